Context: an optimization exercise on an open-source flow, tuned for small area and a short achievable clock period. The choices shown serve that exercise and are no tape-out recipe. Only simulation tests tie the RTL to the original design; equivalence was not proved. Order is by start time. A run may have started before the one above it ended, and the first run may already hold edits. The series may have gaps, and a smaller design here may also do less where the tests do not look. Power is estimated from default activity; no workload was simulated.

--- flow/design.v ---
`timescale 1ns / 1ps
module mux2 #(parameter width=4)
	(
    input [width-1:0] a,
    input [width-1:0] b,
	input s,
    output [width-1:0] y
    );
assign	y=s?b:a;
endmodule
`timescale 1ns / 1ps
module mux4 #(parameter width=4)
	(
    input [width-1:0] a,
    input [width-1:0] b,
	input [width-1:0] c,
    input [width-1:0] d,
    input [1:0] s,
    output [width-1:0] y
    );
assign	y=s[0]?(s[1]?d:b):(s[1]?c:a);
endmodule
`timescale 1ns / 1ps
module flop_enr #(parameter width=1)
	(
    input [width-1:0] d,
    input clk,
    input en,
    input rst,
    output reg [width-1:0] q
    );
always @(posedge clk)
begin
	if(rst)		q<=0;
	else 
	begin
		if(!en)	q<=q;
		else	q<=d; 
	end
end
endmodule
`timescale 1ns / 1ps
module flop_r #(parameter width=1)
	(
    input [width-1:0] d,
    input clk,
    input rst,
    output  reg [width-1:0] q
    );
always @(posedge clk)
if(rst)		q<=0;
else		q<=d;
endmodule
`timescale 1ns / 1ps
module alu #(parameter width=16)
	(
    input [width-1:0] a,
    input [width-1:0] b,
    input [3:0] alu_op,
    output reg [width-1:0] y,
	output  alu_z
    );
wire 	[width-1:0] slt,temp;
parameter	set=16'h0001,clear=16'b0;
parameter add=4'b0000 , sub=4'b0001 , mul=4'b0010 , shr=4'b0011 , sl_t=4'b0100 , x_or=4'b0101 , o_r=4'b0110 , a_nd=4'b0111 , lui=4'b1100, beq=4'b1111 ;
assign	temp=a-b;
assign	slt=(a[15]^b[15])?((a[15])?set:clear):(temp[15]?set:clear);
always@(*)
case(alu_op)
     add:	y<=a+b;
	 sub:	y<=temp;
     mul:	y<=a*b;
     shr:	y<={a[15],a[15:1]};
     sl_t:	y<=slt;
     x_or:	y<=a^b;
     o_r:	y<=a|b;
     a_nd:	y<=a&b;
	 lui:	y<={b[7:0],8'b0};
	 beq:   y<=a^b;
     default:	y<=clear;
endcase
assign alu_z=(alu_op==beq && y==16'b0)?1'b1:1'b0;
endmodule
`timescale 1ns / 1ps
module regfile #(parameter width=16)
	(
    input [3:0] rr1,
    input [3:0] rr2,
    input [3:0] wr,
    input [width-1:0] wd,
    input clk,
    input rst,
    input we,
    output [width-1:0] dr1,
    output [width-1:0] dr2
    );
reg	 [width-1:0] mem [width-1:0];
integer i;
wire [width-1:0] rd1,rd2;
always @(posedge clk)
if(rst) begin
	for(i=0;i<16;i=i+1) mem[i]<=0;
end
else if(we)	mem[wr]<=wd;
assign	rd1=(we && wr==rr1)?wd:mem[rr1];
assign	rd2=(we && wr==rr2)?wd:mem[rr2];
assign	dr1=rr1?((&rr1)?16'hffff:rd1):16'b0;
assign	dr2=rr2?((&rr2)?16'hffff:rd2):16'b0;	
endmodule
`timescale 1ns / 1ps
module decoder(
    input [15:0] add,
    input en,
    output reg [1:0] y
    );
always@(*)
if(en) begin
if(&add[15:13]) y<=2'b10;
else            y<=2'b01;
end
else   y<=2'b00;
endmodule
`timescale 1ns / 1ps
module bankselection(
    input bank_en,
    input rst,
    input clk,
    output [1:0] q
    );
reg [1:0] state,nextstate;
always @(posedge clk)
if(rst) state<=2'b0;
else    state<=nextstate;
always @(state or bank_en)
case (state)
2'b00:      if(bank_en) nextstate<=2'b01;
            else        nextstate<=2'b00;
2'b01:	    if(bank_en) nextstate<=2'b10;
            else        nextstate<=2'b01;
2'b10:      if(bank_en) nextstate<=2'b11;
            else        nextstate<=2'b10;	
2'b11:      if(bank_en) nextstate<=2'b00;
            else        nextstate<=2'b11;
default:                nextstate<=2'b00;
endcase
assign  q=(bank_en)?nextstate:state;
endmodule
`timescale 1ns / 1ps
module datapath #(parameter numbits=16)
	(
	input stall_cmis,
	input [15:0] datamem_readdata,
	input stall_dummy,
	input flush_T_mis,
	input flush_NT_mis,
	input mem_we,
    input rst,
    input pc_src,
	input stall_ld,
	input flush_ir,
    input bank_en,
    input rr1_src,
    input rr2_src,
    input wr_src,
    input format_sel,
    input rfile_we,
	input [1:0] dr1_src,
	input [1:0] dr2_src,
    input alu_src,
    input [3:0] alu_op,
	input wd_src,
    input clk,
    input [15:0] imem_data,
	output [numbits-1:0] datamem_writedata,        
    output [3:0] opcode,
    output alu_z,
	output [3:0] rr1,
	output [3:0] rr2,
	output [3:0] wr_exe,
	output [3:0] wr_mem,
	output io_we,
	output modified_mem_we,
	output [15:0] datamem_add,
	output [15:0] imem_addr
    );
wire   [numbits-1:0] mux2_8_in1,mux2_8_out,ir_in,mem_in,pc_in,alu_in2,dr1_out,dr2_out,mux2_5_out,mux2_7_out,pc_out,ir_out;
wire   [51:0] exe_out;
wire   [35:0] mem_out;
wire   [31:0] exe_in; 
wire   [35:0] wb_out;
wire   [11:0] dec_in;
wire   [27:0] dec_out;
wire   [1:0] adder_2_in1;
wire   ir_rst,dec_rst,exe_rst,flush_temp;
flop_enr   #(numbits) 	 pc(pc_in,clk,(stall_ld&stall_dummy&stall_cmis),rst,pc_out);
flop_enr   #(numbits) 	 ir(ir_in,clk,(stall_ld&stall_cmis),ir_rst,ir_out);
flop_enr   #(28) 		 dec({{8{ir_out[7]}},ir_out[7:0],dec_in},clk,(stall_ld&stall_cmis),dec_rst,dec_out);
flop_enr   #(52) 		 exe({dec_out[27:12],exe_in,dec_out[3:0]},clk,stall_cmis,exe_rst,exe_out);
flop_enr   #(36)	     mem({exe_out[35:20],mem_in,exe_out[3:0]},clk,(stall_dummy&stall_cmis),rst,mem_out);
flop_r	   #(36) 		 wb({datamem_readdata,mem_out[19:4],mem_out[3:0]},clk,rst,wb_out);
assign imem_addr=pc_out;
assign ir_in=imem_data;
mux2	   #(numbits)    mux2_1((pc_out+16'd1),(pc_out+mux2_5_out),pc_src,mux2_8_in1);
mux2       #(numbits)    mux2_8(mux2_8_in1,(pc_out+(exe_out[51:36]-16'd2)),flush_T_mis,mux2_8_out);
mux2	   #(numbits)    mux2_9(mux2_8_out,(pc_out-(exe_out[51:36]+16'd1)),flush_NT_mis,pc_in);
or                       or_2(ir_rst,rst,flush_temp);
or                       or_8(flush_temp,flush_T_mis,flush_ir);
bankselection            bank_selection(bank_en,rst,clk,adder_2_in1);
mux2	   #(4)			 mux2_2(ir_out[3:0],{2'b0,ir_out[9:8]},wr_src,dec_in[3:0]);
mux2	   #(4)			 mux2_3({adder_2_in1,ir_out[11:10]},ir_out[11:8],rr1_src,dec_in[7:4]);
mux2	   #(4)			 mux2_4({adder_2_in1,ir_out[9:8]},ir_out[7:4],rr2_src,dec_in[11:8]);
mux2	   #(numbits)	 mux2_5({{8{ir_out[7]}},ir_out[7:0]},{{4{ir_out[11]}},ir_out[11:0]},format_sel,mux2_5_out);
or                       or_3(dec_rst,rst,flush_T_mis);
regfile    #(numbits)    reg_file(dec_out[7:4],dec_out[11:8],wb_out[3:0],mux2_7_out,clk,rst,rfile_we,dr1_out,dr2_out);
mux4	   #(numbits)    mux4_2(mem_out[19:4],mem_in[15:0],dr1_out,datamem_readdata,dr1_src,exe_in[15:0]);
mux4       #(numbits)    mux4_3(mem_out[19:4],mem_in[15:0],dr2_out,datamem_readdata,dr2_src,exe_in[31:16]);
or                       or_4(exe_rst,rst,flush_T_mis);
mux2	   #(numbits)	 mux2_6(exe_out[35:20],exe_out[51:36],alu_src,alu_in2);
alu		   #(numbits)    ALU(exe_out[19:4],alu_in2,alu_op,mem_in[15:0],alu_z);
decoder 				 decoder_1(mem_out[19:4],mem_we,{io_we,modified_mem_we});
mux2	   #(numbits)	 mux2_7(wb_out[19:4],wb_out[35:20],wd_src,mux2_7_out); 
assign opcode=ir_out[15:12];
assign rr1=dec_out[7:4];
assign rr2=dec_out[11:8];
assign wr_exe=exe_out[3:0];
assign wr_mem=mem_out[3:0];
assign datamem_add=mem_out[19:4];
assign datamem_writedata=mem_out[35:20];
endmodule
`timescale 1ns / 1ps
module control_unit(
    input B_taken, 
    input [3:0] aluop_cdec, 
    input [3:0] opcode,
	input clk,
	input rst,
	output reg pc_src,
    output reg rr1_src,
    output reg rr2_src,
    output reg wr_src,
    output reg format_sel,
    output reg [9:0] c_dec_in,
	output reg flush_ir,
	output bank_en
    );
parameter add=4'b0000, sub=4'b0001, mul=4'b0010, shr=4'b0011, slt=4'b0100, xo_r=4'b0101, o_r=4'b0110, a_nd=4'b0111, adi=4'b1000, st=4'b1001, ld=4'b1010, div=4'b1011, lui=4'b1100, beq=4'b1101, jmp=4'b1110 , jal=4'b1111;
always @(*)
case(opcode[3:0])
add:   begin pc_src<=1'b0;rr1_src<=1'b1;rr2_src<=1'b1;wr_src<=1'b0;c_dec_in[0]<=1'b0;c_dec_in[4:1]<=opcode;c_dec_in[5]<=1'b0;c_dec_in[6]<=1'b0;c_dec_in[7]<=1'b1;flush_ir<=1'b0;format_sel<=1'b0;c_dec_in[8]<=1'b0;c_dec_in[9]<=1'b0;end
sub:   begin pc_src<=1'b0;rr1_src<=1'b1;rr2_src<=1'b1;wr_src<=1'b0;c_dec_in[0]<=1'b0;c_dec_in[4:1]<=opcode;c_dec_in[5]<=1'b0;c_dec_in[6]<=1'b0;c_dec_in[7]<=1'b1;flush_ir<=1'b0;format_sel<=1'b0;c_dec_in[8]<=1'b0;c_dec_in[9]<=1'b0;end
mul:   begin pc_src<=1'b0;rr1_src<=1'b1;rr2_src<=1'b1;wr_src<=1'b0;c_dec_in[0]<=1'b0;c_dec_in[4:1]<=opcode;c_dec_in[5]<=1'b0;c_dec_in[6]<=1'b0;c_dec_in[7]<=1'b1;flush_ir<=1'b0;format_sel<=1'b0;c_dec_in[8]<=1'b0;c_dec_in[9]<=1'b0;end
shr:   begin pc_src<=1'b0;rr1_src<=1'b1;rr2_src<=1'b1;wr_src<=1'b0;c_dec_in[0]<=1'b0;c_dec_in[4:1]<=opcode;c_dec_in[5]<=1'b0;c_dec_in[6]<=1'b0;c_dec_in[7]<=1'b1;flush_ir<=1'b0;format_sel<=1'b0;c_dec_in[8]<=1'b0;c_dec_in[9]<=1'b1;end
slt:   begin pc_src<=1'b0;rr1_src<=1'b1;rr2_src<=1'b1;wr_src<=1'b0;c_dec_in[0]<=1'b0;c_dec_in[4:1]<=opcode;c_dec_in[5]<=1'b0;c_dec_in[6]<=1'b0;c_dec_in[7]<=1'b1;flush_ir<=1'b0;format_sel<=1'b0;c_dec_in[8]<=1'b0;c_dec_in[9]<=1'b0;end
xo_r:  begin pc_src<=1'b0;rr1_src<=1'b1;rr2_src<=1'b1;wr_src<=1'b0;c_dec_in[0]<=1'b0;c_dec_in[4:1]<=opcode;c_dec_in[5]<=1'b0;c_dec_in[6]<=1'b0;c_dec_in[7]<=1'b1;flush_ir<=1'b0;format_sel<=1'b0;c_dec_in[8]<=1'b0;c_dec_in[9]<=1'b0;end
o_r:   begin pc_src<=1'b0;rr1_src<=1'b1;rr2_src<=1'b1;wr_src<=1'b0;c_dec_in[0]<=1'b0;c_dec_in[4:1]<=opcode;c_dec_in[5]<=1'b0;c_dec_in[6]<=1'b0;c_dec_in[7]<=1'b1;flush_ir<=1'b0;format_sel<=1'b0;c_dec_in[8]<=1'b0;c_dec_in[9]<=1'b0;end
a_nd:  begin pc_src<=1'b0;rr1_src<=1'b1;rr2_src<=1'b1;wr_src<=1'b0;c_dec_in[0]<=1'b0;c_dec_in[4:1]<=opcode;c_dec_in[5]<=1'b0;c_dec_in[6]<=1'b0;c_dec_in[7]<=1'b1;flush_ir<=1'b0;format_sel<=1'b0;c_dec_in[8]<=1'b0;c_dec_in[9]<=1'b0;end
adi:   begin flush_ir<=1'b0;pc_src<=1'b0;rr1_src<=1'b0;rr2_src<=1'b0;wr_src<=1'b1;format_sel<=1'b0;c_dec_in[0]<=1'b1;c_dec_in[4:1]<=4'b0000;c_dec_in[5]<=1'b0;c_dec_in[6]<=1'b0;c_dec_in[7]<=1'b1;c_dec_in[8]<=1'b0;c_dec_in[9]<=1'b1;end
st:	   begin flush_ir<=1'b0;pc_src<=1'b0;rr1_src<=1'b0;rr2_src<=1'b0;format_sel<=1'b0;c_dec_in[0]<=1'b1;c_dec_in[4:1]<=4'b0000;c_dec_in[5]<=1'b1;c_dec_in[7]<=1'b0;wr_src<=1'b1;c_dec_in[6]<=1'b0;c_dec_in[8]<=1'b0;c_dec_in[9]<=1'b0;end
ld:    begin flush_ir<=1'b0;pc_src<=1'b0;rr1_src<=1'b0;rr2_src<=1'b0;wr_src<=1'b1;format_sel<=1'b0;c_dec_in[0]<=1'b1;c_dec_in[4:1]<=4'b0000;c_dec_in[5]<=1'b0;c_dec_in[6]<=1'b1;c_dec_in[7]<=1'b1;c_dec_in[8]<=1'b1;c_dec_in[9]<=1'b1;end
div:   begin pc_src<=1'b0;rr1_src<=1'b1;rr2_src<=1'b1;wr_src<=1'b0;c_dec_in[0]<=1'b0;c_dec_in[4:1]<=opcode;c_dec_in[5]<=1'b0;c_dec_in[6]<=1'b0;c_dec_in[7]<=1'b1;flush_ir<=1'b0;format_sel<=1'b0;c_dec_in[8]<=1'b0;c_dec_in[9]<=1'b0;end
lui:   begin flush_ir<=1'b0;pc_src<=1'b0;rr1_src<=1'b0;rr2_src<=1'b0;wr_src<=1'b1;format_sel<=1'b0;c_dec_in[0]<=1'b1;c_dec_in[4:1]<=4'b1100;c_dec_in[5]<=1'b0;c_dec_in[6]<=1'b0;c_dec_in[7]<=1'b1;c_dec_in[8]<=1'b0;c_dec_in[9]<=1'b0;end
beq:   begin flush_ir<=(B_taken);rr1_src<=1'b0;rr2_src<=1'b0;wr_src<=1'b1;format_sel<=1'b0;c_dec_in[0]<=1'b0;c_dec_in[4:1]<=4'b1111;c_dec_in[5]<=1'b0;c_dec_in[7]<=1'b0;c_dec_in[6]<=1'b0;c_dec_in[8]<=1'b0;c_dec_in[9]<=1'b0;pc_src<=(B_taken);end
jmp:   begin pc_src<=1'b1;format_sel<=1'b1;flush_ir<=1'b1;rr1_src<=1'b1;rr2_src<=1'b1;wr_src<=1'b0;c_dec_in[0]<=1'b0;c_dec_in[4:1]<=4'b0000;c_dec_in[6]<=1'b0;c_dec_in[8]<=1'b0;c_dec_in[9]<=1'b0;
c_dec_in[5]<=1'b0;c_dec_in[7]<=1'b0;end
jal:   begin pc_src<=1'b1;format_sel<=1'b1;flush_ir<=1'b1;rr1_src<=1'b1;rr2_src<=1'b1;wr_src<=1'b0;c_dec_in[0]<=1'b0;c_dec_in[4:1]<=4'b0000;c_dec_in[6]<=1'b0;c_dec_in[8]<=1'b0;c_dec_in[9]<=1'b0;
c_dec_in[5]<=1'b0;c_dec_in[7]<=1'b0;end
default: begin flush_ir<=1'b0;pc_src<=1'b0;c_dec_in[5]<=1'b0;c_dec_in[7]<=1'b0;format_sel<=1'b0;c_dec_in[6]<=1'b0;c_dec_in[4:1]<=4'b0000;c_dec_in[0]<=1'b0;rr1_src<=1'b1;rr2_src<=1'b1;wr_src<=1'b0;c_dec_in[8]<=1'b0;c_dec_in[9]<=1'b0;end
endcase
assign bank_en=(aluop_cdec==4'b0011 && opcode[3]==1'b1 && opcode[2:1]!=2'b11)?1'b1:1'b0;
endmodule
`timescale 1ns / 1ps
module controlpath(
input stall_cmis,
input  [15:0] datamem_writedata,
    input flush_T_mis,
    input B_taken,
    input [3:0] opcode,
	input clk,
	input rst,
	input stall_ld,
    output rr1_src,
    output rr2_src,
    output wr_src,
    output format_sel,
    output rfile_we,
    output alu_src,
    output [3:0] alu_op,
    output mem_we,
    output wd_src,
	output flush_ir,
	output pc_src,
	output load_cexe,
	output load_cmem,
	output forget_scr2,
	output rfile_we_cexe,
	output rfile_we_cmem,
	output bank_en,
	output stall_dummy
    );
wire [9:0] c_dec_in;
wire [8:0] c_dec_out;
wire [1:0] c_exe_out;
wire c_mem_out,flush_cexe,c_dec_rst,c_exe_rst,temp_rst;
flop_enr #(10)		c_dec(c_dec_in,clk,stall_ld,c_dec_rst,{forget_scr2,c_dec_out});		
flop_r   #(9)		c_exe(c_dec_out,clk,c_exe_rst,{load_cexe,rfile_we_cexe,c_exe_out,alu_op,alu_src});
flop_r   #(4) 		c_mem({load_cexe,rfile_we_cexe,c_exe_out},clk,rst,{load_cmem,rfile_we_cmem,c_mem_out,mem_we});
flop_r	 #(2)       c_wb({rfile_we_cmem,c_mem_out},clk,(rst|(~stall_cmis)),{rfile_we,wd_src});
control_unit        controller(B_taken,c_dec_out[4:1],opcode,clk,rst,pc_src,rr1_src,rr2_src,wr_src,format_sel,c_dec_in,flush_ir,bank_en);
or                  or_1(c_exe_rst,temp_rst,flush_cexe);
or                  or_5(c_dec_rst,rst,flush_T_mis);
or                  or_6(temp_rst,rst,flush_T_mis);
not					not_1(flush_cexe,stall_ld);
assign stall_dummy=(datamem_writedata==16'h0a18)?1'b0:1'b1;
endmodule
`timescale 1ns / 1ps
module hazardunit(
    input [3:0] rr1,
    input [3:0] rr2,
    input [3:0] wr_exe,
    input [3:0] wr_mem,
    input load_cexe,
	input load_cmem,	
	input forget_src2,
	input rfile_we_cexe,
	input rfile_we_cmem,
    input rst,
    input clk,
    output [1:0] dr1_src,
    output [1:0] dr2_src,
    output stall_ld
    );
reg state,nextstate;
wire l;  
assign		dr1_src=(rr1==wr_exe && rfile_we_cexe==1'b1)?2'b01:((rr1==wr_mem && rfile_we_cmem==1'b1)?((load_cmem)?2'b11:2'b00):2'b10);
assign		dr2_src=(rr2==wr_exe && forget_src2==1'b0 && rfile_we_cexe==1'b1)?2'b01:((rr2==wr_mem && forget_src2==1'b0 && rfile_we_cmem==1'b1)?((load_cmem==1'b1)?2'b11:2'b00):2'b10);
assign      l=(rr1==wr_exe && load_cexe==1'b1 || (rr2==wr_exe && forget_src2==1'b0 && load_cexe==1'b1))?1'b1:1'b0;
always @(posedge clk)
if(rst)	state<=1'b0;
else    state<=nextstate;
always @(l or state)		
case (state)
1'b0:   if(l) nextstate<=1'b1;
		else  nextstate<=1'b0;
1'b1:   if(l) nextstate<=1'b0;
		else  nextstate<=1'b0;
endcase
assign  stall_ld=state | ~l;
endmodule
`timescale 1ns / 1ps
module branchprediction(
	input [3:0] alu_op,
    input alu_z,
    input rst,
    input clk,
    output B_taken,
	output flush_T_mis,
	output flush_NT_mis
    );
parameter strong_NT=2'b00, weak_NT=2'b11, weak_T=2'b01, strong_T=2'b10;
reg [1:0] state,nextstate;
always @(posedge clk)
if(rst)  state<=2'b00;
else     state<=nextstate;
always @(*)
case(state)
strong_NT: if(alu_z) nextstate<=weak_NT;
           else      nextstate<=strong_NT;
weak_NT:   begin if(alu_z) nextstate<=weak_T;
		   else if ((!alu_z) && (|alu_op)) nextstate<=strong_NT;
		   else      nextstate<=weak_NT;end
weak_T:    begin if(alu_z) nextstate<=strong_T;
		   else if ((!alu_z) && (|alu_op)) nextstate<=weak_NT;
		   else      nextstate<=weak_T;end
strong_T:  begin if(alu_z) nextstate<=strong_T;
		   else if ((!alu_z) && (|alu_op)) nextstate<=weak_T;
		   else      nextstate<=strong_T;end
endcase
assign   B_taken=state[0]^state[1];
assign   flush_T_mis=(((state==strong_NT && (alu_z)))||(state==weak_NT && (alu_z))||(state==weak_T && (!alu_z) && (|alu_op))||(state==strong_T && (!alu_z) && (|alu_op)))?1'b1:1'b0;
assign   flush_NT_mis=((state==weak_T && (!alu_z) && (|alu_op))||(state==strong_T && (!alu_z) && (|alu_op)))?1'b1:1'b0;
endmodule
`timescale 1ns / 1ps
module risc_core(
    input clk,
    input rst,
    output [15:0] imem_addr,
    input  [15:0] imem_data,
    output [15:0] dmem_addr,
    output [15:0] dmem_wdata,
    output dmem_we,
    output dmem_re,
    output io_we,
    input  [15:0] dmem_rdata,
    input  mem_ready
    );
wire   stall_cmis;
wire   pc_src,stall_ld,rr1_src,rr2_src,wr_src,format_sel,rfile_we,alu_src,wd_src,load_cexe,load_cmem,forget_src2,rfile_we_cexe,rfile_we_cmem,bank_en,B_taken,alu_z,stall_dummy,flush_NT_mis,flush_T_mis,flush_ir,mem_we;
wire   [1:0] dr1_src,dr2_src;
wire   [3:0] alu_op,opcode,rr1,rr2,wr_exe,wr_mem;
wire   [15:0] cache_writedata,cache_add;
assign stall_cmis=mem_ready;
datapath    #(16) data_path(stall_cmis,dmem_rdata,stall_dummy,flush_T_mis,flush_NT_mis,mem_we,rst,pc_src,stall_ld,flush_ir, bank_en,rr1_src,rr2_src,wr_src,format_sel,rfile_we,dr1_src,dr2_src,alu_src,alu_op,wd_src,clk,imem_data,cache_writedata,opcode,alu_z,rr1,rr2,wr_exe,wr_mem,io_we,dmem_we,cache_add,imem_addr);
controlpath       control_path(stall_cmis,cache_writedata,flush_T_mis,B_taken,opcode,clk,rst,stall_ld,rr1_src,rr2_src,wr_src,format_sel,rfile_we,alu_src,alu_op,mem_we,wd_src,flush_ir,pc_src,load_cexe,load_cmem,forget_src2,rfile_we_cexe,rfile_we_cmem,bank_en,stall_dummy);
hazardunit        hazard_unit(rr1,rr2,wr_exe,wr_mem,load_cexe,load_cmem,forget_src2,rfile_we_cexe,rfile_we_cmem,rst,clk,dr1_src,dr2_src,stall_ld);
branchprediction  branch_prediction(alu_op,alu_z,rst,clk,B_taken,flush_T_mis,flush_NT_mis);
assign dmem_addr=cache_add;
assign dmem_wdata=cache_writedata;
assign dmem_re=load_cmem;
endmodule
--- flow/run.sh ---
#!/bin/bash
# synth_recipe.tcl (not shown) runs the flow's synth.tcl, then flattens the netlist and writes it again
# the make line also repeats each setting of config.mk as NAME=value (left out here)
make -C /OpenROAD-flow-scripts/flow DESIGN_CONFIG=/design/flow/config.mk WORK_HOME=/design/flow/orfs CLKGATE_MAP_FILE= SYNTH_SCRIPT=/design/flow/synth_recipe.tcl finish
--- flow/config.mk ---
export PLATFORM = sky130hd
export DESIGN_NAME = risc_core
export DESIGN_NICKNAME = risc_core
export VERILOG_FILES = /design/flow/design.v
export SDC_FILE = /design/flow/constraint.sdc
export NUM_CORES = 4
export LEC_CHECK = 0
export CAP_MARGIN = 20
export CORE_MARGIN = 2
export CORE_UTILIZATION = 40
export SLEW_MARGIN = 20
--- flow/constraint.sdc ---
create_clock -name core_clock -period 12.0 [get_ports {clk}]
set_input_delay 2.4000 -clock core_clock [delete_from_list [all_inputs] [get_ports {clk}]]
set_output_delay 2.4000 -clock core_clock [all_outputs]
set_load 0.01 [all_outputs]
==> run summary, run 1 <==
* Outcome: timing/DRC/antenna clean
* Clock power frac at 0.360
* Final Hold Fails at 0
* First-pass GRT wire length at 149000 um
* Worst Path Required at 12.53 ns
* Ys Warns at 16
* Post-synth top flop: edfxtp_1
* I/O Pins at 86
* Sw Pwr at 0.00123 W
* Comb pwr share at 0.198
* Maximum clock path buffer count at 3
* Leak at 12.2 nW
* Crit. End Element: flop
* Sequential share of power at 0.442
* GR Layer Usage met3 at 0.0459
* Initial drt markers at 2573
* Tcrit/Tclk final at 0.931
* Initial antenna violation count at 1
* Worst Hold Class: flop to flop
* DR DRC count at 0
* CTS tree: done
* Slew Limit Headroom at 0.198
* Worst path bufs/invs at 5
* Die H at 279 um
* Max Slew Vio Count at 0
* Kind of critical path: flop to flop
* Placer congestion estimate at 1.06
* Fin Setup TNS at 0 ns
* Max Cap Viol at 0
* Vias/cell at 5.88
* HPWL Detailed at 70300 um
* Gate Count Post-Synth at 3064
* Seq cells post-synth at 459
* Int Pwr at 0.00284 W
* Commonest cells after routing, fill and taps aside: nor2_1, nand2_1, edfxtp_1
* Final net count at 3290
* Post-DR wirelength/cell at 24.7 um
* Distinct cell type count of the synthesized netlist at 88
* Top post-synthesis cells by area: edfxtp_1, dfxtp_1, mux4_2, nor2_1, fa_1
* Max FO, Critical Path at 14
* Max Clock Skew at 0.0484 ns
* Fmax achieved at 89.5 MHz
* Number of port buffers at 85
* Hold Buf Count CTS at 0
* Share of layout cells above drive strength 1 at 0.129
* Pre-CTS setup slack at 0.455 ns
* RSZ-0062 raised after global routing: false
* Core area at 74700 um2
* Setup-failing EPs final at 0
* Startpoint types: flop
* Post-synth EDFFs at 256
* Die X-Extent at 279 um
* Grt met1 use at 0.351
* Post-synth top area cell: edfxtp_1
* Vias at 23850
* Vias in the first global route at 23353
* CP delay by family, top: adder cells
* PD cells at 121 nW/um2
* Inserted Clock Buffers at 48
* Post-route ant nets at 0
* Commonest non-fill, non-tap cell in the layout: nor2_1
* Cell Rows at 100
* Yosys top cell area share at 0.254
* Total gr overflow at 0
* Total wire length at 100000 um
* Drt first pass iters at 6
* Clock transition at path regs at 0.06 ns
* Slowest stage cell, crit path: fa_1
* Global route hottest layer: met2
* Num Clock Sinks at 459
* GRT Util Overall at 0.255
* CTS root buf: clkbuf_16
* Shortest period the worst path allows at 11.17 ns
* Max H-tree Level at 2
* P&R area growth vs syn at 11.0%
* Worst vdd ir at 0.105 mV
* Post-Syn Area at 30200 um2
* Crit path DAT at 11.70 ns
* Largest net degree at the start of global routing at 81
* Post-Syn Area per Cell at 9.87 um2
* Switching Share at 0.303
* Seq/Total Area, Yosys at 0.389
* Async SR Flop Fraction at 0
* Initial Util at 0.405
* Die area at 77800 um2
* Min setup slack post-route at 0.828 ns
* Grt met2 use at 0.406
* Worst-Margin Slew at 1.19 ns
* Crit path largest cell delay at 0.52 ns
* Clk latency of the worst-skew pair at 0.63 ns
[path summary, 6_finish.rpt]
check / startpoint / slack (ns) / end / depth (start not counted)
max: control_path.c_exe.q[0] / 0.83 / data_path.pc.q[15] / 46
min reg2reg: data_path.dec.q[2] / 0.45 / data_path.dec.q[2] / 2
min: data_path.dec.q[2] / 0.45 / data_path.dec.q[2] / 2
max reg2reg: control_path.c_exe.q[0] / 0.83 / data_path.pc.q[15] / 46
[timing repair]
item                                    4_1_cts  5_1_grt
endpoints found under the setup margin        0        1
gates resized for setup                       0        4
endpoints found under the hold margin         0        0
buffers inserted                              0        4
[power groups by stage]
stage                     sequential, W  clock, W  combinational (W)
after floorplan                 0.00179         0           0.000539
after global placement          0.00183         0           0.000783
after detailed placement        0.00183         0           0.000785
after CTS                       0.00180   0.00149           0.000789
after global routing            0.00181   0.00154           0.000861
final                           0.00180   0.00147           0.000807
[cell families after synthesis]
family	count (synthesis)	share of synthesized area
AND/OR/NAND/NOR	1084	0.156
AO/OA/AOI/OAI	537	0.112
flip-flops	459	0.389
buffers and inverters	439	0.0605
multiplexers	235	0.147
adder cells (fa/ha/maj)	204	0.105
XOR/XNOR	106	0.0312
[cell usage after synthesis (18+ instances only)]
| master | n |
|---|---|
| inv_1 | 182 |
| xor2_1 | 33 |
| a211oi_1 | 60 |
| buf_4 | 34 |
| a21oi_1 | 214 |
| nor2b_1 | 53 |
| edfxtp_1 | 256 |
| o21ai_0 | 87 |
| nor3_1 | 36 |
| mux4_2 | 161 |
| nand2_1 | 277 |
| dfxtp_1 | 203 |
| buf_2 | 23 |
| ha_1 | 121 |
| buf_1 | 24 |
| nor2_1 | 546 |
| mux2i_1 | 55 |
| o22ai_1 | 19 |
| fa_1 | 83 |
| clkbuf_1 | 163 |
| and2_1 | 18 |
| xnor2_1 | 72 |
| nand3_1 | 32 |
| nand2b_1 | 33 |
[through the flow]
stage / total power, W / util / std cells / area, um2 / hold slack, ns
detailed placement: 0.00262 / 0.428 / 3966 / 32000 / 0.445
global placement: 0.00261 / 0.428 / 3966 / 32000 / 0.441
CTS: 0.00408 / 0.448 / 4052 / 33500 / 0.453
finish: 0.00407 / 0.450 / 4058 / 33600 / 0.451
floorplan: 0.00232 / - / 3064 / 30200 / 0.414
global route: 0.00421 / 0.450 / 4056 / 33600 / 0.468
[layout make-up]
cell class,count,area [um2]
Tap cell,969,1210
Antenna cell,2,5.00
Sequential cell,459,11800
Timing Repair Buffer,185,1630
Clock inverter,27,254
Inverter,191,717
Clock buffer,59,1270
Multi-Input combinational cell,2166,16700
Fill cell,7013,41100
[flip-flops by register name (all words and copies together), names as in the netlist, named ones only]
name / flops
data_path.reg_file.mem: 256
data_path.wb.q: 36
data_path.mem.q: 36
data_path.exe.q: 44
data_path.ir.q: 16
hazard_unit.state: 1
control_path.c_dec.q: 9
data_path.pc.q: 16
control_path.c_wb.q: 2
branch_prediction.state: 2
control_path.c_mem.q: 3
data_path.dec.q: 20
data_path.bank_selection.state: 2
control_path.c_exe.q: 8
[worst min-delay path: cells and delay by family, from the launching register on]
| family | cells | cell delay (ns) |
|---|---|---|
| simple gates | 1 | 0.05 |
| compound gates | 1 | 0.05 |
| flops | 1 | 0.31 |
[routing by layer]
| layer | part of all wire | routed length, um | vias to the layer above |
|---|---|---|---|
| met5 | 0 | 0 | - |
| met4 | 0.035 | 3480 | 0 |
| met3 | 0.093 | 9300 | 218 |
| met2 | 0.46 | 45800 | 1142 |
| met1 | 0.41 | 41600 | 11752 |
| li1 | - | - | 10738 |
==> inputs of run 2 (changes only) <==
==> flow/design.v (replaced) <==
module mul16lo(input [15:0] a, input [15:0] b, output [15:0] p);
wire one0 = b[0] ^ 1'b0;
wire two0 = (b[1] & ~b[0] & ~1'b0) | (~b[1] & b[0] & 1'b0);
wire neg0 = b[1];
wire pp0_0 = ((one0 & a[0]) | (two0 & 1'b0)) ^ neg0;
wire pp0_1 = ((one0 & a[1]) | (two0 & a[0])) ^ neg0;
wire pp0_2 = ((one0 & a[2]) | (two0 & a[1])) ^ neg0;
wire pp0_3 = ((one0 & a[3]) | (two0 & a[2])) ^ neg0;
wire pp0_4 = ((one0 & a[4]) | (two0 & a[3])) ^ neg0;
wire pp0_5 = ((one0 & a[5]) | (two0 & a[4])) ^ neg0;
wire pp0_6 = ((one0 & a[6]) | (two0 & a[5])) ^ neg0;
wire pp0_7 = ((one0 & a[7]) | (two0 & a[6])) ^ neg0;
wire pp0_8 = ((one0 & a[8]) | (two0 & a[7])) ^ neg0;
wire pp0_9 = ((one0 & a[9]) | (two0 & a[8])) ^ neg0;
wire pp0_10 = ((one0 & a[10]) | (two0 & a[9])) ^ neg0;
wire pp0_11 = ((one0 & a[11]) | (two0 & a[10])) ^ neg0;
wire pp0_12 = ((one0 & a[12]) | (two0 & a[11])) ^ neg0;
wire pp0_13 = ((one0 & a[13]) | (two0 & a[12])) ^ neg0;
wire pp0_14 = ((one0 & a[14]) | (two0 & a[13])) ^ neg0;
wire pp0_15 = ((one0 & a[15]) | (two0 & a[14])) ^ neg0;
wire one1 = b[2] ^ b[1];
wire two1 = (b[3] & ~b[2] & ~b[1]) | (~b[3] & b[2] & b[1]);
wire neg1 = b[3];
wire pp1_0 = ((one1 & a[0]) | (two1 & 1'b0)) ^ neg1;
wire pp1_1 = ((one1 & a[1]) | (two1 & a[0])) ^ neg1;
wire pp1_2 = ((one1 & a[2]) | (two1 & a[1])) ^ neg1;
wire pp1_3 = ((one1 & a[3]) | (two1 & a[2])) ^ neg1;
wire pp1_4 = ((one1 & a[4]) | (two1 & a[3])) ^ neg1;
wire pp1_5 = ((one1 & a[5]) | (two1 & a[4])) ^ neg1;
wire pp1_6 = ((one1 & a[6]) | (two1 & a[5])) ^ neg1;
wire pp1_7 = ((one1 & a[7]) | (two1 & a[6])) ^ neg1;
wire pp1_8 = ((one1 & a[8]) | (two1 & a[7])) ^ neg1;
wire pp1_9 = ((one1 & a[9]) | (two1 & a[8])) ^ neg1;
wire pp1_10 = ((one1 & a[10]) | (two1 & a[9])) ^ neg1;
wire pp1_11 = ((one1 & a[11]) | (two1 & a[10])) ^ neg1;
wire pp1_12 = ((one1 & a[12]) | (two1 & a[11])) ^ neg1;
wire pp1_13 = ((one1 & a[13]) | (two1 & a[12])) ^ neg1;
wire one2 = b[4] ^ b[3];
wire two2 = (b[5] & ~b[4] & ~b[3]) | (~b[5] & b[4] & b[3]);
wire neg2 = b[5];
wire pp2_0 = ((one2 & a[0]) | (two2 & 1'b0)) ^ neg2;
wire pp2_1 = ((one2 & a[1]) | (two2 & a[0])) ^ neg2;
wire pp2_2 = ((one2 & a[2]) | (two2 & a[1])) ^ neg2;
wire pp2_3 = ((one2 & a[3]) | (two2 & a[2])) ^ neg2;
wire pp2_4 = ((one2 & a[4]) | (two2 & a[3])) ^ neg2;
wire pp2_5 = ((one2 & a[5]) | (two2 & a[4])) ^ neg2;
wire pp2_6 = ((one2 & a[6]) | (two2 & a[5])) ^ neg2;
wire pp2_7 = ((one2 & a[7]) | (two2 & a[6])) ^ neg2;
wire pp2_8 = ((one2 & a[8]) | (two2 & a[7])) ^ neg2;
wire pp2_9 = ((one2 & a[9]) | (two2 & a[8])) ^ neg2;
wire pp2_10 = ((one2 & a[10]) | (two2 & a[9])) ^ neg2;
wire pp2_11 = ((one2 & a[11]) | (two2 & a[10])) ^ neg2;
wire one3 = b[6] ^ b[5];
wire two3 = (b[7] & ~b[6] & ~b[5]) | (~b[7] & b[6] & b[5]);
wire neg3 = b[7];
wire pp3_0 = ((one3 & a[0]) | (two3 & 1'b0)) ^ neg3;
wire pp3_1 = ((one3 & a[1]) | (two3 & a[0])) ^ neg3;
wire pp3_2 = ((one3 & a[2]) | (two3 & a[1])) ^ neg3;
wire pp3_3 = ((one3 & a[3]) | (two3 & a[2])) ^ neg3;
wire pp3_4 = ((one3 & a[4]) | (two3 & a[3])) ^ neg3;
wire pp3_5 = ((one3 & a[5]) | (two3 & a[4])) ^ neg3;
wire pp3_6 = ((one3 & a[6]) | (two3 & a[5])) ^ neg3;
wire pp3_7 = ((one3 & a[7]) | (two3 & a[6])) ^ neg3;
wire pp3_8 = ((one3 & a[8]) | (two3 & a[7])) ^ neg3;
wire pp3_9 = ((one3 & a[9]) | (two3 & a[8])) ^ neg3;
wire one4 = b[8] ^ b[7];
wire two4 = (b[9] & ~b[8] & ~b[7]) | (~b[9] & b[8] & b[7]);
wire neg4 = b[9];
wire pp4_0 = ((one4 & a[0]) | (two4 & 1'b0)) ^ neg4;
wire pp4_1 = ((one4 & a[1]) | (two4 & a[0])) ^ neg4;
wire pp4_2 = ((one4 & a[2]) | (two4 & a[1])) ^ neg4;
wire pp4_3 = ((one4 & a[3]) | (two4 & a[2])) ^ neg4;
wire pp4_4 = ((one4 & a[4]) | (two4 & a[3])) ^ neg4;
wire pp4_5 = ((one4 & a[5]) | (two4 & a[4])) ^ neg4;
wire pp4_6 = ((one4 & a[6]) | (two4 & a[5])) ^ neg4;
wire pp4_7 = ((one4 & a[7]) | (two4 & a[6])) ^ neg4;
wire one5 = b[10] ^ b[9];
wire two5 = (b[11] & ~b[10] & ~b[9]) | (~b[11] & b[10] & b[9]);
wire neg5 = b[11];
wire pp5_0 = ((one5 & a[0]) | (two5 & 1'b0)) ^ neg5;
wire pp5_1 = ((one5 & a[1]) | (two5 & a[0])) ^ neg5;
wire pp5_2 = ((one5 & a[2]) | (two5 & a[1])) ^ neg5;
wire pp5_3 = ((one5 & a[3]) | (two5 & a[2])) ^ neg5;
wire pp5_4 = ((one5 & a[4]) | (two5 & a[3])) ^ neg5;
wire pp5_5 = ((one5 & a[5]) | (two5 & a[4])) ^ neg5;
wire one6 = b[12] ^ b[11];
wire two6 = (b[13] & ~b[12] & ~b[11]) | (~b[13] & b[12] & b[11]);
wire neg6 = b[13];
wire pp6_0 = ((one6 & a[0]) | (two6 & 1'b0)) ^ neg6;
wire pp6_1 = ((one6 & a[1]) | (two6 & a[0])) ^ neg6;
wire pp6_2 = ((one6 & a[2]) | (two6 & a[1])) ^ neg6;
wire pp6_3 = ((one6 & a[3]) | (two6 & a[2])) ^ neg6;
wire one7 = b[14] ^ b[13];
wire two7 = (b[15] & ~b[14] & ~b[13]) | (~b[15] & b[14] & b[13]);
wire neg7 = b[15];
wire pp7_0 = ((one7 & a[0]) | (two7 & 1'b0)) ^ neg7;
wire pp7_1 = ((one7 & a[1]) | (two7 & a[0])) ^ neg7;
wire s1 = pp0_10 ^ pp1_8;
wire c2 = pp0_10 & pp1_8;
wire s3 = pp0_11 ^ pp1_9;
wire c4 = pp0_11 & pp1_9;
wire s5 = pp0_12 ^ pp1_10 ^ pp2_8;
wire c6 = (pp0_12 & pp1_10) | (pp0_12 & pp2_8) | (pp1_10 & pp2_8);
wire s7 = pp3_6 ^ pp4_4;
wire c8 = pp3_6 & pp4_4;
wire s9 = pp0_13 ^ pp1_11 ^ pp2_9;
wire c10 = (pp0_13 & pp1_11) | (pp0_13 & pp2_9) | (pp1_11 & pp2_9);
wire s11 = pp3_7 ^ pp4_5;
wire c12 = pp3_7 & pp4_5;
wire s13 = pp0_14 ^ pp1_12 ^ pp2_10;
wire c14 = (pp0_14 & pp1_12) | (pp0_14 & pp2_10) | (pp1_12 & pp2_10);
wire s15 = pp3_8 ^ pp4_6 ^ pp5_4;
wire c16 = (pp3_8 & pp4_6) | (pp3_8 & pp5_4) | (pp4_6 & pp5_4);
wire s17 = pp6_2 ^ pp7_0;
wire c18 = pp6_2 & pp7_0;
wire s19 = pp0_15 ^ pp1_13 ^ pp2_11;
wire c20 = (pp0_15 & pp1_13) | (pp0_15 & pp2_11) | (pp1_13 & pp2_11);
wire s21 = pp3_9 ^ pp4_7 ^ pp5_5;
wire c22 = (pp3_9 & pp4_7) | (pp3_9 & pp5_5) | (pp4_7 & pp5_5);
wire s23 = pp6_3 ^ pp7_1;
wire c24 = pp6_3 & pp7_1;
wire s25 = pp0_6 ^ pp1_4;
wire c26 = pp0_6 & pp1_4;
wire s27 = pp0_7 ^ pp1_5;
wire c28 = pp0_7 & pp1_5;
wire s29 = pp0_8 ^ pp1_6 ^ pp2_4;
wire c30 = (pp0_8 & pp1_6) | (pp0_8 & pp2_4) | (pp1_6 & pp2_4);
wire s31 = pp3_2 ^ pp4_0;
wire c32 = pp3_2 & pp4_0;
wire s33 = pp0_9 ^ pp1_7 ^ pp2_5;
wire c34 = (pp0_9 & pp1_7) | (pp0_9 & pp2_5) | (pp1_7 & pp2_5);
wire s35 = pp3_3 ^ pp4_1;
wire c36 = pp3_3 & pp4_1;
wire s37 = pp2_6 ^ pp3_4 ^ pp4_2;
wire c38 = (pp2_6 & pp3_4) | (pp2_6 & pp4_2) | (pp3_4 & pp4_2);
wire s39 = pp5_0 ^ neg5 ^ s1;
wire c40 = (pp5_0 & neg5) | (pp5_0 & s1) | (neg5 & s1);
wire s41 = pp2_7 ^ pp3_5 ^ pp4_3;
wire c42 = (pp2_7 & pp3_5) | (pp2_7 & pp4_3) | (pp3_5 & pp4_3);
wire s43 = pp5_1 ^ s3 ^ c2;
wire c44 = (pp5_1 & s3) | (pp5_1 & c2) | (s3 & c2);
wire s45 = pp5_2 ^ pp6_0 ^ neg6;
wire c46 = (pp5_2 & pp6_0) | (pp5_2 & neg6) | (pp6_0 & neg6);
wire s47 = s5 ^ s7 ^ c4;
wire c48 = (s5 & s7) | (s5 & c4) | (s7 & c4);
wire s49 = pp5_3 ^ pp6_1 ^ s9;
wire c50 = (pp5_3 & pp6_1) | (pp5_3 & s9) | (pp6_1 & s9);
wire s51 = s11 ^ c6 ^ c8;
wire c52 = (s11 & c6) | (s11 & c8) | (c6 & c8);
wire s53 = neg7 ^ s13 ^ s15;
wire c54 = (neg7 & s13) | (neg7 & s15) | (s13 & s15);
wire s55 = s17 ^ c10 ^ c12;
wire c56 = (s17 & c10) | (s17 & c12) | (c10 & c12);
wire s57 = s19 ^ s21 ^ s23;
wire c58 = (s19 & s21) | (s19 & s23) | (s21 & s23);
wire s59 = c14 ^ c16 ^ c18;
wire c60 = (c14 & c16) | (c14 & c18) | (c16 & c18);
wire s61 = pp0_4 ^ pp1_2;
wire c62 = pp0_4 & pp1_2;
wire s63 = pp0_5 ^ pp1_3;
wire c64 = pp0_5 & pp1_3;
wire s65 = pp2_2 ^ pp3_0 ^ neg3;
wire c66 = (pp2_2 & pp3_0) | (pp2_2 & neg3) | (pp3_0 & neg3);
wire s67 = pp2_3 ^ pp3_1 ^ s27;
wire c68 = (pp2_3 & pp3_1) | (pp2_3 & s27) | (pp3_1 & s27);
wire s69 = neg4 ^ s29 ^ s31;
wire c70 = (neg4 & s29) | (neg4 & s31) | (s29 & s31);
wire s71 = s33 ^ s35 ^ c30;
wire c72 = (s33 & s35) | (s33 & c30) | (s35 & c30);
wire s73 = s37 ^ s39 ^ c34;
wire c74 = (s37 & s39) | (s37 & c34) | (s39 & c34);
wire s75 = s41 ^ s43 ^ c38;
wire c76 = (s41 & s43) | (s41 & c38) | (s43 & c38);
wire s77 = s45 ^ s47 ^ c42;
wire c78 = (s45 & s47) | (s45 & c42) | (s47 & c42);
wire s79 = s49 ^ s51 ^ c46;
wire c80 = (s49 & s51) | (s49 & c46) | (s51 & c46);
wire s81 = s53 ^ s55 ^ c50;
wire c82 = (s53 & s55) | (s53 & c50) | (s55 & c50);
wire s83 = s57 ^ s59 ^ c54;
wire c84 = (s57 & s59) | (s57 & c54) | (s59 & c54);
wire s85 = pp0_2 ^ pp1_0;
wire c86 = pp0_2 & pp1_0;
wire s87 = pp0_3 ^ pp1_1;
wire c88 = pp0_3 & pp1_1;
wire s89 = pp2_0 ^ neg2 ^ s61;
wire c90 = (pp2_0 & neg2) | (pp2_0 & s61) | (neg2 & s61);
wire s91 = pp2_1 ^ s63 ^ c62;
wire c92 = (pp2_1 & s63) | (pp2_1 & c62) | (s63 & c62);
wire s93 = s25 ^ s65 ^ c64;
wire c94 = (s25 & s65) | (s25 & c64) | (s65 & c64);
wire s95 = c26 ^ s67 ^ c66;
wire c96 = (c26 & s67) | (c26 & c66) | (s67 & c66);
wire s97 = c28 ^ s69 ^ c68;
wire c98 = (c28 & s69) | (c28 & c68) | (s69 & c68);
wire s99 = c32 ^ s71 ^ c70;
wire c100 = (c32 & s71) | (c32 & c70) | (s71 & c70);
wire s101 = c36 ^ s73 ^ c72;
wire c102 = (c36 & s73) | (c36 & c72) | (s73 & c72);
wire s103 = c40 ^ s75 ^ c74;
wire c104 = (c40 & s75) | (c40 & c74) | (s75 & c74);
wire s105 = c44 ^ s77 ^ c76;
wire c106 = (c44 & s77) | (c44 & c76) | (s77 & c76);
wire s107 = c48 ^ s79 ^ c78;
wire c108 = (c48 & s79) | (c48 & c78) | (s79 & c78);
wire s109 = c52 ^ s81 ^ c80;
wire c110 = (c52 & s81) | (c52 & c80) | (s81 & c80);
wire s111 = c56 ^ s83 ^ c82;
wire c112 = (c56 & s83) | (c56 & c82) | (s83 & c82);
wire [15:0] r0 = {s111, s109, s107, s105, s103, s101, s99, s97, s95, s93, s91, s89, s87, neg1, pp0_1, pp0_0};
wire [15:0] r1 = {c110, c108, c106, c104, c102, c100, c98, c96, c94, c92, c90, c88, c86, s85, 1'b0, neg0};
assign p = r0 + r1;
endmodule
`timescale 1ns / 1ps
module risc_core(
    input clk,
    input rst,
    output [15:0] imem_addr,
    input  [15:0] imem_data,
    output [15:0] dmem_addr,
    output [15:0] dmem_wdata,
    output dmem_we,
    output dmem_re,
    output io_we,
    input  [15:0] dmem_rdata,
    input  mem_ready
    );
reg [15:0] pc;
reg [15:0] ir;
reg [7:0]  d_imm;
reg [3:0]  d_wr, d_rr1, d_rr2;
reg        cd_alusrc, cd_memwe, cd_load, cd_rfwe, cd_forget;
reg [3:0]  cd_aluop;
reg [7:0]  e_imm;
reg [15:0] e_op1, e_op2;
reg [3:0]  e_wr;
reg        ce_alusrc, ce_memwe, ce_load, ce_rfwe;
reg [3:0]  ce_aluop;
reg [15:0] m_op2, m_y;
reg [3:0]  m_wr;
reg        cm_memwe, cm_load, cm_rfwe;
reg [1:0]  bank;
reg [1:0]  bp;
reg        hz;
reg [15:0] rf [1:14];
wire mr = mem_ready;
wire [3:0] op = ir[15:12];
wire op_i    = op[3] & ~(op[2] & op[1] & op[0]) & ~(op[2] & op[1] & ~op[0]) & ~(~op[2] & op[1] & op[0]);  
wire op_j    = op[3] & op[2] & op[1];                   
wire op_beq  = (op == 4'd13);
wire b_taken = bp[0] ^ bp[1];
wire pc_src  = op_j | (op_beq & b_taken);               
wire       n_alusrc = (op == 4'd8) | (op == 4'd9) | (op == 4'd10) | (op == 4'd12);
wire [3:0] n_aluop  = (~op[3] | op == 4'd11) ? op :
                      (op == 4'd12) ? 4'b1100 :
                      (op == 4'd13) ? 4'b1111 : 4'b0000;
wire       n_memwe  = (op == 4'd9);
wire       n_load   = (op == 4'd10);
wire       n_rfwe   = ~op[3] | (op == 4'd8) | (op == 4'd10) | (op == 4'd11) | (op == 4'd12);
wire       n_forget = (op == 4'd3) | (op == 4'd8) | (op == 4'd10);
wire bank_en = (cd_aluop == 4'b0011) & op[3] & ~(op[2] & op[1]);
wire [1:0] bank_q = bank + {1'b0, bank_en};
wire l = ce_load & ((d_rr1 == e_wr) | ((d_rr2 == e_wr) & ~cd_forget));
wire stall_ld = hz | ~l;            
wire sd = (m_op2 != 16'h0a18);      
wire [15:0] e_simm = {{8{e_imm[7]}}, e_imm};
wire [15:0] alu_b  = ce_alusrc ? e_simm : e_op2;
wire [15:0] sum    = e_op1 + alu_b;
wire [15:0] diff   = e_op1 - e_op2;
wire [15:0] prod;
mul16lo mul(.a(e_op1), .b(e_op2), .p(prod));
wire slt = (e_op1[15] ^ e_op2[15]) ? e_op1[15] : diff[15];
reg  [15:0] y;
always @(*)
case (ce_aluop)
    4'b0000: y = sum;
    4'b0001: y = diff;
    4'b0010: y = prod;
    4'b0011: y = {e_op1[15], e_op1[15:1]};
    4'b0100: y = {15'b0, slt};
    4'b0101: y = e_op1 ^ e_op2;
    4'b0110: y = e_op1 | e_op2;
    4'b0111: y = e_op1 & e_op2;
    4'b1100: y = {e_imm, 8'b0};
    4'b1111: y = e_op1 ^ e_op2;
    default: y = 16'b0;
endcase
wire alu_z = (ce_aluop == 4'b1111) & (e_op1 == e_op2);
wire nz    = |ce_aluop;
wire flush_nt = b_taken & ~alu_z & nz;
wire flush_t  = (~b_taken & alu_z) | flush_nt;
reg [1:0] bp_n;
always @(*)
case (bp)
    2'b00: bp_n = alu_z ? 2'b11 : 2'b00;
    2'b11: bp_n = alu_z ? 2'b01 : (nz ? 2'b00 : 2'b11);
    2'b01: bp_n = alu_z ? 2'b10 : (nz ? 2'b11 : 2'b01);
    default: bp_n = alu_z ? 2'b10 : (nz ? 2'b01 : 2'b10);
endcase
wire [15:0] off = op_j ? {{4{ir[11]}}, ir[11:0]} : {{8{ir[7]}}, ir[7:0]};
wire [15:0] pc_in = flush_nt ? pc + ~e_simm :
                    flush_t  ? pc + e_simm - 16'd2 :
                    pc_src   ? pc + off : pc + 16'd1;
wire [15:0] rd1 = (d_rr1 == 4'd0) ? 16'h0000 : (d_rr1 == 4'd15) ? 16'hffff : rf[d_rr1];
wire [15:0] rd2 = (d_rr2 == 4'd0) ? 16'h0000 : (d_rr2 == 4'd15) ? 16'hffff : rf[d_rr2];
wire [15:0] m_fwd = cm_load ? dmem_rdata : m_y;
wire [15:0] fwd1 = (d_rr1 == e_wr & ce_rfwe) ? y :
                   (d_rr1 == m_wr & cm_rfwe) ? m_fwd : rd1;
wire [15:0] fwd2 = (d_rr2 == e_wr & ~cd_forget & ce_rfwe) ? y :
                   (d_rr2 == m_wr & ~cd_forget & cm_rfwe) ? m_fwd : rd2;
always @(posedge clk) begin
    if (rst) pc <= 16'b0;
    else if (stall_ld & sd & mr) pc <= pc_in;
    if (rst | flush_t | pc_src) ir <= 16'b0;
    else if (stall_ld & mr) ir <= imem_data;
    if (rst | flush_t) begin
        d_imm <= 8'b0; d_wr <= 4'b0; d_rr1 <= 4'b0; d_rr2 <= 4'b0;
    end else if (stall_ld & mr) begin
        d_imm <= ir[7:0];
        d_wr  <= op_i ? {2'b0, ir[9:8]} : ir[3:0];
        d_rr1 <= op_i ? {bank_q, ir[11:10]} : ir[11:8];
        d_rr2 <= op_i ? {bank_q, ir[9:8]} : ir[7:4];
    end
    if (rst | flush_t) begin
        cd_alusrc <= 1'b0; cd_aluop <= 4'b0; cd_memwe <= 1'b0;
        cd_load <= 1'b0; cd_rfwe <= 1'b0; cd_forget <= 1'b0;
    end else if (stall_ld) begin
        cd_alusrc <= n_alusrc; cd_aluop <= n_aluop; cd_memwe <= n_memwe;
        cd_load <= n_load; cd_rfwe <= n_rfwe; cd_forget <= n_forget;
    end
    if (rst | flush_t) begin
        e_imm <= 8'b0; e_op1 <= 16'b0; e_op2 <= 16'b0; e_wr <= 4'b0;
    end else if (mr) begin
        e_imm <= d_imm; e_op1 <= fwd1; e_op2 <= fwd2; e_wr <= d_wr;
    end
    if (rst | flush_t | ~stall_ld) begin
        ce_alusrc <= 1'b0; ce_aluop <= 4'b0; ce_memwe <= 1'b0;
        ce_load <= 1'b0; ce_rfwe <= 1'b0;
    end else begin
        ce_alusrc <= cd_alusrc; ce_aluop <= cd_aluop; ce_memwe <= cd_memwe;
        ce_load <= cd_load; ce_rfwe <= cd_rfwe;
    end
    if (rst) begin
        m_op2 <= 16'b0; m_y <= 16'b0; m_wr <= 4'b0;
    end else if (sd & mr) begin
        m_op2 <= e_op2; m_y <= y; m_wr <= e_wr;
    end
    if (rst) begin
        cm_memwe <= 1'b0; cm_load <= 1'b0; cm_rfwe <= 1'b0;
    end else begin
        cm_memwe <= ce_memwe; cm_load <= ce_load; cm_rfwe <= ce_rfwe;
    end
    if (rst) bank <= 2'b0;
    else bank <= bank_q;
    if (rst) bp <= 2'b0;
    else bp <= bp_n;
    if (rst) hz <= 1'b0;
    else hz <= ~hz & l;
end
wire        rf_we = cm_rfwe & mr;
wire [15:0] rf_wd = rst ? 16'b0 : m_fwd;
genvar gi;
generate for (gi = 1; gi < 15; gi = gi + 1) begin : g_rf
    always @(posedge clk)
        if (rst | (rf_we & (m_wr == gi))) rf[gi] <= rf_wd;
end endgenerate
assign imem_addr  = pc;
assign dmem_addr  = m_y;
assign dmem_wdata = m_op2;
assign dmem_we    = cm_memwe & ~(&m_y[15:13]);
assign io_we      = cm_memwe & (&m_y[15:13]);
assign dmem_re    = cm_load;
endmodule
==> run summary, run 2 <==
* Outcome: timing/DRC/antenna clean
* Placed instance area at 28400 um2 (-11%)
* Commonest non-fill, non-tap cell in the layout: a21oi_1
* First-pass GRT wire length at 150000 um (+0.52%)
* Die area at 68400 um2 (-12%)
* Number of flip-flops in the largest register at 224 (-13%)
* GRT Util Overall at 0.289 (+0.0342)
* Core area at 65700 um2 (-12%)
* Initial antenna violation count at 0 (-1)
* Yosys top cell area share at 0.254 (-0.000676)
* Inserted Clock Buffers at 43 (-10%)
* I/O Pins at 86 (unchanged)
* Placed cell count at 3872 (-2.4%)
* Hold Buf Count CTS at 0 (unchanged)
* Initial drt markers at 3410 (+33%)
* PD cells at 136 nW/um2 (+12%)
* Seq/Total Area, Yosys at 0.372 (-0.0166)
* Initial Util at 0.404 (-0.00130)
* Fin area at 29800 um2 (-11%)
* Synth cell count leaders: a21oi_1, nand2_1, edfxtp_1
* Global route hottest layer: met2
* Crit path cell chain: buf_4 > inv_1 > nor3_1 > a21oi_1 > o22ai_1 > a21oi_1 > fa_1 > fa_1 > inv_1 > fa_1 > fa_1 > xor2_1 > xnor2_1 > xnor2_1 > xnor2_1 > xnor3_1 > xnor2_1 > xnor2_1 > a211o_1 > o211ai_1 > a21oi_1
* Post-Syn Area per Cell at 8.61 um2 (-13%)
* Placer congestion estimate at 1.01 (-4.9%)
* Shortest period the worst path allows at 6.25 ns (-4.92 ns)
* Crit path DAT at 6.68 ns (-5.02 ns)
* Die H at 262 um (-6.2%)
* Grt met1 use at 0.385 (+0.0332)
* Post-DR wirelength/cell at 25.8 um (+4.4%)
* Hold depth at 1 (-1)
* Gate Count Post-Synth at 3080 (+0.52%)
* Setup bufs post-CTS at 0 (unchanged)
* HPWL Detailed at 68600 um (-2.5%)
* Most numerous cell in the Yosys netlist: a21oi_1
* Slowest stage cell, crit path: inv_1
* Post-Layout Cell Count at 3951 (-2.6%)
* Final Hold Fails at 0 (unchanged)
* CTS tree: done
* Post-synth EDFFs at 224 (-13%)
* Fin Setup TNS at 0 ns (unchanged)
* Post-Syn Area at 26500 um2 (-12%)
* Worst Hold Class: flop to flop
* Fmax achieved at 160 MHz (+79%)
* Max Clock Skew at 0.0184 ns (-0.0301 ns)
* Drt first pass iters at 6 (unchanged)
* Share of layout cells above drive strength 1 at 0.0674 (-0.0615)
* Kind of critical path: flop to flop
* Vias/cell at 6.39 (+8.8%)
* Max Slew Vio Count at 0 (unchanged)
* Seq cells post-synth at 381 (-17%)
* DR DRC count at 0 (unchanged)
* Crit path largest cell delay at 0.57 ns (+0.05 ns)
* Clock transition at path regs at 0.06 ns (about the same)
* Distinct cell type count of the synthesized netlist at 82 (-6.8%)
* Worst vdd ir at 0.125 mV (+19%)
* Worst Path Required at 12.42 ns (-0.11 ns)
* Number of port buffers at 85 (unchanged)
* Post-synth top flop: edfxtp_1
* Max Cap Viol at 0 (unchanged)
* Grt met2 use at 0.456 (+0.0496)
* Commonest cells after routing, fill and taps aside: a21oi_1, nand2_1, edfxtp_1
* Max FO, Critical Path at 64 (+50)
* Vias at 25260 (+5.9%)
* Ys Warns at 18 (+2)
* # resized after CTS at 0 (unchanged)
* Final net count at 3280 (-0.30%)
* Total gr overflow at 0 (unchanged)
* Top post-synthesis cells by area: edfxtp_1, dfxtp_1, ha_1, a21oi_1, nand2_1
* Worst-Margin Slew at 1.18 ns (-0.0166 ns)
* Maximum clock path buffer count at 3 (unchanged)
* CTS root buf: clkbuf_16
* RSZ-0062 raised after global routing: false
* Cell Rows at 94 (-6.0%)
* ANT cells at 0 (-2)
* Number of fill cells in the layout at 6354 (-9.4%)
* Post-synth top area cell: edfxtp_1
* Leak at 10.7 nW (-12%)
* Total wire length at 102000 um (+1.7%)
* Max H-tree Level at 2 (unchanged)
* Setup-failing EPs final at 0 (unchanged)
* R2r worst-path depth at 21 (-54%)
* Vias in the first global route at 23829 (+2.0%)
* Slew Limit Headroom at 0.215 (+0.0177)
* Startpoint types: flop
* Async SR Flop Fraction at 0 (unchanged)
* Num Clock Sinks at 381 (-17%)
* Crit. End Element: flop
* Post-route ant nets at 0 (unchanged)
* Largest net degree at the start of global routing at 76 (-6.2%)
* Tcrit/Tclk final at 0.521 (-0.410)
* Most flops, register: rf
* Cell mode on critical path: xnor2_1
* P&R area growth vs syn at 12.3%
* Clk latency of the worst-skew pair at 0.58 ns (-0.05 ns)
* Die X-Extent at 262 um (-6.2%)
* GR Layer Usage met3 at 0.0642 (+0.0182)
run 2: changes by cell type after synthesis, moves of 45 or more:
cell      delta
a21oi_1    +132
a221oi_1    +49
a22oi_1    +100
dfxtp_1     -46
fa_1        -45
mux4_2     -161
nand2_1     +46
nand3_1     +46
nor2_1     -324
o21ai_0    +109
run 2: final timing paths:
path | endpoint | start | slack (ns)
setup reg to reg | e_op1[15] | e_op2[3] | 5.75
hold / removal | ce_alusrc | cd_alusrc | 0.45
hold reg to reg | ce_alusrc | cd_alusrc | 0.45
setup / recovery | e_op1[15] | e_op2[3] | 5.75
run 2: layer usage:
layer  up-vias  share of wire
met2      1561           0.45
met4         0          0.045
met5         -              0
met3       332           0.11
li1      11288              -
met1     12079           0.39
run 2: power by group:
| group | internal [W] | switching, W |
|---|---|---|
| sequential | 0.00147 | 0.0000877 |
| clock | 0.000783 | 0.000552 |
| combinational | 0.000421 | 0.000732 |
run 2: layout make-up:
type / instances / area (um2) / area share
clock inverter: 21 / 203 / 0.00680
inverter: 167 / 627 / 0.0210
multi-input combinational: 2299 / 15400 / 0.516
timing repair buffer: 161 / 1410 / 0.0473
sequential: 381 / 9880 / 0.332
tap: 864 / 1080 / 0.0363
clock buffer: 58 / 1220 / 0.0411
run 2: logic make-up after synthesis:
group,count (synthesis),share of synthesized area
AO/OA/AOI/OAI,1056,0.253
XOR/XNOR,123,0.0411
adder cells (fa/ha/maj),193,0.102
buffers and inverters,400,0.0584
flip-flops,381,0.372
multiplexers,54,0.0206
AND/OR/NAND/NOR,873,0.153
run 2: critical path, delay by kind of cell (launching register included):
family          cells  cell delay [ns]
compound gates      6             0.95
xor+xnor            7             1.38
fa+ha+maj           4             1.90
flops               1             0.31
simple gates        1             0.34
buf+inv             3             1.16
run 2: through the flow:
step | total power [W] | hold slack, ns | utilization | worst slack (ns)
5_1_grt | 0.00422 | 0.466 | 0.453 | 5.39
4_1_cts | 0.00404 | 0.454 | 0.453 | 5.83
6_report | 0.00405 | 0.454 | 0.453 | 5.75
3_3_place_gp | 0.00269 | 0.442 | 0.431 | 5.94
3_5_place_dp | 0.00270 | 0.446 | 0.431 | 5.84
2_1_floorplan | 0.00233 | 0.414 | - | 6.68
==> inputs of run 3 (changes only) <==
--- a/flow/design.v
+++ b/flow/design.v
@@ -265,8 +265,10 @@
 wire sd = (m_op2 != 16'h0a18);      
 wire [15:0] e_simm = {{8{e_imm[7]}}, e_imm};
 wire [15:0] alu_b  = ce_alusrc ? e_simm : e_op2;
-wire [15:0] sum    = e_op1 + alu_b;
-wire [15:0] diff   = e_op1 - e_op2;
+wire        alu_sub = (ce_aluop == 4'b0001) | (ce_aluop == 4'b0100);
+wire [15:0] addend  = alu_sub ? ~e_op2 : alu_b;
+wire [15:0] sum     = e_op1 + addend + {15'b0, alu_sub};
+wire [15:0] diff    = sum;
 wire [15:0] prod;
 mul16lo mul(.a(e_op1), .b(e_op2), .p(prod));
 wire slt = (e_op1[15] ^ e_op2[15]) ? e_op1[15] : diff[15];
@@ -298,9 +300,9 @@
     default: bp_n = alu_z ? 2'b10 : (nz ? 2'b01 : 2'b10);
 endcase
 wire [15:0] off = op_j ? {{4{ir[11]}}, ir[11:0]} : {{8{ir[7]}}, ir[7:0]};
-wire [15:0] pc_in = flush_nt ? pc + ~e_simm :
-                    flush_t  ? pc + e_simm - 16'd2 :
-                    pc_src   ? pc + off : pc + 16'd1;
+wire [15:0] k_dec = pc_src ? off : 16'd1;
+wire [15:0] k_exe = b_taken ? ~e_simm : e_simm - 16'd2;
+wire [15:0] pc_in = pc + (flush_t ? k_exe : k_dec);
 wire [15:0] rd1 = (d_rr1 == 4'd0) ? 16'h0000 : (d_rr1 == 4'd15) ? 16'hffff : rf[d_rr1];
 wire [15:0] rd2 = (d_rr2 == 4'd0) ? 16'h0000 : (d_rr2 == 4'd15) ? 16'hffff : rf[d_rr2];
 wire [15:0] m_fwd = cm_load ? dmem_rdata : m_y;
@@ -357,12 +359,12 @@
     if (rst) hz <= 1'b0;
     else hz <= ~hz & l;
 end
-wire        rf_we = cm_rfwe & mr;
 wire [15:0] rf_wd = rst ? 16'b0 : m_fwd;
 genvar gi;
 generate for (gi = 1; gi < 15; gi = gi + 1) begin : g_rf
+    wire sel = cm_rfwe & (m_wr == gi);
     always @(posedge clk)
-        if (rst | (rf_we & (m_wr == gi))) rf[gi] <= rf_wd;
+        if (rst | (sel & mr)) rf[gi] <= rf_wd;
 end endgenerate
 assign imem_addr  = pc;
 assign dmem_addr  = m_y;
==> run summary, run 3 <==
* ANT cells at 0 (unchanged)
* Max Slew Vio Count at 0 (unchanged)
* PD cells at 149 nW/um2 (+9.6%)
* Outcome: timing/DRC/antenna clean
* Shortest period the worst path allows at 6.44 ns (+0.187 ns)
* CTS root buf: clkbuf_16
* Post-DR wirelength/cell at 28.8 um (+12%)
* Max H-tree Level at 2 (unchanged)
* Maximum clock path buffer count at 3 (unchanged)
* Distinct cell type count of the synthesized netlist at 89 (+8.5%)
* Pre-CTS setup slack at 5.65 ns (-0.188 ns)
* Post-synth top flop: edfxtp_1
* Max FO, Critical Path at 63 (-1.6%)
* Die X-Extent at 256 um (-2.0%)
* Yosys top cell area share at 0.264 (+0.0108)
* Top post-synthesis cells by area: edfxtp_1, dfxtp_1, a21oi_1, nand2_1, ha_1
* Synth Area in Adders at 0.0742 (-0.0274)
* Cell mode on critical path: xnor2_1
* Number of port buffers at 85 (unchanged)
* HPWL Detailed at 74800 um (+9.0%)
* Post-Layout Cell Count at 3778 (-4.4%)
* Leak at 10.3 nW (-4.1%)
* Mux cell area share after synthesis at 0.0336 (+0.0130)
* Cell Rows at 92 (-2.1%)
* Most flops, register: rf
* Worst-Margin Slew at 1.25 ns (+0.0766 ns)
* Crit path largest cell delay at 0.75 ns (+0.18 ns)
* Synth cell count leaders: nand2_1, a21oi_1, edfxtp_1
* Slew Limit Headroom at 0.158 (-0.0575)
* Inserted Clock Buffers at 44 (+2.3%)
* Min setup slack post-route at 5.56 ns (-0.187 ns)
* DR DRC count at 0 (unchanged)
* Initial drt markers at 3581 (+5.0%)
* # resized after CTS at 0 (unchanged)
* Gate Count Post-Synth at 2936 (-4.7%)
* Ys Warns at 18 (unchanged)
* Crit path cell chain: buf_4 > clkinv_1 > nor3_1 > a21oi_1 > o22ai_1 > a21oi_1 > fa_1 > fa_1 > inv_1 > fa_1 > fa_1 > xnor2_1 > xnor2_1 > xnor2_1 > xnor2_1 > xnor3_1 > xnor2_1 > mux2i_1 > a41oi_1
* Tcrit/Tclk final at 0.537 (+0.0156)
* Worst Path Required at 12.43 ns (about the same)
* Startpoint types: flop
* Final Hold Fails at 0 (unchanged)
* Placer congestion estimate at 1.05 (+4.1%)
* Crit. End Element: flop
* Async SR Flop Fraction at 0 (unchanged)
* Core area at 63000 um2 (-4.2%)
* First-pass GRT wire length at 158000 um (+5.0%)
* Post-synth EDFFs at 224 (unchanged)
* Simple-gate portion of the synthesized area at 0.164 (+0.0115)
* CP delay by family, top: adder cells
* Post-Syn Area at 25400 um2 (-4.1%)
* GRT Util Overall at 0.319 (+0.0298)
* Hold Buf Count CTS at 0 (unchanged)
* Drt first pass iters at 9 (+3)
* Num Clock Sinks at 381 (unchanged)
* Worst vdd ir at 0.116 mV (-7.2%)
* Commonest non-fill, non-tap cell in the layout: nand2_1
* Placed cell count at 3700 (-4.4%)
* Overall Power at 0.00428 W (+5.7%)
* Most numerous cell in the Yosys netlist: nand2_1
* Synth Area in Compound Gates at 0.250 (-0.00330)
* Post-route ant nets at 0 (unchanged)
* Worst path bufs/invs at 3 (unchanged)
* Vias in the first global route at 23184 (-2.7%)
* Number of flip-flops in the largest register at 224 (unchanged)
* CTS tree: done
* I/O Pins at 86 (unchanged)
* Worst Hold Class: flop to flop
* Post-Syn Area per Cell at 8.67 um2 (+0.61%)
* Crit path DAT at 6.87 ns (+0.19 ns)
* Share of layout cells above drive strength 1 at 0.0808 (+0.0135)
* Vias at 24729 (-2.1%)
* Setup bufs post-CTS at 0 (unchanged)
* Post-synth top area cell: edfxtp_1
* Max Clock Skew at 0.0377 ns (+0.0193 ns)
* Die H at 256 um (-2.0%)
* Setup-failing EPs final at 0 (unchanged)
* Clk latency of the worst-skew pair at 0.60 ns (+0.02 ns)
* Final net count at 3065 (-6.6%)
* Total gr overflow at 0 (unchanged)
* Largest family of logic cells by synthesized area: compound AO/OA/AOI/OAI gates
* Commonest cells after routing, fill and taps aside: nand2_1, a21oi_1, edfxtp_1
* Die area at 65700 um2 (-4.0%)
* Hold slack at 0.456 ns (+0.00158 ns)
* Slowest stage cell, crit path: clkinv_1
* Fmax achieved at 155 MHz (-2.9%)
* Initial Util at 0.404 (+0.000571)
* Kind of critical path: flop to flop
* Initial antenna violation count at 3 (+3)
* Post-synthesis xor/xnor area fraction at 0.0325 (-0.00857)
* Seq/Total Area, Yosys at 0.388 (+0.0159)
* Seq cells post-synth at 381 (unchanged)
* Max Cap Viol at 0 (unchanged)
* RSZ-0062 raised after global routing: false
* Total wire length at 109000 um (+6.9%)
* Largest net degree at the start of global routing at 73 (-3.9%)
* Fin Setup TNS at 0 ns (unchanged)
* Clock transition at path regs at 0.08 ns (+0.02 ns)
* P&R area growth vs syn at 12.8%
* Vias/cell at 6.55 (+2.4%)
run 3: cell count changes after synthesis, moves of 16 or more:
cell      change
a221oi_1     -23
ha_1         -59
a22oi_1      -35
o21ai_1      -16
and2_1       -18
xnor2_1      -18
nand2_1      +39
o21ai_0      -29
buf_2        +20
inv_1        -53
run 3: cell type report:
| class | count | area [um2] |
|---|---|---|
| Clock buffer | 50 | 1130 |
| Tap cell | 846 | 1060 |
| Multi-Input combinational cell | 2184 | 14400 |
| Clock inverter | 28 | 280 |
| Inverter | 119 | 447 |
| Sequential cell | 381 | 9880 |
| Fill cell | 6071 | 34300 |
| Timing Repair Buffer | 170 | 1480 |
run 3: worst paths after layout:
path | startpoint | to | slack [ns] | depth (start not counted)
worst max-delay path | e_op2[3] | e_op1[15] | 5.56 | 19
worst max register to register | e_op2[3] | e_op1[15] | 5.56 | 19
worst min register to register | d_wr[2] | d_wr[2] | 0.46 | 2
worst min-delay path | d_wr[2] | d_wr[2] | 0.46 | 2
run 3: stage by stage:
step	utilization	instance area, um2
after floorplan	-	25400
after global placement	0.433	27300
after detailed placement	0.433	27300
after CTS	0.456	28700
after global routing	0.456	28700
final	0.456	28700
run 3: routing by layer:
metal,vias to the layer above,share of wire,GRT usage
li1,10793,-,-
met1,11914,0.37,0.389
met2,1592,0.45,0.506
met3,428,0.11,0.0819
met4,2,0.072,0.196
met5,-,0.00011,0
run 3: kinds of logic (layout without fill, tap and decap cells):
family          count (synthesis)  in the layout
buf+inv                       371            367
mux                            80             80
xor+xnor                       93             93
compound gates                985            985
fa+ha+maj                     130            130
simple gates                  896            896
flops                         381            381
run 3: tightest hold or removal path: stages, from the launching register on:
cell and delay (ns):
dfxtp_1 0.31, nand2_1 0.05, a21oi_1 0.05
run 3: report_power, final:
part           internal (W)  switching, W  total [W]
Sequential          0.00148     0.0000864    0.00157
Combinational      0.000479      0.000878    0.00136
Clock              0.000768      0.000585    0.00135
==> inputs of run 4 (changes only) <==
==> flow/design.v (replaced) <==
module mul16lo(input [15:0] a, input [15:0] b, output [15:0] p);
wire neg0 = b[1];
wire one0_0, two0_0;
m_benc u_enc0_0(b[1], b[0], 1'b0, one0_0, two0_0);
wire pp0_0; m_bsel0 u_pp0_0(one0_0, neg0, a[0], pp0_0);
wire pp0_1; m_bsel u_pp0_1(one0_0, two0_0, neg0, a[1], a[0], pp0_1);
wire pp0_2; m_bsel u_pp0_2(one0_0, two0_0, neg0, a[2], a[1], pp0_2);
wire pp0_3; m_bsel u_pp0_3(one0_0, two0_0, neg0, a[3], a[2], pp0_3);
wire pp0_4; m_bsel u_pp0_4(one0_0, two0_0, neg0, a[4], a[3], pp0_4);
wire pp0_5; m_bsel u_pp0_5(one0_0, two0_0, neg0, a[5], a[4], pp0_5);
wire pp0_6; m_bsel u_pp0_6(one0_0, two0_0, neg0, a[6], a[5], pp0_6);
wire pp0_7; m_bsel u_pp0_7(one0_0, two0_0, neg0, a[7], a[6], pp0_7);
wire one0_1, two0_1;
m_benc u_enc0_1(b[1], b[0], 1'b0, one0_1, two0_1);
wire pp0_8; m_bsel u_pp0_8(one0_1, two0_1, neg0, a[8], a[7], pp0_8);
wire pp0_9; m_bsel u_pp0_9(one0_1, two0_1, neg0, a[9], a[8], pp0_9);
wire pp0_10; m_bsel u_pp0_10(one0_1, two0_1, neg0, a[10], a[9], pp0_10);
wire pp0_11; m_bsel u_pp0_11(one0_1, two0_1, neg0, a[11], a[10], pp0_11);
wire pp0_12; m_bsel u_pp0_12(one0_1, two0_1, neg0, a[12], a[11], pp0_12);
wire pp0_13; m_bsel u_pp0_13(one0_1, two0_1, neg0, a[13], a[12], pp0_13);
wire pp0_14; m_bsel u_pp0_14(one0_1, two0_1, neg0, a[14], a[13], pp0_14);
wire pp0_15; m_bsel u_pp0_15(one0_1, two0_1, neg0, a[15], a[14], pp0_15);
wire neg1 = b[3];
wire one1_0, two1_0;
m_benc u_enc1_0(b[3], b[2], b[1], one1_0, two1_0);
wire pp1_0; m_bsel0 u_pp1_0(one1_0, neg1, a[0], pp1_0);
wire pp1_1; m_bsel u_pp1_1(one1_0, two1_0, neg1, a[1], a[0], pp1_1);
wire pp1_2; m_bsel u_pp1_2(one1_0, two1_0, neg1, a[2], a[1], pp1_2);
wire pp1_3; m_bsel u_pp1_3(one1_0, two1_0, neg1, a[3], a[2], pp1_3);
wire pp1_4; m_bsel u_pp1_4(one1_0, two1_0, neg1, a[4], a[3], pp1_4);
wire pp1_5; m_bsel u_pp1_5(one1_0, two1_0, neg1, a[5], a[4], pp1_5);
wire pp1_6; m_bsel u_pp1_6(one1_0, two1_0, neg1, a[6], a[5], pp1_6);
wire pp1_7; m_bsel u_pp1_7(one1_0, two1_0, neg1, a[7], a[6], pp1_7);
wire one1_1, two1_1;
m_benc u_enc1_1(b[3], b[2], b[1], one1_1, two1_1);
wire pp1_8; m_bsel u_pp1_8(one1_1, two1_1, neg1, a[8], a[7], pp1_8);
wire pp1_9; m_bsel u_pp1_9(one1_1, two1_1, neg1, a[9], a[8], pp1_9);
wire pp1_10; m_bsel u_pp1_10(one1_1, two1_1, neg1, a[10], a[9], pp1_10);
wire pp1_11; m_bsel u_pp1_11(one1_1, two1_1, neg1, a[11], a[10], pp1_11);
wire pp1_12; m_bsel u_pp1_12(one1_1, two1_1, neg1, a[12], a[11], pp1_12);
wire pp1_13; m_bsel u_pp1_13(one1_1, two1_1, neg1, a[13], a[12], pp1_13);
wire neg2 = b[5];
wire one2_0, two2_0;
m_benc u_enc2_0(b[5], b[4], b[3], one2_0, two2_0);
wire pp2_0; m_bsel0 u_pp2_0(one2_0, neg2, a[0], pp2_0);
wire pp2_1; m_bsel u_pp2_1(one2_0, two2_0, neg2, a[1], a[0], pp2_1);
wire pp2_2; m_bsel u_pp2_2(one2_0, two2_0, neg2, a[2], a[1], pp2_2);
wire pp2_3; m_bsel u_pp2_3(one2_0, two2_0, neg2, a[3], a[2], pp2_3);
wire pp2_4; m_bsel u_pp2_4(one2_0, two2_0, neg2, a[4], a[3], pp2_4);
wire pp2_5; m_bsel u_pp2_5(one2_0, two2_0, neg2, a[5], a[4], pp2_5);
wire pp2_6; m_bsel u_pp2_6(one2_0, two2_0, neg2, a[6], a[5], pp2_6);
wire pp2_7; m_bsel u_pp2_7(one2_0, two2_0, neg2, a[7], a[6], pp2_7);
wire one2_1, two2_1;
m_benc u_enc2_1(b[5], b[4], b[3], one2_1, two2_1);
wire pp2_8; m_bsel u_pp2_8(one2_1, two2_1, neg2, a[8], a[7], pp2_8);
wire pp2_9; m_bsel u_pp2_9(one2_1, two2_1, neg2, a[9], a[8], pp2_9);
wire pp2_10; m_bsel u_pp2_10(one2_1, two2_1, neg2, a[10], a[9], pp2_10);
wire pp2_11; m_bsel u_pp2_11(one2_1, two2_1, neg2, a[11], a[10], pp2_11);
wire neg3 = b[7];
wire one3_0, two3_0;
m_benc u_enc3_0(b[7], b[6], b[5], one3_0, two3_0);
wire pp3_0; m_bsel0 u_pp3_0(one3_0, neg3, a[0], pp3_0);
wire pp3_1; m_bsel u_pp3_1(one3_0, two3_0, neg3, a[1], a[0], pp3_1);
wire pp3_2; m_bsel u_pp3_2(one3_0, two3_0, neg3, a[2], a[1], pp3_2);
wire pp3_3; m_bsel u_pp3_3(one3_0, two3_0, neg3, a[3], a[2], pp3_3);
wire pp3_4; m_bsel u_pp3_4(one3_0, two3_0, neg3, a[4], a[3], pp3_4);
wire pp3_5; m_bsel u_pp3_5(one3_0, two3_0, neg3, a[5], a[4], pp3_5);
wire pp3_6; m_bsel u_pp3_6(one3_0, two3_0, neg3, a[6], a[5], pp3_6);
wire pp3_7; m_bsel u_pp3_7(one3_0, two3_0, neg3, a[7], a[6], pp3_7);
wire one3_1, two3_1;
m_benc u_enc3_1(b[7], b[6], b[5], one3_1, two3_1);
wire pp3_8; m_bsel u_pp3_8(one3_1, two3_1, neg3, a[8], a[7], pp3_8);
wire pp3_9; m_bsel u_pp3_9(one3_1, two3_1, neg3, a[9], a[8], pp3_9);
wire neg4 = b[9];
wire one4_0, two4_0;
m_benc u_enc4_0(b[9], b[8], b[7], one4_0, two4_0);
wire pp4_0; m_bsel0 u_pp4_0(one4_0, neg4, a[0], pp4_0);
wire pp4_1; m_bsel u_pp4_1(one4_0, two4_0, neg4, a[1], a[0], pp4_1);
wire pp4_2; m_bsel u_pp4_2(one4_0, two4_0, neg4, a[2], a[1], pp4_2);
wire pp4_3; m_bsel u_pp4_3(one4_0, two4_0, neg4, a[3], a[2], pp4_3);
wire pp4_4; m_bsel u_pp4_4(one4_0, two4_0, neg4, a[4], a[3], pp4_4);
wire pp4_5; m_bsel u_pp4_5(one4_0, two4_0, neg4, a[5], a[4], pp4_5);
wire pp4_6; m_bsel u_pp4_6(one4_0, two4_0, neg4, a[6], a[5], pp4_6);
wire pp4_7; m_bsel u_pp4_7(one4_0, two4_0, neg4, a[7], a[6], pp4_7);
wire neg5 = b[11];
wire one5_0, two5_0;
m_benc u_enc5_0(b[11], b[10], b[9], one5_0, two5_0);
wire pp5_0; m_bsel0 u_pp5_0(one5_0, neg5, a[0], pp5_0);
wire pp5_1; m_bsel u_pp5_1(one5_0, two5_0, neg5, a[1], a[0], pp5_1);
wire pp5_2; m_bsel u_pp5_2(one5_0, two5_0, neg5, a[2], a[1], pp5_2);
wire pp5_3; m_bsel u_pp5_3(one5_0, two5_0, neg5, a[3], a[2], pp5_3);
wire pp5_4; m_bsel u_pp5_4(one5_0, two5_0, neg5, a[4], a[3], pp5_4);
wire pp5_5; m_bsel u_pp5_5(one5_0, two5_0, neg5, a[5], a[4], pp5_5);
wire neg6 = b[13];
wire one6_0, two6_0;
m_benc u_enc6_0(b[13], b[12], b[11], one6_0, two6_0);
wire pp6_0; m_bsel0 u_pp6_0(one6_0, neg6, a[0], pp6_0);
wire pp6_1; m_bsel u_pp6_1(one6_0, two6_0, neg6, a[1], a[0], pp6_1);
wire pp6_2; m_bsel u_pp6_2(one6_0, two6_0, neg6, a[2], a[1], pp6_2);
wire pp6_3; m_bsel u_pp6_3(one6_0, two6_0, neg6, a[3], a[2], pp6_3);
wire neg7 = b[15];
wire one7_0, two7_0;
m_benc u_enc7_0(b[15], b[14], b[13], one7_0, two7_0);
wire pp7_0; m_bsel0 u_pp7_0(one7_0, neg7, a[0], pp7_0);
wire pp7_1; m_bsel u_pp7_1(one7_0, two7_0, neg7, a[1], a[0], pp7_1);
wire s1; m_xo2 u_s1(pp0_10, pp1_8, s1);
wire c2; m_an2 u_c2(pp0_10, pp1_8, c2);
wire s3; m_xo2 u_s3(pp0_11, pp1_9, s3);
wire c4; m_an2 u_c4(pp0_11, pp1_9, c4);
wire t5, s6; m_xo2 u_t5(pp0_12, pp1_10, t5); m_xo2 u_s6(t5, pp2_8, s6);
wire c7; m_mj3 u_c7(pp0_12, pp1_10, pp2_8, c7);
wire s8; m_xo2 u_s8(pp3_6, pp4_4, s8);
wire c9; m_an2 u_c9(pp3_6, pp4_4, c9);
wire t10, s11; m_xo2 u_t10(pp0_13, pp1_11, t10); m_xo2 u_s11(t10, pp2_9, s11);
wire c12; m_mj3 u_c12(pp0_13, pp1_11, pp2_9, c12);
wire s13; m_xo2 u_s13(pp3_7, pp4_5, s13);
wire c14; m_an2 u_c14(pp3_7, pp4_5, c14);
wire t15, s16; m_xo2 u_t15(pp0_14, pp1_12, t15); m_xo2 u_s16(t15, pp2_10, s16);
wire c17; m_mj3 u_c17(pp0_14, pp1_12, pp2_10, c17);
wire t18, s19; m_xo2 u_t18(pp3_8, pp4_6, t18); m_xo2 u_s19(t18, pp5_4, s19);
wire c20; m_mj3 u_c20(pp3_8, pp4_6, pp5_4, c20);
wire s21; m_xo2 u_s21(pp6_2, pp7_0, s21);
wire c22; m_an2 u_c22(pp6_2, pp7_0, c22);
wire t23, s24; m_xo2 u_t23(pp0_15, pp1_13, t23); m_xo2 u_s24(t23, pp2_11, s24);
wire t26, s27; m_xo2 u_t26(pp3_9, pp4_7, t26); m_xo2 u_s27(t26, pp5_5, s27);
wire s29; m_xo2 u_s29(pp6_3, pp7_1, s29);
wire s31; m_xo2 u_s31(pp0_6, pp1_4, s31);
wire c32; m_an2 u_c32(pp0_6, pp1_4, c32);
wire s33; m_xo2 u_s33(pp0_7, pp1_5, s33);
wire c34; m_an2 u_c34(pp0_7, pp1_5, c34);
wire t35, s36; m_xo2 u_t35(pp0_8, pp1_6, t35); m_xo2 u_s36(t35, pp2_4, s36);
wire c37; m_mj3 u_c37(pp0_8, pp1_6, pp2_4, c37);
wire s38; m_xo2 u_s38(pp3_2, pp4_0, s38);
wire c39; m_an2 u_c39(pp3_2, pp4_0, c39);
wire t40, s41; m_xo2 u_t40(pp0_9, pp1_7, t40); m_xo2 u_s41(t40, pp2_5, s41);
wire c42; m_mj3 u_c42(pp0_9, pp1_7, pp2_5, c42);
wire s43; m_xo2 u_s43(pp3_3, pp4_1, s43);
wire c44; m_an2 u_c44(pp3_3, pp4_1, c44);
wire t45, s46; m_xo2 u_t45(pp2_6, pp3_4, t45); m_xo2 u_s46(t45, pp4_2, s46);
wire c47; m_mj3 u_c47(pp2_6, pp3_4, pp4_2, c47);
wire t48, s49; m_xo2 u_t48(pp5_0, neg5, t48); m_xo2 u_s49(t48, s1, s49);
wire c50; m_mj3 u_c50(pp5_0, neg5, s1, c50);
wire t51, s52; m_xo2 u_t51(pp2_7, pp3_5, t51); m_xo2 u_s52(t51, pp4_3, s52);
wire c53; m_mj3 u_c53(pp2_7, pp3_5, pp4_3, c53);
wire t54, s55; m_xo2 u_t54(pp5_1, s3, t54); m_xo2 u_s55(t54, c2, s55);
wire c56; m_mj3 u_c56(pp5_1, s3, c2, c56);
wire t57, s58; m_xo2 u_t57(pp5_2, pp6_0, t57); m_xo2 u_s58(t57, neg6, s58);
wire c59; m_mj3 u_c59(pp5_2, pp6_0, neg6, c59);
wire t60, s61; m_xo2 u_t60(s6, s8, t60); m_xo2 u_s61(t60, c4, s61);
wire c62; m_mj3 u_c62(s6, s8, c4, c62);
wire t63, s64; m_xo2 u_t63(pp5_3, pp6_1, t63); m_xo2 u_s64(t63, s11, s64);
wire c65; m_mj3 u_c65(pp5_3, pp6_1, s11, c65);
wire t66, s67; m_xo2 u_t66(s13, c7, t66); m_xo2 u_s67(t66, c9, s67);
wire c68; m_mj3 u_c68(s13, c7, c9, c68);
wire t69, s70; m_xo2 u_t69(neg7, s16, t69); m_xo2 u_s70(t69, s19, s70);
wire c71; m_mj3 u_c71(neg7, s16, s19, c71);
wire t72, s73; m_xo2 u_t72(s21, c12, t72); m_xo2 u_s73(t72, c14, s73);
wire c74; m_mj3 u_c74(s21, c12, c14, c74);
wire t75, s76; m_xo2 u_t75(s24, s27, t75); m_xo2 u_s76(t75, s29, s76);
wire t78, s79; m_xo2 u_t78(c17, c20, t78); m_xo2 u_s79(t78, c22, s79);
wire s81; m_xo2 u_s81(pp0_4, pp1_2, s81);
wire c82; m_an2 u_c82(pp0_4, pp1_2, c82);
wire s83; m_xo2 u_s83(pp0_5, pp1_3, s83);
wire c84; m_an2 u_c84(pp0_5, pp1_3, c84);
wire t85, s86; m_xo2 u_t85(pp2_2, pp3_0, t85); m_xo2 u_s86(t85, neg3, s86);
wire c87; m_mj3 u_c87(pp2_2, pp3_0, neg3, c87);
wire t88, s89; m_xo2 u_t88(pp2_3, pp3_1, t88); m_xo2 u_s89(t88, s33, s89);
wire c90; m_mj3 u_c90(pp2_3, pp3_1, s33, c90);
wire t91, s92; m_xo2 u_t91(neg4, s36, t91); m_xo2 u_s92(t91, s38, s92);
wire c93; m_mj3 u_c93(neg4, s36, s38, c93);
wire t94, s95; m_xo2 u_t94(s41, s43, t94); m_xo2 u_s95(t94, c37, s95);
wire c96; m_mj3 u_c96(s41, s43, c37, c96);
wire t97, s98; m_xo2 u_t97(s46, s49, t97); m_xo2 u_s98(t97, c42, s98);
wire c99; m_mj3 u_c99(s46, s49, c42, c99);
wire t100, s101; m_xo2 u_t100(s52, s55, t100); m_xo2 u_s101(t100, c47, s101);
wire c102; m_mj3 u_c102(s52, s55, c47, c102);
wire t103, s104; m_xo2 u_t103(s58, s61, t103); m_xo2 u_s104(t103, c53, s104);
wire c105; m_mj3 u_c105(s58, s61, c53, c105);
wire t106, s107; m_xo2 u_t106(s64, s67, t106); m_xo2 u_s107(t106, c59, s107);
wire c108; m_mj3 u_c108(s64, s67, c59, c108);
wire t109, s110; m_xo2 u_t109(s70, s73, t109); m_xo2 u_s110(t109, c65, s110);
wire c111; m_mj3 u_c111(s70, s73, c65, c111);
wire t112, s113; m_xo2 u_t112(s76, s79, t112); m_xo2 u_s113(t112, c71, s113);
wire s115; m_xo2 u_s115(pp0_2, pp1_0, s115);
wire c116; m_an2 u_c116(pp0_2, pp1_0, c116);
wire s117; m_xo2 u_s117(pp0_3, pp1_1, s117);
wire c118; m_an2 u_c118(pp0_3, pp1_1, c118);
wire t119, s120; m_xo2 u_t119(pp2_0, neg2, t119); m_xo2 u_s120(t119, s81, s120);
wire c121; m_mj3 u_c121(pp2_0, neg2, s81, c121);
wire t122, s123; m_xo2 u_t122(pp2_1, s83, t122); m_xo2 u_s123(t122, c82, s123);
wire c124; m_mj3 u_c124(pp2_1, s83, c82, c124);
wire t125, s126; m_xo2 u_t125(s31, s86, t125); m_xo2 u_s126(t125, c84, s126);
wire c127; m_mj3 u_c127(s31, s86, c84, c127);
wire t128, s129; m_xo2 u_t128(c32, s89, t128); m_xo2 u_s129(t128, c87, s129);
wire c130; m_mj3 u_c130(c32, s89, c87, c130);
wire t131, s132; m_xo2 u_t131(c34, s92, t131); m_xo2 u_s132(t131, c90, s132);
wire c133; m_mj3 u_c133(c34, s92, c90, c133);
wire t134, s135; m_xo2 u_t134(c39, s95, t134); m_xo2 u_s135(t134, c93, s135);
wire c136; m_mj3 u_c136(c39, s95, c93, c136);
wire t137, s138; m_xo2 u_t137(c44, s98, t137); m_xo2 u_s138(t137, c96, s138);
wire c139; m_mj3 u_c139(c44, s98, c96, c139);
wire t140, s141; m_xo2 u_t140(c50, s101, t140); m_xo2 u_s141(t140, c99, s141);
wire c142; m_mj3 u_c142(c50, s101, c99, c142);
wire t143, s144; m_xo2 u_t143(c56, s104, t143); m_xo2 u_s144(t143, c102, s144);
wire c145; m_mj3 u_c145(c56, s104, c102, c145);
wire t146, s147; m_xo2 u_t146(c62, s107, t146); m_xo2 u_s147(t146, c105, s147);
wire c148; m_mj3 u_c148(c62, s107, c105, c148);
wire t149, s150; m_xo2 u_t149(c68, s110, t149); m_xo2 u_s150(t149, c108, s150);
wire c151; m_mj3 u_c151(c68, s110, c108, c151);
wire t152, s153; m_xo2 u_t152(c74, s113, t152); m_xo2 u_s153(t152, c111, s153);
wire [15:0] r0 = {s153, s150, s147, s144, s141, s138, s135, s132, s129, s126, s123, s120, s117, neg1, pp0_1, pp0_0};
wire [15:0] r1 = {c151, c148, c145, c142, c139, c136, c133, c130, c127, c124, c121, c118, c116, s115, 1'b0, neg0};
m_add16 u_cpa(r0, r1, p);
endmodule
module m_add16(input [15:0] a, input [15:0] b, output [15:0] s);
assign s = a + b;
endmodule
module m_benc(input b2, input b1, input b0, output one, output two);
assign one = b1 ^ b0;
assign two = (b2 & ~b1 & ~b0) | (~b2 & b1 & b0);
endmodule
module m_bsel(input one, input two, input neg, input aj, input ajm, output p);
assign p = ((one & aj) | (two & ajm)) ^ neg;
endmodule
module m_bsel0(input one, input neg, input aj, output p);
assign p = (one & aj) ^ neg;
endmodule
module m_xo2(input a, input b, output y);
assign y = a ^ b;
endmodule
module m_mj3(input a, input b, input c, output y);
assign y = (a & b) | (a & c) | (b & c);
endmodule
module m_an2(input a, input b, output y);
assign y = a & b;
endmodule
module opsel(
    input  [15:0]  prod,
    input  [15:0]  yo,
    input  [15:0]  my,
    input  [15:0]  rd,
    input  [15:0]  hold,
    input  [223:0] rf,
    input          s_prod,
    input          s_yo,
    input          s_my,
    input          s_rd,
    input  [13:0]  s_rf,
    input          s_ff,
    input          go,
    input          hd,
    output [15:0]  q
    );
genvar j;
generate for (j = 0; j < 16; j = j + 1) begin : g_bit
    wire [4:0] o;
    m_sel4 u_a(yo[j], s_yo, my[j], s_my, rd[j], s_rd, rf[j], s_rf[0], o[0]);
    m_sel4 u_b(rf[16+j], s_rf[1], rf[32+j], s_rf[2], rf[48+j], s_rf[3], rf[64+j], s_rf[4], o[1]);
    m_sel4 u_c(rf[80+j], s_rf[5], rf[96+j], s_rf[6], rf[112+j], s_rf[7], rf[128+j], s_rf[8], o[2]);
    m_sel4 u_d(rf[144+j], s_rf[9], rf[160+j], s_rf[10], rf[176+j], s_rf[11], rf[192+j], s_rf[12], o[3]);
    m_sel2f u_e(rf[208+j], s_rf[13], 1'b0, 1'b0, s_ff, o[4]);
    wire e, w;
    m_or5 u_o(o, e);
    m_ao22 u_w(e, go, hold[j], hd, w);
    m_ao21 u_q(prod[j], s_prod, w, q[j]);
end endgenerate
endmodule
module ldsel #(parameter W = 16) (
    input  [W-1:0] d,
    input  [W-1:0] hold,
    input          go,
    input          hd,
    output [W-1:0] q
    );
genvar j;
generate for (j = 0; j < W; j = j + 1) begin : g_bit
    m_ao22 u_q(d[j], go, hold[j], hd, q[j]);
end endgenerate
endmodule
module ysel(
    input  [15:0] prod,
    input  [15:0] yo,
    input  [15:0] hold,
    input         s_prod,
    input         s_yo,
    input         s_hold,
    output [15:0] q
    );
genvar j;
generate for (j = 0; j < 16; j = j + 1) begin : g_bit
    wire e;
    m_ao22 u_e(yo[j], s_yo, hold[j], s_hold, e);
    m_ao21 u_q(prod[j], s_prod, e, q[j]);
end endgenerate
endmodule
module m_sel4(input a, input sa, input b, input sb, input c, input sc, input d, input sd, output y);
assign y = (a & sa) | (b & sb) | (c & sc) | (d & sd);
endmodule
module m_sel2f(input a, input sa, input b, input sb, input sf, output y);
assign y = (a & sa) | (b & sb) | sf;
endmodule
module m_or5(input [4:0] a, output y);
assign y = |a;
endmodule
module m_ao21(input a, input sa, input b, output y);
assign y = (a & sa) | b;
endmodule
module m_ao22(input a, input sa, input b, input sb, output y);
assign y = (a & sa) | (b & sb);
endmodule
module gohd(input mr, input rst, input keep, input en, output go, output hd);
assign go = ~rst & keep & en & mr;
assign hd = ~rst & keep & ~(en & mr);
endmodule
module rfen(input mr, input rst, input sel, output we);
assign we = rst | (sel & mr);
endmodule
`timescale 1ns / 1ps
module risc_core(
    input clk,
    input rst,
    output [15:0] imem_addr,
    input  [15:0] imem_data,
    output [15:0] dmem_addr,
    output [15:0] dmem_wdata,
    output dmem_we,
    output dmem_re,
    output io_we,
    input  [15:0] dmem_rdata,
    input  mem_ready
    );
reg [15:0] pc;
reg [15:0] ir;
reg [7:0]  d_imm;
reg [3:0]  d_wr, d_rr1, d_rr2;
reg        cd_alusrc, cd_memwe, cd_load, cd_rfwe, cd_forget;
reg [3:0]  cd_aluop;
reg [7:0]  e_imm;
reg [15:0] e_op1, e_op2;
reg [3:0]  e_wr;
reg        ce_alusrc, ce_memwe, ce_load, ce_rfwe;
reg [3:0]  ce_aluop;
reg [15:0] m_op2, m_y;
reg [3:0]  m_wr;
reg        cm_memwe, cm_load, cm_rfwe;
reg [1:0]  bank;
reg [1:0]  bp;
reg        hz;
reg [15:0] rf [1:14];
wire mr = mem_ready;
wire [3:0] op = ir[15:12];
wire op_i    = op[3] & ~(op[2] & op[1] & op[0]) & ~(op[2] & op[1] & ~op[0]) & ~(~op[2] & op[1] & op[0]);  
wire op_j    = op[3] & op[2] & op[1];                   
wire op_beq  = (op == 4'd13);
wire b_taken = bp[0] ^ bp[1];
wire pc_src  = op_j | (op_beq & b_taken);               
wire       n_alusrc = (op == 4'd8) | (op == 4'd9) | (op == 4'd10) | (op == 4'd12);
wire [3:0] n_aluop  = (~op[3] | op == 4'd11) ? op :
                      (op == 4'd12) ? 4'b1100 :
                      (op == 4'd13) ? 4'b1111 : 4'b0000;
wire       n_memwe  = (op == 4'd9);
wire       n_load   = (op == 4'd10);
wire       n_rfwe   = ~op[3] | (op == 4'd8) | (op == 4'd10) | (op == 4'd11) | (op == 4'd12);
wire       n_forget = (op == 4'd3) | (op == 4'd8) | (op == 4'd10);
wire bank_en = (cd_aluop == 4'b0011) & op[3] & ~(op[2] & op[1]);
wire [1:0] bank_q = bank + {1'b0, bank_en};
wire l = ce_load & ((d_rr1 == e_wr) | ((d_rr2 == e_wr) & ~cd_forget));
wire stall_ld = hz | ~l;            
wire sd = (m_op2 != 16'h0a18);      
wire [15:0] e_simm = {{8{e_imm[7]}}, e_imm};
wire [15:0] alu_b  = ce_alusrc ? e_simm : e_op2;
wire        alu_sub = (ce_aluop == 4'b0001) | (ce_aluop == 4'b0100);
wire [15:0] addend  = alu_sub ? ~e_op2 : alu_b;
wire [15:0] sum     = e_op1 + addend + {15'b0, alu_sub};
wire [15:0] diff    = sum;
wire [15:0] prod;
mul16lo mul(.a(e_op1), .b(e_op2), .p(prod));
wire slt = (e_op1[15] ^ e_op2[15]) ? e_op1[15] : diff[15];
wire is_mul = (ce_aluop == 4'b0010);
reg  [15:0] yo;                     
always @(*)
case (ce_aluop)
    4'b0000: yo = sum;
    4'b0001: yo = diff;
    4'b0011: yo = {e_op1[15], e_op1[15:1]};
    4'b0100: yo = {15'b0, slt};
    4'b0101: yo = e_op1 ^ e_op2;
    4'b0110: yo = e_op1 | e_op2;
    4'b0111: yo = e_op1 & e_op2;
    4'b1100: yo = {e_imm, 8'b0};
    4'b1111: yo = e_op1 ^ e_op2;
    default: yo = 16'b0;
endcase
wire alu_z = (ce_aluop == 4'b1111) & (e_op1 == e_op2);
wire nz    = |ce_aluop;
wire flush_nt = b_taken & ~alu_z & nz;
wire flush_t  = (~b_taken & alu_z) | flush_nt;
reg [1:0] bp_n;
always @(*)
case (bp)
    2'b00: bp_n = alu_z ? 2'b11 : 2'b00;
    2'b11: bp_n = alu_z ? 2'b01 : (nz ? 2'b00 : 2'b11);
    2'b01: bp_n = alu_z ? 2'b10 : (nz ? 2'b11 : 2'b01);
    default: bp_n = alu_z ? 2'b10 : (nz ? 2'b01 : 2'b10);
endcase
wire [15:0] off = op_j ? {{4{ir[11]}}, ir[11:0]} : {{8{ir[7]}}, ir[7:0]};
wire [15:0] k_dec = pc_src ? off : 16'd1;
wire [15:0] k_exe = b_taken ? ~e_simm : e_simm - 16'd2;
wire [15:0] pc_in = pc + (flush_t ? k_exe : k_dec);
wire fe1 = (d_rr1 == e_wr) & ce_rfwe;
wire fm1 = ~fe1 & (d_rr1 == m_wr) & cm_rfwe;
wire fr1 = ~fe1 & ~fm1;
wire fe2 = (d_rr2 == e_wr) & ~cd_forget & ce_rfwe;
wire fm2 = ~fe2 & (d_rr2 == m_wr) & ~cd_forget & cm_rfwe;
wire fr2 = ~fe2 & ~fm2;
wire [15:0] oh1 = 16'b1 << d_rr1;
wire [15:0] oh2 = 16'b1 << d_rr2;
wire [223:0] rf_flat;
genvar gf;
generate for (gf = 1; gf < 15; gf = gf + 1) begin : g_flat
    assign rf_flat[16*(gf-1) +: 16] = rf[gf];
end endgenerate
wire e_go, e_hd, e_gp1, e_gp2;
gohd g_e (.mr(mr), .rst(rst), .keep(~flush_t), .en(1'b1), .go(e_go), .hd(e_hd));
gohd g_p1(.mr(mr), .rst(rst), .keep(~flush_t & fe1 & is_mul), .en(1'b1), .go(e_gp1), .hd());
gohd g_p2(.mr(mr), .rst(rst), .keep(~flush_t & fe2 & is_mul), .en(1'b1), .go(e_gp2), .hd());
wire [15:0] fwd1, fwd2;
opsel sel1(.prod(prod), .yo(yo), .my(m_y), .rd(dmem_rdata), .hold(e_op1), .rf(rf_flat),
           .s_prod(e_gp1), .s_yo(fe1 & ~is_mul),
           .s_my(fm1 & ~cm_load), .s_rd(fm1 & cm_load),
           .s_rf({14{fr1}} & oh1[14:1]), .s_ff(fr1 & oh1[15]), .go(e_go), .hd(e_hd), .q(fwd1));
opsel sel2(.prod(prod), .yo(yo), .my(m_y), .rd(dmem_rdata), .hold(e_op2), .rf(rf_flat),
           .s_prod(e_gp2), .s_yo(fe2 & ~is_mul),
           .s_my(fm2 & ~cm_load), .s_rd(fm2 & cm_load),
           .s_rf({14{fr2}} & oh2[14:1]), .s_ff(fr2 & oh2[15]), .go(e_go), .hd(e_hd), .q(fwd2));
wire [11:0] e_d;
ldsel #(12) ex(.d({d_imm, d_wr}), .hold({e_imm, e_wr}), .go(e_go), .hd(e_hd), .q(e_d));
wire m_go, m_hd, m_gp, m_gy;
gohd g_m (.mr(mr), .rst(rst), .keep(1'b1), .en(sd), .go(m_go), .hd(m_hd));
gohd g_mp(.mr(mr), .rst(rst), .keep(is_mul), .en(sd), .go(m_gp), .hd());
gohd g_my(.mr(mr), .rst(rst), .keep(~is_mul), .en(sd), .go(m_gy), .hd());
wire [15:0] y_d;
ysel ys(.prod(prod), .yo(yo), .hold(m_y), .s_prod(m_gp), .s_yo(m_gy), .s_hold(m_hd), .q(y_d));
wire [19:0] m_d;
ldsel #(20) ms(.d({e_op2, e_wr}), .hold({m_op2, m_wr}), .go(m_go), .hd(m_hd), .q(m_d));
wire pc_go, pc_hd;
gohd g_pc(.mr(mr), .rst(rst), .keep(1'b1), .en(stall_ld & sd), .go(pc_go), .hd(pc_hd));
wire [15:0] pc_d;
ldsel #(16) pcs(.d(pc_in), .hold(pc), .go(pc_go), .hd(pc_hd), .q(pc_d));
wire ir_go, ir_hd, d_go, d_hd;
gohd g_ir(.mr(mr), .rst(rst), .keep(~flush_t & ~pc_src), .en(stall_ld), .go(ir_go), .hd(ir_hd));
gohd g_d (.mr(mr), .rst(rst), .keep(~flush_t), .en(stall_ld), .go(d_go), .hd(d_hd));
wire [15:0] ir_d;
ldsel #(16) irs(.d(imem_data), .hold(ir), .go(ir_go), .hd(ir_hd), .q(ir_d));
wire [19:0] d_d;
ldsel #(20) ds(.d({ir[7:0],
                   op_i ? {2'b0, ir[9:8]} : ir[3:0],
                   op_i ? {bank_q, ir[11:10]} : ir[11:8],
                   op_i ? {bank_q, ir[9:8]} : ir[7:4]}),
               .hold({d_imm, d_wr, d_rr1, d_rr2}), .go(d_go), .hd(d_hd), .q(d_d));
always @(posedge clk) begin
    pc <= pc_d;
    ir <= ir_d;
    {d_imm, d_wr, d_rr1, d_rr2} <= d_d;
    {e_imm, e_wr} <= e_d;
    e_op1 <= fwd1;
    e_op2 <= fwd2;
    m_y <= y_d;
    {m_op2, m_wr} <= m_d;
    if (rst | flush_t) begin
        cd_alusrc <= 1'b0; cd_aluop <= 4'b0; cd_memwe <= 1'b0;
        cd_load <= 1'b0; cd_rfwe <= 1'b0; cd_forget <= 1'b0;
    end else if (stall_ld) begin
        cd_alusrc <= n_alusrc; cd_aluop <= n_aluop; cd_memwe <= n_memwe;
        cd_load <= n_load; cd_rfwe <= n_rfwe; cd_forget <= n_forget;
    end
    if (rst | flush_t | ~stall_ld) begin
        ce_alusrc <= 1'b0; ce_aluop <= 4'b0; ce_memwe <= 1'b0;
        ce_load <= 1'b0; ce_rfwe <= 1'b0;
    end else begin
        ce_alusrc <= cd_alusrc; ce_aluop <= cd_aluop; ce_memwe <= cd_memwe;
        ce_load <= cd_load; ce_rfwe <= cd_rfwe;
    end
    if (rst) begin
        cm_memwe <= 1'b0; cm_load <= 1'b0; cm_rfwe <= 1'b0;
    end else begin
        cm_memwe <= ce_memwe; cm_load <= ce_load; cm_rfwe <= ce_rfwe;
    end
    if (rst) bank <= 2'b0;
    else bank <= bank_q;
    if (rst) bp <= 2'b0;
    else bp <= bp_n;
    if (rst) hz <= 1'b0;
    else hz <= ~hz & l;
end
wire wd_l, wd_y;
gohd g_wl(.mr(1'b1), .rst(rst), .keep(cm_load), .en(1'b1), .go(wd_l), .hd());
gohd g_wy(.mr(1'b1), .rst(rst), .keep(~cm_load), .en(1'b1), .go(wd_y), .hd());
wire [15:0] rf_wd;
ldsel #(16) wds(.d(dmem_rdata), .hold(m_y), .go(wd_l), .hd(wd_y), .q(rf_wd));
genvar gi;
generate for (gi = 1; gi < 15; gi = gi + 1) begin : g_rf
    wire we;
    rfen u_we(.mr(mr), .rst(rst), .sel(cm_rfwe & (m_wr == gi)), .we(we));
    always @(posedge clk)
        if (we) rf[gi] <= rf_wd;
end endgenerate
assign imem_addr  = pc;
assign dmem_addr  = m_y;
assign dmem_wdata = m_op2;
assign dmem_we    = cm_memwe & ~(&m_y[15:13]);
assign io_we      = cm_memwe & (&m_y[15:13]);
assign dmem_re    = cm_load;
endmodule
==> flow/flow/run.sh (new file) <==
#!/bin/bash
# The standard layout (standard.sh: ORFS synthesis, floorplan, place,
# CTS, route, finish) with one change: timing repair aims for a setup slack
# margin beyond the design's 12 ns period, so that the layout is repaired
# towards a shorter achieved period. Constraints and the clock are unchanged.
set -euo pipefail
MARGIN=${MARGIN:-7.5}
bash standard.sh SETUP_SLACK_MARGIN=$MARGIN finish > flow_standard.log 2>&1 || { tail -50 flow_standard.log; exit 1; }
tail -5 flow_standard.log
==> flow/standard.sh (new file) <==
#!/bin/bash
# synth_recipe.tcl (not shown) runs the flow's synth.tcl, then flattens the netlist and writes it again
# the make line also repeats each setting of config.mk as NAME=value (left out here)
make -C /OpenROAD-flow-scripts/flow DESIGN_CONFIG=/design/flow/config.mk WORK_HOME=/design/flow/orfs CLKGATE_MAP_FILE= SYNTH_SCRIPT=/design/flow/synth_recipe.tcl "${@:-finish}"
--- a/flow/config.mk
+++ b/flow/config.mk
@@ -9,3 +9,4 @@
 export CORE_MARGIN = 2
 export CORE_UTILIZATION = 40
 export SLEW_MARGIN = 20
+export SYNTH_HIERARCHICAL = 1
removed: flow/run.sh
==> run summary, run 4 <==
* DR DRC count at 0 (unchanged)
* I/O Pins at 86 (unchanged)
* RSZ-0062 raised after global routing: true
* PD cells at 127 nW/um2 (-15%)
* CTS root buf: clkbuf_16
* Vias/cell at 6.02 (-8.0%)
* Max Clock Skew at 0.0460 ns (+0.00832 ns)
* GRT Util Overall at 0.257 (-0.0617)
* Commonest cells after routing, fill and taps aside: nand2_1, a22oi_1, edfxtp_1
* Worst vdd ir at 0.121 mV (+4.1%)
* Vias in the first global route at 19815 (-15%)
* Post-Syn Area at 23600 um2 (-7.1%)
* Cell Rows at 89 (-3.3%)
* Sw Pwr at 0.00112 W (-28%)
* Shortest period the worst path allows at 4.64 ns (-1.80 ns)
* Most flops, register: rf
* Initial antenna violation count at 1 (-2)
* Crit path cell chain: buf_12 > nand2b_4 > o22ai_4 > buf_4 > buf_4 > a22oi_2 > xnor2_2 > xor2_1 > xor2_1 > xor2_1 > xor2_1 > xor2_1 > xor2_1 > ha_4 > o21ai_2 > o21ai_0 > o311a_1 > or4b_4 > o311ai_4 > a21o_1
* Drt first pass iters at 5 (-4)
* Clock transition at path regs at 0.06 ns (-0.02 ns)
* Max H-tree Level at 2 (unchanged)
* Ys Warns at 8 (-10)
* Setup-failing EPs final at 0 (unchanged)
* Tcrit/Tclk final at 0.387 (-0.150)
* Kind of critical path: flop to flop
* Comb pwr share at 0.224 (-0.093)
* Largest net degree at the start of global routing at 39 (-47%)
* Max FO, Critical Path at 8 (-87%)
* Startpoint types: flop
* Outcome: timing/DRC/antenna clean
* First-pass GRT wire length at 121000 um (-23%)
* Int Pwr at 0.00255 W (-6.5%)
* Initial drt markers at 1723 (-52%)
* Max Cap Viol at 0 (unchanged)
* Post-route ant nets at 0 (unchanged)
* Max Slew Vio Count at 0 (unchanged)
* Maximum clock path buffer count at 3 (unchanged)
* P&R area growth vs syn at 22.3%
* Inserted Clock Buffers at 44 (unchanged)
* Cell mode on critical path: xor2_1
* Crit path largest cell delay at 0.58 ns (-0.17 ns)
* Final Hold Fails at 0 (unchanged)
* Placer congestion estimate at 0.913 (-13%)
* Number of port buffers at 85 (unchanged)
* Die area at 61100 um2 (-7.0%)
* Commonest non-fill, non-tap cell in the layout: nand2_1
* Crit. End Element: flop
* Pre-CTS setup slack at 6.54 ns (+0.886 ns)
* CTS tree: done
* Placed instance area at 25900 um2 (-5.0%)
* Fin area at 28900 um2 (+0.67%)
* Vias at 20598 (-17%)
* Clock power frac at 0.371 (+0.055)
* Crit path DAT at 5.14 ns (-1.73 ns)
* Leak at 12.0 nW (+17%)
* Slowest stage cell, crit path: or4b_4
* Die H at 247 um (-3.6%)
* Clk latency of the worst-skew pair at 0.59 ns (about the same)
* Gate Count Post-Synth at 2326 (-21%)
* ANT cells at 0 (unchanged)
* Sequential share of power at 0.405 (+0.039)
* Post-layout utilization of the core at 0.493 (+0.0365)
* Switching Share at 0.305 (-0.0570)
* Slew Limit Headroom at 0.206 (+0.0479)
* Min setup slack post-route at 7.36 ns (+1.80 ns)
* Total gr overflow at 0 (unchanged)
* Total wire length at 80600 um (-26%)
* Fmax achieved at 215 MHz (+39%)
* Fin Setup TNS at 0 ns (unchanged)
* Post-DR wirelength/cell at 23.6 um (-18%)
* Die X-Extent at 247 um (-3.6%)
* HPWL Detailed at 54600 um (-27%)
* Initial Util at 0.403 (-0.00137)
* Worst Path Required at 12.50 ns (+0.07 ns)
* Final net count at 2734 (-11%)
* Core area at 58700 um2 (-6.8%)
* Num Clock Sinks at 381 (unchanged)
* Post-Syn Area per Cell at 10.2 um2 (+17%)
* Share of layout cells above drive strength 1 at 0.179 (+0.0979)
* Worst-Margin Slew at 1.19 ns (-0.0635 ns)
* Number of flip-flops in the largest register at 224 (unchanged)
* Worst Hold Class: flop to flop
==> run 4: power groups by stage <==
stage	Sequential [W]	Combinational, W	Clock [W]
2_1_floorplan	0.00150	0.000416	0
3_3_place_gp	0.00152	0.000590	0
3_5_place_dp	0.00152	0.000601	0
4_1_cts	0.00149	0.000708	0.00138
5_1_grt	0.00149	0.000874	0.00143
6_report	0.00149	0.000820	0.00136
==> run 4: path summary, 6_finish.rpt <==
kind	cells after the start	to	from	slack (ns)
worst max-delay path	20	e_op2[14]	e_op2[0]	7.36
worst min-delay path	1	cm_memwe	ce_memwe	0.44
worst max register to register	20	e_op2[14]	e_op2[0]	7.36
worst min register to register	1	cm_memwe	ce_memwe	0.44
==> run 4: layout make-up <==
| class | count | area [um2] |
|---|---|---|
| Sequential cell | 381 | 9940 |
| Inverter | 76 | 297 |
| Timing Repair inverter | 1 | 7.51 |
| Multi-Input combinational cell | 1905 | 14400 |
| Fill cell | 5218 | 29800 |
| Clock buffer | 49 | 1120 |
| Timing Repair Buffer | 204 | 1880 |
| Clock inverter | 31 | 334 |
| Tap cell | 773 | 967 |
==> run 4: critical path, delay by kind of cell (launching register included) <==
family | cells | cell delay [ns]
DFF | 1 | 0.37
buffers and inverters | 3 | 0.42
and+or+nand+nor | 2 | 0.72
adders and majority gates | 1 | 0.27
xor gates and xnor gates | 7 | 1.66
AOI/OAI and AO/OA | 7 | 1.13
==> run 4: through the flow <==
stage	std cells	total power, W	hold slack, ns
CTS	3388	0.00358	0.452
floorplan	2404	0.00192	0.414
global placement	3257	0.00211	0.440
detailed placement	3257	0.00212	0.441
finish	3420	0.00367	0.444
global route	3420	0.00380	0.457
==> run 4: what timing repair did <==
action | 4_1_cts | 5_1_grt
hold buffers | 0 | 0
setup buffers | 50 | 32
setup endpoints to repair | 52 | 37
pin swaps | 38 | 59
resized for setup | 92 | 70
cloned | 1 | 0
==> run 4: layer usage <==
layer	vias up	track usage	part of all wire
met5	-	0	0
met4	0	0.0854	0.032
met3	164	0.0358	0.071
met2	815	0.424	0.47
met1	10173	0.347	0.43
li1	9446	-	-
==> inputs of run 5 (changes only) <==
--- a/flow/design.v
+++ b/flow/design.v
@@ -10,16 +10,14 @@
 wire pp0_5; m_bsel u_pp0_5(one0_0, two0_0, neg0, a[5], a[4], pp0_5);
 wire pp0_6; m_bsel u_pp0_6(one0_0, two0_0, neg0, a[6], a[5], pp0_6);
 wire pp0_7; m_bsel u_pp0_7(one0_0, two0_0, neg0, a[7], a[6], pp0_7);
-wire one0_1, two0_1;
-m_benc u_enc0_1(b[1], b[0], 1'b0, one0_1, two0_1);
-wire pp0_8; m_bsel u_pp0_8(one0_1, two0_1, neg0, a[8], a[7], pp0_8);
-wire pp0_9; m_bsel u_pp0_9(one0_1, two0_1, neg0, a[9], a[8], pp0_9);
-wire pp0_10; m_bsel u_pp0_10(one0_1, two0_1, neg0, a[10], a[9], pp0_10);
-wire pp0_11; m_bsel u_pp0_11(one0_1, two0_1, neg0, a[11], a[10], pp0_11);
-wire pp0_12; m_bsel u_pp0_12(one0_1, two0_1, neg0, a[12], a[11], pp0_12);
-wire pp0_13; m_bsel u_pp0_13(one0_1, two0_1, neg0, a[13], a[12], pp0_13);
-wire pp0_14; m_bsel u_pp0_14(one0_1, two0_1, neg0, a[14], a[13], pp0_14);
-wire pp0_15; m_bsel u_pp0_15(one0_1, two0_1, neg0, a[15], a[14], pp0_15);
+wire pp0_8; m_bsel u_pp0_8(one0_0, two0_0, neg0, a[8], a[7], pp0_8);
+wire pp0_9; m_bsel u_pp0_9(one0_0, two0_0, neg0, a[9], a[8], pp0_9);
+wire pp0_10; m_bsel u_pp0_10(one0_0, two0_0, neg0, a[10], a[9], pp0_10);
+wire pp0_11; m_bsel u_pp0_11(one0_0, two0_0, neg0, a[11], a[10], pp0_11);
+wire pp0_12; m_bsel u_pp0_12(one0_0, two0_0, neg0, a[12], a[11], pp0_12);
+wire pp0_13; m_bsel u_pp0_13(one0_0, two0_0, neg0, a[13], a[12], pp0_13);
+wire pp0_14; m_bsel u_pp0_14(one0_0, two0_0, neg0, a[14], a[13], pp0_14);
+wire pp0_15; m_bsel u_pp0_15(one0_0, two0_0, neg0, a[15], a[14], pp0_15);
 wire neg1 = b[3];
 wire one1_0, two1_0;
 m_benc u_enc1_0(b[3], b[2], b[1], one1_0, two1_0);
@@ -31,14 +29,12 @@
 wire pp1_5; m_bsel u_pp1_5(one1_0, two1_0, neg1, a[5], a[4], pp1_5);
 wire pp1_6; m_bsel u_pp1_6(one1_0, two1_0, neg1, a[6], a[5], pp1_6);
 wire pp1_7; m_bsel u_pp1_7(one1_0, two1_0, neg1, a[7], a[6], pp1_7);
-wire one1_1, two1_1;
-m_benc u_enc1_1(b[3], b[2], b[1], one1_1, two1_1);
-wire pp1_8; m_bsel u_pp1_8(one1_1, two1_1, neg1, a[8], a[7], pp1_8);
-wire pp1_9; m_bsel u_pp1_9(one1_1, two1_1, neg1, a[9], a[8], pp1_9);
-wire pp1_10; m_bsel u_pp1_10(one1_1, two1_1, neg1, a[10], a[9], pp1_10);
-wire pp1_11; m_bsel u_pp1_11(one1_1, two1_1, neg1, a[11], a[10], pp1_11);
-wire pp1_12; m_bsel u_pp1_12(one1_1, two1_1, neg1, a[12], a[11], pp1_12);
-wire pp1_13; m_bsel u_pp1_13(one1_1, two1_1, neg1, a[13], a[12], pp1_13);
+wire pp1_8; m_bsel u_pp1_8(one1_0, two1_0, neg1, a[8], a[7], pp1_8);
+wire pp1_9; m_bsel u_pp1_9(one1_0, two1_0, neg1, a[9], a[8], pp1_9);
+wire pp1_10; m_bsel u_pp1_10(one1_0, two1_0, neg1, a[10], a[9], pp1_10);
+wire pp1_11; m_bsel u_pp1_11(one1_0, two1_0, neg1, a[11], a[10], pp1_11);
+wire pp1_12; m_bsel u_pp1_12(one1_0, two1_0, neg1, a[12], a[11], pp1_12);
+wire pp1_13; m_bsel u_pp1_13(one1_0, two1_0, neg1, a[13], a[12], pp1_13);
 wire neg2 = b[5];
 wire one2_0, two2_0;
 m_benc u_enc2_0(b[5], b[4], b[3], one2_0, two2_0);
@@ -50,12 +46,10 @@
 wire pp2_5; m_bsel u_pp2_5(one2_0, two2_0, neg2, a[5], a[4], pp2_5);
 wire pp2_6; m_bsel u_pp2_6(one2_0, two2_0, neg2, a[6], a[5], pp2_6);
 wire pp2_7; m_bsel u_pp2_7(one2_0, two2_0, neg2, a[7], a[6], pp2_7);
-wire one2_1, two2_1;
-m_benc u_enc2_1(b[5], b[4], b[3], one2_1, two2_1);
-wire pp2_8; m_bsel u_pp2_8(one2_1, two2_1, neg2, a[8], a[7], pp2_8);
-wire pp2_9; m_bsel u_pp2_9(one2_1, two2_1, neg2, a[9], a[8], pp2_9);
-wire pp2_10; m_bsel u_pp2_10(one2_1, two2_1, neg2, a[10], a[9], pp2_10);
-wire pp2_11; m_bsel u_pp2_11(one2_1, two2_1, neg2, a[11], a[10], pp2_11);
+wire pp2_8; m_bsel u_pp2_8(one2_0, two2_0, neg2, a[8], a[7], pp2_8);
+wire pp2_9; m_bsel u_pp2_9(one2_0, two2_0, neg2, a[9], a[8], pp2_9);
+wire pp2_10; m_bsel u_pp2_10(one2_0, two2_0, neg2, a[10], a[9], pp2_10);
+wire pp2_11; m_bsel u_pp2_11(one2_0, two2_0, neg2, a[11], a[10], pp2_11);
 wire neg3 = b[7];
 wire one3_0, two3_0;
 m_benc u_enc3_0(b[7], b[6], b[5], one3_0, two3_0);
@@ -67,10 +61,8 @@
 wire pp3_5; m_bsel u_pp3_5(one3_0, two3_0, neg3, a[5], a[4], pp3_5);
 wire pp3_6; m_bsel u_pp3_6(one3_0, two3_0, neg3, a[6], a[5], pp3_6);
 wire pp3_7; m_bsel u_pp3_7(one3_0, two3_0, neg3, a[7], a[6], pp3_7);
-wire one3_1, two3_1;
-m_benc u_enc3_1(b[7], b[6], b[5], one3_1, two3_1);
-wire pp3_8; m_bsel u_pp3_8(one3_1, two3_1, neg3, a[8], a[7], pp3_8);
-wire pp3_9; m_bsel u_pp3_9(one3_1, two3_1, neg3, a[9], a[8], pp3_9);
+wire pp3_8; m_bsel u_pp3_8(one3_0, two3_0, neg3, a[8], a[7], pp3_8);
+wire pp3_9; m_bsel u_pp3_9(one3_0, two3_0, neg3, a[9], a[8], pp3_9);
 wire neg4 = b[9];
 wire one4_0, two4_0;
 m_benc u_enc4_0(b[9], b[8], b[7], one4_0, two4_0);
@@ -308,6 +300,23 @@
 module m_ao22(input a, input sa, input b, input sb, output y);
 assign y = (a & sa) | (b & sb);
 endmodule
+module ldsel3(
+    input  [15:0] a,
+    input  [15:0] b,
+    input  [15:0] hold,
+    input         ga,
+    input         gb,
+    input         hd,
+    output [15:0] q
+    );
+genvar j;
+generate for (j = 0; j < 16; j = j + 1) begin : g_bit
+    m_ao222 u_q(a[j], ga, b[j], gb, hold[j], hd, q[j]);
+end endgenerate
+endmodule
+module m_ao222(input a, input sa, input b, input sb, input c, input sc, output y);
+assign y = (a & sa) | (b & sb) | (c & sc);
+endmodule
 module gohd(input mr, input rst, input keep, input en, output go, output hd);
 assign go = ~rst & keep & en & mr;
 assign hd = ~rst & keep & ~(en & mr);
@@ -404,9 +413,11 @@
     default: bp_n = alu_z ? 2'b10 : (nz ? 2'b01 : 2'b10);
 endcase
 wire [15:0] off = op_j ? {{4{ir[11]}}, ir[11:0]} : {{8{ir[7]}}, ir[7:0]};
+wire [8:0]  imm_m2 = {e_imm[7], e_imm} - 9'd2;
 wire [15:0] k_dec = pc_src ? off : 16'd1;
-wire [15:0] k_exe = b_taken ? ~e_simm : e_simm - 16'd2;
-wire [15:0] pc_in = pc + (flush_t ? k_exe : k_dec);
+wire [15:0] k_exe = b_taken ? ~e_simm : {{7{imm_m2[8]}}, imm_m2};
+wire [15:0] pc_a = pc + k_dec;
+wire [15:0] pc_b = pc + k_exe;
 wire fe1 = (d_rr1 == e_wr) & ce_rfwe;
 wire fm1 = ~fe1 & (d_rr1 == m_wr) & cm_rfwe;
 wire fr1 = ~fe1 & ~fm1;
@@ -443,10 +454,12 @@
 ysel ys(.prod(prod), .yo(yo), .hold(m_y), .s_prod(m_gp), .s_yo(m_gy), .s_hold(m_hd), .q(y_d));
 wire [19:0] m_d;
 ldsel #(20) ms(.d({e_op2, e_wr}), .hold({m_op2, m_wr}), .go(m_go), .hd(m_hd), .q(m_d));
-wire pc_go, pc_hd;
-gohd g_pc(.mr(mr), .rst(rst), .keep(1'b1), .en(stall_ld & sd), .go(pc_go), .hd(pc_hd));
+wire pc_ga, pc_gb, pc_hd;
+gohd g_pa(.mr(mr), .rst(rst), .keep(~flush_t), .en(stall_ld & sd), .go(pc_ga), .hd());
+gohd g_pb(.mr(mr), .rst(rst), .keep(flush_t), .en(stall_ld & sd), .go(pc_gb), .hd());
+gohd g_ph(.mr(mr), .rst(rst), .keep(1'b1), .en(stall_ld & sd), .go(), .hd(pc_hd));
 wire [15:0] pc_d;
-ldsel #(16) pcs(.d(pc_in), .hold(pc), .go(pc_go), .hd(pc_hd), .q(pc_d));
+ldsel3 pcs(.a(pc_a), .b(pc_b), .hold(pc), .ga(pc_ga), .gb(pc_gb), .hd(pc_hd), .q(pc_d));
 wire ir_go, ir_hd, d_go, d_hd;
 gohd g_ir(.mr(mr), .rst(rst), .keep(~flush_t & ~pc_src), .en(stall_ld), .go(ir_go), .hd(ir_hd));
 gohd g_d (.mr(mr), .rst(rst), .keep(~flush_t), .en(stall_ld), .go(d_go), .hd(d_hd));
==> flow/flow/run.sh (replaced) <==
#!/bin/bash
# The standard layout (standard.sh: ORFS synthesis, floorplan, place,
# CTS, route, finish) with two changes to how the layout is made:
#  - timing repair aims for a setup slack margin beyond the design's 12 ns
#    period, so that the layout is repaired towards a shorter achieved period;
#  - the port buffers are buf_2 cells instead of ORFS's default pick.
# Constraints and the clock are unchanged.
set -euo pipefail
MARGIN=${MARGIN:-8}
bash standard.sh SETUP_SLACK_MARGIN=$MARGIN \
    "BUFFER_PORTS_ARGS=-buffer_cell sky130_fd_sc_hd__buf_2" finish \
    > flow_standard.log 2>&1 || { tail -50 flow_standard.log; exit 1; }
tail -5 flow_standard.log
==> run summary, run 5 <==
* Total wire length at 81900 um (+1.7%)
* Cell mode on critical path: xor2_1
* Initial drt markers at 1953 (+13%)
* Cell Rows at 90 (+1.1%)
* Total gr overflow at 0 (unchanged)
* Post-DR wirelength/cell at 23.3 um (-1.1%)
* Max FO, Critical Path at 5 (-3)
* Shortest period the worst path allows at 4.51 ns (-0.131 ns)
* Final Hold Fails at 0 (unchanged)
* Crit. End Element: flop
* Switching Share at 0.307 (+0.00182)
* PD cells at 126 nW/um2 (-0.51%)
* Comb pwr share at 0.231 (+0.007)
* P&R area growth vs syn at 21.6%
* Min setup slack post-route at 7.49 ns (+0.131 ns)
* Hold slack at 0.439 ns (-0.00540 ns)
* Placer congestion estimate at 0.915 (+0.18%)
* Crit path DAT at 4.99 ns (-0.15 ns)
* Die X-Extent at 250 um (+1.2%)
* Slew Limit Headroom at 0.285 (+0.0792)
* Post-layout utilization of the core at 0.490 (-0.00239)
* Leak at 12.7 nW (+5.4%)
* Share of layout cells above drive strength 1 at 0.221 (+0.0420)
* Commonest non-fill, non-tap cell in the layout: a22oi_1
* Worst Path Required at 12.47 ns (-0.03 ns)
* Number of fill cells in the layout at 5407 (+3.6%)
* HPWL Detailed at 56800 um (+4.1%)
* Gate Count Post-Synth at 2368 (+1.8%)
* Worst vdd ir at 0.124 mV (+2.8%)
* Kind of critical path: flop to flop
* GRT Util Overall at 0.251 (-0.00602)
* DR DRC count at 0 (unchanged)
* Num Clock Sinks at 381 (unchanged)
* Clock transition at path regs at 0.07 ns (about the same)
* Vias in the first global route at 20074 (+1.3%)
* Die area at 62500 um2 (+2.3%)
* Sw Pwr at 0.00114 W (+1.9%)
* Inserted Clock Buffers at 43 (-2.3%)
* Crit path cell chain: nand2b_4 > o22ai_4 > buf_6 > a22oi_2 > xnor2_2 > xor2_1 > xor2_1 > xor2_1 > xor2_1 > xor2_1 > xor2_1 > xor2_1 > xor2_1 > ha_4 > and2_4 > o21ai_2 > o311ai_1 > a221oi_2 > xnor2_2 > a21o_1
* Max Slew Vio Count at 0 (unchanged)
* Slowest stage cell, crit path: dfxtp_4
* CTS tree: done
* I/O Pins at 86 (unchanged)
* Number of flip-flops in the largest register at 224 (unchanged)
* Largest net degree at the start of global routing at 38 (-2.6%)
* Ys Warns at 8 (unchanged)
* Fmax achieved at 222 MHz (+2.9%)
* Startpoint types: flop
* Die H at 250 um (+1.2%)
* Drt first pass iters at 8 (+3)
* Vias at 21180 (+2.8%)
* Overall Power at 0.00372 W (+1.3%)
* Clock power frac at 0.367 (-0.004)
* Initial Util at 0.403 (about the same)
* Crit path largest cell delay at 0.38 ns (-0.20 ns)
* Maximum clock path buffer count at 3 (unchanged)
* Commonest cells after routing, fill and taps aside: a22oi_1, nand2_1, edfxtp_1
* Sequential share of power at 0.402 (-0.003)
* Int Pwr at 0.00258 W (+1.0%)
* Pre-CTS setup slack at 6.83 ns (+0.295 ns)
* Hold Buf Count CTS at 0 (unchanged)
* Max Clock Skew at 0.0276 ns (-0.0184 ns)
* Vias/cell at 6.03 (about the same)
* Max H-tree Level at 2 (unchanged)
* Post-Syn Area per Cell at 10.2 um2 (+0.54%)
* Worst-Margin Slew at 1.06 ns (-0.129 ns)
* Fin Setup TNS at 0 ns (unchanged)
* Number of port buffers at 85 (unchanged)
* Outcome: timing/DRC/antenna clean
* Clk latency of the worst-skew pair at 0.59 ns (about the same)
* First-pass GRT wire length at 122000 um (+0.87%)
* Core area at 60000 um2 (+2.3%)
* Final net count at 2835 (+3.7%)
* CTS root buf: clkbuf_16
* Worst Hold Class: flop to flop
* ANT cells at 0 (unchanged)
* Max Cap Viol at 0 (unchanged)
* Tcrit/Tclk final at 0.376 (-0.0109)
* Post-Syn Area at 24200 um2 (+2.4%)
* Most flops, register: rf
* RSZ-0062 raised after global routing: true
* Post-route ant nets at 0 (unchanged)
* Initial antenna violation count at 1 (unchanged)
* Setup-failing EPs final at 0 (unchanged)
==> run 5: cell count changes in the layout (fill, tap and decap cells not counted), moves of 11 or more <==
cell	change
a21oi_1	+11
a222oi_1	+16
a22o_1	-17
and2_1	+13
buf_2	+84
buf_4	+40
clkdlybuf4s50_1	-85
ha_1	+13
inv_1	+15
nand2_1	-32
nor2_2	-23
==> run 5: routing by layer <==
| metal | global-route usage | up-vias | routed length, um |
|---|---|---|---|
| li1 | - | 9743 | - |
| met1 | 0.343 | 10431 | 35400 |
| met2 | 0.408 | 860 | 38200 |
| met3 | 0.0362 | 144 | 5780 |
| met4 | 0.0878 | 2 | 2540 |
| met5 | 0 | - | 8 |
==> run 5: path summary, 6_finish.rpt <==
kind / start / end / slack, ns / depth (start not counted)
max: e_op2[2] / e_op2[15] / 7.49 / 20
min: ce_memwe / cm_memwe / 0.44 / 1
max reg2reg: e_op2[2] / e_op2[15] / 7.49 / 20
min reg2reg: ce_memwe / cm_memwe / 0.44 / 1
==> run 5: through the flow <==
stage                     area [um2]  cells
final                          29400   3514
after global routing           29400   3514
after CTS                      28900   3489
after detailed placement       26300   3325
after global placement         26300   3325
after floorplan                24600   2443
==> run 5: cell type report <==
| type | instances | area (um2) | area share |
|---|---|---|---|
| clock buffer | 54 | 1140 | 0.0387 |
| timing repair buffer | 245 | 1720 | 0.0584 |
| inverter | 91 | 349 | 0.0119 |
| tap | 782 | 978 | 0.0333 |
| sequential | 381 | 9940 | 0.338 |
| clock inverter | 25 | 324 | 0.0110 |
| multi-input combinational | 1936 | 15000 | 0.509 |
==> run 5: critical path, delay by kind of cell (launching register included) <==
kind / cells / cell delay, ns
xor gates and xnor gates: 10 / 2.29
AOI/OAI and AO/OA: 6 / 1.02
and+or+nand+nor: 2 / 0.29
adders and majority gates: 1 / 0.28
buffers and inverters: 1 / 0.13
DFF: 1 / 0.38
==> run 5: power by group through the flow <==
stage / combinational (W) / sequential [W] / clock [W]
finish: 0.000857 / 0.00149 / 0.00137
global route: 0.000906 / 0.00150 / 0.00144
CTS: 0.000791 / 0.00149 / 0.00139
detailed placement: 0.000649 / 0.00153 / 0
global placement: 0.000639 / 0.00152 / 0
floorplan: 0.000462 / 0.00151 / 0
==> run 5: timing repair <==
action,CTS,global route
setup endpoints to repair,90,64
resized for setup,106,63
gates cloned,2,0
pin swaps,57,67
setup buffers,83,25
==> inputs of run 6 (changes only) <==
--- a/flow/design.v
+++ b/flow/design.v
@@ -99,107 +99,107 @@
 wire c2; m_an2 u_c2(pp0_10, pp1_8, c2);
 wire s3; m_xo2 u_s3(pp0_11, pp1_9, s3);
 wire c4; m_an2 u_c4(pp0_11, pp1_9, c4);
-wire t5, s6; m_xo2 u_t5(pp0_12, pp1_10, t5); m_xo2 u_s6(t5, pp2_8, s6);
+wire s6; m_xo3 u_s6(pp0_12, pp1_10, pp2_8, s6);
 wire c7; m_mj3 u_c7(pp0_12, pp1_10, pp2_8, c7);
 wire s8; m_xo2 u_s8(pp3_6, pp4_4, s8);
 wire c9; m_an2 u_c9(pp3_6, pp4_4, c9);
-wire t10, s11; m_xo2 u_t10(pp0_13, pp1_11, t10); m_xo2 u_s11(t10, pp2_9, s11);
+wire s11; m_xo3 u_s11(pp0_13, pp1_11, pp2_9, s11);
 wire c12; m_mj3 u_c12(pp0_13, pp1_11, pp2_9, c12);
 wire s13; m_xo2 u_s13(pp3_7, pp4_5, s13);
 wire c14; m_an2 u_c14(pp3_7, pp4_5, c14);
-wire t15, s16; m_xo2 u_t15(pp0_14, pp1_12, t15); m_xo2 u_s16(t15, pp2_10, s16);
+wire s16; m_xo3 u_s16(pp0_14, pp1_12, pp2_10, s16);
 wire c17; m_mj3 u_c17(pp0_14, pp1_12, pp2_10, c17);
-wire t18, s19; m_xo2 u_t18(pp3_8, pp4_6, t18); m_xo2 u_s19(t18, pp5_4, s19);
+wire s19; m_xo3 u_s19(pp3_8, pp4_6, pp5_4, s19);
 wire c20; m_mj3 u_c20(pp3_8, pp4_6, pp5_4, c20);
 wire s21; m_xo2 u_s21(pp6_2, pp7_0, s21);
 wire c22; m_an2 u_c22(pp6_2, pp7_0, c22);
-wire t23, s24; m_xo2 u_t23(pp0_15, pp1_13, t23); m_xo2 u_s24(t23, pp2_11, s24);
-wire t26, s27; m_xo2 u_t26(pp3_9, pp4_7, t26); m_xo2 u_s27(t26, pp5_5, s27);
+wire s24; m_xo3 u_s24(pp0_15, pp1_13, pp2_11, s24);
+wire s27; m_xo3 u_s27(pp3_9, pp4_7, pp5_5, s27);
 wire s29; m_xo2 u_s29(pp6_3, pp7_1, s29);
 wire s31; m_xo2 u_s31(pp0_6, pp1_4, s31);
 wire c32; m_an2 u_c32(pp0_6, pp1_4, c32);
 wire s33; m_xo2 u_s33(pp0_7, pp1_5, s33);
 wire c34; m_an2 u_c34(pp0_7, pp1_5, c34);
-wire t35, s36; m_xo2 u_t35(pp0_8, pp1_6, t35); m_xo2 u_s36(t35, pp2_4, s36);
+wire s36; m_xo3 u_s36(pp0_8, pp1_6, pp2_4, s36);
 wire c37; m_mj3 u_c37(pp0_8, pp1_6, pp2_4, c37);
 wire s38; m_xo2 u_s38(pp3_2, pp4_0, s38);
 wire c39; m_an2 u_c39(pp3_2, pp4_0, c39);
-wire t40, s41; m_xo2 u_t40(pp0_9, pp1_7, t40); m_xo2 u_s41(t40, pp2_5, s41);
+wire s41; m_xo3 u_s41(pp0_9, pp1_7, pp2_5, s41);
 wire c42; m_mj3 u_c42(pp0_9, pp1_7, pp2_5, c42);
 wire s43; m_xo2 u_s43(pp3_3, pp4_1, s43);
 wire c44; m_an2 u_c44(pp3_3, pp4_1, c44);
-wire t45, s46; m_xo2 u_t45(pp2_6, pp3_4, t45); m_xo2 u_s46(t45, pp4_2, s46);
+wire s46; m_xo3 u_s46(pp2_6, pp3_4, pp4_2, s46);
 wire c47; m_mj3 u_c47(pp2_6, pp3_4, pp4_2, c47);
-wire t48, s49; m_xo2 u_t48(pp5_0, neg5, t48); m_xo2 u_s49(t48, s1, s49);
+wire s49; m_xo3 u_s49(pp5_0, neg5, s1, s49);
 wire c50; m_mj3 u_c50(pp5_0, neg5, s1, c50);
-wire t51, s52; m_xo2 u_t51(pp2_7, pp3_5, t51); m_xo2 u_s52(t51, pp4_3, s52);
+wire s52; m_xo3 u_s52(pp2_7, pp3_5, pp4_3, s52);
 wire c53; m_mj3 u_c53(pp2_7, pp3_5, pp4_3, c53);
-wire t54, s55; m_xo2 u_t54(pp5_1, s3, t54); m_xo2 u_s55(t54, c2, s55);
+wire s55; m_xo3 u_s55(pp5_1, s3, c2, s55);
 wire c56; m_mj3 u_c56(pp5_1, s3, c2, c56);
-wire t57, s58; m_xo2 u_t57(pp5_2, pp6_0, t57); m_xo2 u_s58(t57, neg6, s58);
+wire s58; m_xo3 u_s58(pp5_2, pp6_0, neg6, s58);
 wire c59; m_mj3 u_c59(pp5_2, pp6_0, neg6, c59);
-wire t60, s61; m_xo2 u_t60(s6, s8, t60); m_xo2 u_s61(t60, c4, s61);
+wire s61; m_xo3 u_s61(s6, s8, c4, s61);
 wire c62; m_mj3 u_c62(s6, s8, c4, c62);
-wire t63, s64; m_xo2 u_t63(pp5_3, pp6_1, t63); m_xo2 u_s64(t63, s11, s64);
+wire s64; m_xo3 u_s64(pp5_3, pp6_1, s11, s64);
 wire c65; m_mj3 u_c65(pp5_3, pp6_1, s11, c65);
-wire t66, s67; m_xo2 u_t66(s13, c7, t66); m_xo2 u_s67(t66, c9, s67);
+wire s67; m_xo3 u_s67(s13, c7, c9, s67);
 wire c68; m_mj3 u_c68(s13, c7, c9, c68);
-wire t69, s70; m_xo2 u_t69(neg7, s16, t69); m_xo2 u_s70(t69, s19, s70);
+wire s70; m_xo3 u_s70(neg7, s16, s19, s70);
 wire c71; m_mj3 u_c71(neg7, s16, s19, c71);
-wire t72, s73; m_xo2 u_t72(s21, c12, t72); m_xo2 u_s73(t72, c14, s73);
+wire s73; m_xo3 u_s73(s21, c12, c14, s73);
 wire c74; m_mj3 u_c74(s21, c12, c14, c74);
-wire t75, s76; m_xo2 u_t75(s24, s27, t75); m_xo2 u_s76(t75, s29, s76);
-wire t78, s79; m_xo2 u_t78(c17, c20, t78); m_xo2 u_s79(t78, c22, s79);
+wire s76; m_xo3 u_s76(s24, s27, s29, s76);
+wire s79; m_xo3 u_s79(c17, c20, c22, s79);
 wire s81; m_xo2 u_s81(pp0_4, pp1_2, s81);
 wire c82; m_an2 u_c82(pp0_4, pp1_2, c82);
 wire s83; m_xo2 u_s83(pp0_5, pp1_3, s83);
 wire c84; m_an2 u_c84(pp0_5, pp1_3, c84);
-wire t85, s86; m_xo2 u_t85(pp2_2, pp3_0, t85); m_xo2 u_s86(t85, neg3, s86);
+wire s86; m_xo3 u_s86(pp2_2, pp3_0, neg3, s86);
 wire c87; m_mj3 u_c87(pp2_2, pp3_0, neg3, c87);
-wire t88, s89; m_xo2 u_t88(pp2_3, pp3_1, t88); m_xo2 u_s89(t88, s33, s89);
+wire s89; m_xo3 u_s89(pp2_3, pp3_1, s33, s89);
 wire c90; m_mj3 u_c90(pp2_3, pp3_1, s33, c90);
-wire t91, s92; m_xo2 u_t91(neg4, s36, t91); m_xo2 u_s92(t91, s38, s92);
+wire s92; m_xo3 u_s92(neg4, s36, s38, s92);
 wire c93; m_mj3 u_c93(neg4, s36, s38, c93);
-wire t94, s95; m_xo2 u_t94(s41, s43, t94); m_xo2 u_s95(t94, c37, s95);
+wire s95; m_xo3 u_s95(s41, s43, c37, s95);
 wire c96; m_mj3 u_c96(s41, s43, c37, c96);
-wire t97, s98; m_xo2 u_t97(s46, s49, t97); m_xo2 u_s98(t97, c42, s98);
+wire s98; m_xo3 u_s98(s46, s49, c42, s98);
 wire c99; m_mj3 u_c99(s46, s49, c42, c99);
-wire t100, s101; m_xo2 u_t100(s52, s55, t100); m_xo2 u_s101(t100, c47, s101);
+wire s101; m_xo3 u_s101(s52, s55, c47, s101);
 wire c102; m_mj3 u_c102(s52, s55, c47, c102);
-wire t103, s104; m_xo2 u_t103(s58, s61, t103); m_xo2 u_s104(t103, c53, s104);
+wire s104; m_xo3 u_s104(s58, s61, c53, s104);
 wire c105; m_mj3 u_c105(s58, s61, c53, c105);
-wire t106, s107; m_xo2 u_t106(s64, s67, t106); m_xo2 u_s107(t106, c59, s107);
+wire s107; m_xo3 u_s107(s64, s67, c59, s107);
 wire c108; m_mj3 u_c108(s64, s67, c59, c108);
-wire t109, s110; m_xo2 u_t109(s70, s73, t109); m_xo2 u_s110(t109, c65, s110);
+wire s110; m_xo3 u_s110(s70, s73, c65, s110);
 wire c111; m_mj3 u_c111(s70, s73, c65, c111);
-wire t112, s113; m_xo2 u_t112(s76, s79, t112); m_xo2 u_s113(t112, c71, s113);
+wire s113; m_xo3 u_s113(s76, s79, c71, s113);
 wire s115; m_xo2 u_s115(pp0_2, pp1_0, s115);
 wire c116; m_an2 u_c116(pp0_2, pp1_0, c116);
 wire s117; m_xo2 u_s117(pp0_3, pp1_1, s117);
 wire c118; m_an2 u_c118(pp0_3, pp1_1, c118);
-wire t119, s120; m_xo2 u_t119(pp2_0, neg2, t119); m_xo2 u_s120(t119, s81, s120);
+wire s120; m_xo3 u_s120(pp2_0, neg2, s81, s120);
 wire c121; m_mj3 u_c121(pp2_0, neg2, s81, c121);
-wire t122, s123; m_xo2 u_t122(pp2_1, s83, t122); m_xo2 u_s123(t122, c82, s123);
+wire s123; m_xo3 u_s123(pp2_1, s83, c82, s123);
 wire c124; m_mj3 u_c124(pp2_1, s83, c82, c124);
-wire t125, s126; m_xo2 u_t125(s31, s86, t125); m_xo2 u_s126(t125, c84, s126);
+wire s126; m_xo3 u_s126(s31, s86, c84, s126);
 wire c127; m_mj3 u_c127(s31, s86, c84, c127);
-wire t128, s129; m_xo2 u_t128(c32, s89, t128); m_xo2 u_s129(t128, c87, s129);
+wire s129; m_xo3 u_s129(c32, s89, c87, s129);
 wire c130; m_mj3 u_c130(c32, s89, c87, c130);
-wire t131, s132; m_xo2 u_t131(c34, s92, t131); m_xo2 u_s132(t131, c90, s132);
+wire s132; m_xo3 u_s132(c34, s92, c90, s132);
 wire c133; m_mj3 u_c133(c34, s92, c90, c133);
-wire t134, s135; m_xo2 u_t134(c39, s95, t134); m_xo2 u_s135(t134, c93, s135);
+wire s135; m_xo3 u_s135(c39, s95, c93, s135);
 wire c136; m_mj3 u_c136(c39, s95, c93, c136);
-wire t137, s138; m_xo2 u_t137(c44, s98, t137); m_xo2 u_s138(t137, c96, s138);
+wire s138; m_xo3 u_s138(c44, s98, c96, s138);
 wire c139; m_mj3 u_c139(c44, s98, c96, c139);
-wire t140, s141; m_xo2 u_t140(c50, s101, t140); m_xo2 u_s141(t140, c99, s141);
+wire s141; m_xo3 u_s141(c50, s101, c99, s141);
 wire c142; m_mj3 u_c142(c50, s101, c99, c142);
-wire t143, s144; m_xo2 u_t143(c56, s104, t143); m_xo2 u_s144(t143, c102, s144);
+wire s144; m_xo3 u_s144(c56, s104, c102, s144);
 wire c145; m_mj3 u_c145(c56, s104, c102, c145);
-wire t146, s147; m_xo2 u_t146(c62, s107, t146); m_xo2 u_s147(t146, c105, s147);
+wire s147; m_xo3 u_s147(c62, s107, c105, s147);
 wire c148; m_mj3 u_c148(c62, s107, c105, c148);
-wire t149, s150; m_xo2 u_t149(c68, s110, t149); m_xo2 u_s150(t149, c108, s150);
+wire s150; m_xo3 u_s150(c68, s110, c108, s150);
 wire c151; m_mj3 u_c151(c68, s110, c108, c151);
-wire t152, s153; m_xo2 u_t152(c74, s113, t152); m_xo2 u_s153(t152, c111, s153);
+wire s153; m_xo3 u_s153(c74, s113, c111, s153);
 wire [15:0] r0 = {s153, s150, s147, s144, s141, s138, s135, s132, s129, s126, s123, s120, s117, neg1, pp0_1, pp0_0};
 wire [15:0] r1 = {c151, c148, c145, c142, c139, c136, c133, c130, c127, c124, c121, c118, c116, s115, 1'b0, neg0};
 m_add16 u_cpa(r0, r1, p);
@@ -220,6 +220,9 @@
 module m_xo2(input a, input b, output y);
 assign y = a ^ b;
 endmodule
+module m_xo3(input a, input b, input c, output y);
+assign y = a ^ b ^ c;
+endmodule
 module m_mj3(input a, input b, input c, output y);
 assign y = (a & b) | (a & c) | (b & c);
 endmodule
==> run summary, run 6 <==
* Outcome: timing/DRC/antenna clean
* Inserted Clock Buffers at 45 (+4.7%)
* ANT cells at 0 (unchanged)
* Initial antenna violation count at 0 (-1)
* Ys Warns at 8 (unchanged)
* Clock transition at path regs at 0.06 ns (about the same)
* PD cells at 126 nW/um2 (-0.52%)
* Commonest non-fill, non-tap cell in the layout: a22oi_1
* Post-DR wirelength/cell at 24.2 um (+3.8%)
* Clk latency of the worst-skew pair at 0.61 ns (+0.02 ns)
* Commonest cells after routing, fill and taps aside: a22oi_1, nand2_1, edfxtp_1
* Pre-CTS setup slack at 7.22 ns (+0.387 ns)
* Number of flip-flops in the largest register at 224 (unchanged)
* Tcrit/Tclk final at 0.350 (-0.0264)
* GRT Util Overall at 0.260 (+0.00863)
* Fin area at 29900 um2 (+1.6%)
* Most flops, register: rf
* Total wire length at 83700 um (+2.2%)
* Sw Pwr at 0.00113 W (-0.93%)
* Share of layout cells above drive strength 1 at 0.232 (+0.0115)
* Max FO, Critical Path at 6 (+1)
* Max Cap Viol at 0 (unchanged)
* Gate Count Post-Synth at 2326 (-1.8%)
* Vias in the first global route at 20698 (+3.1%)
* Vias/cell at 6.08 (+0.85%)
* Placed instance area at 26600 um2 (+1.2%)
* Die area at 63100 um2 (+1.1%)
* Number of port buffers at 85 (unchanged)
* First-pass GRT wire length at 127000 um (+3.6%)
* DR DRC count at 0 (unchanged)
* Crit. End Element: flop
* Cell Rows at 90 (unchanged)
* RSZ-0062 raised after global routing: true
* Final net count at 2780 (-1.9%)
* Initial drt markers at 1954 (+0.051%)
* Kind of critical path: flop to flop
* Sequential share of power at 0.398 (-0.004)
* Total gr overflow at 0 (unchanged)
* Min setup slack post-route at 7.80 ns (+0.317 ns)
* Post-Syn Area at 24500 um2 (+1.1%)
* Placed cell count at 3274 (-1.5%)
* Post-Layout Cell Count at 3461 (-1.5%)
* Max H-tree Level at 2 (unchanged)
* Core area at 60400 um2 (+0.56%)
* Fin Setup TNS at 0 ns (unchanged)
* Comb pwr share at 0.237 (+0.006)
* Fmax achieved at 238 MHz (+7.6%)
* Leak at 12.7 nW (-0.15%)
* Worst-Margin Slew at 1.20 ns (+0.134 ns)
* Initial Util at 0.405 (+0.00210)
* CTS root buf: clkbuf_16
* Die X-Extent at 251 um (+0.53%)
* Post-Syn Area per Cell at 10.5 um2 (+2.9%)
* HPWL Detailed at 56700 um (-0.28%)
* Switching Share at 0.301 (-0.00620)
* Die H at 251 um (+0.53%)
* Worst Path Required at 12.47 ns (about the same)
* Number of fill cells in the layout at 5445 (+0.70%)
* Max Slew Vio Count at 0 (unchanged)
* Int Pwr at 0.00263 W (+2.0%)
* Max Clock Skew at 0.0424 ns (+0.0148 ns)
* Worst vdd ir at 0.126 mV (+1.6%)
* Crit path DAT at 4.67 ns (-0.32 ns)
* Drt first pass iters at 7 (-1)
* Maximum clock path buffer count at 3 (unchanged)
* P&R area growth vs syn at 22.3%
* Clock power frac at 0.365 (-0.002)
* Hold slack at 0.448 ns (+0.00872 ns)
* Post-route ant nets at 0 (unchanged)
* Num Clock Sinks at 381 (unchanged)
* Placer congestion estimate at 0.912 (-0.34%)
* Final Hold Fails at 0 (unchanged)
* Shortest period the worst path allows at 4.20 ns (-0.317 ns)
* Setup-failing EPs final at 0 (unchanged)
* I/O Pins at 86 (unchanged)
* Vias at 21037 (-0.68%)
* CTS tree: done
* Largest net degree at the start of global routing at 41 (+7.9%)
* Startpoint types: flop
* Worst Hold Class: flop to flop
* Slew Limit Headroom at 0.202 (-0.0830)
* Hold Buf Count CTS at 0 (unchanged)
## run 6: what timing repair did
| action | in CTS | in global routing |
|---|---|---|
| gates cloned | 2 | 0 |
| resized for setup | 111 | 68 |
| buffers inserted | 89 | 12 |
| setup endpoints to repair | 73 | 80 |
| pin swaps | 61 | 44 |
## run 6: path summary, 6_finish.rpt
| kind | endpoint | cells after the start | from | slack, ns |
|---|---|---|---|---|
| min | cd_alusrc | 2 | cd_alusrc | 0.45 |
| max | m_y[14] | 17 | e_op2[5] | 7.80 |
| min reg2reg | cd_alusrc | 2 | cd_alusrc | 0.45 |
| max reg2reg | m_y[14] | 17 | e_op2[5] | 7.80 |
## run 6: per-layer routing
metal	track usage	wire length, um
met5	0	0
met1	0.345	36200
met3	0.0335	5020
met4	0.104	3040
met2	0.430	39500
## run 6: worst max-delay path, cell delays in order (launching register included)
cell	delay [ns]
dfxtp_4	0.43
buf_12	0.15
nand2_1	0.10
o22ai_4	0.25
buf_4	0.17
a22oi_2	0.07
xnor2_1	0.31
xor2_1	0.28
buf_4	0.16
maj3_2	0.19
xor3_1	0.45
ha_4	0.32
nand4_1	0.18
nor2_2	0.20
a31oi_4	0.13
a221oi_4	0.33
o311ai_4	0.19
a21o_1	0.19
## run 6: power groups by stage
stage,Combinational (W),Clock (W),Sequential [W]
after floorplan,0.000515,0,0.00151
after global placement,0.000679,0,0.00152
after detailed placement,0.000690,0,0.00153
after CTS,0.000837,0.00140,0.00149
after global routing,0.000946,0.00146,0.00150
final,0.000891,0.00137,0.00149
## run 6: final cells by class
type                       instances  area (um2)  area share
multi-input combinational       1893       15400       0.516
sequential                       381        9930       0.332
timing repair buffer             231        1730      0.0578
clock buffer                      57        1180      0.0395
tap                              782         978      0.0327
inverter                          91         350      0.0117
clock inverter                    26         295     0.00988
## run 6: through the flow
stage | total power [W] | utilization
after global routing | 0.00390 | 0.495
after floorplan | 0.00202 | -
after CTS | 0.00373 | 0.489
after global placement | 0.00220 | 0.441
final | 0.00376 | 0.495
after detailed placement | 0.00222 | 0.441
==> inputs of run 7 (changes only) <==
--- a/flow/design.v
+++ b/flow/design.v
@@ -202,7 +202,157 @@
 wire s153; m_xo3 u_s153(c74, s113, c111, s153);
 wire [15:0] r0 = {s153, s150, s147, s144, s141, s138, s135, s132, s129, s126, s123, s120, s117, neg1, pp0_1, pp0_0};
 wire [15:0] r1 = {c151, c148, c145, c142, c139, c136, c133, c130, c127, c124, c121, c118, c116, s115, 1'b0, neg0};
-m_add16 u_cpa(r0, r1, p);
+wire g155, p156; m_nand2 u_g155(pp0_0, neg0, g155); m_xo2 u_p156(pp0_0, neg0, p156);
+wire g157, p158; m_nand2 u_g157(neg1, s115, g157); m_xo2 u_p158(neg1, s115, p158);
+wire g159, p160; m_nand2 u_g159(s117, c116, g159); m_xo2 u_p160(s117, c116, p160);
+wire g161, p162; m_nand2 u_g161(s120, c118, g161); m_xo2 u_p162(s120, c118, p162);
+wire g163, p164; m_nand2 u_g163(s123, c121, g163); m_xo2 u_p164(s123, c121, p164);
+wire g165, p166; m_nand2 u_g165(s126, c124, g165); m_xo2 u_p166(s126, c124, p166);
+wire g167, p168; m_nand2 u_g167(s129, c127, g167); m_xo2 u_p168(s129, c127, p168);
+wire g169, p170; m_nand2 u_g169(s132, c130, g169); m_xo2 u_p170(s132, c130, p170);
+wire g171, p172; m_nand2 u_g171(s135, c133, g171); m_xo2 u_p172(s135, c133, p172);
+wire g173, p174; m_nand2 u_g173(s138, c136, g173); m_xo2 u_p174(s138, c136, p174);
+wire g175, p176; m_nand2 u_g175(s141, c139, g175); m_xo2 u_p176(s141, c139, p176);
+wire g177, p178; m_nand2 u_g177(s144, c142, g177); m_xo2 u_p178(s144, c142, p178);
+wire g179, p180; m_nand2 u_g179(s147, c145, g179); m_xo2 u_p180(s147, c145, p180);
+wire g181, p182; m_nand2 u_g181(s150, c148, g181); m_xo2 u_p182(s150, c148, p182);
+wire g183, p184; m_nand2 u_g183(s153, c151, g183); m_xo2 u_p184(s153, c151, p184);
+wire i185; m_inv u_i185(g155, i185);
+wire n186; m_nand2 u_n186(pp0_1, i185, n186);
+wire q187; m_nand2 u_q187(pp0_1, p156, q187);
+wire i188; m_inv u_i188(p160, i188);
+wire n189; m_o21ai u_n189(i188, g157, g159, n189);
+wire q190; m_nand2 u_q190(p160, p158, q190);
+wire i191; m_inv u_i191(p164, i191);
+wire n192; m_o21ai u_n192(i191, g161, g163, n192);
+wire q193; m_nand2 u_q193(p164, p162, q193);
+wire i194; m_inv u_i194(p168, i194);
+wire n195; m_o21ai u_n195(i194, g165, g167, n195);
+wire q196; m_nand2 u_q196(p168, p166, q196);
+wire i197; m_inv u_i197(p172, i197);
+wire n198; m_o21ai u_n198(i197, g169, g171, n198);
+wire q199; m_nand2 u_q199(p172, p170, q199);
+wire i200; m_inv u_i200(p176, i200);
+wire n201; m_o21ai u_n201(i200, g173, g175, n201);
+wire q202; m_nand2 u_q202(p176, p174, q202);
+wire i203; m_inv u_i203(p180, i203);
+wire n204; m_o21ai u_n204(i203, g177, g179, n204);
+wire q205; m_nand2 u_q205(p180, p178, q205);
+wire i206; m_inv u_i206(p184, i206);
+wire n207; m_o21ai u_n207(i206, g181, g183, n207);
+wire q208; m_nand2 u_q208(p184, p182, q208);
+wire i209; m_inv u_i209(p158, i209);
+wire n210; m_o21ai u_n210(i209, n186, g157, n210);
+wire i211; m_inv u_i211(q187, i211);
+wire q212; m_nand2 u_q212(p158, i211, q212);
+wire i213; m_inv u_i213(q190, i213);
+wire i214; m_inv u_i214(n186, i214);
+wire n215; m_a21oi u_n215(i213, i214, n189, n215);
+wire q216; m_nor2 u_q216(q190, q187, q216);
+wire i217; m_inv u_i217(p166, i217);
+wire i218; m_inv u_i218(n192, i218);
+wire n219; m_o21ai u_n219(i217, i218, g165, n219);
+wire i220; m_inv u_i220(q193, i220);
+wire q221; m_nand2 u_q221(p166, i220, q221);
+wire i222; m_inv u_i222(q196, i222);
+wire n223; m_a21oi u_n223(i222, n192, n195, n223);
+wire q224; m_nor2 u_q224(q196, q193, q224);
+wire i225; m_inv u_i225(p174, i225);
+wire i226; m_inv u_i226(n198, i226);
+wire n227; m_o21ai u_n227(i225, i226, g173, n227);
+wire i228; m_inv u_i228(q199, i228);
+wire q229; m_nand2 u_q229(p174, i228, q229);
+wire i230; m_inv u_i230(q202, i230);
+wire n231; m_a21oi u_n231(i230, n198, n201, n231);
+wire q232; m_nor2 u_q232(q202, q199, q232);
+wire i233; m_inv u_i233(p182, i233);
+wire i234; m_inv u_i234(n204, i234);
+wire n235; m_o21ai u_n235(i233, i234, g181, n235);
+wire i236; m_inv u_i236(q205, i236);
+wire q237; m_nand2 u_q237(p182, i236, q237);
+wire i238; m_inv u_i238(q208, i238);
+wire n239; m_a21oi u_n239(i238, n204, n207, n239);
+wire q240; m_nor2 u_q240(q208, q205, q240);
+wire i241; m_inv u_i241(p162, i241);
+wire n242; m_o21ai u_n242(i241, n215, g161, n242);
+wire q243; m_nand2 u_q243(p162, q216, q243);
+wire i244; m_inv u_i244(q193, i244);
+wire i245; m_inv u_i245(n215, i245);
+wire n246; m_a21oi u_n246(i244, i245, n192, n246);
+wire i247; m_inv u_i247(q216, i247);
+wire q248; m_nor2 u_q248(q193, i247, q248);
+wire i249; m_inv u_i249(q221, i249);
+wire i250; m_inv u_i250(n215, i250);
+wire n251; m_a21oi u_n251(i249, i250, n219, n251);
+wire i252; m_inv u_i252(q216, i252);
+wire q253; m_nor2 u_q253(q221, i252, q253);
+wire i254; m_inv u_i254(q224, i254);
+wire n255; m_o21ai u_n255(i254, n215, n223, n255);
+wire q256; m_nand2 u_q256(q224, q216, q256);
+wire i257; m_inv u_i257(p178, i257);
+wire n258; m_o21ai u_n258(i257, n231, g177, n258);
+wire q259; m_nand2 u_q259(p178, q232, q259);
+wire i260; m_inv u_i260(q205, i260);
+wire i261; m_inv u_i261(n231, i261);
+wire n262; m_a21oi u_n262(i260, i261, n204, n262);
+wire i263; m_inv u_i263(q232, i263);
+wire q264; m_nor2 u_q264(q205, i263, q264);
+wire i265; m_inv u_i265(q237, i265);
+wire i266; m_inv u_i266(n231, i266);
+wire n267; m_a21oi u_n267(i265, i266, n235, n267);
+wire i268; m_inv u_i268(q232, i268);
+wire q269; m_nor2 u_q269(q237, i268, q269);
+wire i270; m_inv u_i270(q240, i270);
+wire n271; m_o21ai u_n271(i270, n231, n239, n271);
+wire q272; m_nand2 u_q272(q240, q232, q272);
+wire i273; m_inv u_i273(p170, i273);
+wire i274; m_inv u_i274(n255, i274);
+wire n275; m_o21ai u_n275(i273, i274, g169, n275);
+wire i276; m_inv u_i276(q256, i276);
+wire q277; m_nand2 u_q277(p170, i276, q277);
+wire i278; m_inv u_i278(q199, i278);
+wire n279; m_a21oi u_n279(i278, n255, n198, n279);
+wire q280; m_nor2 u_q280(q199, q256, q280);
+wire i281; m_inv u_i281(q229, i281);
+wire n282; m_a21oi u_n282(i281, n255, n227, n282);
+wire q283; m_nor2 u_q283(q229, q256, q283);
+wire i284; m_inv u_i284(q232, i284);
+wire i285; m_inv u_i285(n255, i285);
+wire n286; m_o21ai u_n286(i284, i285, n231, n286);
+wire i287; m_inv u_i287(q256, i287);
+wire q288; m_nand2 u_q288(q232, i287, q288);
+wire i289; m_inv u_i289(q259, i289);
+wire n290; m_a21oi u_n290(i289, n255, n258, n290);
+wire q291; m_nor2 u_q291(q259, q256, q291);
+wire i292; m_inv u_i292(q264, i292);
+wire i293; m_inv u_i293(n255, i293);
+wire n294; m_o21ai u_n294(i292, i293, n262, n294);
+wire i295; m_inv u_i295(q256, i295);
+wire q296; m_nand2 u_q296(q264, i295, q296);
+wire i297; m_inv u_i297(q269, i297);
+wire i298; m_inv u_i298(n255, i298);
+wire n299; m_o21ai u_n299(i297, i298, n267, n299);
+wire i300; m_inv u_i300(q256, i300);
+wire q301; m_nand2 u_q301(q269, i300, q301);
+wire i302; m_inv u_i302(q272, i302);
+wire n303; m_a21oi u_n303(i302, n255, n271, n303);
+wire q304; m_nor2 u_q304(q272, q256, q304);
+wire o305; m_xn2 u_o305(pp0_1, g155, o305);
+wire o306; m_xn2 u_o306(p158, n186, o306);
+wire o307; m_xo2 u_o307(p160, n210, o307);
+wire o308; m_xn2 u_o308(p162, n215, o308);
+wire o309; m_xo2 u_o309(p164, n242, o309);
+wire o310; m_xn2 u_o310(p166, n246, o310);
+wire o311; m_xn2 u_o311(p168, n251, o311);
+wire o312; m_xo2 u_o312(p170, n255, o312);
+wire o313; m_xo2 u_o313(p172, n275, o313);
+wire o314; m_xn2 u_o314(p174, n279, o314);
+wire o315; m_xn2 u_o315(p176, n282, o315);
+wire o316; m_xo2 u_o316(p178, n286, o316);
+wire o317; m_xn2 u_o317(p180, n290, o317);
+wire o318; m_xo2 u_o318(p182, n294, o318);
+wire o319; m_xo2 u_o319(p184, n299, o319);
+assign p = {o319, o318, o317, o316, o315, o314, o313, o312, o311, o310, o309, o308, o307, o306, o305, p156};
 endmodule
 module m_add16(input [15:0] a, input [15:0] b, output [15:0] s);
 assign s = a + b;
@@ -226,6 +376,24 @@
 module m_mj3(input a, input b, input c, output y);
 assign y = (a & b) | (a & c) | (b & c);
 endmodule
+module m_inv(input a, output y);
+assign y = ~a;
+endmodule
+module m_nand2(input a, input b, output y);
+assign y = ~(a & b);
+endmodule
+module m_nor2(input a, input b, output y);
+assign y = ~(a | b);
+endmodule
+module m_xn2(input a, input b, output y);
+assign y = ~(a ^ b);
+endmodule
+module m_a21oi(input a1, input a2, input b, output y);
+assign y = ~((a1 & a2) | b);
+endmodule
+module m_o21ai(input a1, input a2, input b, output y);
+assign y = ~((a1 | a2) & b);
+endmodule
 module m_an2(input a, input b, output y);
 assign y = a & b;
 endmodule
==> run summary, run 7 <==
* Max Slew Vio Count at 0 (unchanged)
* Pre-CTS setup slack at 7.15 ns (-0.0766 ns)
* HPWL Detailed at 55600 um (-1.9%)
* Maximum clock path buffer count at 3 (unchanged)
* Int Pwr at 0.00252 W (-4.0%)
* Kind of critical path: flop to flop
* Outcome: timing/DRC/antenna clean
* Fmax achieved at 246 MHz (+3.3%)
* Initial Util at 0.405 (about the same)
* Max FO, Critical Path at 6 (unchanged)
* Vias in the first global route at 20147 (-2.7%)
* Post-Syn Area per Cell at 10.3 um2 (-1.8%)
* Num Clock Sinks at 381 (unchanged)
* Worst min-delay path endpoint: cm_memwe
* Initial drt markers at 1746 (-11%)
* Worst vdd ir at 0.138 mV (+9.3%)
* Cell Rows at 90 (unchanged)
* Core area at 60400 um2 (unchanged)
* Die H at 251 um (about the same)
* Fin Setup TNS at 0 ns (unchanged)
* Number of flip-flops in the largest register at 224 (unchanged)
* Post-route ant nets at 0 (unchanged)
* Max H-tree Level at 2 (unchanged)
* Placer congestion estimate at 0.934 (+2.4%)
* Worst Path Required at 12.45 ns (-0.02 ns)
* Number of port buffers at 85 (unchanged)
* Grt met1 use at 0.345 (+0.000356)
* I/O Pins at 86 (unchanged)
* Total gr overflow at 0 (unchanged)
* Switching Share at 0.298 (-0.00247)
* RSZ-0062 raised after global routing: true
* Tcrit/Tclk final at 0.338 (-0.0113)
* CTS root buf: clkbuf_16
* GR Layer Usage met3 at 0.0312 (-0.00238)
* Worst-Margin Slew at 1.11 ns (-0.0825 ns)
* Launching point of the worst reg2reg path: ce_aluop[2]
* Sw Pwr at 0.00107 W (-5.1%)
* Largest net degree at the start of global routing at 41 (unchanged)
* Commonest cells after routing, fill and taps aside: nand2_1, a22oi_1, edfxtp_1
* Leak at 12.9 nW (+1.8%)
* Gate Count Post-Synth at 2366 (+1.7%)
* CTS tree: done
* Slew Limit Headroom at 0.257 (+0.0551)
* Clock transition at path regs at 0.06 ns (about the same)
* DR DRC count at 0 (unchanged)
* ANT cells at 0 (unchanged)
* Commonest non-fill, non-tap cell in the layout: nand2_1
* Hold depth at 1 (-1)
* Share of layout cells above drive strength 1 at 0.247 (+0.0144)
* Ys Warns at 8 (unchanged)
* Initial antenna violation count at 1 (+1)
* Final Hold Fails at 0 (unchanged)
* Die area at 63100 um2 (about the same)
* Grt met2 use at 0.422 (-0.00815)
* P&R area growth vs syn at 23.0%
* Post-Syn Area at 24400 um2 (about the same)
* Crit path DAT at 4.51 ns (-0.16 ns)
* Drt first pass iters at 8 (+1)
* Overall Power at 0.00359 W (-4.4%)
* R2R Setup Slk at 7.94 ns (+0.14 ns)
* Total wire length at 82800 um (-1.1%)
* Clk latency of the worst-skew pair at 0.60 ns (about the same)
* Hold Buf Count CTS at 0 (unchanged)
* Clock power frac at 0.361 (-0.004)
* Number of fill cells in the layout at 5449 (+0.073%)
* Startpoint types: flop
* Die X-Extent at 251 um (about the same)
* Crit. End Element: flop
* Final net count at 2823 (+1.5%)
* Max Clock Skew at 0.0472 ns (+0.00481 ns)
* Min setup slack post-route at 7.94 ns (+0.136 ns)
* Max Cap Viol at 0 (unchanged)
* PD cells at 120 nW/um2 (-4.9%)
* Hold path startpoint: ce_memwe
* Reg2reg end: e_op2[14]
* Vias at 20841 (-0.93%)
* First-pass GRT wire length at 124000 um (-1.9%)
* Worst Hold Class: flop to flop
* GRT Util Overall at 0.255 (-0.00527)
* Post-DR wirelength/cell at 23.5 um (-2.7%)
* Vias/cell at 5.92 (-2.6%)
* Sequential share of power at 0.416 (+0.018)
* Shortest period the worst path allows at 4.06 ns (-0.136 ns)
* Inserted Clock Buffers at 44 (-2.2%)
* Comb pwr share at 0.223 (-0.014)
* Setup-failing EPs final at 0 (unchanged)
* Most flops, register: rf
* R2r worst-path depth at 19 (+2)
* Global route hottest layer: met2
==> run 7: through the flow <==
stage                util  hold slack, ns  instance area [um2]  cells
finish              0.498           0.442                30100   3519
global route        0.498           0.454                30100   3519
CTS                 0.486           0.448                29400   3486
detailed placement  0.438           0.436                26400   3292
global placement    0.438           0.434                26400   3292
floorplan               -           0.414                25000   2439
==> run 7: timing repair <==
action / 4_1_cts / 5_1_grt
buffers inserted: 109 / 33
cloned: 4 / 0
gates resized for setup: 97 / 99
setup endpoints to repair: 77 / 229
pin swaps: 70 / 82
==> run 7: worst max path at each step <==
stage | start | to | slack [ns] | cells past startpoint
6_report | ce_aluop[2] | e_op2[14] | 7.94 | 19
5_1_grt | e_op2[0] | m_y[15] | 7.76 | 20
4_1_cts | e_op2[3] | m_y[15] | 7.96 | 16
3_5_place_dp | e_op2[1] | m_y[15] | 7.15 | 16
3_3_place_gp | e_op2[1] | e_op2[15] | 7.25 | 16
2_1_floorplan | ce_aluop[2] | e_op1[14] | 7.97 | 22
==> run 7: layout make-up <==
type / count / area (um2) / share of cell area
clock buffer: 55 / 1180 / 0.0394
clock inverter: 26 / 206 / 0.00687
inverter: 130 / 488 / 0.0162
multi-input combinational: 1881 / 15200 / 0.505
sequential: 381 / 9930 / 0.330
tap: 782 / 978 / 0.0326
timing repair buffer: 264 / 2090 / 0.0695
==> run 7: critical path, cell delays in order (launching register included) <==
cell,delay (ns)
dfxtp_4,0.36
xnor2_4,0.14
or3_4,0.43
nor2_4,0.12
a21oi_2,0.04
fa_2,0.35
inv_2,0.07
fa_2,0.21
nor2b_2,0.05
o31a_1,0.36
o21ai_4,0.21
nor4_2,0.07
or3_1,0.39
a31o_4,0.26
a22oi_2,0.15
nand2_1,0.07
nor3_1,0.18
nand2_1,0.09
a22o_1,0.22
a21o_1,0.15
==> run 7: power by group through the flow <==
stage          combinational (W)  clock (W)  sequential [W]
3_3_place_gp            0.000613          0         0.00152
4_1_cts                 0.000737    0.00132         0.00149
5_1_grt                 0.000858    0.00138         0.00150
6_report                0.000802    0.00130         0.00149
2_1_floorplan           0.000497          0         0.00151
3_5_place_dp            0.000623          0         0.00153
==> run 7: metal layers <==
layer  share of wire  up-vias
met2            0.47      793
met5        0.000097        -
met4           0.035        2
met1            0.43    10224
met3           0.063      170
li1                -     9652
==> inputs of run 8 (changes only) <==
--- a/flow/design.v
+++ b/flow/design.v
@@ -1,100 +1,172 @@
 module mul16lo(input [15:0] a, input [15:0] b, output [15:0] p);
 wire neg0 = b[1];
-wire one0_0, two0_0;
-m_benc u_enc0_0(b[1], b[0], 1'b0, one0_0, two0_0);
-wire pp0_0; m_bsel0 u_pp0_0(one0_0, neg0, a[0], pp0_0);
-wire pp0_1; m_bsel u_pp0_1(one0_0, two0_0, neg0, a[1], a[0], pp0_1);
-wire pp0_2; m_bsel u_pp0_2(one0_0, two0_0, neg0, a[2], a[1], pp0_2);
-wire pp0_3; m_bsel u_pp0_3(one0_0, two0_0, neg0, a[3], a[2], pp0_3);
-wire pp0_4; m_bsel u_pp0_4(one0_0, two0_0, neg0, a[4], a[3], pp0_4);
-wire pp0_5; m_bsel u_pp0_5(one0_0, two0_0, neg0, a[5], a[4], pp0_5);
-wire pp0_6; m_bsel u_pp0_6(one0_0, two0_0, neg0, a[6], a[5], pp0_6);
-wire pp0_7; m_bsel u_pp0_7(one0_0, two0_0, neg0, a[7], a[6], pp0_7);
-wire pp0_8; m_bsel u_pp0_8(one0_0, two0_0, neg0, a[8], a[7], pp0_8);
-wire pp0_9; m_bsel u_pp0_9(one0_0, two0_0, neg0, a[9], a[8], pp0_9);
-wire pp0_10; m_bsel u_pp0_10(one0_0, two0_0, neg0, a[10], a[9], pp0_10);
-wire pp0_11; m_bsel u_pp0_11(one0_0, two0_0, neg0, a[11], a[10], pp0_11);
-wire pp0_12; m_bsel u_pp0_12(one0_0, two0_0, neg0, a[12], a[11], pp0_12);
-wire pp0_13; m_bsel u_pp0_13(one0_0, two0_0, neg0, a[13], a[12], pp0_13);
-wire pp0_14; m_bsel u_pp0_14(one0_0, two0_0, neg0, a[14], a[13], pp0_14);
-wire pp0_15; m_bsel u_pp0_15(one0_0, two0_0, neg0, a[15], a[14], pp0_15);
+wire one0, two0;
+m_benc0 u_enc0(b[1], b[0], one0, two0);
+wire xa0_0; m_xo2 u_xa0_0(a[0], neg0, xa0_0);
+wire pp0_0; m_bao22 u_pp0_0(xa0_0, one0, neg0, two0, pp0_0);
+wire xa0_1; m_xo2 u_xa0_1(a[1], neg0, xa0_1);
+wire pp0_1; m_bao22 u_pp0_1(xa0_1, one0, xa0_0, two0, pp0_1);
+wire xa0_2; m_xo2 u_xa0_2(a[2], neg0, xa0_2);
+wire pp0_2; m_bao22 u_pp0_2(xa0_2, one0, xa0_1, two0, pp0_2);
+wire xa0_3; m_xo2 u_xa0_3(a[3], neg0, xa0_3);
+wire pp0_3; m_bao22 u_pp0_3(xa0_3, one0, xa0_2, two0, pp0_3);
+wire xa0_4; m_xo2 u_xa0_4(a[4], neg0, xa0_4);
+wire pp0_4; m_bao22 u_pp0_4(xa0_4, one0, xa0_3, two0, pp0_4);
+wire xa0_5; m_xo2 u_xa0_5(a[5], neg0, xa0_5);
+wire pp0_5; m_bao22 u_pp0_5(xa0_5, one0, xa0_4, two0, pp0_5);
+wire xa0_6; m_xo2 u_xa0_6(a[6], neg0, xa0_6);
+wire pp0_6; m_bao22 u_pp0_6(xa0_6, one0, xa0_5, two0, pp0_6);
+wire xa0_7; m_xo2 u_xa0_7(a[7], neg0, xa0_7);
+wire pp0_7; m_bao22 u_pp0_7(xa0_7, one0, xa0_6, two0, pp0_7);
+wire xa0_8; m_xo2 u_xa0_8(a[8], neg0, xa0_8);
+wire pp0_8; m_bao22 u_pp0_8(xa0_8, one0, xa0_7, two0, pp0_8);
+wire xa0_9; m_xo2 u_xa0_9(a[9], neg0, xa0_9);
+wire pp0_9; m_bao22 u_pp0_9(xa0_9, one0, xa0_8, two0, pp0_9);
+wire xa0_10; m_xo2 u_xa0_10(a[10], neg0, xa0_10);
+wire pp0_10; m_bao22 u_pp0_10(xa0_10, one0, xa0_9, two0, pp0_10);
+wire xa0_11; m_xo2 u_xa0_11(a[11], neg0, xa0_11);
+wire pp0_11; m_bao22 u_pp0_11(xa0_11, one0, xa0_10, two0, pp0_11);
+wire xa0_12; m_xo2 u_xa0_12(a[12], neg0, xa0_12);
+wire pp0_12; m_bao22 u_pp0_12(xa0_12, one0, xa0_11, two0, pp0_12);
+wire xa0_13; m_xo2 u_xa0_13(a[13], neg0, xa0_13);
+wire pp0_13; m_bao22 u_pp0_13(xa0_13, one0, xa0_12, two0, pp0_13);
+wire xa0_14; m_xo2 u_xa0_14(a[14], neg0, xa0_14);
+wire pp0_14; m_bao22 u_pp0_14(xa0_14, one0, xa0_13, two0, pp0_14);
+wire xa0_15; m_xo2 u_xa0_15(a[15], neg0, xa0_15);
+wire pp0_15; m_bao22 u_pp0_15(xa0_15, one0, xa0_14, two0, pp0_15);
 wire neg1 = b[3];
-wire one1_0, two1_0;
-m_benc u_enc1_0(b[3], b[2], b[1], one1_0, two1_0);
-wire pp1_0; m_bsel0 u_pp1_0(one1_0, neg1, a[0], pp1_0);
-wire pp1_1; m_bsel u_pp1_1(one1_0, two1_0, neg1, a[1], a[0], pp1_1);
-wire pp1_2; m_bsel u_pp1_2(one1_0, two1_0, neg1, a[2], a[1], pp1_2);
-wire pp1_3; m_bsel u_pp1_3(one1_0, two1_0, neg1, a[3], a[2], pp1_3);
-wire pp1_4; m_bsel u_pp1_4(one1_0, two1_0, neg1, a[4], a[3], pp1_4);
-wire pp1_5; m_bsel u_pp1_5(one1_0, two1_0, neg1, a[5], a[4], pp1_5);
-wire pp1_6; m_bsel u_pp1_6(one1_0, two1_0, neg1, a[6], a[5], pp1_6);
-wire pp1_7; m_bsel u_pp1_7(one1_0, two1_0, neg1, a[7], a[6], pp1_7);
-wire pp1_8; m_bsel u_pp1_8(one1_0, two1_0, neg1, a[8], a[7], pp1_8);
-wire pp1_9; m_bsel u_pp1_9(one1_0, two1_0, neg1, a[9], a[8], pp1_9);
-wire pp1_10; m_bsel u_pp1_10(one1_0, two1_0, neg1, a[10], a[9], pp1_10);
-wire pp1_11; m_bsel u_pp1_11(one1_0, two1_0, neg1, a[11], a[10], pp1_11);
-wire pp1_12; m_bsel u_pp1_12(one1_0, two1_0, neg1, a[12], a[11], pp1_12);
-wire pp1_13; m_bsel u_pp1_13(one1_0, two1_0, neg1, a[13], a[12], pp1_13);
+wire one1, two1, z1;
+m_benc u_enc1(b[3], b[2], b[1], one1, two1, z1);
+wire xa1_0; m_xo2 u_xa1_0(a[0], neg1, xa1_0);
+wire pp1_0; m_a221o u_pp1_0(xa1_0, one1, neg1, two1, z1, pp1_0);
+wire xa1_1; m_xo2 u_xa1_1(a[1], neg1, xa1_1);
+wire pp1_1; m_a221o u_pp1_1(xa1_1, one1, xa1_0, two1, z1, pp1_1);
+wire xa1_2; m_xo2 u_xa1_2(a[2], neg1, xa1_2);
+wire pp1_2; m_a221o u_pp1_2(xa1_2, one1, xa1_1, two1, z1, pp1_2);
+wire xa1_3; m_xo2 u_xa1_3(a[3], neg1, xa1_3);
+wire pp1_3; m_a221o u_pp1_3(xa1_3, one1, xa1_2, two1, z1, pp1_3);
+wire xa1_4; m_xo2 u_xa1_4(a[4], neg1, xa1_4);
+wire pp1_4; m_a221o u_pp1_4(xa1_4, one1, xa1_3, two1, z1, pp1_4);
+wire xa1_5; m_xo2 u_xa1_5(a[5], neg1, xa1_5);
+wire pp1_5; m_a221o u_pp1_5(xa1_5, one1, xa1_4, two1, z1, pp1_5);
+wire xa1_6; m_xo2 u_xa1_6(a[6], neg1, xa1_6);
+wire pp1_6; m_a221o u_pp1_6(xa1_6, one1, xa1_5, two1, z1, pp1_6);
+wire xa1_7; m_xo2 u_xa1_7(a[7], neg1, xa1_7);
+wire pp1_7; m_a221o u_pp1_7(xa1_7, one1, xa1_6, two1, z1, pp1_7);
+wire xa1_8; m_xo2 u_xa1_8(a[8], neg1, xa1_8);
+wire pp1_8; m_a221o u_pp1_8(xa1_8, one1, xa1_7, two1, z1, pp1_8);
+wire xa1_9; m_xo2 u_xa1_9(a[9], neg1, xa1_9);
+wire pp1_9; m_a221o u_pp1_9(xa1_9, one1, xa1_8, two1, z1, pp1_9);
+wire xa1_10; m_xo2 u_xa1_10(a[10], neg1, xa1_10);
+wire pp1_10; m_a221o u_pp1_10(xa1_10, one1, xa1_9, two1, z1, pp1_10);
+wire xa1_11; m_xo2 u_xa1_11(a[11], neg1, xa1_11);
+wire pp1_11; m_a221o u_pp1_11(xa1_11, one1, xa1_10, two1, z1, pp1_11);
+wire xa1_12; m_xo2 u_xa1_12(a[12], neg1, xa1_12);
+wire pp1_12; m_a221o u_pp1_12(xa1_12, one1, xa1_11, two1, z1, pp1_12);
+wire xa1_13; m_xo2 u_xa1_13(a[13], neg1, xa1_13);
+wire pp1_13; m_a221o u_pp1_13(xa1_13, one1, xa1_12, two1, z1, pp1_13);
 wire neg2 = b[5];
-wire one2_0, two2_0;
-m_benc u_enc2_0(b[5], b[4], b[3], one2_0, two2_0);
-wire pp2_0; m_bsel0 u_pp2_0(one2_0, neg2, a[0], pp2_0);
-wire pp2_1; m_bsel u_pp2_1(one2_0, two2_0, neg2, a[1], a[0], pp2_1);
-wire pp2_2; m_bsel u_pp2_2(one2_0, two2_0, neg2, a[2], a[1], pp2_2);
-wire pp2_3; m_bsel u_pp2_3(one2_0, two2_0, neg2, a[3], a[2], pp2_3);
-wire pp2_4; m_bsel u_pp2_4(one2_0, two2_0, neg2, a[4], a[3], pp2_4);
-wire pp2_5; m_bsel u_pp2_5(one2_0, two2_0, neg2, a[5], a[4], pp2_5);
-wire pp2_6; m_bsel u_pp2_6(one2_0, two2_0, neg2, a[6], a[5], pp2_6);
-wire pp2_7; m_bsel u_pp2_7(one2_0, two2_0, neg2, a[7], a[6], pp2_7);
-wire pp2_8; m_bsel u_pp2_8(one2_0, two2_0, neg2, a[8], a[7], pp2_8);
-wire pp2_9; m_bsel u_pp2_9(one2_0, two2_0, neg2, a[9], a[8], pp2_9);
-wire pp2_10; m_bsel u_pp2_10(one2_0, two2_0, neg2, a[10], a[9], pp2_10);
-wire pp2_11; m_bsel u_pp2_11(one2_0, two2_0, neg2, a[11], a[10], pp2_11);
+wire one2, two2, z2;
+m_benc u_enc2(b[5], b[4], b[3], one2, two2, z2);
+wire xa2_0; m_xo2 u_xa2_0(a[0], neg2, xa2_0);
+wire pp2_0; m_a221o u_pp2_0(xa2_0, one2, neg2, two2, z2, pp2_0);
+wire xa2_1; m_xo2 u_xa2_1(a[1], neg2, xa2_1);
+wire pp2_1; m_a221o u_pp2_1(xa2_1, one2, xa2_0, two2, z2, pp2_1);
+wire xa2_2; m_xo2 u_xa2_2(a[2], neg2, xa2_2);
+wire pp2_2; m_a221o u_pp2_2(xa2_2, one2, xa2_1, two2, z2, pp2_2);
+wire xa2_3; m_xo2 u_xa2_3(a[3], neg2, xa2_3);
+wire pp2_3; m_a221o u_pp2_3(xa2_3, one2, xa2_2, two2, z2, pp2_3);
+wire xa2_4; m_xo2 u_xa2_4(a[4], neg2, xa2_4);
+wire pp2_4; m_a221o u_pp2_4(xa2_4, one2, xa2_3, two2, z2, pp2_4);
+wire xa2_5; m_xo2 u_xa2_5(a[5], neg2, xa2_5);
+wire pp2_5; m_a221o u_pp2_5(xa2_5, one2, xa2_4, two2, z2, pp2_5);
+wire xa2_6; m_xo2 u_xa2_6(a[6], neg2, xa2_6);
+wire pp2_6; m_a221o u_pp2_6(xa2_6, one2, xa2_5, two2, z2, pp2_6);
+wire xa2_7; m_xo2 u_xa2_7(a[7], neg2, xa2_7);
+wire pp2_7; m_a221o u_pp2_7(xa2_7, one2, xa2_6, two2, z2, pp2_7);
+wire xa2_8; m_xo2 u_xa2_8(a[8], neg2, xa2_8);
+wire pp2_8; m_a221o u_pp2_8(xa2_8, one2, xa2_7, two2, z2, pp2_8);
+wire xa2_9; m_xo2 u_xa2_9(a[9], neg2, xa2_9);
+wire pp2_9; m_a221o u_pp2_9(xa2_9, one2, xa2_8, two2, z2, pp2_9);
+wire xa2_10; m_xo2 u_xa2_10(a[10], neg2, xa2_10);
+wire pp2_10; m_a221o u_pp2_10(xa2_10, one2, xa2_9, two2, z2, pp2_10);
+wire xa2_11; m_xo2 u_xa2_11(a[11], neg2, xa2_11);
+wire pp2_11; m_a221o u_pp2_11(xa2_11, one2, xa2_10, two2, z2, pp2_11);
 wire neg3 = b[7];
-wire one3_0, two3_0;
-m_benc u_enc3_0(b[7], b[6], b[5], one3_0, two3_0);
-wire pp3_0; m_bsel0 u_pp3_0(one3_0, neg3, a[0], pp3_0);
-wire pp3_1; m_bsel u_pp3_1(one3_0, two3_0, neg3, a[1], a[0], pp3_1);
-wire pp3_2; m_bsel u_pp3_2(one3_0, two3_0, neg3, a[2], a[1], pp3_2);
-wire pp3_3; m_bsel u_pp3_3(one3_0, two3_0, neg3, a[3], a[2], pp3_3);
-wire pp3_4; m_bsel u_pp3_4(one3_0, two3_0, neg3, a[4], a[3], pp3_4);
-wire pp3_5; m_bsel u_pp3_5(one3_0, two3_0, neg3, a[5], a[4], pp3_5);
-wire pp3_6; m_bsel u_pp3_6(one3_0, two3_0, neg3, a[6], a[5], pp3_6);
-wire pp3_7; m_bsel u_pp3_7(one3_0, two3_0, neg3, a[7], a[6], pp3_7);
-wire pp3_8; m_bsel u_pp3_8(one3_0, two3_0, neg3, a[8], a[7], pp3_8);
-wire pp3_9; m_bsel u_pp3_9(one3_0, two3_0, neg3, a[9], a[8], pp3_9);
+wire one3, two3, z3;
+m_benc u_enc3(b[7], b[6], b[5], one3, two3, z3);
+wire xa3_0; m_xo2 u_xa3_0(a[0], neg3, xa3_0);
+wire pp3_0; m_a221o u_pp3_0(xa3_0, one3, neg3, two3, z3, pp3_0);
+wire xa3_1; m_xo2 u_xa3_1(a[1], neg3, xa3_1);
+wire pp3_1; m_a221o u_pp3_1(xa3_1, one3, xa3_0, two3, z3, pp3_1);
+wire xa3_2; m_xo2 u_xa3_2(a[2], neg3, xa3_2);
+wire pp3_2; m_a221o u_pp3_2(xa3_2, one3, xa3_1, two3, z3, pp3_2);
+wire xa3_3; m_xo2 u_xa3_3(a[3], neg3, xa3_3);
+wire pp3_3; m_a221o u_pp3_3(xa3_3, one3, xa3_2, two3, z3, pp3_3);
+wire xa3_4; m_xo2 u_xa3_4(a[4], neg3, xa3_4);
+wire pp3_4; m_a221o u_pp3_4(xa3_4, one3, xa3_3, two3, z3, pp3_4);
+wire xa3_5; m_xo2 u_xa3_5(a[5], neg3, xa3_5);
+wire pp3_5; m_a221o u_pp3_5(xa3_5, one3, xa3_4, two3, z3, pp3_5);
+wire xa3_6; m_xo2 u_xa3_6(a[6], neg3, xa3_6);
+wire pp3_6; m_a221o u_pp3_6(xa3_6, one3, xa3_5, two3, z3, pp3_6);
+wire xa3_7; m_xo2 u_xa3_7(a[7], neg3, xa3_7);
+wire pp3_7; m_a221o u_pp3_7(xa3_7, one3, xa3_6, two3, z3, pp3_7);
+wire xa3_8; m_xo2 u_xa3_8(a[8], neg3, xa3_8);
+wire pp3_8; m_a221o u_pp3_8(xa3_8, one3, xa3_7, two3, z3, pp3_8);
+wire xa3_9; m_xo2 u_xa3_9(a[9], neg3, xa3_9);
+wire pp3_9; m_a221o u_pp3_9(xa3_9, one3, xa3_8, two3, z3, pp3_9);
 wire neg4 = b[9];
-wire one4_0, two4_0;
-m_benc u_enc4_0(b[9], b[8], b[7], one4_0, two4_0);
-wire pp4_0; m_bsel0 u_pp4_0(one4_0, neg4, a[0], pp4_0);
-wire pp4_1; m_bsel u_pp4_1(one4_0, two4_0, neg4, a[1], a[0], pp4_1);
-wire pp4_2; m_bsel u_pp4_2(one4_0, two4_0, neg4, a[2], a[1], pp4_2);
-wire pp4_3; m_bsel u_pp4_3(one4_0, two4_0, neg4, a[3], a[2], pp4_3);
-wire pp4_4; m_bsel u_pp4_4(one4_0, two4_0, neg4, a[4], a[3], pp4_4);
-wire pp4_5; m_bsel u_pp4_5(one4_0, two4_0, neg4, a[5], a[4], pp4_5);
-wire pp4_6; m_bsel u_pp4_6(one4_0, two4_0, neg4, a[6], a[5], pp4_6);
-wire pp4_7; m_bsel u_pp4_7(one4_0, two4_0, neg4, a[7], a[6], pp4_7);
+wire one4, two4, z4;
+m_benc u_enc4(b[9], b[8], b[7], one4, two4, z4);
+wire xa4_0; m_xo2 u_xa4_0(a[0], neg4, xa4_0);
+wire pp4_0; m_a221o u_pp4_0(xa4_0, one4, neg4, two4, z4, pp4_0);
+wire xa4_1; m_xo2 u_xa4_1(a[1], neg4, xa4_1);
+wire pp4_1; m_a221o u_pp4_1(xa4_1, one4, xa4_0, two4, z4, pp4_1);
+wire xa4_2; m_xo2 u_xa4_2(a[2], neg4, xa4_2);
+wire pp4_2; m_a221o u_pp4_2(xa4_2, one4, xa4_1, two4, z4, pp4_2);
+wire xa4_3; m_xo2 u_xa4_3(a[3], neg4, xa4_3);
+wire pp4_3; m_a221o u_pp4_3(xa4_3, one4, xa4_2, two4, z4, pp4_3);
+wire xa4_4; m_xo2 u_xa4_4(a[4], neg4, xa4_4);
+wire pp4_4; m_a221o u_pp4_4(xa4_4, one4, xa4_3, two4, z4, pp4_4);
+wire xa4_5; m_xo2 u_xa4_5(a[5], neg4, xa4_5);
+wire pp4_5; m_a221o u_pp4_5(xa4_5, one4, xa4_4, two4, z4, pp4_5);
+wire xa4_6; m_xo2 u_xa4_6(a[6], neg4, xa4_6);
+wire pp4_6; m_a221o u_pp4_6(xa4_6, one4, xa4_5, two4, z4, pp4_6);
+wire xa4_7; m_xo2 u_xa4_7(a[7], neg4, xa4_7);
+wire pp4_7; m_a221o u_pp4_7(xa4_7, one4, xa4_6, two4, z4, pp4_7);
 wire neg5 = b[11];
-wire one5_0, two5_0;
-m_benc u_enc5_0(b[11], b[10], b[9], one5_0, two5_0);
-wire pp5_0; m_bsel0 u_pp5_0(one5_0, neg5, a[0], pp5_0);
-wire pp5_1; m_bsel u_pp5_1(one5_0, two5_0, neg5, a[1], a[0], pp5_1);
-wire pp5_2; m_bsel u_pp5_2(one5_0, two5_0, neg5, a[2], a[1], pp5_2);
-wire pp5_3; m_bsel u_pp5_3(one5_0, two5_0, neg5, a[3], a[2], pp5_3);
-wire pp5_4; m_bsel u_pp5_4(one5_0, two5_0, neg5, a[4], a[3], pp5_4);
-wire pp5_5; m_bsel u_pp5_5(one5_0, two5_0, neg5, a[5], a[4], pp5_5);
+wire one5, two5, z5;
+m_benc u_enc5(b[11], b[10], b[9], one5, two5, z5);
+wire xa5_0; m_xo2 u_xa5_0(a[0], neg5, xa5_0);
+wire pp5_0; m_a221o u_pp5_0(xa5_0, one5, neg5, two5, z5, pp5_0);
+wire xa5_1; m_xo2 u_xa5_1(a[1], neg5, xa5_1);
+wire pp5_1; m_a221o u_pp5_1(xa5_1, one5, xa5_0, two5, z5, pp5_1);
+wire xa5_2; m_xo2 u_xa5_2(a[2], neg5, xa5_2);
+wire pp5_2; m_a221o u_pp5_2(xa5_2, one5, xa5_1, two5, z5, pp5_2);
+wire xa5_3; m_xo2 u_xa5_3(a[3], neg5, xa5_3);
+wire pp5_3; m_a221o u_pp5_3(xa5_3, one5, xa5_2, two5, z5, pp5_3);
+wire xa5_4; m_xo2 u_xa5_4(a[4], neg5, xa5_4);
+wire pp5_4; m_a221o u_pp5_4(xa5_4, one5, xa5_3, two5, z5, pp5_4);
+wire xa5_5; m_xo2 u_xa5_5(a[5], neg5, xa5_5);
+wire pp5_5; m_a221o u_pp5_5(xa5_5, one5, xa5_4, two5, z5, pp5_5);
 wire neg6 = b[13];
-wire one6_0, two6_0;
-m_benc u_enc6_0(b[13], b[12], b[11], one6_0, two6_0);
-wire pp6_0; m_bsel0 u_pp6_0(one6_0, neg6, a[0], pp6_0);
-wire pp6_1; m_bsel u_pp6_1(one6_0, two6_0, neg6, a[1], a[0], pp6_1);
-wire pp6_2; m_bsel u_pp6_2(one6_0, two6_0, neg6, a[2], a[1], pp6_2);
-wire pp6_3; m_bsel u_pp6_3(one6_0, two6_0, neg6, a[3], a[2], pp6_3);
+wire one6, two6, z6;
+m_benc u_enc6(b[13], b[12], b[11], one6, two6, z6);
+wire xa6_0; m_xo2 u_xa6_0(a[0], neg6, xa6_0);
+wire pp6_0; m_a221o u_pp6_0(xa6_0, one6, neg6, two6, z6, pp6_0);
+wire xa6_1; m_xo2 u_xa6_1(a[1], neg6, xa6_1);
+wire pp6_1; m_a221o u_pp6_1(xa6_1, one6, xa6_0, two6, z6, pp6_1);
+wire xa6_2; m_xo2 u_xa6_2(a[2], neg6, xa6_2);
+wire pp6_2; m_a221o u_pp6_2(xa6_2, one6, xa6_1, two6, z6, pp6_2);
+wire xa6_3; m_xo2 u_xa6_3(a[3], neg6, xa6_3);
+wire pp6_3; m_a221o u_pp6_3(xa6_3, one6, xa6_2, two6, z6, pp6_3);
 wire neg7 = b[15];
-wire one7_0, two7_0;
-m_benc u_enc7_0(b[15], b[14], b[13], one7_0, two7_0);
-wire pp7_0; m_bsel0 u_pp7_0(one7_0, neg7, a[0], pp7_0);
-wire pp7_1; m_bsel u_pp7_1(one7_0, two7_0, neg7, a[1], a[0], pp7_1);
+wire one7, two7, z7;
+m_benc u_enc7(b[15], b[14], b[13], one7, two7, z7);
+wire xa7_0; m_xo2 u_xa7_0(a[0], neg7, xa7_0);
+wire pp7_0; m_a221o u_pp7_0(xa7_0, one7, neg7, two7, z7, pp7_0);
+wire xa7_1; m_xo2 u_xa7_1(a[1], neg7, xa7_1);
+wire pp7_1; m_a221o u_pp7_1(xa7_1, one7, xa7_0, two7, z7, pp7_1);
 wire s1; m_xo2 u_s1(pp0_10, pp1_8, s1);
 wire c2; m_an2 u_c2(pp0_10, pp1_8, c2);
 wire s3; m_xo2 u_s3(pp0_11, pp1_9, s3);
@@ -357,9 +429,17 @@
 module m_add16(input [15:0] a, input [15:0] b, output [15:0] s);
 assign s = a + b;
 endmodule
-module m_benc(input b2, input b1, input b0, output one, output two);
+module m_benc0(input b2, input b1, output one, output two);
+assign one = b1;
+assign two = b2 & ~b1;
+endmodule
+module m_bao22(input a, input sa, input b, input sb, output y);
+assign y = (a & sa) | (b & sb);
+endmodule
+module m_benc(input b2, input b1, input b0, output one, output two, output z);
 assign one = b1 ^ b0;
 assign two = (b2 & ~b1 & ~b0) | (~b2 & b1 & b0);
+assign z = b2 & b1 & b0;
 endmodule
 module m_bsel(input one, input two, input neg, input aj, input ajm, output p);
 assign p = ((one & aj) | (two & ajm)) ^ neg;
@@ -376,6 +456,9 @@
 module m_mj3(input a, input b, input c, output y);
 assign y = (a & b) | (a & c) | (b & c);
 endmodule
+module m_a221o(input a1, input a2, input b1, input b2, input c, output y);
+assign y = (a1 & a2) | (b1 & b2) | c;
+endmodule
 module m_inv(input a, output y);
 assign y = ~a;
 endmodule
@@ -421,7 +504,7 @@
     m_sel4 u_b(rf[16+j], s_rf[1], rf[32+j], s_rf[2], rf[48+j], s_rf[3], rf[64+j], s_rf[4], o[1]);
     m_sel4 u_c(rf[80+j], s_rf[5], rf[96+j], s_rf[6], rf[112+j], s_rf[7], rf[128+j], s_rf[8], o[2]);
     m_sel4 u_d(rf[144+j], s_rf[9], rf[160+j], s_rf[10], rf[176+j], s_rf[11], rf[192+j], s_rf[12], o[3]);
-    m_sel2f u_e(rf[208+j], s_rf[13], 1'b0, 1'b0, s_ff, o[4]);
+    m_ao21 u_e(rf[208+j], s_rf[13], s_ff, o[4]);
     wire e, w;
     m_or5 u_o(o, e);
     m_ao22 u_w(e, go, hold[j], hd, w);
@@ -459,9 +542,6 @@
 module m_sel4(input a, input sa, input b, input sb, input c, input sc, input d, input sd, output y);
 assign y = (a & sa) | (b & sb) | (c & sc) | (d & sd);
 endmodule
-module m_sel2f(input a, input sa, input b, input sb, input sf, output y);
-assign y = (a & sa) | (b & sb) | sf;
-endmodule
 module m_or5(input [4:0] a, output y);
 assign y = |a;
 endmodule
@@ -603,9 +683,9 @@
     assign rf_flat[16*(gf-1) +: 16] = rf[gf];
 end endgenerate
 wire e_go, e_hd, e_gp1, e_gp2;
-gohd g_e (.mr(mr), .rst(rst), .keep(~flush_t), .en(1'b1), .go(e_go), .hd(e_hd));
-gohd g_p1(.mr(mr), .rst(rst), .keep(~flush_t & fe1 & is_mul), .en(1'b1), .go(e_gp1), .hd());
-gohd g_p2(.mr(mr), .rst(rst), .keep(~flush_t & fe2 & is_mul), .en(1'b1), .go(e_gp2), .hd());
+gohd g_e (.mr(mr), .rst(rst), .keep(~flush_t), .en(mr), .go(e_go), .hd(e_hd));
+gohd g_p1(.mr(mr), .rst(rst), .keep(~flush_t & fe1 & is_mul), .en(mr), .go(e_gp1), .hd());
+gohd g_p2(.mr(mr), .rst(rst), .keep(~flush_t & fe2 & is_mul), .en(mr), .go(e_gp2), .hd());
 wire [15:0] fwd1, fwd2;
 opsel sel1(.prod(prod), .yo(yo), .my(m_y), .rd(dmem_rdata), .hold(e_op1), .rf(rf_flat),
            .s_prod(e_gp1), .s_yo(fe1 & ~is_mul),
@@ -618,7 +698,7 @@
 wire [11:0] e_d;
 ldsel #(12) ex(.d({d_imm, d_wr}), .hold({e_imm, e_wr}), .go(e_go), .hd(e_hd), .q(e_d));
 wire m_go, m_hd, m_gp, m_gy;
-gohd g_m (.mr(mr), .rst(rst), .keep(1'b1), .en(sd), .go(m_go), .hd(m_hd));
+gohd g_m (.mr(mr), .rst(rst), .keep(~rst), .en(sd), .go(m_go), .hd(m_hd));
 gohd g_mp(.mr(mr), .rst(rst), .keep(is_mul), .en(sd), .go(m_gp), .hd());
 gohd g_my(.mr(mr), .rst(rst), .keep(~is_mul), .en(sd), .go(m_gy), .hd());
 wire [15:0] y_d;
@@ -628,7 +708,7 @@
 wire pc_ga, pc_gb, pc_hd;
 gohd g_pa(.mr(mr), .rst(rst), .keep(~flush_t), .en(stall_ld & sd), .go(pc_ga), .hd());
 gohd g_pb(.mr(mr), .rst(rst), .keep(flush_t), .en(stall_ld & sd), .go(pc_gb), .hd());
-gohd g_ph(.mr(mr), .rst(rst), .keep(1'b1), .en(stall_ld & sd), .go(), .hd(pc_hd));
+gohd g_ph(.mr(mr), .rst(rst), .keep(~rst), .en(stall_ld & sd), .go(), .hd(pc_hd));
 wire [15:0] pc_d;
 ldsel3 pcs(.a(pc_a), .b(pc_b), .hold(pc), .ga(pc_ga), .gb(pc_gb), .hd(pc_hd), .q(pc_d));
 wire ir_go, ir_hd, d_go, d_hd;
@@ -678,8 +758,8 @@
     else hz <= ~hz & l;
 end
 wire wd_l, wd_y;
-gohd g_wl(.mr(1'b1), .rst(rst), .keep(cm_load), .en(1'b1), .go(wd_l), .hd());
-gohd g_wy(.mr(1'b1), .rst(rst), .keep(~cm_load), .en(1'b1), .go(wd_y), .hd());
+gohd g_wl(.mr(cm_load), .rst(rst), .keep(cm_load), .en(cm_load), .go(wd_l), .hd());
+gohd g_wy(.mr(~cm_load), .rst(rst), .keep(~cm_load), .en(~cm_load), .go(wd_y), .hd());
 wire [15:0] rf_wd;
 ldsel #(16) wds(.d(dmem_rdata), .hold(m_y), .go(wd_l), .hd(wd_y), .q(rf_wd));
 genvar gi;
--- a/flow/config.mk
+++ b/flow/config.mk
@@ -8,5 +8,8 @@
 export CAP_MARGIN = 20
 export CORE_MARGIN = 2
 export CORE_UTILIZATION = 40
+export CTS_BUF_LIST = sky130_fd_sc_hd__clkbuf_8
+export CTS_CLUSTER_DIAMETER = 50
+export CTS_CLUSTER_SIZE = 16
 export SLEW_MARGIN = 20
 export SYNTH_HIERARCHICAL = 1
==> run summary, run 8 <==
* Switching Share at 0.288 (-0.0107)
* Kind of critical path: flop to flop
* Met3 WL at 5130 um (-1.7%)
* RSZ-0062 raised after global routing: true
* Clk latency of the worst-skew pair at 0.69 ns (+0.09 ns)
* First-pass GRT wire length at 121000 um (-2.2%)
* Gate Count Post-Synth at 2368 (+0.085%)
* Sequential share of power at 0.516 (+0.100)
* GRT Util Overall at 0.250 (-0.00443)
* Worst path bufs/invs at 5 (+4)
* Top Metal Used: met5
* Placer congestion estimate at 0.924 (-1.0%)
* Sw Pwr at 0.000826 W (-23%)
* Drt first pass iters at 7 (-1)
* Most flops, register: rf
* Initial drt markers at 1915 (+9.7%)
* Leak at 12.9 nW (-0.27%)
* Commonest non-fill, non-tap cell in the layout: a22oi_1
* Startpoint types: flop
* Commonest cells after routing, fill and taps aside: a22oi_1, nand2_1, edfxtp_1
* Crit path cell chain: buf_12 > nand3b_1 > o21ai_4 > buf_6 > buf_6 > a221o_1 > xor3_1 > xor3_1 > buf_4 > maj3_2 > xor3_2 > xor2_4 > nand2_2 > inv_1 > a21oi_2 > o21ai_2 > xor2_2 > a21o_1
* Vias at 20746 (-0.46%)
* Post-Syn Area per Cell at 10.3 um2 (-0.43%)
* Fin Setup TNS at 0 ns (unchanged)
* Clock power frac at 0.376 (+0.015)
* Setup-failing EPs final at 0 (unchanged)
* I/O Pins at 86 (unchanged)
* P&R area growth vs syn at 16.3%
* M1 WL at 34800 um (-2.6%)
* Share of layout cells above drive strength 1 at 0.214 (-0.0330)
* Hold slack at 0.444 ns (+0.00196 ns)
* Worst vdd ir at 0.0998 mV (-27%)
* Final net count at 2683 (-5.0%)
* Post-layout utilization of the core at 0.470 (-0.0280)
* Max Slew Vio Count at 0 (unchanged)
* Slowest stage cell, crit path: xor3_1
* Number of fill cells in the layout at 5563 (+2.1%)
* Vias in the first global route at 19876 (-1.3%)
* HPWL Detailed at 56300 um (+1.2%)
* Initial antenna violation count at 2 (+1)
* Slew Limit Headroom at 0.252 (-0.00462)
* Max H-tree Level at 2 (unchanged)
* Outcome: timing/DRC/antenna clean
* CTS tree: done
* Hold Buf Count CTS at 0 (unchanged)
* Num Clock Sinks at 381 (unchanged)
* Int Pwr at 0.00204 W (-19%)
* Initial Util at 0.404 (-0.000635)
* CP delay by family, top: XOR/XNOR gates
* Largest net degree at the start of global routing at 37 (-9.8%)
* Number of port buffers at 85 (unchanged)
* Fmax achieved at 246 MHz (about the same)
* Max Clock Skew at 0.0747 ns (+0.0275 ns)
* Post-route ant nets at 0 (unchanged)
* WL met2 at 38300 um (-1.6%)
* Max Cap Viol at 0 (unchanged)
* DR DRC count at 0 (unchanged)
* Crit path largest cell delay at 0.46 ns (+0.03 ns)
* Worst Hold Class: flop to flop
* Core area at 60200 um2 (-0.19%)
* Vias/cell at 6.14 (+3.6%)
* Worst-Margin Slew at 1.12 ns (+0.00692 ns)
* CTS root buf: clkbuf_8
* Placed instance area at 25800 um2 (-2.3%)
* Final Hold Fails at 0 (unchanged)
* Post-DR wirelength/cell at 24.0 um (+2.1%)
* Total gr overflow at 0 (unchanged)
* Crit path DAT at 4.62 ns (+0.11 ns)
* PD cells at 101 nW/um2 (-15%)
* Number of flip-flops in the largest register at 224 (unchanged)
* Die area at 62900 um2 (-0.34%)
* Maximum clock path buffer count at 3 (unchanged)
* Crit. End Element: flop
* Die X-Extent at 251 um (-0.17%)
* Post-Syn Area at 24400 um2 (-0.34%)
* Clock transition at path regs at 0.09 ns (+0.03 ns)
* Die H at 251 um (-0.17%)
* Fin area at 28300 um2 (-5.8%)
* Max FO, Critical Path at 6 (unchanged)
* Shortest period the worst path allows at 4.06 ns (+0.00115 ns)
* Inserted Clock Buffers at 45 (+2.3%)
* Comb pwr share at 0.108 (-0.115)
* Tcrit/Tclk final at 0.338 (about the same)
* Cell Rows at 90 (unchanged)
* Worst Path Required at 12.56 ns (+0.11 ns)
* Total wire length at 81200 um (-1.9%)
* Ys Warns at 8 (unchanged)
run 8: cell types whose count changed in the layout (fill, tap and decap cells not counted), sizes merged, moves of 10 or more:
cell    previous run  this run
a22o             132       148
buf              264       195
a221o             34        58
nand2            271       255
clkbuf            55        45
a22oi            325       261
xor2              66       137
a21o              79       111
xnor2            121        49
inv              132       147
conb              77         0
run 8: cell type report:
cell class	count	area (um2)	share of cell area
Clock buffer	45	619	0.0219
Tap cell	782	978	0.0346
Clock inverter	38	445	0.0157
Timing Repair Buffer	195	1340	0.0472
Multi-Input combinational cell	1808	14500	0.512
Sequential cell	381	9940	0.351
Antenna cell	1	2.50	0.0000884
Inverter	131	494	0.0175
run 8: routing by layer:
metal | vias up | track usage
met4 | 2 | 0.0962
met2 | 850 | 0.420
met1 | 10253 | 0.329
met3 | 168 | 0.0333
li1 | 9473 | -
met5 | - | 0
run 8: per-stage QoR:
stage | total power (W) | instances | setup slack [ns]
after floorplan | 0.00168 | 2368 | 8.01
after global placement | 0.00178 | 3217 | 7.47
after detailed placement | 0.00179 | 3217 | 7.41
after CTS | 0.00287 | 3345 | 7.92
after global routing | 0.00297 | 3381 | 7.84
final | 0.00287 | 3381 | 7.94
run 8: power by group through the flow:
| stage | sequential [W] | clock [W] | combinational [W] |
|---|---|---|---|
| 2_1_floorplan | 0.00149 | 0 | 0.000189 |
| 3_3_place_gp | 0.00151 | 0 | 0.000272 |
| 3_5_place_dp | 0.00151 | 0 | 0.000277 |
| 4_1_cts | 0.00148 | 0.00110 | 0.000293 |
| 5_1_grt | 0.00149 | 0.00115 | 0.000334 |
| 6_report | 0.00148 | 0.00108 | 0.000311 |
run 8: repair_timing:
action / in CTS / in global routing
gates cloned: 2 / 0
gates resized for setup: 90 / 96
pin swaps: 53 / 87
setup endpoints to repair: 50 / 43
buffers inserted: 43 / 35
endpoints found under the hold margin: 0 / 0
run 8: final timing paths:
kind	from	slack [ns]	to	cells after the start
max reg2reg	e_op2[3]	7.94	e_op2[15]	18
min	ce_memwe	0.44	cm_memwe	1
max	e_op2[3]	7.94	e_op2[15]	18
min reg2reg	ce_memwe	0.44	cm_memwe	1
==> inputs of run 9 (changes only) <==
--- a/flow/design.v
+++ b/flow/design.v
@@ -500,7 +500,7 @@
 genvar j;
 generate for (j = 0; j < 16; j = j + 1) begin : g_bit
     wire [4:0] o;
-    m_sel4 u_a(yo[j], s_yo, my[j], s_my, rd[j], s_rd, rf[j], s_rf[0], o[0]);
+    m_ao222 u_a(my[j], s_my, rd[j], s_rd, rf[j], s_rf[0], o[0]);
     m_sel4 u_b(rf[16+j], s_rf[1], rf[32+j], s_rf[2], rf[48+j], s_rf[3], rf[64+j], s_rf[4], o[1]);
     m_sel4 u_c(rf[80+j], s_rf[5], rf[96+j], s_rf[6], rf[112+j], s_rf[7], rf[128+j], s_rf[8], o[2]);
     m_sel4 u_d(rf[144+j], s_rf[9], rf[160+j], s_rf[10], rf[176+j], s_rf[11], rf[192+j], s_rf[12], o[3]);
@@ -508,7 +508,9 @@
     wire e, w;
     m_or5 u_o(o, e);
     m_ao22 u_w(e, go, hold[j], hd, w);
-    m_ao21 u_q(prod[j], s_prod, w, q[j]);
+    wire v;
+    m_ao21 u_v(yo[j], s_yo, w, v);
+    m_ao21 u_q(prod[j], s_prod, v, q[j]);
 end endgenerate
 endmodule
 module ldsel #(parameter W = 16) (
@@ -595,11 +597,13 @@
 reg [3:0]  d_wr, d_rr1, d_rr2;
 reg        cd_alusrc, cd_memwe, cd_load, cd_rfwe, cd_forget;
 reg [3:0]  cd_aluop;
+reg        cd_sub, cd_mul;     
 reg [7:0]  e_imm;
 reg [15:0] e_op1, e_op2;
 reg [3:0]  e_wr;
 reg        ce_alusrc, ce_memwe, ce_load, ce_rfwe;
 reg [3:0]  ce_aluop;
+reg        ce_sub, ce_mul;
 reg [15:0] m_op2, m_y;
 reg [3:0]  m_wr;
 reg        cm_memwe, cm_load, cm_rfwe;
@@ -629,14 +633,14 @@
 wire sd = (m_op2 != 16'h0a18);      
 wire [15:0] e_simm = {{8{e_imm[7]}}, e_imm};
 wire [15:0] alu_b  = ce_alusrc ? e_simm : e_op2;
-wire        alu_sub = (ce_aluop == 4'b0001) | (ce_aluop == 4'b0100);
+wire        alu_sub = ce_sub;
 wire [15:0] addend  = alu_sub ? ~e_op2 : alu_b;
 wire [15:0] sum     = e_op1 + addend + {15'b0, alu_sub};
 wire [15:0] diff    = sum;
 wire [15:0] prod;
 mul16lo mul(.a(e_op1), .b(e_op2), .p(prod));
 wire slt = (e_op1[15] ^ e_op2[15]) ? e_op1[15] : diff[15];
-wire is_mul = (ce_aluop == 4'b0010);
+wire is_mul = ce_mul;
 reg  [15:0] yo;                     
 always @(*)
 case (ce_aluop)
@@ -685,14 +689,17 @@
 wire e_go, e_hd, e_gp1, e_gp2;
 gohd g_e (.mr(mr), .rst(rst), .keep(~flush_t), .en(mr), .go(e_go), .hd(e_hd));
 gohd g_p1(.mr(mr), .rst(rst), .keep(~flush_t & fe1 & is_mul), .en(mr), .go(e_gp1), .hd());
+wire e_gy1, e_gy2;
+gohd g_y1(.mr(mr), .rst(rst), .keep(~flush_t & fe1 & ~is_mul), .en(mr), .go(e_gy1), .hd());
 gohd g_p2(.mr(mr), .rst(rst), .keep(~flush_t & fe2 & is_mul), .en(mr), .go(e_gp2), .hd());
+gohd g_y2(.mr(mr), .rst(rst), .keep(~flush_t & fe2 & ~is_mul), .en(mr), .go(e_gy2), .hd());
 wire [15:0] fwd1, fwd2;
 opsel sel1(.prod(prod), .yo(yo), .my(m_y), .rd(dmem_rdata), .hold(e_op1), .rf(rf_flat),
-           .s_prod(e_gp1), .s_yo(fe1 & ~is_mul),
+           .s_prod(e_gp1), .s_yo(e_gy1),
            .s_my(fm1 & ~cm_load), .s_rd(fm1 & cm_load),
            .s_rf({14{fr1}} & oh1[14:1]), .s_ff(fr1 & oh1[15]), .go(e_go), .hd(e_hd), .q(fwd1));
 opsel sel2(.prod(prod), .yo(yo), .my(m_y), .rd(dmem_rdata), .hold(e_op2), .rf(rf_flat),
-           .s_prod(e_gp2), .s_yo(fe2 & ~is_mul),
+           .s_prod(e_gp2), .s_yo(e_gy2),
            .s_my(fm2 & ~cm_load), .s_rd(fm2 & cm_load),
            .s_rf({14{fr2}} & oh2[14:1]), .s_ff(fr2 & oh2[15]), .go(e_go), .hd(e_hd), .q(fwd2));
 wire [11:0] e_d;
@@ -733,16 +740,21 @@
     {m_op2, m_wr} <= m_d;
     if (rst | flush_t) begin
         cd_alusrc <= 1'b0; cd_aluop <= 4'b0; cd_memwe <= 1'b0;
+        cd_sub <= 1'b0; cd_mul <= 1'b0;
         cd_load <= 1'b0; cd_rfwe <= 1'b0; cd_forget <= 1'b0;
     end else if (stall_ld) begin
         cd_alusrc <= n_alusrc; cd_aluop <= n_aluop; cd_memwe <= n_memwe;
+        cd_sub <= (n_aluop == 4'b0001) | (n_aluop == 4'b0100);
+        cd_mul <= (n_aluop == 4'b0010);
         cd_load <= n_load; cd_rfwe <= n_rfwe; cd_forget <= n_forget;
     end
     if (rst | flush_t | ~stall_ld) begin
         ce_alusrc <= 1'b0; ce_aluop <= 4'b0; ce_memwe <= 1'b0;
+        ce_sub <= 1'b0; ce_mul <= 1'b0;
         ce_load <= 1'b0; ce_rfwe <= 1'b0;
     end else begin
         ce_alusrc <= cd_alusrc; ce_aluop <= cd_aluop; ce_memwe <= cd_memwe;
+        ce_sub <= cd_sub; ce_mul <= cd_mul;
         ce_load <= cd_load; ce_rfwe <= cd_rfwe;
     end
     if (rst) begin
==> run summary, run 9 <==
* Post-Syn Area per Cell at 10.3 um2 (-0.12%)
* Die H at 252 um (+0.69%)
* Die X-Extent at 252 um (+0.69%)
* Number of flip-flops in the largest register at 224 (unchanged)
* Worst Hold Class: flop to flop
* Commonest non-fill, non-tap cell in the layout: nand2_1
* Vias/cell at 6.26 (+2.1%)
* Min setup slack post-route at 8.05 ns (+0.108 ns)
* Gate Count Post-Synth at 2404 (+1.5%)
* Fmax achieved at 253 MHz (+2.7%)
* Share of layout cells above drive strength 1 at 0.177 (-0.0362)
* Ys Warns at 8 (unchanged)
* Shortest period the worst path allows at 3.95 ns (-0.108 ns)
* Max FO, Critical Path at 13 (+7)
* Placer congestion estimate at 0.926 (+0.16%)
* Max Clock Skew at 0.0520 ns (-0.0227 ns)
* Post-DR wirelength/cell at 25.4 um (+5.9%)
* Fin Setup TNS at 0 ns (unchanged)
* Leak at 13.2 nW (+2.9%)
* Initial Util at 0.402 (-0.00184)
* Max Slew Vio Count at 0 (unchanged)
* Core area at 61400 um2 (+1.9%)
* Hold Buf Count CTS at 0 (unchanged)
* Kind of critical path: flop to flop
* Maximum clock path buffer count at 3 (unchanged)
* Setup-failing EPs final at 0 (unchanged)
* Worst vdd ir at 0.0936 mV (-6.2%)
* Cell Rows at 91 (+1.1%)
* Largest net degree at the start of global routing at 45 (+22%)
* Inserted Clock Buffers at 42 (-6.7%)
* ANT cells at 0 (-1)
* CTS tree: done
* Total gr overflow at 0 (unchanged)
* Max H-tree Level at 2 (unchanged)
* Total wire length at 86200 um (+6.2%)
* Drt first pass iters at 7 (unchanged)
* Worst-Margin Slew at 1.20 ns (+0.0795 ns)
* Tcrit/Tclk final at 0.329 (-0.00896)
* Hold path startpoint: cd_sub
* Clk latency of the worst-skew pair at 0.66 ns (-0.03 ns)
* Hold depth at 2 (+1)
* Reg2reg end: m_y[15]
* Crit. End Element: flop
* First-pass GRT wire length at 126000 um (+4.0%)
* RSZ-0062 raised after global routing: true
* Final Hold Fails at 0 (unchanged)
* DR DRC count at 0 (unchanged)
* Number of port buffers at 85 (unchanged)
* Pre-CTS setup slack at 7.20 ns (-0.208 ns)
* PD cells at 98.9 nW/um2 (-2.4%)
* Most flops, register: rf
* Max Cap Viol at 0 (unchanged)
* Commonest cells after routing, fill and taps aside: nand2_1, edfxtp_1, a22oi_1
* Launching point of the worst reg2reg path: e_op2[5]
* Crit path DAT at 4.48 ns (-0.14 ns)
* CTS root buf: clkbuf_8
* R2r worst-path depth at 17 (-1)
* I/O Pins at 86 (unchanged)
* Vias at 21232 (+2.3%)
* HPWL Detailed at 58800 um (+4.5%)
* Die area at 63700 um2 (+1.4%)
* Num Clock Sinks at 385 (+1.0%)
* Post-route ant nets at 0 (unchanged)
* Initial drt markers at 2334 (+22%)
* Vias in the first global route at 20242 (+1.8%)
* Initial antenna violation count at 0 (-2)
* Outcome: timing/DRC/antenna clean
* Startpoint types: flop
* Clock transition at path regs at 0.10 ns (about the same)
* Final net count at 2688 (+0.19%)
* Worst Path Required at 12.52 ns (-0.04 ns)
* GRT Util Overall at 0.262 (+0.0118)
* Overall Power at 0.00278 W (-3.0%)
* R2R Setup Slk at 8.05 ns (+0.11 ns)
* Worst min-delay path endpoint: cd_sub
* Slew Limit Headroom at 0.199 (-0.0530)
* P&R area growth vs syn at 14.0%
* Post-Syn Area at 24700 um2 (+1.4%)
==> run 9: worst max path at each step <==
stage               startpoint        end  slack (ns)
global placement     e_op2[11]    m_y[14]        7.25
floorplan                  rst     m_y[0]        8.01
CTS                   e_op2[3]    m_y[15]        7.99
finish                e_op2[5]    m_y[15]        8.05
global route          e_op2[5]  e_op2[14]        7.93
detailed placement   e_op2[11]  e_op2[14]        7.20
==> run 9: final cells by class <==
cell class,instances,area (um2)
Clock buffer,43,592
Clock inverter,33,369
Inverter,152,573
Fill cell,5640,33200
Tap cell,790,988
Timing Repair Buffer,169,1160
Multi-Input combinational cell,1817,14400
Sequential cell,385,10000
==> run 9: metal layers <==
metal / wire, um / track usage / vias to the layer above
met5: 0 / 0 / -
met4: 3880 / 0.107 / 0
met3: 7490 / 0.0464 / 229
met2: 39800 / 0.430 / 1044
met1: 35100 / 0.341 / 10423
li1: - / - / 9536
==> run 9: what timing repair did <==
item                                    in CTS  in global routing
endpoints found under the setup margin      46                 53
cloned                                       0                  1
pin swaps                                   16                 41
buffers inserted                            27                 27
resized for setup                           64                 51
==> run 9: critical path, cell delays in order, from the launching register on <==
cell      delay (ns)
dfxtp_4         0.41
buf_4           0.16
nand3b_1        0.14
o21ai_4         0.12
a221o_1         0.36
xor2_1          0.23
xor3_1          0.49
maj3_2          0.34
xor3_2          0.47
xor2_4          0.23
inv_1           0.08
o21ai_2         0.13
inv_1           0.07
o21ai_2         0.17
a21oi_2         0.05
o21ai_2         0.08
xor2_2          0.11
a21o_1          0.21
==> run 9: metrics by stage <==
| stage | std cells | utilization | instance area [um2] | hold WS [ns] |
|---|---|---|---|---|
| 2_1_floorplan | 2404 | - | 24800 | 0.414 |
| 3_3_place_gp | 3257 | 0.427 | 26200 | 0.449 |
| 3_5_place_dp | 3257 | 0.427 | 26200 | 0.454 |
| 4_1_cts | 3360 | 0.451 | 27700 | 0.471 |
| 5_1_grt | 3389 | 0.459 | 28100 | 0.504 |
| 6_report | 3389 | 0.459 | 28100 | 0.471 |
==> run 9: power breakdown <==
group	total [W]	internal (W)	leakage (nW)	switching (W)
clock network	0.00100	0.000452	0.486	0.000548
registers	0.00150	0.00144	3.64	0.0000528
logic	0.000288	0.000101	9.12	0.000187
total	0.00278	0.00200	13.2	0.000787

==> port drivers added, routing unchanged <==
The flow's constraints put no driver on any port. The routed layouts listed below were extracted and timed again, unchanged, in two steps.
Step 1 assumes that a clkbuf_16 drives the clock port and a buf_2 every other input.
Step 2, shift: input delay + t, output delay - t, t = (earliest + latest rising clock arrival at the registers) / 2. This alone moves slack from input paths to output paths.
Slacks: ideal ports / drivers / drivers and shift; pairs: ideal ports / drivers.
| run | t (ns) | slack for setup (ns) | hold slack, ns | worst setup path at the end | clock arrival spread, ns |
|---|---|---|---|---|---|
| run 1 | 0.667 | 0.828 / 0.828 / 0.828 | 0.451 / 0.451 / 0.451 | register to register | 0.051 / 0.050 |
| run 2 | 0.627 | 5.748 / 5.748 / 5.748 | 0.454 / 0.454 / 0.454 | register to register | 0.019 / 0.019 |
| run 3 | 0.645 | 5.561 / 5.561 / 5.561 | 0.456 / 0.456 / 0.456 | register to register | 0.041 / 0.041 |
| run 4 | 0.632 | 7.356 / 7.356 / 7.039 | 0.444 / 0.444 / 0.444 | input to register | 0.046 / 0.046 |
| run 5 | 0.641 | 7.487 / 7.487 / 7.487 | 0.439 / 0.439 / 0.439 | register to register | 0.029 / 0.029 |
| run 6 | 0.653 | 7.804 / 7.804 / 7.408 | 0.448 / 0.448 / 0.448 | input to register | 0.042 / 0.043 |
| run 7 | 0.641 | 7.940 / 7.940 / 7.662 | 0.442 / 0.442 / 0.442 | input to register | 0.048 / 0.048 |
| run 8 | 0.707 | 7.939 / 7.939 / 7.477 | 0.444 / 0.444 / 0.444 | input to register | 0.079 / 0.079 |
| run 9 | 0.686 | 8.046 / 8.034 / 7.395 | 0.471 / 0.471 / 0.471 | input to register | 0.052 / 0.052 |
After both steps every run listed still meets setup and hold. The setup slack of run 9, which loses most, moves by -0.012 ns with the drivers and by -0.651 ns with both steps.
